From an optimization exercise on the open Yosys and OpenROAD flow, aimed at small area, a short achievable clock period and few clock cycles; shortcuts taken in it are not production practice. Where RTL was checked, it was by simulation tests only, not by an equivalence proof against the original. Order is by start time. A run may have started before the one above it ended, and the first run may already hold edits. Not every run is shown, and edits may drop behaviour that the tests do not exercise. Only the layout flow was run in runs 2 to 6, 8, 10 and 11; the RTL was not checked for function there. No activity file was given, so power comes from the tool's default toggle rates.

File: flow/config.mk
export PLATFORM = sky130hd
export DESIGN_NAME = mips_core
export DESIGN_NICKNAME = mips_core
export VERILOG_FILES = /design/flow/design.v
export SDC_FILE = /design/flow/constraint.sdc
export NUM_CORES = 4
export LEC_CHECK = 0
export CAP_MARGIN = 20
export CORE_MARGIN = 2
export CORE_UTILIZATION = 40
export SLEW_MARGIN = 20
File: flow/constraint.sdc
create_clock -name core_clock -period 10.0 [get_ports {clk}]
set_input_delay 2.0000 -clock core_clock [delete_from_list [all_inputs] [get_ports {clk}]]
set_output_delay 2.0000 -clock core_clock [all_outputs]
set_load 0.01 [all_outputs]
File: flow/design.v
module mips_core (
    input         clk,
    input         rst,         
    output [31:0] imem_addr,
    input  [31:0] imem_data,
    output [31:0] dmem_addr,
    output [31:0] dmem_wdata,
    output        dmem_we,
    input  [31:0] dmem_rdata
);
reg  [29:0] pc;                  
reg         r1;                  
reg         v2;                  
reg  [31:0] a2, b2;              
reg  [15:0] imm2;
reg         fa2, fb2;            
reg         imm_sel2, sub2, and2, or2, slt2;
reg         wr2, ld2, st2, beq2, bne2, pred2;
reg  [4:0]  rd2;
reg  [29:0] alt2;                
reg  [31:0] res3, sd3;
reg  [4:0]  rd3;
reg         wr3, ld3, st3;
reg  [31:0] rf [1:31];
wire [31:0] wbv = ld3 ? dmem_rdata : res3;
always @(posedge clk)
    if (wr3) rf[rd3] <= wbv;
assign dmem_addr  = res3;
assign dmem_wdata = sd3;
assign dmem_we    = st3;
wire [31:0] A = fa2 ? wbv : a2;
wire [31:0] B = fb2 ? wbv : b2;
wire [31:0] Bop = imm_sel2 ? {{16{imm2[15]}}, imm2} : B;
wire [32:0] sum = {1'b0, A} + {1'b0, sub2 ? ~Bop : Bop} + {32'd0, sub2};
wire [31:0] res = slt2 ? {31'd0, ~sum[32]} :
                  and2 ? (A & Bop) :
                  or2  ? (A | Bop) : sum[31:0];
wire        eq = (A == B);
wire        taken = beq2 ? eq : ~eq;
wire        misp = v2 & (beq2 | bne2) & (taken ^ pred2);
always @(posedge clk) begin
    res3 <= res;
    sd3  <= B;
    rd3  <= rd2;
    ld3  <= ld2;
    wr3  <= ~rst & v2 & wr2;
    st3  <= ~rst & v2 & st2;
end
wire [31:0] ins = imem_data;
wire [5:0]  op  = ins[31:26];
wire [4:0]  rs  = ins[25:21];
wire [4:0]  rt  = ins[20:16];
wire [5:0]  fn  = ins[5:0];
wire        is_r    = (op == 6'b000000);
wire        is_addi = (op == 6'b001000);
wire        is_andi = (op == 6'b001100);
wire        is_lw   = (op == 6'b100011);
wire        is_sw   = (op == 6'b101011);
wire        is_beq  = (op == 6'b000100);
wire        is_bne  = (op == 6'b000101);
wire        is_j    = (op == 6'b000010);
wire        f_add = (fn == 6'b100000);
wire        f_sub = (fn == 6'b100010);
wire        f_or  = (fn == 6'b100101);
wire        f_slt = (fn == 6'b101010);
wire [4:0]  dst = is_r ? ins[15:11] : rt;
wire        wr  = (is_r | is_addi | is_andi | is_lw) & (dst != 5'd0);
wire        same = (rs == rt);
wire        pred = (is_beq & same) | (ins[15] & (is_beq | (is_bne & ~same)));
wire [29:0] pc1  = pc + 30'd1;
wire [29:0] btgt = pc1 + {{14{ins[15]}}, ins[15:0]};
wire [29:0] jtgt = {pc1[29:26], ins[25:0]};
wire [31:0] ra = (wr3 && rd3 == rs) ? wbv : (rs == 5'd0) ? 32'd0 : rf[rs];
wire [31:0] rb = (wr3 && rd3 == rt) ? wbv : (rt == 5'd0) ? 32'd0 : rf[rt];
always @(posedge clk) begin
    r1 <= rst;
    if (rst)
        pc <= 30'h3FFFFFFF;
    else if (r1)
        pc <= 30'd0;
    else if (misp)
        pc <= alt2;
    else if (is_j)
        pc <= jtgt;
    else if (pred)
        pc <= btgt;
    else
        pc <= pc1;
    v2       <= ~rst & ~r1 & ~misp;
    a2       <= ra;
    b2       <= rb;
    imm2     <= ins[15:0];
    fa2      <= v2 & wr2 & (rd2 == rs);
    fb2      <= v2 & wr2 & (rd2 == rt);
    imm_sel2 <= ~is_r;
    sub2     <= is_r & (f_sub | f_slt);
    slt2     <= is_r & f_slt;
    or2      <= is_r & f_or;
    and2     <= is_andi | (is_r & ~f_add & ~f_sub & ~f_or & ~f_slt);
    wr2      <= wr;
    rd2      <= dst;
    ld2      <= is_lw;
    st2      <= is_sw;
    beq2     <= is_beq;
    bne2     <= is_bne;
    pred2    <= pred;
    alt2     <= pred ? pc1 : btgt;
end
assign imem_addr = {pc, 2'b00};
endmodule
File: flow/run.sh
#!/bin/bash
# synth_recipe.tcl (not shown) runs the flow's synth.tcl, then flattens the netlist and writes it again
# the make line also repeats each setting of config.mk as NAME=value (left out here)
make -C /OpenROAD-flow-scripts/flow DESIGN_CONFIG=/design/flow/config.mk WORK_HOME=/design/flow/orfs CLKGATE_MAP_FILE= SYNTH_SCRIPT=/design/flow/synth_recipe.tcl finish
==> results of run 1 <==
==> final cells by class <==
| type | count | area share |
|---|---|---|
| Clock buffer | 191 | 0.05646 |
| Timing Repair Buffer | 257 | 0.03493 |
| Multi-Input combinational cell | 2362 | 0.3539 |
| Tap cell | 1930 | 0.03536 |
| Sequential cell | 1224 | 0.5044 |
| Inverter | 111 | 0.006102 |
| Clock inverter | 57 | 0.008832 |
| Antenna cell | 1 | 0.00003665 |
==> synthesized netlist by cell type, types with 11 or more instances <==
master	n
o221ai_1	51
nand2_1	114
nor4_1	15
buf_2	28
o211ai_1	11
mux2_2	73
mux2i_1	271
nand2b_1	19
o21ai_1	16
nand3_1	59
a211oi_1	22
buf_1	58
and3_1	19
edfxtp_1	992
a31oi_1	18
mux4_2	436
xnor2_1	113
o22ai_1	15
o21ai_0	143
ha_1	70
o32ai_1	64
dfxtp_1	232
nor3_1	29
a21o_1	44
nor2_1	168
a221oi_1	66
inv_1	103
xor2_1	55
nand4_1	19
clkbuf_1	194
o21a_1	31
nor2b_1	37
a21oi_1	244
==> placed cells by master (no fill, tap or decap), types with 11 or more instances in the layout <==
cell	synthesis	routed
o21a_1	31	31
a21oi_1	244	244
inv_1	103	103
nand2b_1	19	19
mux2_2	73	73
nand4_1	19	19
buf_4	4	99
clkbuf_1	194	35
and3_1	19	19
xor2_1	55	55
o21ai_0	143	143
nand2_1	114	112
xnor2_1	113	113
a211oi_1	22	22
nor2_1	168	136
a221oi_1	66	66
o21ai_1	16	16
clkinv_2	0	15
nor2b_1	37	35
a21o_1	44	44
mux4_2	436	436
clkdlybuf4s50_1	0	150
o221ai_1	51	51
o22ai_1	15	14
edfxtp_1	992	992
nor2_4	0	31
ha_1	70	70
nor4_1	15	15
nor3_1	29	27
dfxtp_1	232	227
nand3_1	59	57
clkinv_1	1	19
a31oi_1	18	18
clkbuf_16	0	140
o32ai_1	64	63
mux2i_1	271	270
clkbuf_8	0	16
o211ai_1	11	11
==> path summary, 6_finish.rpt <==
kind,cells past startpoint,start,end
worst min register to register,0,ld2,ld3
worst max register to register,14,ld3,res3[30]
worst min-delay path,0,ld2,ld3
worst max-delay path,13,dmem_rdata[23],pc[29]
==> routing by layer <==
| metal | up-vias | track usage | share of wire |
|---|---|---|---|
| li1 | 16290 | - | - |
| met3 | 422 | 0.05491 | 0.099 |
| met1 | 20420 | 0.3620 | 0.41 |
| met5 | - | 0 | 0.00020 |
| met4 | 6 | 0.09681 | 0.039 |
| met2 | 2188 | 0.3935 | 0.45 |
==> flip-flops by register name, summed over array words and instances (netlist names), 5 cells and up <==
signal / flops
rf: 992
a2: 32
b2: 32
res3: 32
sd3: 32
alt2: 30
pc: 30
imm2: 16
rd2: 5
rd3: 5
==> metrics by stage <==
| stage | hold slack [ns] | power [mW] | worst slack (ns) |
|---|---|---|---|
| floorplan | 0.3096 | 7.529 | 4.837 |
| global placement | 0.3119 | 8.423 | 2.975 |
| detailed placement | 0.3120 | 8.440 | 2.877 |
| CTS | 0.3291 | 13.39 | 3.603 |
| global route | 0.3317 | 13.79 | 3.393 |
| finish | 0.3231 | 13.38 | 3.558 |
==> cell families after synthesis <==
| group | count (synthesis) |
|---|---|
| flip-flops | 1224 |
| multiplexers | 795 |
| AO/OA/AOI/OAI | 791 |
| AND/OR/NAND/NOR | 534 |
| buffers and inverters | 400 |
| XOR/XNOR | 168 |
| adder cells (fa/ha/maj) | 72 |
| other | 1 |
==> power by group through the flow <==
stage	logic (mW)	clock network, mW	registers, mW
floorplan	1.26	0	6.27
global placement	2.10	0	6.32
detailed placement	2.12	0	6.32
CTS	2.13	5.05	6.22
global route	2.31	5.25	6.23
finish	2.17	4.99	6.22
==> metrics.cfg, run 1 <==
[pwr]
p_comb_frac=0.162
leakagePower_nw=23.02
p_clk_frac=0.373
p_switching_mw=3.661
seq_power_share=0.465
p_int_mw=9.715
ir_drop_mv=0.1722
power.density_nw_per_um2=195.9
p_sw_frac=0.2737

[setup_path]
end_kind=register
crit_arrival_ns=7.10
critical_path.startpoint_type=input port
critPathBufInv=4
cp_top_family=simple AND/OR/NAND/NOR gates
max_stage_delay_ns=0.91
slowest_stage=nor4_1
setup.worst_path.class=in -> reg
r2r_setup_slack_ns=4.03
worstPathRequired_ns=10.66
cp_max_fo=34
cp_cell_sequence=clkdlybuf4s50_1 -> mux2i_2 -> buf_4 -> inv_1 -> mux2i_2 -> xnor2_1 -> nor4_1 -> and4_1 -> a31oi_1 -> nor4_4 -> buf_4 -> nand2b_1 -> o221ai_1

[logic_synthesis]
syn_inst=3985
synth-seq-cells=1224
synth-edff-count=992
ys_types=82
synth_compound_area_frac=0.08701
synth_simple_gate_area_frac=0.04350
async_reset_ff_frac=0
ys_top_cells_by_area=edfxtp_1 50%, mux4_2 16%, dfxtp_1 7.8%
synth_xor_area_frac=0.02459
yosys.area.top_type_share=0.4977
netlist_area_um2=59850
yosys.area.top_type=edfxtp_1
syn_area_per_cell_um2=15.02
ys_seq_area_frac=0.5753
yosys_warnings=1
synthMuxAreaShare=0.2276
synth-adder-area-share=0.01530
synth_top_family_by_area=multiplexers
synth_ff_type=edfxtp_1

[placed_design]
dp_hpwl_mm=120.3
dp.cells=5884
postPlaceCellArea_um2=63820
gp_congestion=0.9743
io_buffers=160

[layout]
syn_to_final_growth_pct=14.09
drive_gt1_frac=0.2142
postLayoutCoreUtil=0.4608
layout.nets=4229
multiInputGateArea_um2=24170
fillers=12810
regArea_um2=34440
final_cells=6133
stdcell_area_um2=68280

[sta]
slew_violations=0
period_share=0.6442
rsz0062_at_grt=false
worst_pin_slew_ns=1.203
max_slew_margin=0.1754
fmax_mhz=155.2
setup_viol=0
finalHoldViolCount=0
skew_ns=0.02680
final.setup.tns_ns=0
fin_crit_ns=6.442

[clocking]
hold_buffers=0
post_cts_buffers=0
numCtsBuffers=135
cts_buffer_depth=3
cts_tree=yes
postCtsResizedCells=0
clock-root-buffer=clkbuf_16
cts_max_level=4
cts.clk_slew.worst_paths_ns=0.06
insertion_delay_ns=0.78
clkSinkCount=1224

[global_route]
grt.overflow.total=0
grt_pass1_wl_mm=281.3
grt_usage=0.2577
antenna_found_initial=5
grt_pass1_vias=38670
grt_max_degree=106

[die]
num_rows=141
io_pins=163
die_h_um=390.8
die_w_um=390.8
die_area_um2=152700
core_area_um2=148200
start_util=0.4039

[detailed_routing]
ant_nets=0
finalWirelength_mm=199.1
avgViaCountPerCell=6.412
drt_iter0_drc=5311
first_pass_iters=6
drcViolationCount=0
wire_per_inst_um=32.47
via_count=39330

[run_status]
status=timing/DRC/antenna clean

[min_path]
hp-class=reg -> reg

[run]
cap_violations=0

Testbench counts, summed over its fixed seeds: cycles 36,541.
==> run 2, diff against run 1 <==
--- a/flow/design.v
+++ b/flow/design.v
@@ -56,8 +56,9 @@
 wire        is_andi = (op == 6'b001100);
 wire        is_lw   = (op == 6'b100011);
 wire        is_sw   = (op == 6'b101011);
-wire        is_beq  = (op == 6'b000100);
-wire        is_bne  = (op == 6'b000101);
+wire        off0    = (ins[15:0] == 16'd0);    
+wire        is_beq  = (op == 6'b000100) & ~off0;
+wire        is_bne  = (op == 6'b000101) & ~off0;
 wire        is_j    = (op == 6'b000010);
 wire        f_add = (fn == 6'b100000);
 wire        f_sub = (fn == 6'b100010);
@@ -66,7 +67,7 @@
 wire [4:0]  dst = is_r ? ins[15:11] : rt;
 wire        wr  = (is_r | is_addi | is_andi | is_lw) & (dst != 5'd0);
 wire        same = (rs == rt);
-wire        pred = (is_beq & same) | (ins[15] & (is_beq | (is_bne & ~same)));
+wire        pred = (is_beq & (same | ins[15])) | (is_bne & ~same);
 wire [29:0] pc1  = pc + 30'd1;
 wire [29:0] btgt = pc1 + {{14{ins[15]}}, ins[15:0]};
 wire [29:0] jtgt = {pc1[29:26], ins[25:0]};
--- a/flow/config.mk
+++ b/flow/config.mk
@@ -5,7 +5,9 @@
 export SDC_FILE = /design/flow/constraint.sdc
 export NUM_CORES = 4
 export LEC_CHECK = 0
+export ABC_CLOCK_PERIOD_IN_PS = 3000
 export CAP_MARGIN = 20
 export CORE_MARGIN = 2
 export CORE_UTILIZATION = 40
+export SETUP_SLACK_MARGIN = 5
 export SLEW_MARGIN = 20
==> metrics.cfg, run 2 <==
[run_status]
status=timing/DRC/antenna clean  ; unchanged

[die]
die_area_um2=152800  ; was 152700 um^2
die_w_um=390.9  ; was 390.8 um
core_area_um2=148200  ; unchanged
num_rows=141  ; unchanged
die_h_um=390.9  ; was 390.8 um
io_pins=163  ; unchanged
start_util=0.4040  ; was 0.4039

[detailed_routing]
wire_per_inst_um=31.22  ; was 32.47 um
finalWirelength_mm=194.5  ; was 199.1 mm
drt_iter0_drc=5025  ; was 5311
first_pass_iters=7  ; was 6
avgViaCountPerCell=6.322  ; was 6.412
drcViolationCount=0  ; unchanged
ant_nets=0  ; unchanged
via_count=39390  ; was 39330

[logic_synthesis]
yosys.area.top_type=edfxtp_1  ; unchanged
ys_top_cells_by_area=edfxtp_1 50%, mux4_2 17%, dfxtp_1 7.8%  ; was edfxtp_1 50%, mux4_2 16%, dfxtp_1 7.8%
yosys.area.top_type_share=0.4976  ; was 0.4977
syn_area_per_cell_um2=14.97  ; was 15.02 um^2
synth-seq-cells=1224  ; unchanged
yosys_warnings=1  ; unchanged
netlist_area_um2=59870  ; was 59850 um^2
ys_top_cells_by_count=992 x edfxtp_1, 442 x mux4_2, 243 x mux2i_1  ; was 992 x edfxtp_1, 436 x mux4_2, 271 x mux2i_1
async_reset_ff_frac=0  ; unchanged
ys_types=76  ; was 82
ys_seq_area_frac=0.5751  ; was 0.5753
synth-edff-count=992  ; unchanged
synth_ff_type=edfxtp_1  ; unchanged
syn_inst=3999  ; was 3985
yosysMostFrequentCell=edfxtp_1  ; unchanged

[sta]
fmax_mhz=199.5  ; was 155.2 MHz
slew_violations=0  ; unchanged
max_slew_margin=0.2010  ; was 0.1754
worst_pin_slew_ns=1.195  ; was 1.203 ns
period_share=0.5012  ; was 0.6442
skew_ns=0.02935  ; was 0.02680 ns
rsz0062_at_grt=true  ; was false
final.setup.tns_ns=0  ; unchanged
finalHoldViolCount=0  ; unchanged
fin_crit_ns=5.012  ; was 6.442 ns
setup_viol=0  ; unchanged

[layout]
stdcell_area_um2=69830  ; was 68280 um^2
final_common_cell=edfxtp_1  ; unchanged
syn_to_final_growth_pct=16.64  ; was 14.09%
fillers=12700  ; was 12810
layout.nets=4331  ; was 4229
final_cells=6230  ; was 6133
regMostFlops=rf  ; unchanged
largest_register_ffs=992  ; unchanged
drive_gt1_frac=0.2592  ; was 0.2142
layout_common_cells=992 x edfxtp_1, 442 x mux4_2, 228 x dfxtp_1  ; was 992 x edfxtp_1, 436 x mux4_2, 270 x mux2i_1

[setup_path]
crit_arrival_ns=5.66  ; was 7.10 ns
worst-r2r-cell-count=16  ; was 14
critical_path.startpoint_type=input port  ; unchanged
setup.worst_path.class=in -> reg  ; unchanged
cp_max_fo=43  ; was 34
worstPathRequired_ns=10.65  ; was 10.66 ns
end_kind=register  ; unchanged

[clocking]
cts_tree=yes  ; unchanged
cts_max_level=4  ; unchanged
clkSinkCount=1224  ; unchanged
cts_buffer_depth=3  ; unchanged
cts.clk_slew.worst_paths_ns=0.06  ; about the same
insertion_delay_ns=0.77  ; was 0.78 ns
hold_buffers=0  ; unchanged
clock-root-buffer=clkbuf_16  ; unchanged
numCtsBuffers=130  ; was 135

[placed_design]
dp.cells=5892  ; was 5884
gp_congestion=0.9143  ; was 0.9743
dp_hpwl_mm=116.4  ; was 120.3 mm
postPlaceCellArea_um2=63860  ; was 63820 um^2
io_buffers=160  ; unchanged

[global_route]
grt_pass1_vias=38380  ; was 38670
grtUsageMet3=0.04602  ; was 0.05491
grt.overflow.total=0  ; unchanged
grt_usage=0.2502  ; was 0.2577
met2_usage=0.3932  ; was 0.3935
grt.met1_usage=0.3485  ; was 0.3620
grt_pass1_wl_mm=275.1  ; was 281.3 mm
antenna_found_initial=7  ; was 5
grt_max_degree=92  ; was 106
top_usage_layer=met2  ; unchanged

[min_path]
hp-class=reg -> reg  ; unchanged
whs_path_depth=0  ; unchanged

[pwr]
power.density_nw_per_um2=194.7  ; was 195.9 nW/um^2
ir_drop_mv=0.1978  ; was 0.1722 mV
leakagePower_nw=23.39  ; was 23.02 nW

[run]
cap_violations=0  ; unchanged

run 2: logic make-up after synthesis:
logic type | count (synthesis) | share of synthesized area
buffers and inverters | 399 | 0.02642
and+or+nand+nor | 586 | 0.04704
xor gates and xnor gates | 174 | 0.02546
muxes | 772 | 0.2253
AOI/OAI and AO/OA | 771 | 0.08533
adders and majority gates | 72 | 0.01530
other | 1 | 0.00006264
DFF | 1224 | 0.5751
run 2: metal layers:
metal / part of all wire / up-vias
li1: - / 16470
met1: 0.41 / 20440
met2: 0.46 / 2086
met3: 0.096 / 376
met4: 0.034 / 8
met5: 0.00047 / -
run 2: final cells by class:
class / count / area (um^2) / share of cell area
flip-flops and latches: 1224 / 34440 / 0.4932
well taps: 1930 / 2415 / 0.03458
clock buffers: 171 / 3615 / 0.05177
diodes: 2 / 5.005 / 0.00007167
clock inverters: 66 / 636.9 / 0.009120
inverters: 112 / 518.0 / 0.007418
repair inverters: 13 / 71.32 / 0.001021
repair buffers: 335 / 3077 / 0.04406
multi-input cells: 2377 / 25050 / 0.3587
run 2: what timing repair did:
item | in CTS | in global routing
cloned | 11 | 2
pin swaps | 10 | 39
gates resized for setup | 92 | 102
setup buffers | 38 | 48
endpoints found under the setup margin | 55 | 51
run 2: where the power goes:
| part | internal, mW | total [mW] | switching [mW] |
|---|---|---|---|
| registers | 6.08 | 6.21 | 0.130 |
| logic | 0.951 | 2.54 | 1.59 |
| clock network | 2.80 | 4.84 | 2.04 |
run 2: metrics by stage:
step | utilization | worst slack [ns] | total power [mW] | hold WS, ns
after global routing | 0.4712 | 4.874 | 14.01 | 0.3285
after detailed placement | 0.4309 | 3.395 | 8.467 | 0.3120
after CTS | 0.4654 | 4.903 | 13.46 | 0.3238
final | 0.4712 | 4.988 | 13.59 | 0.3235
after global placement | 0.4309 | 3.410 | 8.448 | 0.3114
after floorplan | - | 4.634 | 7.577 | 0.3096
run 2: path summary, 6_finish.rpt:
| kind | to | start | slack (ns) |
|---|---|---|---|
| max | pc[29] | dmem_rdata[30] | 4.99 |
| min | ld3 | ld2 | 0.32 |
| min reg2reg | ld3 | ld2 | 0.32 |
| max reg2reg | res3[30] | ld3 | 5.23 |
run 2: critical path, cell delays in order:
cell and delay [ns]:
clkdlybuf4s50_1 0.44, mux2i_4 0.33, inv_4 0.23, mux2i_1 0.40, xnor2_1 0.17, nand4_1 0.14, or4_1 0.59, nor4_2 0.39
nor4_4 0.10, buf_6 0.22, nand2b_2 0.19, a211oi_1 0.06, a221o_1 0.33
==> run 3, diff against run 2 <==
--- a/flow/design.v
+++ b/flow/design.v
@@ -28,8 +28,8 @@
 assign dmem_addr  = res3;
 assign dmem_wdata = sd3;
 assign dmem_we    = st3;
-wire [31:0] A = fa2 ? wbv : a2;
-wire [31:0] B = fb2 ? wbv : b2;
+wire [31:0] A = fa2 ? res3 : a2;
+wire [31:0] B = fb2 ? res3 : b2;
 wire [31:0] Bop = imm_sel2 ? {{16{imm2[15]}}, imm2} : B;
 wire [32:0] sum = {1'b0, A} + {1'b0, sub2 ? ~Bop : Bop} + {32'd0, sub2};
 wire [31:0] res = slt2 ? {31'd0, ~sum[32]} :
@@ -67,6 +67,11 @@
 wire [4:0]  dst = is_r ? ins[15:11] : rt;
 wire        wr  = (is_r | is_addi | is_andi | is_lw) & (dst != 5'd0);
 wire        same = (rs == rt);
+wire        use_rs = is_r | is_addi | is_andi | is_lw | is_sw | is_beq | is_bne;
+wire        use_rt = is_r | is_sw | is_beq | is_bne;
+wire        hit_rs = v2 & wr2 & (rd2 == rs) & use_rs;
+wire        hit_rt = v2 & wr2 & (rd2 == rt) & use_rt;
+wire        lu = ld2 & (hit_rs | hit_rt);
 wire        pred = (is_beq & (same | ins[15])) | (is_bne & ~same);
 wire [29:0] pc1  = pc + 30'd1;
 wire [29:0] btgt = pc1 + {{14{ins[15]}}, ins[15:0]};
@@ -81,18 +86,20 @@
         pc <= 30'd0;
     else if (misp)
         pc <= alt2;
+    else if (lu)
+        pc <= pc;
     else if (is_j)
         pc <= jtgt;
     else if (pred)
         pc <= btgt;
     else
         pc <= pc1;
-    v2       <= ~rst & ~r1 & ~misp;
+    v2       <= ~rst & ~r1 & ~misp & ~lu;
     a2       <= ra;
     b2       <= rb;
     imm2     <= ins[15:0];
-    fa2      <= v2 & wr2 & (rd2 == rs);
-    fb2      <= v2 & wr2 & (rd2 == rt);
+    fa2      <= hit_rs;
+    fb2      <= hit_rt;
     imm_sel2 <= ~is_r;
     sub2     <= is_r & (f_sub | f_slt);
     slt2     <= is_r & f_slt;
==> flow/flow/run.sh (new file) <==
#!/bin/bash
set -eo pipefail
extra=$(grep -v '^#' flow/extra_vars | tr '\n' ' ')
bash standard.sh $extra finish > flow_standard.log 2>&1
==> flow/flow/extra_vars (new file) <==
SETUP_SLACK_MARGIN=6.8
TNS_END_PERCENT=20
==> flow/standard.sh (new file) <==
#!/bin/bash
# synth_recipe.tcl (not shown) runs the flow's synth.tcl, then flattens the netlist and writes it again
# the make line also repeats each setting of config.mk as NAME=value (left out here)
make -C /OpenROAD-flow-scripts/flow DESIGN_CONFIG=/design/flow/config.mk WORK_HOME=/design/flow/orfs CLKGATE_MAP_FILE= SYNTH_SCRIPT=/design/flow/synth_recipe.tcl "${@:-finish}"
--- a/flow/config.mk
+++ b/flow/config.mk
@@ -9,5 +9,4 @@
 export CAP_MARGIN = 20
 export CORE_MARGIN = 2
 export CORE_UTILIZATION = 40
-export SETUP_SLACK_MARGIN = 5
 export SLEW_MARGIN = 20
removed: flow/run.sh
==> metrics.cfg, run 3 <==
[sta]
fin_crit_ns=4.047  ; was 5.012 ns
fmax_mhz=247.1  ; was 199.5 MHz
final.setup.tns_ns=0  ; unchanged
slew_violations=0  ; unchanged
worst_pin_slew_ns=1.115  ; was 1.195 ns
period_share=0.4047  ; was 0.5012
holdWs_ns=0.4067  ; was 0.3235 ns
max_slew_margin=0.2555  ; was 0.2010
finalHoldViolCount=0  ; unchanged
skew_ns=0.02964  ; was 0.02935 ns
worst_slack_ns=5.953  ; was 4.988 ns
rsz0062_at_grt=true  ; unchanged
setup_viol=0  ; unchanged

[setup_path]
critical_path.startpoint_type=input port  ; unchanged
end_kind=register  ; unchanged
crit_arrival_ns=4.72  ; was 5.66 ns
cp_max_fo=3  ; was 43
setup.worst_path.class=in -> reg  ; unchanged
worstPathRequired_ns=10.67  ; was 10.65 ns

[placed_design]
dp_hpwl_mm=117.7  ; was 116.4 mm
io_buffers=160  ; unchanged
postPlaceCellArea_um2=64560  ; was 63860 um^2
dpl_worst_slack_ns=4.119  ; was 3.395 ns
gp_congestion=0.9080  ; was 0.9143

[logic_synthesis]
synth_ff_type=edfxtp_1  ; unchanged
yosys_warnings=1  ; unchanged
ys_seq_area_frac=0.5721  ; was 0.5751
syn_inst=4056  ; was 3999
yosys.area.top_type=edfxtp_1  ; unchanged
async_reset_ff_frac=0  ; unchanged
ys_top_cells_by_area=edfxtp_1 49%, mux4_2 15%, dfxtp_1 7.7%  ; was edfxtp_1 50%, mux4_2 17%, dfxtp_1 7.8%
netlist_area_um2=60180  ; was 59870 um^2
yosysMostFrequentCell=edfxtp_1  ; unchanged
ys_top_cells_by_count=992 x edfxtp_1, 414 x mux4_2, 304 x mux2i_1  ; was 992 x edfxtp_1, 442 x mux4_2, 243 x mux2i_1
ys_types=77  ; was 76
syn_area_per_cell_um2=14.84  ; was 14.97 um^2
yosys.area.top_type_share=0.4950  ; was 0.4976
synth-seq-cells=1224  ; unchanged
synth-edff-count=992  ; unchanged

[detailed_routing]
finalWirelength_mm=223.4  ; was 194.5 mm
via_count=42880  ; was 39390
ant_nets=0  ; unchanged
drt_iter0_drc=5833  ; was 5025
drcViolationCount=0  ; unchanged
first_pass_iters=6  ; was 7
wire_per_inst_um=33.79  ; was 31.22 um
avgViaCountPerCell=6.487  ; was 6.322

[layout]
syn_to_final_growth_pct=26.47  ; was 16.64%
multiInputGateArea_um2=26820  ; was 25050 um^2
layout.nets=4624  ; was 4331
largest_register_ffs=992  ; unchanged
stdcell_area_um2=76120  ; was 69830 um^2
drive_gt1_frac=0.3615  ; was 0.2592
final_common_cell=edfxtp_1  ; unchanged
fillers=12180  ; was 12700
layout_common_cells=992 x edfxtp_1, 414 x mux4_2, 276 x mux2i_1  ; was 992 x edfxtp_1, 442 x mux4_2, 228 x dfxtp_1
regArea_um2=34680  ; was 34440 um^2
regMostFlops=rf  ; unchanged
postLayoutCoreUtil=0.5088  ; was 0.4712

[clocking]
clock-root-buffer=clkbuf_16  ; unchanged
insertion_delay_ns=0.79  ; was 0.77 ns
numCtsBuffers=133  ; was 130
cts_buffer_depth=3  ; unchanged
cts_max_level=4  ; unchanged
clkSinkCount=1224  ; unchanged
cts.clk_slew.worst_paths_ns=0.06  ; about the same
cts_tree=yes  ; unchanged

[die]
io_pins=163  ; unchanged
die_w_um=391.9  ; was 390.9 um
start_util=0.4023  ; was 0.4040
die_area_um2=153600  ; was 152800 um^2
num_rows=142  ; was 141
die_h_um=391.9  ; was 390.9 um
core_area_um2=149600  ; was 148200 um^2

[min_path]
hp-class=reg -> reg  ; unchanged

[pwr]
ir_drop_mv=0.1922  ; was 0.1978 mV
power.density_nw_per_um2=185.1  ; was 194.7 nW/um^2
leakagePower_nw=26.25  ; was 23.39 nW

[run]
cap_violations=0  ; unchanged

[global_route]
grt_max_degree=54  ; was 92
grt_usage=0.2855  ; was 0.2502
grt_pass1_wl_mm=310.2  ; was 275.1 mm
antenna_found_initial=7  ; unchanged
grt_pass1_vias=41690  ; was 38380
grt.overflow.total=0  ; unchanged

[run_status]
status=timing/DRC/antenna clean  ; unchanged

[run 3: worst max-delay path: stages]
cell and delay [ns]:
buf_12 0.10, ha_4 0.22, a211oi_4 0.23, o211ai_1 0.28
a31o_2 0.28, a2111o_1 0.41, a31o_2 0.27, a21oi_2 0.15
xor2_1 0.12, or3_1 0.38, a32oi_1 0.19, o21ai_1 0.07
[run 3: report_power, final]
group	leakage, nW	internal [mW]	switching (mW)
Combinational	13.3	1.09	1.70
Sequential	10.9	6.13	0.224
Clock	2.10	2.81	2.13
Total	26.3	10.0	4.06
[run 3: cells by family after synthesis]
| family | after synthesis | share of synthesized area |
|---|---|---|
| other | 1 | 0.00006231 |
| XOR/XNOR | 201 | 0.02925 |
| AO/OA/AOI/OAI | 822 | 0.09000 |
| adder cells (fa/ha/maj) | 72 | 0.01522 |
| flip-flops | 1224 | 0.5721 |
| multiplexers | 825 | 0.2257 |
| AND/OR/NAND/NOR | 509 | 0.04089 |
| buffers and inverters | 402 | 0.02676 |
[run 3: area by class of cell]
class | instances | share of cell area
antenna | 3 | 0.00009863
tap | 2016 | 0.03314
multi-input combinational | 2435 | 0.3523
clock inverter | 64 | 0.008827
timing repair inverter | 3 | 0.0002959
clock buffer | 177 | 0.04807
sequential | 1224 | 0.4556
inverter | 110 | 0.005819
timing repair buffer | 579 | 0.09583
[run 3: worst paths after layout]
kind,startpoint,slack (ns),to,cells past startpoint
worst min register to register,rd2[1],0.41,rd3[1],0
worst max-delay path,imem_data[1],5.95,pc[29],12
worst max register to register,pc[5],6.00,pc[29],15
worst min-delay path,rd2[1],0.41,rd3[1],0
[run 3: per-layer routing]
metal | wire (um) | track usage | up-vias
met3 | 25180 | 0.07658 | 624
met4 | 13020 | 0.1457 | 6
met1 | 80560 | 0.3556 | 22100
met2 | 104600 | 0.4576 | 2814
li1 | - | - | 17340
met5 | 46 | 0 | -
[run 3: metrics by stage]
step,power [mW],std cells
finish,14.09,6611
global route,14.48,6611
CTS,13.90,6542
detailed placement,8.582,6038
global placement,8.564,6037
floorplan,7.641,4057
[run 3: repair_timing]
action,in CTS,in global routing
gates resized for setup,736,369
endpoints found under the setup margin,692,857
pin swaps,151,90
buffers inserted,202,60
cloned,61,6
hold buffers,0,0
==> run 4, diff against run 3 <==
--- a/flow/design.v
+++ b/flow/design.v
@@ -1,3 +1,73 @@
+module g_nand2 (input a, input b, output y); assign y = ~(a & b); endmodule
+module g_nor2  (input a, input b, output y); assign y = ~(a | b); endmodule
+module g_and2  (input a, input b, output y); assign y = a & b; endmodule
+module g_or2   (input a, input b, output y); assign y = a | b; endmodule
+module g_xor2  (input a, input b, output y); assign y = a ^ b; endmodule
+module g_inv   (input a, output y); assign y = ~a; endmodule
+module g_a21oi (input a1, input a2, input b1, output y); assign y = ~((a1 & a2) | b1); endmodule
+module g_o21ai (input a1, input a2, input b1, output y); assign y = ~((a1 | a2) & b1); endmodule
+module ks_add32 (
+    input  [31:0] x,
+    input  [31:0] y,
+    input         ci,
+    output [31:0] s,
+    output        co
+);
+wire [31:0] gn0, tn0, p;
+wire        g0b, t0b;
+genvar i, l;
+generate
+    for (i = 0; i < 32; i = i + 1) begin : pg
+        g_xor2 u_p (.a(x[i]), .b(y[i]), .y(p[i]));
+        g_nor2 u_t (.a(x[i]), .b(y[i]), .y(tn0[i]));
+        if (i > 0) begin : gb
+            g_nand2 u_g (.a(x[i]), .b(y[i]), .y(gn0[i]));
+        end
+    end
+endgenerate
+g_and2  u_g0 (.a(x[0]), .b(y[0]), .y(g0b));
+g_or2   u_t0 (.a(x[0]), .b(y[0]), .y(t0b));
+g_a21oi u_c0 (.a1(t0b), .a2(ci), .b1(g0b), .y(gn0[0]));
+wire [31:0] gv [0:5];
+wire [31:0] tv [0:5];
+assign gv[0] = gn0;
+assign tv[0] = tn0;
+generate
+    for (l = 1; l <= 5; l = l + 1) begin : lv
+        localparam integer D = 1 << (l - 1);
+        for (i = 0; i < 32; i = i + 1) begin : nd
+            if (i < D) begin : pass
+                g_inv u_i (.a(gv[l-1][i]), .y(gv[l][i]));
+                assign tv[l][i] = 1'b0;
+            end else if (l % 2 == 1) begin : oai
+                g_o21ai u_g (.a1(tv[l-1][i]), .a2(gv[l-1][i-D]), .b1(gv[l-1][i]), .y(gv[l][i]));
+                if (i >= 2 * D) begin : t
+                    g_nor2 u_t (.a(tv[l-1][i]), .b(tv[l-1][i-D]), .y(tv[l][i]));
+                end else begin : tz
+                    assign tv[l][i] = 1'b0;
+                end
+            end else begin : aoi
+                g_a21oi u_g (.a1(tv[l-1][i]), .a2(gv[l-1][i-D]), .b1(gv[l-1][i]), .y(gv[l][i]));
+                if (i >= 2 * D) begin : t
+                    g_nand2 u_t (.a(tv[l-1][i]), .b(tv[l-1][i-D]), .y(tv[l][i]));
+                end else begin : tz
+                    assign tv[l][i] = 1'b0;
+                end
+            end
+        end
+    end
+endgenerate
+generate
+    for (i = 0; i < 32; i = i + 1) begin : sm
+        if (i == 0) begin : s0
+            g_xor2 u_s (.a(p[0]), .b(ci), .y(s[0]));
+        end else begin : sn
+            g_xor2 u_s (.a(p[i]), .b(gv[5][i-1]), .y(s[i]));
+        end
+    end
+endgenerate
+assign co = gv[5][31];
+endmodule
 module mips_core (
     input         clk,
     input         rst,         
@@ -28,13 +98,15 @@
 assign dmem_addr  = res3;
 assign dmem_wdata = sd3;
 assign dmem_we    = st3;
-wire [31:0] A = fa2 ? res3 : a2;
-wire [31:0] B = fb2 ? res3 : b2;
+wire [31:0] A = fa2 ? wbv : a2;
+wire [31:0] B = fb2 ? wbv : b2;
 wire [31:0] Bop = imm_sel2 ? {{16{imm2[15]}}, imm2} : B;
-wire [32:0] sum = {1'b0, A} + {1'b0, sub2 ? ~Bop : Bop} + {32'd0, sub2};
-wire [31:0] res = slt2 ? {31'd0, ~sum[32]} :
+wire [31:0] sum;
+wire        cout;
+ks_add32 u_add (.x(A), .y(Bop ^ {32{sub2}}), .ci(sub2), .s(sum), .co(cout));
+wire [31:0] res = slt2 ? {31'd0, ~cout} :
                   and2 ? (A & Bop) :
-                  or2  ? (A | Bop) : sum[31:0];
+                  or2  ? (A | Bop) : sum;
 wire        eq = (A == B);
 wire        taken = beq2 ? eq : ~eq;
 wire        misp = v2 & (beq2 | bne2) & (taken ^ pred2);
@@ -67,11 +139,6 @@
 wire [4:0]  dst = is_r ? ins[15:11] : rt;
 wire        wr  = (is_r | is_addi | is_andi | is_lw) & (dst != 5'd0);
 wire        same = (rs == rt);
-wire        use_rs = is_r | is_addi | is_andi | is_lw | is_sw | is_beq | is_bne;
-wire        use_rt = is_r | is_sw | is_beq | is_bne;
-wire        hit_rs = v2 & wr2 & (rd2 == rs) & use_rs;
-wire        hit_rt = v2 & wr2 & (rd2 == rt) & use_rt;
-wire        lu = ld2 & (hit_rs | hit_rt);
 wire        pred = (is_beq & (same | ins[15])) | (is_bne & ~same);
 wire [29:0] pc1  = pc + 30'd1;
 wire [29:0] btgt = pc1 + {{14{ins[15]}}, ins[15:0]};
@@ -86,20 +153,18 @@
         pc <= 30'd0;
     else if (misp)
         pc <= alt2;
-    else if (lu)
-        pc <= pc;
     else if (is_j)
         pc <= jtgt;
     else if (pred)
         pc <= btgt;
     else
         pc <= pc1;
-    v2       <= ~rst & ~r1 & ~misp & ~lu;
+    v2       <= ~rst & ~r1 & ~misp;
     a2       <= ra;
     b2       <= rb;
     imm2     <= ins[15:0];
-    fa2      <= hit_rs;
-    fb2      <= hit_rt;
+    fa2      <= v2 & wr2 & (rd2 == rs);
+    fb2      <= v2 & wr2 & (rd2 == rt);
     imm_sel2 <= ~is_r;
     sub2     <= is_r & (f_sub | f_slt);
     slt2     <= is_r & f_slt;
--- a/flow/config.mk
+++ b/flow/config.mk
@@ -10,3 +10,5 @@
 export CORE_MARGIN = 2
 export CORE_UTILIZATION = 40
 export SLEW_MARGIN = 20
+export SYNTH_HIERARCHICAL = 1
+export SYNTH_MINIMUM_KEEP_SIZE = 0
==> metrics.cfg, run 4 <==
[layout]
postLayoutCoreUtil=0.5197  ; was 0.5088
layout_common_cells=992 x edfxtp_1, 416 x mux4_2, 302 x buf_4  ; was 992 x edfxtp_1, 414 x mux4_2, 276 x mux2i_1
regMostFlops=rf  ; unchanged
layout.nets=4779  ; was 4624
regArea_um2=34460  ; was 34680 um^2
stdcell_area_um2=77940  ; was 76120 um^2
syn_to_final_growth_pct=29.06  ; was 26.47%
drive_gt1_frac=0.3955  ; was 0.3615
final_common_cell=edfxtp_1  ; unchanged
largest_register_ffs=992  ; unchanged
multiInputGateArea_um2=28510  ; was 26820 um^2
fillers=12160  ; was 12180

[sta]
worst_pin_slew_ns=1.115  ; about the same
max_slew_margin=0.2565  ; was 0.2555
finalHoldViolCount=0  ; unchanged
holdWs_ns=0.3203  ; was 0.4067 ns
period_share=0.4218  ; was 0.4047
fin_crit_ns=4.218  ; was 4.047 ns
rsz0062_at_grt=true  ; unchanged
final.setup.tns_ns=0  ; unchanged
slew_violations=0  ; unchanged
setup_viol=0  ; unchanged
skew_ns=0.03363  ; was 0.02964 ns
fmax_mhz=237.1  ; was 247.1 MHz

[global_route]
met2_usage=0.4660  ; was 0.4576
grt_usage=0.3020  ; was 0.2855
top_usage_layer=met2  ; unchanged
grt_pass1_wl_mm=326.8  ; was 310.2 mm
grt_max_degree=58  ; was 54
grt.overflow.total=0  ; unchanged
grt_pass1_vias=43800  ; was 41690
grtUsageMet3=0.07362  ; was 0.07658
grt.met1_usage=0.3927  ; was 0.3556
antenna_found_initial=3  ; was 7

[detailed_routing]
ant_nets=0  ; unchanged
finalWirelength_mm=235.9  ; was 223.4 mm
via_count=44230  ; was 42880
first_pass_iters=6  ; unchanged
drcViolationCount=0  ; unchanged
avgViaCountPerCell=6.502  ; was 6.487
drt_iter0_drc=6229  ; was 5833
wire_per_inst_um=34.69  ; was 33.79 um

[clocking]
clkSinkCount=1224  ; unchanged
cts_tree=yes  ; unchanged
cts.clk_slew.worst_paths_ns=0.06  ; about the same
numCtsBuffers=134  ; was 133
cts_buffer_depth=3  ; unchanged
hold_buffers=0  ; unchanged
cts_max_level=4  ; unchanged
clock-root-buffer=clkbuf_16  ; unchanged
insertion_delay_ns=0.79  ; about the same

[logic_synthesis]
yosys_warnings=8  ; was 1
netlist_area_um2=60390  ; was 60180 um^2
yosys.area.top_type=edfxtp_1  ; unchanged
ys_types=77  ; unchanged
async_reset_ff_frac=0  ; unchanged
yosys.area.top_type_share=0.4933  ; was 0.4950
ys_top_cells_by_count=992 x edfxtp_1, 416 x mux4_2, 295 x nor2_1  ; was 992 x edfxtp_1, 414 x mux4_2, 304 x mux2i_1
syn_area_per_cell_um2=14.39  ; was 14.84 um^2
syn_inst=4198  ; was 4056
ys_top_cells_by_area=edfxtp_1 49%, mux4_2 16%, dfxtp_1 7.7%  ; was edfxtp_1 49%, mux4_2 15%, dfxtp_1 7.7%
synth-seq-cells=1224  ; unchanged
synth_ff_type=edfxtp_1  ; unchanged
yosysMostFrequentCell=edfxtp_1  ; unchanged
ys_seq_area_frac=0.5702  ; was 0.5721
synth-edff-count=992  ; unchanged

[setup_path]
slowest_stage=nor3_4  ; was a2111o_1
worstPathRequired_ns=10.72  ; was 10.67 ns
max_stage_delay_ns=0.33  ; was 0.41 ns
setup.worst_path.class=in -> reg  ; unchanged
crit_arrival_ns=4.94  ; was 4.72 ns
cp_cell_sequence=buf_8 -> mux2i_4 -> a21o_1 -> xor2_2 -> nand4_1 -> nor3_4 -> o211ai_1 -> buf_4 -> mux2i_4 -> nand2_8 -> buf_4 -> buf_6 -> a2111oi_4 -> a311o_1  ; was buf_12 -> ha_4 -> a211oi_4 -> o211ai_1 -> a31o_2 -> a2111o_1 -> a31o_2 -> a21oi_2 -> xor2_1 -> or3_1 -> a32oi_1 -> o21ai_1
critical_path.startpoint_type=input port  ; unchanged
end_kind=register  ; unchanged
cp_max_fo=6  ; was 3

[placed_design]
postPlaceCellArea_um2=64740  ; was 64560 um^2
dp_hpwl_mm=126.4  ; was 117.7 mm
gp_congestion=0.9640  ; was 0.9080
io_buffers=160  ; unchanged

[die]
core_area_um2=150000  ; was 149600 um^2
die_h_um=392.6  ; was 391.9 um
die_area_um2=154100  ; was 153600 um^2
die_w_um=392.6  ; was 391.9 um
start_util=0.4027  ; was 0.4023
num_rows=142  ; unchanged
io_pins=163  ; unchanged

[min_path]
hp-class=reg -> reg  ; unchanged

[run_status]
status=timing/DRC/antenna clean  ; unchanged

[pwr]
power.density_nw_per_um2=189.0  ; was 185.1 nW/um^2
ir_drop_mv=0.1749  ; was 0.1922 mV
leakagePower_nw=26.85  ; was 26.25 nW

[run]
cap_violations=0  ; unchanged

## run 4: logic make-up (layout without fill, tap and decap cells)
family | Yosys count | count (layout) | share of synthesized area
other | 1 | 4 | 0.00006210
AO/OA/AOI/OAI | 834 | 834 | 0.09353
adder cells (fa/ha/maj) | 40 | 40 | 0.008412
flip-flops | 1224 | 1224 | 0.5702
AND/OR/NAND/NOR | 672 | 674 | 0.04966
XOR/XNOR | 213 | 213 | 0.03089
multiplexers | 783 | 783 | 0.2188
buffers and inverters | 431 | 1014 | 0.02843
## run 4: path summary, 6_finish.rpt
path | startpoint | endpoint | slack (ns) | cells past startpoint
setup / recovery | dmem_rdata[4] | pc[12] | 5.78 | 14
hold / removal | ld2 | ld3 | 0.32 | 0
setup reg to reg | ld3 | pc[12] | 5.91 | 15
hold reg to reg | ld2 | ld3 | 0.32 | 0
## run 4: layout make-up
type	count	share of cell area
inverter	140	0.008701
antenna	2	0.00006422
clock inverter	62	0.007337
tap	2016	0.03237
sequential	1224	0.4422
timing repair buffer	613	0.09352
timing repair inverter	14	0.001236
clock buffer	185	0.04882
multi-input combinational	2546	0.3658
## run 4: modules after synthesis, one instance, submodules excluded, excerpt
module	cells inside	cell area (um^2)
g_o21ai	1	5.005
mips_core	3811	58240
g_xor2	1	8.758
g_nand2	1	3.754
g_a21oi	1	8.758
g_inv	1	3.754
g_and2	1	6.256
g_nor2	1	3.754
g_or2	1	6.256
## run 4: layer usage
layer,vias up,wire [um]
li1,17700,-
met1,22690,87050
met2,3056,106300
met3,773,27030
met4,2,15440
met5,-,67
## run 4: through the flow
step / total power, mW / cells / worst slack [ns]
floorplan: 7.776 / 4199 / 5.588
global placement: 8.705 / 6174 / 3.262
detailed placement: 8.719 / 6174 / 3.157
CTS: 14.53 / 6740 / 5.857
global route: 15.11 / 6801 / 5.806
finish: 14.73 / 6802 / 5.782
## run 4: timing repair
action                     4_1_cts  5_1_grt
gates resized for setup        984      178
hold endpoints to repair         0        0
gates cloned                    68        1
buffers inserted               251       59
pin swaps                      227      105
setup endpoints to repair      511      272
## run 4: worst max-delay path: cells and delay by family
family,cells,cell delay (ns)
and+or+nand+nor,3,0.70
AOI/OAI and AO/OA,4,0.84
muxes,2,0.53
xor gates and xnor gates,1,0.25
buffers and inverters,4,0.59
## run 4: report_power, final
part | internal (mW) | leakage [nW] | switching, mW
clock | 2.88 | 2.14 | 2.11
combinational | 1.37 | 13.9 | 2.06
sequential | 6.13 | 10.9 | 0.191
total | 10.4 | 26.9 | 4.35
==> run 5, diff against run 4 <==
--- a/flow/design.v
+++ b/flow/design.v
@@ -1,3 +1,34 @@
+module rf_read (
+    input  [31:1]      sel,
+    input              byp,
+    input  [31:0]      bv,
+    input  [32*32-1:0] q,       
+    output [31:0]      y
+);
+genvar j, k;
+generate
+    for (j = 0; j < 32; j = j + 1) begin : b
+        wire [15:0] t;
+        wire [3:0]  n4;
+        wire [1:0]  n2;
+        for (k = 0; k < 16; k = k + 1) begin : p
+            if (k < 15) begin : r
+                g_a22oi u (.a1(sel[2*k+1]), .a2(q[32*(2*k+1) + j]),
+                           .b1(sel[2*k+2]), .b2(q[32*(2*k+2) + j]), .y(t[k]));
+            end else begin : l
+                g_a22oi u (.a1(sel[31]), .a2(q[32*31 + j]),
+                           .b1(byp), .b2(bv[j]), .y(t[k]));
+            end
+        end
+        for (k = 0; k < 4; k = k + 1) begin : n
+            g_nand4 u (.a(t[4*k]), .b(t[4*k+1]), .c(t[4*k+2]), .d(t[4*k+3]), .y(n4[k]));
+        end
+        g_nor2  u0 (.a(n4[0]), .b(n4[1]), .y(n2[0]));
+        g_nor2  u1 (.a(n4[2]), .b(n4[3]), .y(n2[1]));
+        g_nand2 u2 (.a(n2[0]), .b(n2[1]), .y(y[j]));
+    end
+endgenerate
+endmodule
 module g_nand2 (input a, input b, output y); assign y = ~(a & b); endmodule
 module g_nor2  (input a, input b, output y); assign y = ~(a | b); endmodule
 module g_and2  (input a, input b, output y); assign y = a & b; endmodule
@@ -6,18 +37,18 @@
 module g_inv   (input a, output y); assign y = ~a; endmodule
 module g_a21oi (input a1, input a2, input b1, output y); assign y = ~((a1 & a2) | b1); endmodule
 module g_o21ai (input a1, input a2, input b1, output y); assign y = ~((a1 | a2) & b1); endmodule
-module ks_add32 (
-    input  [31:0] x,
-    input  [31:0] y,
-    input         ci,
-    output [31:0] s,
-    output        co
-);
-wire [31:0] gn0, tn0, p;
+module ks_add #(parameter W = 32) (
+    input  [W-1:0] x,
+    input  [W-1:0] y,
+    input          ci,
+    output [W-1:0] s,
+    output         co
+);
+wire [W-1:0] gn0, tn0, p;
 wire        g0b, t0b;
 genvar i, l;
 generate
-    for (i = 0; i < 32; i = i + 1) begin : pg
+    for (i = 0; i < W; i = i + 1) begin : pg
         g_xor2 u_p (.a(x[i]), .b(y[i]), .y(p[i]));
         g_nor2 u_t (.a(x[i]), .b(y[i]), .y(tn0[i]));
         if (i > 0) begin : gb
@@ -28,14 +59,14 @@
 g_and2  u_g0 (.a(x[0]), .b(y[0]), .y(g0b));
 g_or2   u_t0 (.a(x[0]), .b(y[0]), .y(t0b));
 g_a21oi u_c0 (.a1(t0b), .a2(ci), .b1(g0b), .y(gn0[0]));
-wire [31:0] gv [0:5];
-wire [31:0] tv [0:5];
+wire [W-1:0] gv [0:5];
+wire [W-1:0] tv [0:5];
 assign gv[0] = gn0;
 assign tv[0] = tn0;
 generate
     for (l = 1; l <= 5; l = l + 1) begin : lv
         localparam integer D = 1 << (l - 1);
-        for (i = 0; i < 32; i = i + 1) begin : nd
+        for (i = 0; i < W; i = i + 1) begin : nd
             if (i < D) begin : pass
                 g_inv u_i (.a(gv[l-1][i]), .y(gv[l][i]));
                 assign tv[l][i] = 1'b0;
@@ -58,7 +89,7 @@
     end
 endgenerate
 generate
-    for (i = 0; i < 32; i = i + 1) begin : sm
+    for (i = 0; i < W; i = i + 1) begin : sm
         if (i == 0) begin : s0
             g_xor2 u_s (.a(p[0]), .b(ci), .y(s[0]));
         end else begin : sn
@@ -66,7 +97,33 @@
         end
     end
 endgenerate
-assign co = gv[5][31];
+assign co = gv[5][W-1];
+endmodule
+module g_a22oi (input a1, input a2, input b1, input b2, output y); assign y = ~((a1 & a2) | (b1 & b2)); endmodule
+module g_nand4 (input a, input b, input c, input d, output y); assign y = ~(a & b & c & d); endmodule
+module g_nor4  (input a, input b, input c, input d, output y); assign y = ~(a | b | c | d); endmodule
+module g_xnor2 (input a, input b, output y); assign y = ~(a ^ b); endmodule
+module ne32 (
+    input  [31:0] a,
+    input  [31:0] b,
+    output        ne
+);
+wire [31:0] e;
+wire [7:0]  n4;
+wire [1:0]  z;
+genvar i;
+generate
+    for (i = 0; i < 32; i = i + 1) begin : x
+        g_xnor2 u (.a(a[i]), .b(b[i]), .y(e[i]));
+    end
+    for (i = 0; i < 8; i = i + 1) begin : n
+        g_nand4 u (.a(e[4*i]), .b(e[4*i+1]), .c(e[4*i+2]), .d(e[4*i+3]), .y(n4[i]));
+    end
+    for (i = 0; i < 2; i = i + 1) begin : r
+        g_nor4 u (.a(n4[4*i]), .b(n4[4*i+1]), .c(n4[4*i+2]), .d(n4[4*i+3]), .y(z[i]));
+    end
+endgenerate
+g_nand2 u_ne (.a(z[0]), .b(z[1]), .y(ne));
 endmodule
 module mips_core (
     input         clk,
@@ -83,9 +140,11 @@
 reg         v2;                  
 reg  [31:0] a2, b2;              
 reg  [15:0] imm2;
-reg         fa2, fb2;            
+reg         fla2, faa2;          
+reg         flb2, fab2;          
 reg         imm_sel2, sub2, and2, or2, slt2;
-reg         wr2, ld2, st2, beq2, bne2, pred2;
+reg         wr2, ld2, st2;
+reg         meq2, mne2;          
 reg  [4:0]  rd2;
 reg  [29:0] alt2;                
 reg  [31:0] res3, sd3;
@@ -93,23 +152,30 @@
 reg         wr3, ld3, st3;
 reg  [31:0] rf [1:31];
 wire [31:0] wbv = ld3 ? dmem_rdata : res3;
-always @(posedge clk)
-    if (wr3) rf[rd3] <= wbv;
+wire [31:1] wm;                  
+genvar k;
+generate
+    for (k = 1; k < 32; k = k + 1) begin : w
+        assign wm[k] = wr3 & (rd3 == k);
+        always @(posedge clk)
+            if (wm[k]) rf[k] <= wbv;
+    end
+endgenerate
 assign dmem_addr  = res3;
 assign dmem_wdata = sd3;
 assign dmem_we    = st3;
-wire [31:0] A = fa2 ? wbv : a2;
-wire [31:0] B = fb2 ? wbv : b2;
+wire [31:0] A = fla2 ? dmem_rdata : faa2 ? res3 : a2;
+wire [31:0] B = flb2 ? dmem_rdata : fab2 ? res3 : b2;
 wire [31:0] Bop = imm_sel2 ? {{16{imm2[15]}}, imm2} : B;
 wire [31:0] sum;
 wire        cout;
-ks_add32 u_add (.x(A), .y(Bop ^ {32{sub2}}), .ci(sub2), .s(sum), .co(cout));
+ks_add #(32) u_add (.x(A), .y(Bop ^ {32{sub2}}), .ci(sub2), .s(sum), .co(cout));
 wire [31:0] res = slt2 ? {31'd0, ~cout} :
                   and2 ? (A & Bop) :
                   or2  ? (A | Bop) : sum;
-wire        eq = (A == B);
-wire        taken = beq2 ? eq : ~eq;
-wire        misp = v2 & (beq2 | bne2) & (taken ^ pred2);
+wire        ne;
+ne32 u_ne (.a(A), .b(B), .ne(ne));
+wire        misp = ne ? mne2 : meq2;
 always @(posedge clk) begin
     res3 <= res;
     sd3  <= B;
@@ -123,12 +189,12 @@
 wire [4:0]  rs  = ins[25:21];
 wire [4:0]  rt  = ins[20:16];
 wire [5:0]  fn  = ins[5:0];
+wire        off0    = (ins[15:0] == 16'd0);    
 wire        is_r    = (op == 6'b000000);
 wire        is_addi = (op == 6'b001000);
 wire        is_andi = (op == 6'b001100);
 wire        is_lw   = (op == 6'b100011);
 wire        is_sw   = (op == 6'b101011);
-wire        off0    = (ins[15:0] == 16'd0);    
 wire        is_beq  = (op == 6'b000100) & ~off0;
 wire        is_bne  = (op == 6'b000101) & ~off0;
 wire        is_j    = (op == 6'b000010);
@@ -141,10 +207,32 @@
 wire        same = (rs == rt);
 wire        pred = (is_beq & (same | ins[15])) | (is_bne & ~same);
 wire [29:0] pc1  = pc + 30'd1;
-wire [29:0] btgt = pc1 + {{14{ins[15]}}, ins[15:0]};
+wire [29:0] btgt;
+wire        btgt_co;
+ks_add #(30) u_btgt (.x(pc), .y({{14{ins[15]}}, ins[15:0]}), .ci(1'b1), .s(btgt), .co(btgt_co));
 wire [29:0] jtgt = {pc1[29:26], ins[25:0]};
-wire [31:0] ra = (wr3 && rd3 == rs) ? wbv : (rs == 5'd0) ? 32'd0 : rf[rs];
-wire [31:0] rb = (wr3 && rd3 == rt) ? wbv : (rt == 5'd0) ? 32'd0 : rf[rt];
+wire [31:1] sa, sb;
+generate
+    for (k = 1; k < 32; k = k + 1) begin : s
+        assign sa[k] = (rs == k) & ~wm[k];
+        assign sb[k] = (rt == k) & ~wm[k];
+    end
+endgenerate
+wire        bya = wr3 & (rd3 == rs);
+wire        byb = wr3 & (rd3 == rt);
+wire [32*32-1:0] rfq;
+generate
+    assign rfq[31:0] = 32'd0;
+    for (k = 1; k < 32; k = k + 1) begin : q
+        assign rfq[32*k +: 32] = rf[k];
+    end
+endgenerate
+wire [31:0] ra, rb;
+rf_read u_ra (.sel(sa), .byp(bya), .bv(wbv), .q(rfq), .y(ra));
+rf_read u_rb (.sel(sb), .byp(byb), .bv(wbv), .q(rfq), .y(rb));
+wire        hit_rs = v2 & wr2 & (rd2 == rs);
+wire        hit_rt = v2 & wr2 & (rd2 == rt);
+wire        v_next = ~rst & ~r1 & ~misp;
 always @(posedge clk) begin
     r1 <= rst;
     if (rst)
@@ -159,12 +247,14 @@
         pc <= btgt;
     else
         pc <= pc1;
-    v2       <= ~rst & ~r1 & ~misp;
+    v2       <= v_next;
     a2       <= ra;
     b2       <= rb;
     imm2     <= ins[15:0];
-    fa2      <= v2 & wr2 & (rd2 == rs);
-    fb2      <= v2 & wr2 & (rd2 == rt);
+    fla2     <= hit_rs & ld2;
+    faa2     <= hit_rs & ~ld2;
+    flb2     <= hit_rt & ld2;
+    fab2     <= hit_rt & ~ld2;
     imm_sel2 <= ~is_r;
     sub2     <= is_r & (f_sub | f_slt);
     slt2     <= is_r & f_slt;
@@ -174,9 +264,8 @@
     rd2      <= dst;
     ld2      <= is_lw;
     st2      <= is_sw;
-    beq2     <= is_beq;
-    bne2     <= is_bne;
-    pred2    <= pred;
+    meq2     <= v_next & ((is_beq & ~pred) | (is_bne & pred));
+    mne2     <= v_next & ((is_beq & pred) | (is_bne & ~pred));
     alt2     <= pred ? pc1 : btgt;
 end
 assign imem_addr = {pc, 2'b00};
==> flow/flow/extra_vars (replaced) <==
SETUP_SLACK_MARGIN=6.5
TNS_END_PERCENT=10
==> metrics.cfg, run 5 <==
[placed_design]
io_buffers=160  ; unchanged
dp_hpwl_mm=130.3  ; was 126.4 mm
dp.cells=6793  ; was 6174
dpl_worst_slack_ns=3.800  ; was 3.157 ns
postPlaceCellArea_um2=65860  ; was 64740 um^2
gp_congestion=0.9428  ; was 0.9640

[logic_synthesis]
syn_inst=4578  ; was 4198
syn_area_per_cell_um2=13.23  ; was 14.39 um^2
netlist_area_um2=60580  ; was 60390 um^2
yosys_warnings=10  ; was 8

[global_route]
antenna_found_initial=17  ; was 3
grt_pass1_vias=44590  ; was 43800
grt_usage=0.2773  ; was 0.3020
grt.overflow.total=0  ; unchanged
grt_pass1_wl_mm=310.7  ; was 326.8 mm
grt_max_degree=107  ; was 58

[clocking]
hold_buffers=0  ; unchanged
cts_tree=yes  ; unchanged
numCtsBuffers=136  ; was 134
insertion_delay_ns=0.79  ; about the same
cts_buffer_depth=3  ; unchanged
clkSinkCount=1225  ; was 1224
cts.clk_slew.worst_paths_ns=0.07  ; was 0.06 ns
cts_max_level=4  ; unchanged
clock-root-buffer=clkbuf_16  ; unchanged

[layout]
regMostFlops=rf  ; unchanged
syn_to_final_growth_pct=21.32  ; was 29.06%
fillers=12990  ; was 12160
layout_common_cells=1024 x a22oi_2, 992 x edfxtp_1, 333 x nor2_1  ; was 992 x edfxtp_1, 416 x mux4_2, 302 x buf_4
layout.nets=5105  ; was 4779
largest_register_ffs=992  ; unchanged
final_cells=7169  ; was 6802
final_common_cell=a22oi_2  ; was edfxtp_1
stdcell_area_um2=73500  ; was 77940 um^2
drive_gt1_frac=0.4142  ; was 0.3955

[setup_path]
r2r-start=fla2  ; was ld3
crit_arrival_ns=4.67  ; was 4.94 ns
timing.rr.end=pc[28]  ; was pc[12]
end_kind=register  ; unchanged
worst-r2r-cell-count=14  ; was 15
max_stage_delay_ns=0.58  ; was 0.33 ns
cp_max_fo=6  ; unchanged
r2r_setup_slack_ns=6.17  ; was 5.91 ns
worstPathRequired_ns=10.69  ; was 10.72 ns
cp_top_family=simple AND/OR/NAND/NOR gates  ; was compound AO/OA/AOI/OAI gates
cp_cell_sequence=buf_2 -> a21oi_2 -> inv_2 -> xnor2_2 -> nand4_1 -> nor4_4 -> nand2_2 -> mux2i_4 -> nor2b_4 -> buf_6 -> buf_12 -> nand2b_4 -> o211ai_1  ; was buf_8 -> mux2i_4 -> a21o_1 -> xor2_2 -> nand4_1 -> nor3_4 -> o211ai_1 -> buf_4 -> mux2i_4 -> nand2_8 -> buf_4 -> buf_6 -> a2111oi_4 -> a311o_1
setup.worst_path.class=in -> reg  ; unchanged
critical_path.startpoint_type=input port  ; unchanged
critPathBufInv=4  ; unchanged
slowest_stage=nor4_4  ; was nor3_4

[sta]
slew_violations=0  ; unchanged
skew_ns=0.03227  ; was 0.03363 ns
period_share=0.3978  ; was 0.4218
rsz0062_at_grt=true  ; unchanged
fin_crit_ns=3.978  ; was 4.218 ns
max_slew_margin=0.2737  ; was 0.2565
setup_viol=0  ; unchanged
worst_pin_slew_ns=1.089  ; was 1.115 ns
final.setup.tns_ns=0  ; unchanged
finalHoldViolCount=0  ; unchanged
fmax_mhz=251.4  ; was 237.1 MHz
worst_slack_ns=6.022  ; was 5.782 ns

[pwr]
ir_drop_mv=0.1348  ; was 0.1749 mV
total_power_mw=14.19  ; was 14.73 mW
power.density_nw_per_um2=193.1  ; was 189.0 nW/um^2
leakagePower_nw=22.71  ; was 26.85 nW

[detailed_routing]
drt_iter0_drc=4908  ; was 6229
via_count=45070  ; was 44230
finalWirelength_mm=219.4  ; was 235.9 mm
avgViaCountPerCell=6.287  ; was 6.502
first_pass_iters=6  ; unchanged
drcViolationCount=0  ; unchanged
wire_per_inst_um=30.60  ; was 34.69 um
ant_nets=0  ; unchanged

[die]
io_pins=163  ; unchanged
start_util=0.4035  ; was 0.4027
die_area_um2=154600  ; was 154100 um^2
die_h_um=393.2  ; was 392.6 um
num_rows=142  ; unchanged
die_w_um=393.2  ; was 392.6 um
core_area_um2=150100  ; was 150000 um^2

[min_path]
min_from=rd2[1]  ; was ld2
hp-class=reg -> reg  ; unchanged
worstHoldEndpoint=rd3[1]  ; was ld3
whs_path_depth=0  ; unchanged

[run]
cap_violations=0  ; unchanged

[run_status]
status=timing/DRC/antenna clean  ; unchanged

run 5: stage by stage:
step,hold slack (ns),util
after detailed placement,0.3915,0.4387
after global placement,0.3900,0.4387
after global routing,0.4031,0.4896
after CTS,0.4020,0.4834
final,0.4010,0.4896
after floorplan,0.3675,-
run 5: worst max path at each step:
stage              startpoint  endpoint  slack, ns  depth (start not counted)
2_1_floorplan   imem_data[25]    a2[10]       3.96                          7
3_3_place_gp   dmem_rdata[31]    pc[23]       3.81                         12
3_5_place_dp   dmem_rdata[31]    pc[24]       3.80                         12
4_1_cts        dmem_rdata[31]    pc[17]       6.18                         12
5_1_grt        dmem_rdata[19]  res3[24]       6.06                         14
6_report       dmem_rdata[19]    pc[28]       6.02                         13
run 5: layer usage:
metal	wire length (um)	share of wire	GRT usage
met5	13	0.000059	0
met1	89600	0.41	0.3679
met3	17990	0.082	0.04394
met4	8855	0.040	0.1153
met2	102900	0.47	0.4513
run 5: worst register-to-register path: stages, from the launching register on:
cell and delay, ns:
dfxtp_4 0.53, buf_8 0.46, nor2_1 0.23, a21oi_4 0.16, inv_2 0.08, xnor2_2 0.12, nand4_1 0.24, nor4_4 0.58
nand2_2 0.24, mux2i_4 0.31, nor2b_4 0.27, buf_6 0.18, buf_12 0.13, nand2b_4 0.06, o211ai_1 0.17
run 5: what timing repair did:
action	in CTS	in global routing
endpoints found under the setup margin	256	255
pin swaps	136	54
buffers inserted	95	22
resized for setup	583	229
cloned	4	2
run 5: final cells by class:
type	instances	area, um^2	share of cell area
flip-flops and latches	1225	34560	0.4702
multi-input cells	3157	27610	0.3756
repair buffers	418	3905	0.05313
clock buffers	174	3588	0.04882
well taps	2016	2522	0.03432
clock inverters	73	923.4	0.01256
inverters	100	375.4	0.005107
diodes	6	15.01	0.0002043
run 5: report_power, final:
| group | internal [mW] | leakage, nW | total [mW] | switching [mW] |
|---|---|---|---|---|
| combinational | 0.791 | 9.65 | 2.61 | 1.82 |
| sequential | 6.26 | 10.9 | 6.43 | 0.175 |
| clock | 3.00 | 2.19 | 5.14 | 2.14 |
==> run 6, diff against run 5 <==
--- a/flow/design.v
+++ b/flow/design.v
@@ -1,3 +1,10 @@
+module ao32 (
+    input  [31:0] s,
+    input  [31:0] d,
+    output        y
+);
+assign y = |(s & d);
+endmodule
 module rf_read (
     input  [31:1]      sel,
     input              byp,
@@ -8,24 +15,12 @@
 genvar j, k;
 generate
     for (j = 0; j < 32; j = j + 1) begin : b
-        wire [15:0] t;
-        wire [3:0]  n4;
-        wire [1:0]  n2;
-        for (k = 0; k < 16; k = k + 1) begin : p
-            if (k < 15) begin : r
-                g_a22oi u (.a1(sel[2*k+1]), .a2(q[32*(2*k+1) + j]),
-                           .b1(sel[2*k+2]), .b2(q[32*(2*k+2) + j]), .y(t[k]));
-            end else begin : l
-                g_a22oi u (.a1(sel[31]), .a2(q[32*31 + j]),
-                           .b1(byp), .b2(bv[j]), .y(t[k]));
-            end
-        end
-        for (k = 0; k < 4; k = k + 1) begin : n
-            g_nand4 u (.a(t[4*k]), .b(t[4*k+1]), .c(t[4*k+2]), .d(t[4*k+3]), .y(n4[k]));
-        end
-        g_nor2  u0 (.a(n4[0]), .b(n4[1]), .y(n2[0]));
-        g_nor2  u1 (.a(n4[2]), .b(n4[3]), .y(n2[1]));
-        g_nand2 u2 (.a(n2[0]), .b(n2[1]), .y(y[j]));
+        wire [31:0] d;
+        assign d[0] = bv[j];
+        for (k = 1; k < 32; k = k + 1) begin : c
+            assign d[k] = q[32*k + j];
+        end
+        ao32 u (.s({sel, byp}), .d(d), .y(y[j]));
     end
 endgenerate
 endmodule
@@ -99,9 +94,7 @@
 endgenerate
 assign co = gv[5][W-1];
 endmodule
-module g_a22oi (input a1, input a2, input b1, input b2, output y); assign y = ~((a1 & a2) | (b1 & b2)); endmodule
 module g_nand4 (input a, input b, input c, input d, output y); assign y = ~(a & b & c & d); endmodule
-module g_nor4  (input a, input b, input c, input d, output y); assign y = ~(a | b | c | d); endmodule
 module g_xnor2 (input a, input b, output y); assign y = ~(a ^ b); endmodule
 module ne32 (
     input  [31:0] a,
@@ -109,21 +102,21 @@
     output        ne
 );
 wire [31:0] e;
-wire [7:0]  n4;
-wire [1:0]  z;
+wire [7:0]  d4;
+wire [3:0]  z8;
 genvar i;
 generate
     for (i = 0; i < 32; i = i + 1) begin : x
         g_xnor2 u (.a(a[i]), .b(b[i]), .y(e[i]));
     end
     for (i = 0; i < 8; i = i + 1) begin : n
-        g_nand4 u (.a(e[4*i]), .b(e[4*i+1]), .c(e[4*i+2]), .d(e[4*i+3]), .y(n4[i]));
-    end
-    for (i = 0; i < 2; i = i + 1) begin : r
-        g_nor4 u (.a(n4[4*i]), .b(n4[4*i+1]), .c(n4[4*i+2]), .d(n4[4*i+3]), .y(z[i]));
-    end
-endgenerate
-g_nand2 u_ne (.a(z[0]), .b(z[1]), .y(ne));
+        g_nand4 u (.a(e[4*i]), .b(e[4*i+1]), .c(e[4*i+2]), .d(e[4*i+3]), .y(d4[i]));
+    end
+    for (i = 0; i < 4; i = i + 1) begin : r
+        g_nor2 u (.a(d4[2*i]), .b(d4[2*i+1]), .y(z8[i]));
+    end
+endgenerate
+g_nand4 u_ne (.a(z8[0]), .b(z8[1]), .c(z8[2]), .d(z8[3]), .y(ne));
 endmodule
 module mips_core (
     input         clk,
@@ -144,7 +137,8 @@
 reg         flb2, fab2;          
 reg         imm_sel2, sub2, and2, or2, slt2;
 reg         wr2, ld2, st2;
-reg         meq2, mne2;          
+reg         bx2;                 
+reg         k2;                  
 reg  [4:0]  rd2;
 reg  [29:0] alt2;                
 reg  [31:0] res3, sd3;
@@ -175,7 +169,7 @@
                   or2  ? (A | Bop) : sum;
 wire        ne;
 ne32 u_ne (.a(A), .b(B), .ne(ne));
-wire        misp = ne ? mne2 : meq2;
+wire        misp = bx2 & (ne ^ k2);
 always @(posedge clk) begin
     res3 <= res;
     sd3  <= B;
@@ -205,7 +199,9 @@
 wire [4:0]  dst = is_r ? ins[15:11] : rt;
 wire        wr  = (is_r | is_addi | is_andi | is_lw) & (dst != 5'd0);
 wire        same = (rs == rt);
-wire        pred = (is_beq & (same | ins[15])) | (is_bne & ~same);
+wire        beq_o   = (op == 6'b000100);
+wire        bne_o   = (op == 6'b000101);
+wire        pred = (beq_o & (same | ins[15])) | (bne_o & ~same);
 wire [29:0] pc1  = pc + 30'd1;
 wire [29:0] btgt;
 wire        btgt_co;
@@ -264,8 +260,8 @@
     rd2      <= dst;
     ld2      <= is_lw;
     st2      <= is_sw;
-    meq2     <= v_next & ((is_beq & ~pred) | (is_bne & pred));
-    mne2     <= v_next & ((is_beq & pred) | (is_bne & ~pred));
+    bx2      <= v_next & (is_beq | is_bne);
+    k2       <= beq_o ^ pred;
     alt2     <= pred ? pc1 : btgt;
 end
 assign imem_addr = {pc, 2'b00};
==> flow/flow/run.sh (replaced) <==
#!/bin/bash
set -eo pipefail
mapfile -t extra < <(grep -v '^#' flow/extra_vars | grep -v '^\s*$')
bash standard.sh "${extra[@]}" finish > flow_standard.log 2>&1
==> flow/flow/extra_vars (replaced) <==
SETUP_SLACK_MARGIN=6.6
TNS_END_PERCENT=10
BUFFER_PORTS_ARGS=-buffer_cell sky130_fd_sc_hd__buf_4
--- a/flow/config.mk
+++ b/flow/config.mk
@@ -8,7 +8,9 @@
 export ABC_CLOCK_PERIOD_IN_PS = 3000
 export CAP_MARGIN = 20
 export CORE_MARGIN = 2
-export CORE_UTILIZATION = 40
+export CORE_UTILIZATION = 55
+export CTS_CLUSTER_DIAMETER = 60
+export CTS_CLUSTER_SIZE = 30
 export SLEW_MARGIN = 20
 export SYNTH_HIERARCHICAL = 1
 export SYNTH_MINIMUM_KEEP_SIZE = 0
==> metrics.cfg, run 6 <==
[run_status]
status=timing/DRC/antenna clean  ; unchanged

[detailed_routing]
wire_per_inst_um=32.44  ; was 30.60 um
drt_iter0_drc=7280  ; was 4908
finalWirelength_mm=202.5  ; was 219.4 mm
ant_nets=0  ; unchanged
avgViaCountPerCell=7.128  ; was 6.287
drcViolationCount=0  ; unchanged
first_pass_iters=6  ; unchanged
via_count=44490  ; was 45070

[sta]
final.setup.tns_ns=0  ; unchanged
setup_viol=0  ; unchanged
fmax_mhz=246.1  ; was 251.4 MHz
period_share=0.4063  ; was 0.3978
fin_crit_ns=4.063  ; was 3.978 ns
skew_ns=0.03136  ; was 0.03227 ns
max_slew_margin=0.2523  ; was 0.2737
slew_violations=0  ; unchanged
rsz0062_at_grt=true  ; unchanged
worst_slack_ns=5.937  ; was 6.022 ns
worst_pin_slew_ns=1.117  ; was 1.089 ns
finalHoldViolCount=0  ; unchanged

[setup_path]
cp.depth=13  ; unchanged
r2r_setup_slack_ns=6.02  ; was 6.17 ns
crit_top_cell=nand4_1
crit_arrival_ns=4.62  ; was 4.67 ns
setup.worst_path.class=in -> reg  ; unchanged
cp-startpoint=dmem_rdata[21]  ; was dmem_rdata[19]
cp_cell_sequence=buf_8 -> nand2_4 -> o21ai_4 -> xnor2_1 -> nand4_1 -> nor2_2 -> nand4_1 -> xor2_2 -> and3b_2 -> buf_12 -> a211o_1 -> o32ai_2 -> a21oi_1  ; was buf_2 -> a21oi_2 -> inv_2 -> xnor2_2 -> nand4_1 -> nor4_4 -> nand2_2 -> mux2i_4 -> nor2b_4 -> buf_6 -> buf_12 -> nand2b_4 -> o211ai_1
max_stage_delay_ns=0.34  ; was 0.58 ns
slowest_stage=nand4_1  ; was nor4_4
critical_path.startpoint_type=input port  ; unchanged
r2r-start=fab2  ; was fla2
worstPathRequired_ns=10.56  ; was 10.69 ns
cp_top_family=simple AND/OR/NAND/NOR gates  ; unchanged
worst-r2r-cell-count=14  ; unchanged
critPathBufInv=2  ; was 4
cp_max_fo=8  ; was 6
end_kind=register  ; unchanged

[pwr]
power.density_nw_per_um2=204.5  ; was 193.1 nW/um^2
ir_drop_mv=0.1679  ; was 0.1348 mV
leakagePower_nw=20.99  ; was 22.71 nW

[global_route]
antenna_found_initial=40  ; was 17
grt_pass1_vias=41200  ; was 44590
grt_max_degree=65  ; was 107
grt_pass1_wl_mm=286.9  ; was 310.7 mm
grt_usage=0.3796  ; was 0.2773
grt.overflow.total=0  ; unchanged

[layout]
regMostFlops=rf  ; unchanged
syn_to_final_growth_pct=15.86  ; was 21.32%
layout.nets=4849  ; was 5105
largest_register_ffs=992  ; unchanged
final_common_cell=edfxtp_1  ; was a22oi_2
drive_gt1_frac=0.2079  ; was 0.4142
layout_common_cells=992 x edfxtp_1, 960 x a22oi_1, 294 x buf_4  ; was 1024 x a22oi_2, 992 x edfxtp_1, 333 x nor2_1
final_cells=6242  ; was 7169

[die]
num_rows=116  ; was 142
io_pins=163  ; unchanged
die_h_um=322.8  ; was 393.2 um
die_area_um2=104200  ; was 154600 um^2
core_area_um2=100400  ; was 150100 um^2
die_w_um=322.8  ; was 393.2 um
start_util=0.5567  ; was 0.4035

[placed_design]
dp.cells=5995  ; was 6793
io_buffers=160  ; unchanged
dpl_worst_slack_ns=4.481  ; was 3.800 ns
gp_congestion=0.9875  ; was 0.9428
dp_hpwl_mm=129.1  ; was 130.3 mm

[clocking]
clock-root-buffer=clkbuf_16  ; unchanged
insertion_delay_ns=0.73  ; was 0.79 ns
cts.clk_slew.worst_paths_ns=0.08  ; was 0.07 ns
clkSinkCount=1225  ; unchanged
cts_max_level=3  ; was 4
cts_tree=yes  ; unchanged
cts_buffer_depth=3  ; unchanged
numCtsBuffers=104  ; was 136

[min_path]
min_from=rd2[2]  ; was rd2[1]
whs_path_depth=0  ; unchanged
hp-class=reg -> reg  ; unchanged

[logic_synthesis]
yosys_warnings=10  ; unchanged
netlist_area_um2=55910  ; was 60580 um^2
syn_area_per_cell_um2=12.50  ; was 13.23 um^2
syn_inst=4474  ; was 4578

[run]
cap_violations=0  ; unchanged

[run 6: per-stage QoR]
stage	util	area, um^2	hold slack, ns	power, mW
final	0.6450	64780	0.4134	13.25
after global routing	0.6448	64770	0.4132	13.60
after CTS	0.6382	64100	0.4095	13.11
after detailed placement	0.5946	59720	0.3953	8.730
after global placement	0.5946	59720	0.3995	8.705
after floorplan	-	55980	0.3675	7.715
[run 6: path summary, 6_finish.rpt]
check	end
max	pc[2]
min	rd3[2]
min reg2reg	rd3[2]
max reg2reg	pc[2]
[run 6: timing repair]
action / 4_1_cts / 5_1_grt
hold buffers: 0 / 0
gates cloned: 2 / 0
pin swaps: 35 / 45
resized for setup: 104 / 136
setup endpoints to repair: 171 / 189
setup buffers: 24 / 12
[run 6: layout make-up]
cell class	count	area (um^2)
fill	7759	35660
sequential	1225	34460
multi-input combinational	3038	22020
clock buffer	109	2664
timing repair buffer	308	2422
tap	1357	1698
clock inverter	88	1091
inverter	105	394.1
antenna	12	30.03
[run 6: routing by layer]
layer,global-route usage,part of all wire
met5,0,0.00070
met4,0.1294,0.034
met3,0.09060,0.13
met2,0.5643,0.44
met1,0.5483,0.39
[run 6: report_power, final]
part / internal [mW] / leakage [nW] / switching (mW)
clock: 2.18 / 1.82 / 2.24
combinational: 0.662 / 8.30 / 1.69
sequential: 6.26 / 10.9 / 0.210
total: 9.10 / 21.0 / 4.14
==> run 7, diff against run 6 <==
--- a/flow/design.v
+++ b/flow/design.v
@@ -94,29 +94,16 @@
 endgenerate
 assign co = gv[5][W-1];
 endmodule
+module g_a22oi (input a1, input a2, input b1, input b2, output y); assign y = ~((a1 & a2) | (b1 & b2)); endmodule
 module g_nand4 (input a, input b, input c, input d, output y); assign y = ~(a & b & c & d); endmodule
+module g_nor4  (input a, input b, input c, input d, output y); assign y = ~(a | b | c | d); endmodule
 module g_xnor2 (input a, input b, output y); assign y = ~(a ^ b); endmodule
 module ne32 (
     input  [31:0] a,
     input  [31:0] b,
     output        ne
 );
-wire [31:0] e;
-wire [7:0]  d4;
-wire [3:0]  z8;
-genvar i;
-generate
-    for (i = 0; i < 32; i = i + 1) begin : x
-        g_xnor2 u (.a(a[i]), .b(b[i]), .y(e[i]));
-    end
-    for (i = 0; i < 8; i = i + 1) begin : n
-        g_nand4 u (.a(e[4*i]), .b(e[4*i+1]), .c(e[4*i+2]), .d(e[4*i+3]), .y(d4[i]));
-    end
-    for (i = 0; i < 4; i = i + 1) begin : r
-        g_nor2 u (.a(d4[2*i]), .b(d4[2*i+1]), .y(z8[i]));
-    end
-endgenerate
-g_nand4 u_ne (.a(z8[0]), .b(z8[1]), .c(z8[2]), .d(z8[3]), .y(ne));
+assign ne = (a != b);
 endmodule
 module mips_core (
     input         clk,
@@ -137,8 +124,7 @@
 reg         flb2, fab2;          
 reg         imm_sel2, sub2, and2, or2, slt2;
 reg         wr2, ld2, st2;
-reg         bx2;                 
-reg         k2;                  
+reg         meq2, mne2;          
 reg  [4:0]  rd2;
 reg  [29:0] alt2;                
 reg  [31:0] res3, sd3;
@@ -169,7 +155,7 @@
                   or2  ? (A | Bop) : sum;
 wire        ne;
 ne32 u_ne (.a(A), .b(B), .ne(ne));
-wire        misp = bx2 & (ne ^ k2);
+wire        misp = ne ? mne2 : meq2;
 always @(posedge clk) begin
     res3 <= res;
     sd3  <= B;
@@ -199,9 +185,7 @@
 wire [4:0]  dst = is_r ? ins[15:11] : rt;
 wire        wr  = (is_r | is_addi | is_andi | is_lw) & (dst != 5'd0);
 wire        same = (rs == rt);
-wire        beq_o   = (op == 6'b000100);
-wire        bne_o   = (op == 6'b000101);
-wire        pred = (beq_o & (same | ins[15])) | (bne_o & ~same);
+wire        pred = (is_beq & (same | ins[15])) | (is_bne & ~same);
 wire [29:0] pc1  = pc + 30'd1;
 wire [29:0] btgt;
 wire        btgt_co;
@@ -260,8 +244,8 @@
     rd2      <= dst;
     ld2      <= is_lw;
     st2      <= is_sw;
-    bx2      <= v_next & (is_beq | is_bne);
-    k2       <= beq_o ^ pred;
+    meq2     <= v_next & ((is_beq & ~pred) | (is_bne & pred));
+    mne2     <= v_next & ((is_beq & pred) | (is_bne & ~pred));
     alt2     <= pred ? pc1 : btgt;
 end
 assign imem_addr = {pc, 2'b00};
==> flow/flow/run.sh (replaced) <==
#!/bin/bash
set -eo pipefail
extra=$(grep -v '^#' flow/extra_vars | tr '\n' ' ')
bash standard.sh $extra finish > flow_standard.log 2>&1
==> flow/flow/extra_vars (replaced) <==
SETUP_SLACK_MARGIN=6.5
TNS_END_PERCENT=10
==> metrics.cfg, run 7 <==
[die]
die_area_um2=103500  ; was 104200 um^2
start_util=0.5545  ; was 0.5567
core_area_um2=100100  ; was 100400 um^2
die_w_um=321.7  ; was 322.8 um
die_h_um=321.7  ; was 322.8 um
num_rows=116  ; unchanged
io_pins=163  ; unchanged

[clocking]
numCtsBuffers=102  ; was 104
cts.clk_slew.worst_paths_ns=0.08  ; about the same
cts_buffer_depth=3  ; unchanged
clock-root-buffer=clkbuf_16  ; unchanged
cts_max_level=3  ; unchanged
insertion_delay_ns=0.74  ; was 0.73 ns
cts_tree=yes  ; unchanged
clkSinkCount=1225  ; unchanged
hold_buffers=0  ; unchanged

[detailed_routing]
finalWirelength_mm=215.7  ; was 202.5 mm
drt_iter0_drc=7540  ; was 7280
via_count=45410  ; was 44490
first_pass_iters=8  ; was 6
wire_per_inst_um=34.22  ; was 32.44 um
ant_nets=0  ; unchanged
avgViaCountPerCell=7.203  ; was 7.128
drcViolationCount=0  ; unchanged

[sta]
fmax_mhz=259.0  ; was 246.1 MHz
skew_ns=0.05896  ; was 0.03136 ns
setup_viol=0  ; unchanged
fin_crit_ns=3.861  ; was 4.063 ns
slew_violations=0  ; unchanged
worst_pin_slew_ns=1.442  ; was 1.117 ns
finalHoldViolCount=0  ; unchanged
max_slew_margin=0.03753  ; was 0.2523
holdWs_ns=0.4037  ; was 0.4134 ns
final.setup.tns_ns=0  ; unchanged
rsz0062_at_grt=true  ; unchanged
worst_slack_ns=6.139  ; was 5.937 ns
period_share=0.3861  ; was 0.4063

[placed_design]
dp_hpwl_mm=132.0  ; was 129.1 mm
io_buffers=160  ; unchanged
dpl_worst_slack_ns=4.198  ; was 4.481 ns
gp_congestion=0.9799  ; was 0.9875

[setup_path]
crit_arrival_ns=4.41  ; was 4.62 ns
setup.worst_path.class=in -> reg  ; unchanged
max_stage_delay_ns=0.70  ; was 0.34 ns
slowest_stage=or4_4  ; was nand4_1
cp_max_fo=32  ; was 8
end_kind=register  ; unchanged
cp_cell_sequence=buf_2 -> nor2_1 -> nand2_2 -> nor3_2 -> buf_4 -> a22oi_1 -> nand4_1 -> or4_4  ; was buf_8 -> nand2_4 -> o21ai_4 -> xnor2_1 -> nand4_1 -> nor2_2 -> nand4_1 -> xor2_2 -> and3b_2 -> buf_12 -> a211o_1 -> o32ai_2 -> a21oi_1
critical_path.startpoint_type=input port  ; unchanged
worstPathRequired_ns=10.55  ; was 10.56 ns
timing.rr.end=b2[25]  ; was pc[2]
r2r-start=wr3  ; was fab2
cp_top_family=simple AND/OR/NAND/NOR gates  ; unchanged
critPathBufInv=2  ; unchanged
worst-r2r-cell-count=9  ; was 14
r2r_setup_slack_ns=6.16  ; was 6.02 ns

[logic_synthesis]
netlist_area_um2=55530  ; was 55910 um^2
syn_inst=4450  ; was 4474
yosys_warnings=10  ; unchanged
syn_area_per_cell_um2=12.48  ; was 12.50 um^2

[global_route]
grt_usage=0.4048  ; was 0.3796
grt_max_degree=65  ; unchanged
grt.met1_usage=0.5468  ; was 0.5483
grt_pass1_vias=42500  ; was 41200
met2_usage=0.6106  ; was 0.5643
grt_pass1_wl_mm=300.6  ; was 286.9 mm
top_usage_layer=met2  ; unchanged
antenna_found_initial=33  ; was 40
grt.overflow.total=0  ; unchanged
grtUsageMet3=0.1181  ; was 0.09060

[pwr]
p_comb_frac=0.192  ; was 0.178
p_sw_frac=0.3153  ; was 0.3129
p_switching_mw=4.238  ; was 4.145 mW
p_int_mw=9.204  ; was 9.102 mW
p_clk_frac=0.325  ; was 0.334
leakagePower_nw=21.96  ; was 20.99 nW
power.density_nw_per_um2=199.0  ; was 204.5 nW/um^2
ir_drop_mv=0.1896  ; was 0.1679 mV
seq_power_share=0.483  ; was 0.488

[run]
cap_violations=0  ; unchanged

[layout]
postLayoutCoreUtil=0.6746  ; was 0.6450
final_common_cell=edfxtp_1  ; unchanged
largest_register_ffs=992  ; unchanged
syn_to_final_growth_pct=21.66  ; was 15.86%
layout_common_cells=992 x edfxtp_1, 959 x a22oi_1, 271 x nand4_1  ; was 992 x edfxtp_1, 960 x a22oi_1, 294 x buf_4
regMostFlops=rf  ; unchanged
layout.nets=4973  ; was 4849
drive_gt1_frac=0.2565  ; was 0.2079

[min_path]
hp-class=reg -> reg  ; unchanged
min_from=rd2[3]  ; was rd2[2]
worstHoldEndpoint=rd3[3]  ; was rd3[2]
whs_path_depth=0  ; unchanged

[run_status]
status=timing/DRC/antenna clean  ; unchanged

-- run 7: cell count changes in the layout (fill, tap and decap cells not counted), moves of 25 or more --
| cell | before | now |
|---|---|---|
| buf_4 | 294 | 218 |
| xnor2_1 | 70 | 35 |
| and3_1 | 35 | 8 |
| clkdlybuf4s50_1 | 0 | 100 |
| buf_6 | 8 | 56 |
| o21ai_2 | 27 | 58 |
| nor2_1 | 251 | 208 |
| o21ai_0 | 90 | 32 |
| nand2_2 | 3 | 40 |
| nor2_4 | 35 | 68 |
| dfxtp_1 | 225 | 194 |
| o21ai_4 | 7 | 32 |
-- run 7: how the worst max path moves through the flow --
stage                   startpoint      endpoint  depth (start not counted)  slack [ns]
floorplan            imem_data[25]         a2[0]                          6        3.98
global placement    dmem_rdata[28]        pc[22]                         12        4.14
detailed placement  dmem_rdata[28]        pc[22]                         12        4.20
CTS                          pc[4]  imem_addr[6]                          1        6.23
global route        dmem_rdata[23]        pc[13]                         13        6.14
finish               imem_data[16]         b2[8]                          8        6.14
-- run 7: worst register-to-register path, delay by kind of cell, from the launching register on --
kind	cells	cell delay, ns
compound gates	1	0.31
simple gates	6	2.04
flops	1	0.53
buf+inv	2	0.74
-- run 7: through the flow --
step / total power [mW] / std cells / cell area, um^2
2_1_floorplan: 7.633 / 4452 / 55580
3_3_place_gp: 8.720 / 5923 / 59710
3_5_place_dp: 8.734 / 5923 / 59710
4_1_cts: 13.21 / 6244 / 66070
5_1_grt: 13.76 / 6295 / 67530
6_report: 13.44 / 6304 / 67550
-- run 7: what timing repair did --
action,in CTS,in global routing
setup buffers,122,49
resized for setup,573,331
pin swaps,141,138
gates cloned,6,0
setup endpoints to repair,255,255
-- run 7: power by group through the flow --
stage | clock network [mW] | registers (mW) | logic (mW)
6_report | 4.37 | 6.49 | 2.58
5_1_grt | 4.57 | 6.49 | 2.70
4_1_cts | 4.38 | 6.47 | 2.36
3_3_place_gp | 0 | 6.58 | 2.14
3_5_place_dp | 0 | 6.58 | 2.16
2_1_floorplan | 0 | 6.49 | 1.15
-- run 7: per-layer routing --
layer	share of wire	wire length, um
met5	0.00060	130
met4	0.048	10450
met3	0.14	29470
met2	0.44	95440
met1	0.37	80220
-- run 7: cell type report --
type                       count  area [um^2]
antenna                       11        27.53
clock buffer                 110         2635
clock inverter                83         1074
fill                        7179        32590
inverter                     100        380.4
multi-input combinational   3028        23140
sequential                  1225        34520
tap                         1298         1624
timing repair buffer         449         4153
Testbench counts for the RTL of run 7, summed over its fixed seeds: cycles 35,934.
==> run 8, diff against run 7 <==
--- a/flow/design.v
+++ b/flow/design.v
@@ -1,7 +1,7 @@
-module ao32 (
-    input  [31:0] s,
-    input  [31:0] d,
-    output        y
+module ao8 (
+    input  [7:0] s,
+    input  [7:0] d,
+    output       y
 );
 assign y = |(s & d);
 endmodule
@@ -12,15 +12,23 @@
     input  [32*32-1:0] q,       
     output [31:0]      y
 );
+wire [31:0] s = {sel, byp};
 genvar j, k;
 generate
     for (j = 0; j < 32; j = j + 1) begin : b
         wire [31:0] d;
+        wire [3:0]  o;
+        wire [1:0]  z;
         assign d[0] = bv[j];
         for (k = 1; k < 32; k = k + 1) begin : c
             assign d[k] = q[32*k + j];
         end
-        ao32 u (.s({sel, byp}), .d(d), .y(y[j]));
+        for (k = 0; k < 4; k = k + 1) begin : g
+            ao8 u (.s(s[8*k +: 8]), .d(d[8*k +: 8]), .y(o[k]));
+        end
+        g_nor2  u0 (.a(o[0]), .b(o[1]), .y(z[0]));
+        g_nor2  u1 (.a(o[2]), .b(o[3]), .y(z[1]));
+        g_nand2 u2 (.a(z[0]), .b(z[1]), .y(y[j]));
     end
 endgenerate
 endmodule
@@ -94,16 +102,31 @@
 endgenerate
 assign co = gv[5][W-1];
 endmodule
-module g_a22oi (input a1, input a2, input b1, input b2, output y); assign y = ~((a1 & a2) | (b1 & b2)); endmodule
 module g_nand4 (input a, input b, input c, input d, output y); assign y = ~(a & b & c & d); endmodule
-module g_nor4  (input a, input b, input c, input d, output y); assign y = ~(a | b | c | d); endmodule
 module g_xnor2 (input a, input b, output y); assign y = ~(a ^ b); endmodule
+module g_mux2  (input a, input b, input s, output y); assign y = s ? b : a; endmodule
+module g_a21o  (input a1, input a2, input b1, output y); assign y = (a1 & a2) | b1; endmodule
 module ne32 (
     input  [31:0] a,
     input  [31:0] b,
     output        ne
 );
-assign ne = (a != b);
+wire [31:0] e;
+wire [7:0]  d4;
+wire [3:0]  z8;
+genvar i;
+generate
+    for (i = 0; i < 32; i = i + 1) begin : x
+        g_xnor2 u (.a(a[i]), .b(b[i]), .y(e[i]));
+    end
+    for (i = 0; i < 8; i = i + 1) begin : n
+        g_nand4 u (.a(e[4*i]), .b(e[4*i+1]), .c(e[4*i+2]), .d(e[4*i+3]), .y(d4[i]));
+    end
+    for (i = 0; i < 4; i = i + 1) begin : r
+        g_nor2 u (.a(d4[2*i]), .b(d4[2*i+1]), .y(z8[i]));
+    end
+endgenerate
+g_nand4 u_ne (.a(z8[0]), .b(z8[1]), .c(z8[2]), .d(z8[3]), .y(ne));
 endmodule
 module mips_core (
     input         clk,
@@ -122,9 +145,11 @@
 reg  [15:0] imm2;
 reg         fla2, faa2;          
 reg         flb2, fab2;          
-reg         imm_sel2, sub2, and2, or2, slt2;
+reg         fly2, fay2;          
+reg         imm_sel2, sub2, and2, or2, slt2, sa2;
 reg         wr2, ld2, st2;
-reg         meq2, mne2;          
+reg         bx2;                 
+reg         k2;                  
 reg  [4:0]  rd2;
 reg  [29:0] alt2;                
 reg  [31:0] res3, sd3;
@@ -133,7 +158,6 @@
 reg  [31:0] rf [1:31];
 wire [31:0] wbv = ld3 ? dmem_rdata : res3;
 wire [31:1] wm;                  
-genvar k;
 generate
     for (k = 1; k < 32; k = k + 1) begin : w
         assign wm[k] = wr3 & (rd3 == k);
@@ -146,16 +170,23 @@
 assign dmem_we    = st3;
 wire [31:0] A = fla2 ? dmem_rdata : faa2 ? res3 : a2;
 wire [31:0] B = flb2 ? dmem_rdata : fab2 ? res3 : b2;
-wire [31:0] Bop = imm_sel2 ? {{16{imm2[15]}}, imm2} : B;
+wire [31:0] Y = fly2 ? dmem_rdata : fay2 ? res3 :
+                imm_sel2 ? {{16{imm2[15]}}, imm2} : b2;
 wire [31:0] sum;
 wire        cout;
-ks_add #(32) u_add (.x(A), .y(Bop ^ {32{sub2}}), .ci(sub2), .s(sum), .co(cout));
-wire [31:0] res = slt2 ? {31'd0, ~cout} :
-                  and2 ? (A & Bop) :
-                  or2  ? (A | Bop) : sum;
+ks_add #(32) u_add (.x(A), .y(Y ^ {32{sub2}}), .ci(sub2), .s(sum), .co(cout));
+wire [31:0] lg = ({32{and2}} & A & Y) | ({32{or2}} & (A | Y)) |
+                 {31'd0, slt2 & ~cout};
+wire [31:0] res;
+genvar k;
+generate
+    for (k = 0; k < 32; k = k + 1) begin : rs_
+        g_a21o u (.a1(sa2), .a2(sum[k]), .b1(lg[k]), .y(res[k]));
+    end
+endgenerate
 wire        ne;
 ne32 u_ne (.a(A), .b(B), .ne(ne));
-wire        misp = ne ? mne2 : meq2;
+wire        misp = bx2 & (ne ^ k2);
 always @(posedge clk) begin
     res3 <= res;
     sd3  <= B;
@@ -185,7 +216,9 @@
 wire [4:0]  dst = is_r ? ins[15:11] : rt;
 wire        wr  = (is_r | is_addi | is_andi | is_lw) & (dst != 5'd0);
 wire        same = (rs == rt);
-wire        pred = (is_beq & (same | ins[15])) | (is_bne & ~same);
+wire        beq_o   = (op == 6'b000100);
+wire        bne_o   = (op == 6'b000101);
+wire        pred = (beq_o & (same | ins[15])) | (bne_o & ~same);
 wire [29:0] pc1  = pc + 30'd1;
 wire [29:0] btgt;
 wire        btgt_co;
@@ -213,20 +246,18 @@
 wire        hit_rs = v2 & wr2 & (rd2 == rs);
 wire        hit_rt = v2 & wr2 & (rd2 == rt);
 wire        v_next = ~rst & ~r1 & ~misp;
+wire [29:0] pc_f  = is_j ? jtgt : pred ? btgt : pc1;
+wire [29:0] pc_eq = rst ? 30'h3FFFFFFF : r1 ? 30'd0 : (bx2 & k2)  ? alt2 : pc_f;
+wire [29:0] pc_ne = rst ? 30'h3FFFFFFF : r1 ? 30'd0 : (bx2 & ~k2) ? alt2 : pc_f;
+wire [29:0] pc_n;
+generate
+    for (k = 0; k < 30; k = k + 1) begin : pm
+        g_mux2 u (.a(pc_eq[k]), .b(pc_ne[k]), .s(ne), .y(pc_n[k]));
+    end
+endgenerate
 always @(posedge clk) begin
     r1 <= rst;
-    if (rst)
-        pc <= 30'h3FFFFFFF;
-    else if (r1)
-        pc <= 30'd0;
-    else if (misp)
-        pc <= alt2;
-    else if (is_j)
-        pc <= jtgt;
-    else if (pred)
-        pc <= btgt;
-    else
-        pc <= pc1;
+    pc <= pc_n;
     v2       <= v_next;
     a2       <= ra;
     b2       <= rb;
@@ -235,7 +266,10 @@
     faa2     <= hit_rs & ~ld2;
     flb2     <= hit_rt & ld2;
     fab2     <= hit_rt & ~ld2;
+    fly2     <= hit_rt & ld2 & is_r;
+    fay2     <= hit_rt & ~ld2 & is_r;
     imm_sel2 <= ~is_r;
+    sa2      <= (~is_r & ~is_andi) | (is_r & (f_add | f_sub));
     sub2     <= is_r & (f_sub | f_slt);
     slt2     <= is_r & f_slt;
     or2      <= is_r & f_or;
@@ -244,8 +278,8 @@
     rd2      <= dst;
     ld2      <= is_lw;
     st2      <= is_sw;
-    meq2     <= v_next & ((is_beq & ~pred) | (is_bne & pred));
-    mne2     <= v_next & ((is_beq & pred) | (is_bne & ~pred));
+    bx2      <= v_next & (is_beq | is_bne);
+    k2       <= beq_o ^ pred;
     alt2     <= pred ? pc1 : btgt;
 end
 assign imem_addr = {pc, 2'b00};
==> flow/flow/run.sh (replaced) <==
#!/bin/bash
set -eo pipefail
mapfile -t extra < <(grep -v '^#' flow/extra_vars | grep -v '^\s*$')
bash standard.sh "${extra[@]}" finish > flow_standard.log 2>&1
==> flow/flow/extra_vars (replaced) <==
SETUP_SLACK_MARGIN=6.6
TNS_END_PERCENT=10
BUFFER_PORTS_ARGS=-buffer_cell sky130_fd_sc_hd__buf_4
==> metrics.cfg, run 8 <==
[run_status]
status=timing/DRC/antenna clean  ; unchanged

[global_route]
grt_pass1_wl_mm=294.6  ; was 300.6 mm
grt_usage=0.3778  ; was 0.4048
antenna_found_initial=10  ; was 33
grt_max_degree=65  ; unchanged
grt_pass1_vias=43450  ; was 42500
grt.overflow.total=0  ; unchanged

[layout]
largest_register_ffs=992  ; unchanged
stdcell_area_um2=66670  ; was 67550 um^2
final_common_cell=a22oi_1  ; was edfxtp_1
syn_to_final_growth_pct=16.97  ; was 21.66%
final_cells=6507  ; was 6304
regMostFlops=rf  ; unchanged
postLayoutCoreUtil=0.6460  ; was 0.6746
layout_common_cells=1024 x a22oi_1, 992 x edfxtp_1, 361 x nand2_1  ; was 992 x edfxtp_1, 959 x a22oi_1, 271 x nand4_1
regArea_um2=34530  ; was 34520 um^2
fillers=7963  ; was 7179
multiInputGateArea_um2=23410  ; was 23140 um^2
drive_gt1_frac=0.2066  ; was 0.2565
layout.nets=5105  ; was 4973

[detailed_routing]
drcViolationCount=0  ; unchanged
drt_iter0_drc=6727  ; was 7540
wire_per_inst_um=32.13  ; was 34.22 um
via_count=46020  ; was 45410
first_pass_iters=8  ; unchanged
avgViaCountPerCell=7.072  ; was 7.203
ant_nets=0  ; unchanged
finalWirelength_mm=209.1  ; was 215.7 mm

[logic_synthesis]
syn_area_per_cell_um2=12.09  ; was 12.48 um^2
syn_inst=4715  ; was 4450
yosys_warnings=10  ; unchanged
netlist_area_um2=57000  ; was 55530 um^2

[min_path]
min_from=ld2  ; was rd2[3]
hp-class=reg -> reg  ; unchanged

[die]
num_rows=118  ; was 116
die_area_um2=106200  ; was 103500 um^2
die_h_um=325.9  ; was 321.7 um
die_w_um=325.9  ; was 321.7 um
io_pins=163  ; unchanged
start_util=0.5523  ; was 0.5545
core_area_um2=103200  ; was 100100 um^2

[setup_path]
cp-startpoint=imem_data[17]  ; was imem_data[16]
crit_top_cell=buf_6
setup.worst_path.class=in -> reg  ; unchanged
critPathBufInv=3  ; was 2
cp_cell_sequence=buf_6 -> nand2b_2 -> or2_4 -> nor3_4 -> buf_4 -> buf_6 -> a22oi_1 -> nand4_1 -> nor2_1 -> nand2_1  ; was buf_2 -> nor2_1 -> nand2_2 -> nor3_2 -> buf_4 -> a22oi_1 -> nand4_1 -> or4_4
cp_top_family=simple AND/OR/NAND/NOR gates  ; unchanged
crit_arrival_ns=4.24  ; was 4.41 ns
slowest_stage=nor2_1  ; was or4_4
max_stage_delay_ns=0.53  ; was 0.70 ns
critical_path.startpoint_type=input port  ; unchanged
cp_max_fo=16  ; was 32
worstPathRequired_ns=10.56  ; was 10.55 ns
r2r-start=wr3  ; unchanged
end_kind=register  ; unchanged

[clocking]
numCtsBuffers=99  ; was 102
cts.clk_slew.worst_paths_ns=0.08  ; about the same
insertion_delay_ns=0.73  ; was 0.74 ns
cts_buffer_depth=3  ; unchanged
cts_tree=yes  ; unchanged
cts_max_level=3  ; unchanged
clock-root-buffer=clkbuf_16  ; unchanged
clkSinkCount=1228  ; was 1225

[pwr]
power.density_nw_per_um2=196.1  ; was 199.0 nW/um^2
leakagePower_nw=21.80  ; was 21.96 nW
ir_drop_mv=0.1813  ; was 0.1896 mV
p_sw_frac=0.3135  ; was 0.3153
p_switching_mw=4.098  ; was 4.238 mW
p_comb_frac=0.181  ; was 0.192
p_int_mw=8.974  ; was 9.204 mW
seq_power_share=0.497  ; was 0.483
p_clk_frac=0.322  ; was 0.325

[placed_design]
dp.cells=6274  ; was 5923
dp_hpwl_mm=126.1  ; was 132.0 mm
postPlaceCellArea_um2=61050  ; was 59710 um^2
io_buffers=160  ; unchanged
gp_congestion=0.9870  ; was 0.9799

[run]
cap_violations=0  ; unchanged

[sta]
fin_crit_ns=3.675  ; was 3.861 ns
fmax_mhz=272.1  ; was 259.0 MHz
setup_viol=0  ; unchanged
rsz0062_at_grt=true  ; unchanged
slew_violations=0  ; unchanged
final.setup.tns_ns=0  ; unchanged
holdWs_ns=0.4014  ; was 0.4037 ns
period_share=0.3675  ; was 0.3861
worst_pin_slew_ns=0.9888  ; was 1.442 ns
finalHoldViolCount=0  ; unchanged
max_slew_margin=0.3408  ; was 0.03753
skew_ns=0.04693  ; was 0.05896 ns

-- run 8: power groups by stage --
stage | combinational [mW] | clock [mW] | sequential, mW
2_1_floorplan | 1.21 | 0 | 6.52
3_3_place_gp | 2.14 | 0 | 6.60
3_5_place_dp | 2.18 | 0 | 6.60
4_1_cts | 2.22 | 4.24 | 6.48
5_1_grt | 2.50 | 4.44 | 6.51
6_report | 2.36 | 4.21 | 6.50
-- run 8: cell type report --
type                       count  share of cell area
inverter                      96            0.005442
clock inverter                85             0.01537
tap                         1380             0.02590
timing repair buffer         331             0.04641
clock buffer                 103             0.03768
multi-input combinational   3282              0.3512
antenna                        2          0.00007507
sequential                  1228              0.5180
-- run 8: worst paths after layout --
check / cells past startpoint / slack (ns) / end
max: 10 / 6.33 / b2[17]
max reg2reg: 11 / 6.48 / b2[17]
min: 0 / 0.40 / ld3
min reg2reg: 0 / 0.40 / ld3
-- run 8: layer usage --
| metal | vias to the layer above | routed length [um] | GRT usage |
|---|---|---|---|
| li1 | 19560 | - | - |
| met1 | 22800 | 79360 | 0.5011 |
| met2 | 3054 | 97070 | 0.6063 |
| met3 | 602 | 23510 | 0.08184 |
| met4 | 8 | 9105 | 0.1551 |
| met5 | - | 56 | 0 |
-- run 8: through the flow --
step,setup slack [ns],power [mW]
after floorplan,4.471,7.725
after global placement,4.923,8.743
after detailed placement,4.858,8.773
after CTS,6.364,12.94
after global routing,6.335,13.44
final,6.325,13.07
-- run 8: timing repair --
action | CTS | global route
buffers inserted | 20 | 12
gates cloned | 6 | 5
pin swaps | 46 | 30
hold buffers | 0 | 0
gates resized for setup | 142 | 310
setup endpoints to repair | 181 | 157
==> run 9, diff against run 8 <==
--- a/flow/design.v
+++ b/flow/design.v
@@ -104,7 +104,6 @@
 endmodule
 module g_nand4 (input a, input b, input c, input d, output y); assign y = ~(a & b & c & d); endmodule
 module g_xnor2 (input a, input b, output y); assign y = ~(a ^ b); endmodule
-module g_mux2  (input a, input b, input s, output y); assign y = s ? b : a; endmodule
 module g_a21o  (input a1, input a2, input b1, output y); assign y = (a1 & a2) | b1; endmodule
 module ne32 (
     input  [31:0] a,
@@ -246,18 +245,20 @@
 wire        hit_rs = v2 & wr2 & (rd2 == rs);
 wire        hit_rt = v2 & wr2 & (rd2 == rt);
 wire        v_next = ~rst & ~r1 & ~misp;
-wire [29:0] pc_f  = is_j ? jtgt : pred ? btgt : pc1;
-wire [29:0] pc_eq = rst ? 30'h3FFFFFFF : r1 ? 30'd0 : (bx2 & k2)  ? alt2 : pc_f;
-wire [29:0] pc_ne = rst ? 30'h3FFFFFFF : r1 ? 30'd0 : (bx2 & ~k2) ? alt2 : pc_f;
-wire [29:0] pc_n;
-generate
-    for (k = 0; k < 30; k = k + 1) begin : pm
-        g_mux2 u (.a(pc_eq[k]), .b(pc_ne[k]), .s(ne), .y(pc_n[k]));
-    end
-endgenerate
 always @(posedge clk) begin
     r1 <= rst;
-    pc <= pc_n;
+    if (rst)
+        pc <= 30'h3FFFFFFF;
+    else if (r1)
+        pc <= 30'd0;
+    else if (misp)
+        pc <= alt2;
+    else if (is_j)
+        pc <= jtgt;
+    else if (pred)
+        pc <= btgt;
+    else
+        pc <= pc1;
     v2       <= v_next;
     a2       <= ra;
     b2       <= rb;
==> metrics.cfg, run 9 <==
[run_status]
status=timing/DRC/antenna clean  ; unchanged

[sta]
final.setup.tns_ns=0  ; unchanged
finalHoldViolCount=0  ; unchanged
max_slew_margin=0.2973  ; was 0.3408
worst_slack_ns=6.311  ; was 6.325 ns
rsz0062_at_grt=true  ; unchanged
skew_ns=0.05891  ; was 0.04693 ns
worst_pin_slew_ns=1.054  ; was 0.9888 ns
slew_violations=0  ; unchanged
period_share=0.3689  ; was 0.3675
fmax_mhz=271.0  ; was 272.1 MHz
setup_viol=0  ; unchanged
holdWs_ns=0.3994  ; was 0.4014 ns
fin_crit_ns=3.689  ; was 3.675 ns

[die]
die_h_um=323.6  ; was 325.9 um
die_w_um=323.6  ; was 325.9 um
core_area_um2=101600  ; was 103200 um^2
die_area_um2=104700  ; was 106200 um^2
io_pins=163  ; unchanged
num_rows=117  ; was 118
start_util=0.5530  ; was 0.5523

[clocking]
cts_tree=yes  ; unchanged
cts.clk_slew.worst_paths_ns=0.08  ; about the same
numCtsBuffers=102  ; was 99
cts_max_level=3  ; unchanged
clkSinkCount=1228  ; unchanged
cts_buffer_depth=3  ; unchanged
clock-root-buffer=clkbuf_16  ; unchanged
hold_buffers=0  ; unchanged
insertion_delay_ns=0.74  ; was 0.73 ns

[layout]
final_common_cell=a22oi_1  ; unchanged
layout.nets=5175  ; was 5105
fillers=7790  ; was 7963
drive_gt1_frac=0.2126  ; was 0.2066
layout_common_cells=1024 x a22oi_1, 992 x edfxtp_1, 347 x nor2_1  ; was 1024 x a22oi_1, 992 x edfxtp_1, 361 x nand2_1
largest_register_ffs=992  ; unchanged
regMostFlops=rf  ; unchanged
syn_to_final_growth_pct=19.51  ; was 16.97%

[min_path]
hp-class=reg -> reg  ; unchanged
min_from=ld2  ; unchanged
worstHoldEndpoint=ld3  ; unchanged
whs_path_depth=0  ; unchanged

[setup_path]
end_kind=register  ; unchanged
worstPathRequired_ns=10.62  ; was 10.56 ns
worst-r2r-cell-count=13  ; was 11
r2r_setup_slack_ns=6.44  ; was 6.48 ns
critical_path.startpoint_type=input port  ; unchanged
slowest_stage=nand4_1  ; was nor2_1
crit_arrival_ns=4.31  ; was 4.24 ns
max_stage_delay_ns=0.34  ; was 0.53 ns
r2r-start=fla2  ; was wr3
timing.rr.end=pc[1]  ; was b2[17]
cp_max_fo=10  ; was 16
cp_cell_sequence=buf_8 -> nand2_4 -> o21ai_4 -> xnor2_1 -> nand4_1 -> nor2_2 -> nand4_1 -> xor2_2 -> a21oi_2 -> buf_8 -> buf_12 -> o21ai_0 -> o31ai_1  ; was buf_6 -> nand2b_2 -> or2_4 -> nor3_4 -> buf_4 -> buf_6 -> a22oi_1 -> nand4_1 -> nor2_1 -> nand2_1
setup.worst_path.class=in -> reg  ; unchanged

[detailed_routing]
ant_nets=0  ; unchanged
drcViolationCount=0  ; unchanged
wire_per_inst_um=32.91  ; was 32.13 um
via_count=46850  ; was 46020
finalWirelength_mm=216.2  ; was 209.1 mm
first_pass_iters=7  ; was 8
avgViaCountPerCell=7.131  ; was 7.072
drt_iter0_drc=7418  ; was 6727

[logic_synthesis]
netlist_area_um2=56190  ; was 57000 um^2
yosys_warnings=10  ; unchanged
syn_inst=4699  ; was 4715
syn_area_per_cell_um2=11.96  ; was 12.09 um^2

[global_route]
antenna_found_initial=5  ; was 10
grt_pass1_vias=43750  ; was 43450
grt_max_degree=67  ; was 65
grt.overflow.total=0  ; unchanged
grt_usage=0.4016  ; was 0.3778
grt_pass1_wl_mm=301.5  ; was 294.6 mm

[placed_design]
io_buffers=160  ; unchanged
dp_hpwl_mm=130.2  ; was 126.1 mm
dpl_worst_slack_ns=4.860  ; was 4.858 ns
gp_congestion=0.9669  ; was 0.9870

[pwr]
ir_drop_mv=0.1784  ; was 0.1813 mV
power.density_nw_per_um2=198.9  ; was 196.1 nW/um^2
total_power_mw=13.35  ; was 13.07 mW
leakagePower_nw=22.06  ; was 21.80 nW

[run]
cap_violations=0  ; unchanged

[run 9: timing repair]
item | 4_1_cts | 5_1_grt
hold endpoints to repair | 0 | 0
pin swaps | 75 | 69
gates resized for setup | 334 | 194
setup endpoints to repair | 157 | 175
buffers inserted | 40 | 66
cloned | 3 | 2
[run 9: how the worst max path moves through the flow]
| stage | slack [ns] | end | startpoint | cells after the start |
|---|---|---|---|---|
| 3_5_place_dp | 4.86 | pc[28] | dmem_rdata[23] | 14 |
| 3_3_place_gp | 4.90 | pc[28] | dmem_rdata[31] | 14 |
| 5_1_grt | 6.28 | pc[16] | dmem_rdata[7] | 13 |
| 6_report | 6.31 | pc[1] | dmem_rdata[31] | 13 |
| 4_1_cts | 6.43 | a2[8] | rd3[1] | 9 |
| 2_1_floorplan | 4.46 | b2[0] | imem_data[16] | 8 |
[run 9: power breakdown]
group	leakage [nW]	switching [mW]	internal [mW]
clock network	1.81	2.19	2.22
registers	10.9	0.276	6.26
logic	9.34	1.69	0.714
[run 9: final cells by class]
class                      instances  area (um^2)  area share
inverter                          84        315.3    0.004695
multi-input combinational       3281        23100      0.3440
tap                             1368         1712     0.02549
sequential                      1228        34530      0.5143
antenna                            3        7.507   0.0001118
clock inverter                    85         1069     0.01591
clock buffer                     109         2683     0.03995
timing repair buffer             411         3731     0.05556
[run 9: worst max-delay path, delay by kind of cell]
family	cells	cell delay [ns]
AND/OR/NAND/NOR	4	0.79
AO/OA/AOI/OAI	4	0.64
XOR/XNOR	2	0.49
buffers and inverters	3	0.38
[run 9: per-layer routing]
| layer | vias to the layer above | track usage | share of wire |
|---|---|---|---|
| met5 | - | 0 | 0.00011 |
| met4 | 4 | 0.1776 | 0.047 |
| met3 | 620 | 0.1069 | 0.13 |
| met2 | 3403 | 0.6147 | 0.45 |
| met1 | 23230 | 0.5402 | 0.37 |
| li1 | 19590 | - | - |
[run 9: stage by stage]
stage	std cells	instance area, um^2	util
3_3_place_gp	6261	60330	0.5938
2_1_floorplan	4701	56240	-
6_report	6569	67150	0.6610
5_1_grt	6568	67150	0.6609
3_5_place_dp	6261	60330	0.5938
4_1_cts	6498	65700	0.6467
Testbench counts for the RTL of run 9, summed over its fixed seeds: cycles 35,934.
==> run 10, diff against run 9 <==
--- a/flow/design.v
+++ b/flow/design.v
@@ -40,13 +40,14 @@
 module g_inv   (input a, output y); assign y = ~a; endmodule
 module g_a21oi (input a1, input a2, input b1, output y); assign y = ~((a1 & a2) | b1); endmodule
 module g_o21ai (input a1, input a2, input b1, output y); assign y = ~((a1 | a2) & b1); endmodule
-module ks_add #(parameter W = 32) (
+module ks_add #(parameter W = 32, parameter NOCI = 0) (
     input  [W-1:0] x,
     input  [W-1:0] y,
     input          ci,
     output [W-1:0] s,
     output         co
 );
+localparam integer LV = $clog2(W);
 wire [W-1:0] gn0, tn0, p;
 wire        g0b, t0b;
 genvar i, l;
@@ -54,20 +55,22 @@
     for (i = 0; i < W; i = i + 1) begin : pg
         g_xor2 u_p (.a(x[i]), .b(y[i]), .y(p[i]));
         g_nor2 u_t (.a(x[i]), .b(y[i]), .y(tn0[i]));
-        if (i > 0) begin : gb
+        if (i > 0 || NOCI) begin : gb
             g_nand2 u_g (.a(x[i]), .b(y[i]), .y(gn0[i]));
         end
     end
-endgenerate
-g_and2  u_g0 (.a(x[0]), .b(y[0]), .y(g0b));
-g_or2   u_t0 (.a(x[0]), .b(y[0]), .y(t0b));
-g_a21oi u_c0 (.a1(t0b), .a2(ci), .b1(g0b), .y(gn0[0]));
-wire [W-1:0] gv [0:5];
-wire [W-1:0] tv [0:5];
+    if (!NOCI) begin : c0
+        g_and2  u_g0 (.a(x[0]), .b(y[0]), .y(g0b));
+        g_or2   u_t0 (.a(x[0]), .b(y[0]), .y(t0b));
+        g_a21oi u_c0 (.a1(t0b), .a2(ci), .b1(g0b), .y(gn0[0]));
+    end
+endgenerate
+wire [W-1:0] gv [0:LV];
+wire [W-1:0] tv [0:LV];
 assign gv[0] = gn0;
 assign tv[0] = tn0;
 generate
-    for (l = 1; l <= 5; l = l + 1) begin : lv
+    for (l = 1; l <= LV; l = l + 1) begin : lv
         localparam integer D = 1 << (l - 1);
         for (i = 0; i < W; i = i + 1) begin : nd
             if (i < D) begin : pass
@@ -94,16 +97,27 @@
 generate
     for (i = 0; i < W; i = i + 1) begin : sm
         if (i == 0) begin : s0
-            g_xor2 u_s (.a(p[0]), .b(ci), .y(s[0]));
+            if (NOCI) begin : z
+                assign s[0] = p[0];
+            end else begin : c
+                g_xor2 u_s (.a(p[0]), .b(ci), .y(s[0]));
+            end
+        end else if (LV % 2 == 1) begin : sp
+            g_xor2 u_s (.a(p[i]), .b(gv[LV][i-1]), .y(s[i]));
         end else begin : sn
-            g_xor2 u_s (.a(p[i]), .b(gv[5][i-1]), .y(s[i]));
-        end
-    end
-endgenerate
-assign co = gv[5][W-1];
+            g_xnor2 u_s (.a(p[i]), .b(gv[LV][i-1]), .y(s[i]));
+        end
+    end
+    if (LV % 2 == 1) begin : cp
+        assign co = gv[LV][W-1];
+    end else begin : cn
+        g_inv u_co (.a(gv[LV][W-1]), .y(co));
+    end
+endgenerate
 endmodule
 module g_nand4 (input a, input b, input c, input d, output y); assign y = ~(a & b & c & d); endmodule
 module g_xnor2 (input a, input b, output y); assign y = ~(a ^ b); endmodule
+module g_mux2  (input a, input b, input s, output y); assign y = s ? b : a; endmodule
 module g_a21o  (input a1, input a2, input b1, output y); assign y = (a1 & a2) | b1; endmodule
 module ne32 (
     input  [31:0] a,
@@ -220,8 +234,17 @@
 wire        pred = (beq_o & (same | ins[15])) | (bne_o & ~same);
 wire [29:0] pc1  = pc + 30'd1;
 wire [29:0] btgt;
-wire        btgt_co;
-ks_add #(30) u_btgt (.x(pc), .y({{14{ins[15]}}, ins[15:0]}), .ci(1'b1), .s(btgt), .co(btgt_co));
+wire        c16;
+ks_add #(16, 1) u_btgt (.x(pc1[15:0]), .y(ins[15:0]), .ci(1'b0), .s(btgt[15:0]), .co(c16));
+wire [13:0] hinc = pc1[29:16] + 14'd1;
+wire [13:0] hdec = pc1[29:16] - 14'd1;
+wire [13:0] hc1  = ins[15] ? pc1[29:16] : hinc;     
+wire [13:0] hc0  = ins[15] ? hdec : pc1[29:16];     
+generate
+    for (k = 0; k < 14; k = k + 1) begin : bh
+        g_mux2 u (.a(hc0[k]), .b(hc1[k]), .s(c16), .y(btgt[16 + k]));
+    end
+endgenerate
 wire [29:0] jtgt = {pc1[29:26], ins[25:0]};
 wire [31:1] sa, sb;
 generate
@@ -245,20 +268,18 @@
 wire        hit_rs = v2 & wr2 & (rd2 == rs);
 wire        hit_rt = v2 & wr2 & (rd2 == rt);
 wire        v_next = ~rst & ~r1 & ~misp;
+wire [29:0] pc_f  = is_j ? jtgt : pred ? btgt : pc1;
+wire [29:0] pc_eq = rst ? 30'h3FFFFFFF : r1 ? 30'd0 : (bx2 & k2)  ? alt2 : pc_f;
+wire [29:0] pc_ne = rst ? 30'h3FFFFFFF : r1 ? 30'd0 : (bx2 & ~k2) ? alt2 : pc_f;
+wire [29:0] pc_n;
+generate
+    for (k = 0; k < 30; k = k + 1) begin : pm
+        g_mux2 u (.a(pc_eq[k]), .b(pc_ne[k]), .s(ne), .y(pc_n[k]));
+    end
+endgenerate
 always @(posedge clk) begin
     r1 <= rst;
-    if (rst)
-        pc <= 30'h3FFFFFFF;
-    else if (r1)
-        pc <= 30'd0;
-    else if (misp)
-        pc <= alt2;
-    else if (is_j)
-        pc <= jtgt;
-    else if (pred)
-        pc <= btgt;
-    else
-        pc <= pc1;
+    pc <= pc_n;
     v2       <= v_next;
     a2       <= ra;
     b2       <= rb;
==> metrics.cfg, run 10 <==
[detailed_routing]
wire_per_inst_um=33.11  ; was 32.91 um
first_pass_iters=7  ; unchanged
finalWirelength_mm=213.1  ; was 216.2 mm
drt_iter0_drc=6811  ; was 7418
via_count=46000  ; was 46850
avgViaCountPerCell=7.147  ; was 7.131
ant_nets=0  ; unchanged
drcViolationCount=0  ; unchanged

[setup_path]
slowest_stage=nor4_1  ; was nand4_1
cp_cell_sequence=buf_4 -> xor2_1 -> nor4_1 -> and3_1 -> buf_4 -> a22oi_1 -> nand4_1 -> nor2_1 -> nand2_1  ; was buf_8 -> nand2_4 -> o21ai_4 -> xnor2_1 -> nand4_1 -> nor2_2 -> nand4_1 -> xor2_2 -> a21oi_2 -> buf_8 -> buf_12 -> o21ai_0 -> o31ai_1
r2r-start=rd3[3]  ; was fla2
worst-r2r-cell-count=9  ; was 13
critical_path.startpoint_type=input port  ; unchanged
timing.rr.end=b2[30]  ; was pc[1]
setup.worst_path.class=in -> reg  ; unchanged
crit_arrival_ns=4.52  ; was 4.31 ns
cp_max_fo=32  ; was 10
worstPathRequired_ns=10.61  ; was 10.62 ns
max_stage_delay_ns=0.60  ; was 0.34 ns
crit_top_cell=buf_4
end_kind=register  ; unchanged
r2r_setup_slack_ns=6.10  ; was 6.44 ns

[pwr]
ir_drop_mv=0.2001  ; was 0.1784 mV
p_switching_mw=4.143  ; was 4.158 mW
power.density_nw_per_um2=201.5  ; was 198.9 nW/um^2
p_int_mw=9.161  ; was 9.196 mW
p_clk_frac=0.331  ; was 0.330
p_comb_frac=0.179  ; was 0.180
leakagePower_nw=21.48  ; was 22.06 nW
seq_power_share=0.490  ; about the same
p_sw_frac=0.3114  ; about the same

[global_route]
grt.overflow.total=0  ; unchanged
grt_pass1_vias=43510  ; was 43750
grt_usage=0.3906  ; was 0.4016
antenna_found_initial=4  ; was 5
grt_pass1_wl_mm=301.0  ; was 301.5 mm
grt_max_degree=82  ; was 67

[run_status]
status=timing/DRC/antenna clean  ; unchanged

[logic_synthesis]
yosys.area.top_type_share=0.5256
syn_area_per_cell_um2=12.17  ; was 11.96 um^2
yosysMostFrequentCell=a22oi_1
yosys_warnings=10  ; unchanged
synth_ff_type=edfxtp_1
ys_top_cells_by_count=1024 x a22oi_1, 992 x edfxtp_1, 370 x nand2_1
yosys.area.top_type=edfxtp_1
synth-seq-cells=1228
async_reset_ff_frac=0
syn_inst=4658  ; was 4699
ys_seq_area_frac=0.6089
ys_types=59
synth-edff-count=992
ys_top_cells_by_area=edfxtp_1 53%, a22oi_1 14%, dfxtp_1 8.3%
netlist_area_um2=56680  ; was 56190 um^2

[clocking]
numCtsBuffers=103  ; was 102
cts_tree=yes  ; unchanged
cts_buffer_depth=3  ; unchanged
hold_buffers=0  ; unchanged
cts_max_level=3  ; unchanged
insertion_delay_ns=0.74  ; about the same
cts.clk_slew.worst_paths_ns=0.08  ; about the same
clkSinkCount=1228  ; unchanged
clock-root-buffer=clkbuf_16  ; unchanged

[layout]
regMostFlops=rf  ; unchanged
syn_to_final_growth_pct=16.47  ; was 19.51%
drive_gt1_frac=0.1938  ; was 0.2126
fillers=7786  ; was 7790
antenna-diode-count=0  ; was 3
largest_register_ffs=992  ; unchanged
layout.nets=5046  ; was 5175
layout_common_cells=1024 x a22oi_1, 992 x edfxtp_1, 359 x nand2_1  ; was 1024 x a22oi_1, 992 x edfxtp_1, 347 x nor2_1
final_common_cell=a22oi_1  ; unchanged

[placed_design]
dp_hpwl_mm=126.5  ; was 130.2 mm
io_buffers=160  ; unchanged
gp_congestion=0.9219  ; was 0.9669
dpl_worst_slack_ns=5.011  ; was 4.860 ns

[sta]
finalHoldViolCount=0  ; unchanged
max_slew_margin=0.2385  ; was 0.2973
fin_crit_ns=3.913  ; was 3.689 ns
worst_pin_slew_ns=1.142  ; was 1.054 ns
fmax_mhz=255.5  ; was 271.0 MHz
worst_slack_ns=6.087  ; was 6.311 ns
setup_viol=0  ; unchanged
rsz0062_at_grt=true  ; unchanged
skew_ns=0.06583  ; was 0.05891 ns
slew_violations=0  ; unchanged
final.setup.tns_ns=0  ; unchanged
period_share=0.3913  ; was 0.3689

[min_path]
whs_path_depth=0  ; unchanged
min_from=rd2[2]  ; was ld2
worstHoldEndpoint=rd3[2]  ; was ld3
hp-class=reg -> reg  ; unchanged

[die]
io_pins=163  ; unchanged
die_area_um2=105600  ; was 104700 um^2
num_rows=117  ; unchanged
die_h_um=325.0  ; was 323.6 um
core_area_um2=102000  ; was 101600 um^2
die_w_um=325.0  ; was 323.6 um
start_util=0.5555  ; was 0.5530

[run]
cap_violations=0  ; unchanged

-- run 10: routing by layer --
| metal | wire (um) | vias up | GRT usage |
|---|---|---|---|
| met5 | 30 | - | 0 |
| met4 | 10320 | 4 | 0.1618 |
| met3 | 28180 | 710 | 0.1102 |
| met2 | 95440 | 3284 | 0.6073 |
| met1 | 79100 | 22630 | 0.5167 |
| li1 | - | 19370 | - |
-- run 10: worst max path at each step --
stage	startpoint	endpoint	slack [ns]	depth (start not counted)
after floorplan	imem_data[16]	b2[0]	4.45	8
after global placement	imem_data[19]	pc[22]	4.97	10
after detailed placement	imem_data[4]	pc[25]	5.01	11
after CTS	imem_data[5]	pc[25]	6.26	12
after global routing	imem_data[17]	b2[13]	6.15	9
final	imem_data[17]	b2[13]	6.09	9
-- run 10: repair_timing --
item | CTS | global route
cloned | 1 | 1
pin swaps | 62 | 24
resized for setup | 143 | 182
endpoints found under the setup margin | 138 | 134
buffers inserted | 21 | 19
hold endpoints to repair | 0 | 0
-- run 10: worst max-delay path: cells and delay by family --
family                    cells  cell delay [ns]
AOI/OAI and AO/OA             1             0.19
buffers and inverters         2             0.72
xor gates and xnor gates      1             0.18
and+or+nand+nor               5             1.35
-- run 10: kinds of logic (layout without fill, tap and decap cells) --
logic type	after synthesis	in the layout	synth area share
DFF	1228	1228	0.6089
adders and majority gates	3	3	0.0006623
buffers and inverters	196	605	0.01327
other	1	2	0.00006616
AOI/OAI and AO/OA	1551	1551	0.1965
xor gates and xnor gates	234	234	0.03629
muxes	175	175	0.03561
and+or+nand+nor	1270	1270	0.1087
-- run 10: final cells by class --
cell class / count / area, um^2 / area share
flip-flops and latches: 1228 / 34560 / 0.5236
clock inverters: 85 / 1072 / 0.01624
repair buffers: 336 / 2859 / 0.04331
well taps: 1368 / 1712 / 0.02593
multi-input cells: 3235 / 22880 / 0.3466
inverters: 73 / 277.8 / 0.004208
clock buffers: 111 / 2649 / 0.04013
-- run 10: power by group through the flow --
stage                     sequential (mW)  clock (mW)  combinational, mW
after floorplan                      6.51           0               1.21
final                                6.52        4.41               2.38
after CTS                            6.50        4.43               2.26
after global routing                 6.53        4.63               2.50
after global placement               6.62           0               2.18
after detailed placement             6.61           0               2.20
-- run 10: per-stage QoR --
stage	total power, mW	hold slack (ns)	instance area, um^2	instances	util
CTS	13.19	0.4358	65270	6416	0.6396
finish	13.30	0.4247	66010	6436	0.6469
global route	13.66	0.4376	66010	6436	0.6469
detailed placement	8.812	0.4090	60750	6198	0.5954
global placement	8.792	0.4054	60740	6198	0.5953
floorplan	7.720	0.3746	56730	4659	-
-- run 10: modules after synthesis (local to each module, per instance), a selection --
module	cells	copies in the design
ao8	5	256
g_xor2	1	80
g_a21oi	1	77
g_and2	1	1
g_or2	1	1
g_o21ai	1	102
g_nor2	1	254
g_inv	1	47
==> run 11, diff against run 10 <==
--- a/flow/design.v
+++ b/flow/design.v
@@ -32,6 +32,50 @@
     end
 endgenerate
 endmodule
+module g_nand3 (input a, input b, input c, output y); assign y = ~(a & b & c); endmodule
+module g_nor3  (input a, input b, input c, output y); assign y = ~(a | b | c); endmodule
+module rdec (
+    input  [4:0]  r,
+    input  [31:1] m,
+    output [31:1] sel
+);
+wire [4:0] rn;
+wire [3:0] pan;
+wire [7:0] pbn;
+genvar k;
+generate
+    for (k = 0; k < 5; k = k + 1) begin : iv
+        g_inv u (.a(r[k]), .y(rn[k]));
+    end
+    for (k = 0; k < 4; k = k + 1) begin : pa
+        g_nand2 u (.a(k[1] ? r[1] : rn[1]), .b(k[0] ? r[0] : rn[0]), .y(pan[k]));
+    end
+    for (k = 0; k < 8; k = k + 1) begin : pb
+        g_nand3 u (.a(k[2] ? r[4] : rn[4]), .b(k[1] ? r[3] : rn[3]), .c(k[0] ? r[2] : rn[2]), .y(pbn[k]));
+    end
+    for (k = 1; k < 32; k = k + 1) begin : s
+        g_nor3 u (.a(pan[k % 4]), .b(pbn[k / 4]), .c(m[k]), .y(sel[k]));
+    end
+endgenerate
+endmodule
+module eq5w (
+    input  [4:0] a,
+    input  [4:0] b,
+    input        w,
+    output       y
+);
+wire [4:0] e;
+wire [1:0] n;
+genvar k;
+generate
+    for (k = 0; k < 5; k = k + 1) begin : x
+        g_xnor2 u (.a(a[k]), .b(b[k]), .y(e[k]));
+    end
+endgenerate
+g_nand3 u0 (.a(e[0]), .b(e[1]), .c(e[2]), .y(n[0]));
+g_nand3 u1 (.a(e[3]), .b(e[4]), .c(w), .y(n[1]));
+g_nor2  u2 (.a(n[0]), .b(n[1]), .y(y));
+endmodule
 module g_nand2 (input a, input b, output y); assign y = ~(a & b); endmodule
 module g_nor2  (input a, input b, output y); assign y = ~(a | b); endmodule
 module g_and2  (input a, input b, output y); assign y = a & b; endmodule
@@ -247,14 +291,11 @@
 endgenerate
 wire [29:0] jtgt = {pc1[29:26], ins[25:0]};
 wire [31:1] sa, sb;
-generate
-    for (k = 1; k < 32; k = k + 1) begin : s
-        assign sa[k] = (rs == k) & ~wm[k];
-        assign sb[k] = (rt == k) & ~wm[k];
-    end
-endgenerate
-wire        bya = wr3 & (rd3 == rs);
-wire        byb = wr3 & (rd3 == rt);
+rdec u_da (.r(rs), .m(wm), .sel(sa));
+rdec u_db (.r(rt), .m(wm), .sel(sb));
+wire        bya, byb;
+eq5w u_ea (.a(rs), .b(rd3), .w(wr3), .y(bya));
+eq5w u_eb (.a(rt), .b(rd3), .w(wr3), .y(byb));
 wire [32*32-1:0] rfq;
 generate
     assign rfq[31:0] = 32'd0;
==> metrics.cfg, run 11 <==
[pwr]
ir_drop_mv=0.2014  ; was 0.2001 mV
leakagePower_nw=22.01  ; was 21.48 nW
power.density_nw_per_um2=200.4  ; was 201.5 nW/um^2
total_power_mw=13.49  ; was 13.30 mW

[die]
start_util=0.5531  ; was 0.5555
die_area_um2=106500  ; was 105600 um^2
die_w_um=326.4  ; was 325.0 um
die_h_um=326.4  ; was 325.0 um
io_pins=163  ; unchanged
num_rows=118  ; was 117
core_area_um2=103300  ; was 102000 um^2

[sta]
fmax_mhz=262.4  ; was 255.5 MHz
slew_violations=0  ; unchanged
setup_viol=0  ; unchanged
period_share=0.3811  ; was 0.3913
max_slew_margin=0.05273  ; was 0.2385
holdWs_ns=0.3994  ; was 0.4247 ns
final.setup.tns_ns=0  ; unchanged
finalHoldViolCount=0  ; unchanged
fin_crit_ns=3.811  ; was 3.913 ns
skew_ns=0.07674  ; was 0.06583 ns
worst_slack_ns=6.189  ; was 6.087 ns
rsz0062_at_grt=true  ; unchanged
worst_pin_slew_ns=1.421  ; was 1.142 ns

[logic_synthesis]
ys_seq_area_frac=0.6038  ; was 0.6089
yosys.area.top_type_share=0.5211  ; was 0.5256
netlist_area_um2=57160  ; was 56680 um^2
ys_top_cells_by_area=edfxtp_1 52%, a22oi_1 13%, dfxtp_1 8.3%  ; was edfxtp_1 53%, a22oi_1 14%, dfxtp_1 8.3%
ys_types=71  ; was 59
ys_top_cells_by_count=1024 x a22oi_1, 992 x edfxtp_1, 406 x nand2_1  ; was 1024 x a22oi_1, 992 x edfxtp_1, 370 x nand2_1
synth-seq-cells=1228  ; unchanged
async_reset_ff_frac=0  ; unchanged
synth-edff-count=992  ; unchanged
syn_area_per_cell_um2=12.16  ; was 12.17 um^2
synth_ff_type=edfxtp_1  ; unchanged
yosys_warnings=10  ; unchanged
syn_inst=4702  ; was 4658
yosysMostFrequentCell=a22oi_1  ; unchanged
yosys.area.top_type=edfxtp_1  ; unchanged

[detailed_routing]
finalWirelength_mm=211.0  ; was 213.1 mm
first_pass_iters=6  ; was 7
drt_iter0_drc=6977  ; was 6811
avgViaCountPerCell=7.081  ; was 7.147
drcViolationCount=0  ; unchanged
via_count=46330  ; was 46000
ant_nets=0  ; unchanged
wire_per_inst_um=32.26  ; was 33.11 um

[setup_path]
end_kind=register  ; unchanged
cp_cell_sequence=buf_4 -> inv_1 -> nand3_1 -> nor3_4 -> buf_4 -> a22oi_1 -> nand4_1 -> nor2_1 -> nand2_1  ; was buf_4 -> xor2_1 -> nor4_1 -> and3_1 -> buf_4 -> a22oi_1 -> nand4_1 -> nor2_1 -> nand2_1
worstPathRequired_ns=10.52  ; was 10.61 ns
critical_path.startpoint_type=input port  ; unchanged
setup.worst_path.class=in -> reg  ; unchanged
max_stage_delay_ns=0.46  ; was 0.60 ns
r2r_setup_slack_ns=6.32  ; was 6.10 ns
slowest_stage=nand3_1  ; was nor4_1
crit_top_cell=buf_4  ; unchanged
cp_max_fo=32  ; unchanged
crit_arrival_ns=4.33  ; was 4.52 ns

[global_route]
grt_usage=0.3851  ; was 0.3906
grt_pass1_wl_mm=299.3  ; was 301.0 mm
grt.overflow.total=0  ; unchanged
grt_pass1_vias=43810  ; was 43510
grt_max_degree=68  ; was 82
antenna_found_initial=12  ; was 4

[clocking]
cts_tree=yes  ; unchanged
clkSinkCount=1228  ; unchanged
cts.clk_slew.worst_paths_ns=0.09  ; was 0.08 ns
clock-root-buffer=clkbuf_16  ; unchanged
numCtsBuffers=103  ; unchanged
cts_max_level=3  ; unchanged
cts_buffer_depth=3  ; unchanged
insertion_delay_ns=0.76  ; was 0.74 ns

[layout]
largest_register_ffs=992  ; unchanged
layout.nets=5138  ; was 5046
stdcell_area_um2=67330  ; was 66010 um^2
syn_to_final_growth_pct=17.78  ; was 16.47%
final_cells=6542  ; was 6436
fillers=7854  ; was 7786
drive_gt1_frac=0.2138  ; was 0.1938
layout_common_cells=1024 x a22oi_1, 992 x edfxtp_1, 372 x nand2_1  ; was 1024 x a22oi_1, 992 x edfxtp_1, 359 x nand2_1
regMostFlops=rf  ; unchanged
regArea_um2=34590  ; was 34560 um^2
final_common_cell=a22oi_1  ; unchanged
multiInputGateArea_um2=23760  ; was 22880 um^2
postLayoutCoreUtil=0.6514  ; was 0.6469

[placed_design]
postPlaceCellArea_um2=61540  ; was 60750 um^2
dp.cells=6268  ; was 6198
dpl_worst_slack_ns=5.102  ; was 5.011 ns
io_buffers=160  ; unchanged
dp_hpwl_mm=126.5  ; about the same
gp_congestion=0.9323  ; was 0.9219

[run]
cap_violations=0  ; unchanged

[min_path]
hp-class=reg -> reg  ; unchanged

[run_status]
status=timing/DRC/antenna clean  ; unchanged

run 11: critical path, delay by kind of cell:
family                 cells  cell delay [ns]
and+or+nand+nor            5             1.38
buffers and inverters      3             0.63
AOI/OAI and AO/OA          1             0.27
run 11: logic make-up after synthesis:
family | count (synthesis) | share of synthesized area
compound gates | 1542 | 0.1935
xor+xnor | 239 | 0.03734
fa+ha+maj | 3 | 0.0006567
buf+inv | 198 | 0.01335
flops | 1228 | 0.6038
mux | 175 | 0.03531
other cells | 1 | 0.00006560
simple gates | 1316 | 0.1160
run 11: worst paths after layout:
kind,startpoint,to,cells after the start
setup reg to reg,wr3,a2[25],10
setup / recovery,imem_data[20],b2[0],9
hold reg to reg,rd2[3],rd3[3],0
hold / removal,rd2[3],rd3[3],0
run 11: Yosys stat by module (local to each module, per instance), excerpt:
module / flip-flops and latches / area, um^2
ao8: 0 / 36.28
g_a21oi: 0 / 8.758
g_and2: 0 / 6.256
g_inv: 0 / 3.754
g_mux2: 0 / 15.01
g_nand2: 0 / 3.754
g_nand3: 0 / 5.005
g_nand4: 0 / 6.256
g_nor2: 0 / 3.754
g_nor3: 0 / 10.01
g_o21ai: 0 / 5.005
g_or2: 0 / 6.256
g_xnor2: 0 / 8.758
g_xor2: 0 / 8.758
mips_core: 1228 / 41960
run 11: final cells by class:
type,count,share of cell area
sequential,1228,0.5137
multi-input combinational,3278,0.3530
timing repair buffer,363,0.04451
clock buffer,110,0.03945
tap,1380,0.02565
clock inverter,84,0.01818
inverter,95,0.005352
antenna,4,0.0001487
run 11: timing repair:
item | in CTS | in global routing
endpoints found under the setup margin | 167 | 137
pin swaps | 47 | 56
cloned | 5 | 0
gates resized for setup | 163 | 141
hold buffers | 0 | 0
setup buffers | 48 | 23
run 11: power breakdown:
group | switching, mW | internal [mW] | leakage (nW)
clock network | 2.27 | 2.22 | 1.85
logic | 1.72 | 0.742 | 9.25
registers | 0.266 | 6.28 | 10.9
total | 4.25 | 9.24 | 22.0
run 11: metal layers:
layer | global-route usage | share of wire
met1 | 0.5110 | 0.37
met2 | 0.6066 | 0.46
met3 | 0.09455 | 0.12
met4 | 0.1647 | 0.045
met5 | 0 | 0.00021
==> run 12, diff against run 11 <==
--- a/flow/design.v
+++ b/flow/design.v
@@ -91,7 +91,7 @@
     output [W-1:0] s,
     output         co
 );
-localparam integer LV = $clog2(W);
+localparam integer LV = (W > 16) ? 5 : (W > 8) ? 4 : (W > 4) ? 3 : (W > 2) ? 2 : 1;
 wire [W-1:0] gn0, tn0, p;
 wire        g0b, t0b;
 genvar i, l;
@@ -309,13 +309,23 @@
 wire        hit_rs = v2 & wr2 & (rd2 == rs);
 wire        hit_rt = v2 & wr2 & (rd2 == rt);
 wire        v_next = ~rst & ~r1 & ~misp;
-wire [29:0] pc_f  = is_j ? jtgt : pred ? btgt : pc1;
-wire [29:0] pc_eq = rst ? 30'h3FFFFFFF : r1 ? 30'd0 : (bx2 & k2)  ? alt2 : pc_f;
-wire [29:0] pc_ne = rst ? 30'h3FFFFFFF : r1 ? 30'd0 : (bx2 & ~k2) ? alt2 : pc_f;
-wire [29:0] pc_n;
+wire [29:0] pc_nj = is_j ? jtgt : pc1;
+wire [13:0] ph1   = pred ? hc1 : pc_nj[29:16];
+wire [13:0] ph0   = pred ? hc0 : pc_nj[29:16];
+wire        feq   = rst | r1 | (bx2 & k2);
+wire        fne   = rst | r1 | (bx2 & ~k2);
+wire [29:0] altx  = rst ? 30'h3FFFFFFF : r1 ? 30'd0 : alt2;
+wire [29:0] pc_f, pc_eq, pc_ne, pc_n;
 generate
     for (k = 0; k < 30; k = k + 1) begin : pm
-        g_mux2 u (.a(pc_eq[k]), .b(pc_ne[k]), .s(ne), .y(pc_n[k]));
+        if (k < 16) begin : lo
+            g_mux2 uf (.a(pc_nj[k]), .b(btgt[k]), .s(pred), .y(pc_f[k]));
+        end else begin : hi
+            g_mux2 uf (.a(ph0[k-16]), .b(ph1[k-16]), .s(c16), .y(pc_f[k]));
+        end
+        g_mux2 ue (.a(pc_f[k]), .b(altx[k]), .s(feq), .y(pc_eq[k]));
+        g_mux2 un (.a(pc_f[k]), .b(altx[k]), .s(fne), .y(pc_ne[k]));
+        g_mux2 u  (.a(pc_eq[k]), .b(pc_ne[k]), .s(ne), .y(pc_n[k]));
     end
 endgenerate
 always @(posedge clk) begin
--- a/flow/config.mk
+++ b/flow/config.mk
@@ -9,8 +9,8 @@
 export CAP_MARGIN = 20
 export CORE_MARGIN = 2
 export CORE_UTILIZATION = 55
-export CTS_CLUSTER_DIAMETER = 60
-export CTS_CLUSTER_SIZE = 30
+export CTS_CLUSTER_DIAMETER = 80
+export CTS_CLUSTER_SIZE = 25
 export SLEW_MARGIN = 20
 export SYNTH_HIERARCHICAL = 1
 export SYNTH_MINIMUM_KEEP_SIZE = 0
==> metrics.cfg, run 12 <==
[logic_synthesis]
syn_inst=4712  ; was 4702
synth_top_family_by_area=compound AO/OA/AOI/OAI gates  ; unchanged
yosys_warnings=10  ; unchanged
synth_compound_area_frac=0.1882  ; was 0.1935
synth_xor_area_frac=0.03633  ; was 0.03734
netlist_area_um2=58100  ; was 57160 um^2
yosys.area.top_type_share=0.5127  ; was 0.5211
syn_area_per_cell_um2=12.33  ; was 12.16 um^2
yosys.area.top_type=edfxtp_1  ; unchanged
async_reset_ff_frac=0  ; unchanged
synth_simple_gate_area_frac=0.1077  ; was 0.1160
ys_seq_area_frac=0.5940  ; was 0.6038
synth-edff-count=992  ; unchanged
ys_top_cells_by_count=1025 x a22oi_1, 992 x edfxtp_1, 367 x nand2_1  ; was 1024 x a22oi_1, 992 x edfxtp_1, 406 x nand2_1
ys_types=78  ; was 71
synth-adder-area-share=0.0006461  ; was 0.0006566
yosysMostFrequentCell=a22oi_1  ; unchanged
synth-seq-cells=1228  ; unchanged
synthMuxAreaShare=0.05974  ; was 0.03531
ys_top_cells_by_area=edfxtp_1 51%, a22oi_1 13%, dfxtp_1 8.1%  ; was edfxtp_1 52%, a22oi_1 13%, dfxtp_1 8.3%
synth_ff_type=edfxtp_1  ; unchanged

[sta]
period_share=0.3790  ; was 0.3811
slew_violations=0  ; unchanged
max_slew_margin=0.1785  ; was 0.05273
fin_crit_ns=3.790  ; was 3.811 ns
worst_pin_slew_ns=1.232  ; was 1.421 ns
rsz0062_at_grt=true  ; unchanged
final.setup.tns_ns=0  ; unchanged
skew_ns=0.04541  ; was 0.07674 ns
finalHoldViolCount=0  ; unchanged
fmax_mhz=263.9  ; was 262.4 MHz
setup_viol=0  ; unchanged

[run]
cap_violations=0  ; unchanged

[min_path]
whs_path_depth=0  ; unchanged
worstHoldEndpoint=rd3[1]  ; was rd3[3]
hp-class=reg -> reg  ; unchanged
min_from=rd2[1]  ; was rd2[3]

[placed_design]
gp_congestion=0.9228  ; was 0.9323
dp_hpwl_mm=128.1  ; was 126.5 mm
io_buffers=160  ; unchanged

[layout]
postLayoutCoreUtil=0.6303  ; was 0.6514
regMostFlops=rf  ; unchanged
final_common_cell=a22oi_1  ; unchanged
drive_gt1_frac=0.1982  ; was 0.2138
syn_to_final_growth_pct=13.88  ; was 17.78%
fillers=8131  ; was 7854
layout.nets=5093  ; was 5138
layout_common_cells=1025 x a22oi_1, 992 x edfxtp_1, 340 x nand2_1  ; was 1024 x a22oi_1, 992 x edfxtp_1, 372 x nand2_1
largest_register_ffs=992  ; unchanged

[clocking]
cts.clk_slew.worst_paths_ns=0.09  ; about the same
insertion_delay_ns=0.70  ; was 0.76 ns
numCtsBuffers=67  ; was 103
cts_buffer_depth=3  ; unchanged
clkSinkCount=1228  ; unchanged
hold_buffers=0  ; unchanged
cts_max_level=3  ; unchanged
clock-root-buffer=clkbuf_16  ; unchanged
cts_tree=yes  ; unchanged

[die]
die_h_um=329.0  ; was 326.4 um
die_w_um=329.0  ; was 326.4 um
start_util=0.5535  ; was 0.5531
die_area_um2=108200  ; was 106500 um^2
core_area_um2=105000  ; was 103300 um^2
num_rows=119  ; was 118
io_pins=163  ; unchanged

[setup_path]
worstPathRequired_ns=10.56  ; was 10.52 ns
worst-r2r-cell-count=10  ; unchanged
cp_max_fo=17  ; was 32
r2r_setup_slack_ns=6.36  ; was 6.32 ns
critical_path.startpoint_type=input port  ; unchanged
crit_arrival_ns=4.35  ; was 4.33 ns
timing.rr.end=pc[29]  ; was a2[25]
end_kind=register  ; unchanged
r2r-start=pc[17]  ; was wr3
setup.worst_path.class=in -> reg  ; unchanged

[pwr]
ir_drop_mv=0.1758  ; was 0.2014 mV
total_power_mw=12.74  ; was 13.49 mW
power.density_nw_per_um2=192.5  ; was 200.4 nW/um^2
leakagePower_nw=21.80  ; was 22.01 nW

[detailed_routing]
avgViaCountPerCell=7.146  ; was 7.081
finalWirelength_mm=214.5  ; was 211.0 mm
drt_iter0_drc=6948  ; was 6977
ant_nets=0  ; unchanged
wire_per_inst_um=33.23  ; was 32.26 um
drcViolationCount=0  ; unchanged
first_pass_iters=7  ; was 6
via_count=46120  ; was 46330

[global_route]
grt_pass1_wl_mm=301.4  ; was 299.3 mm
grt_pass1_vias=43350  ; was 43810
grt_max_degree=65  ; was 68
grt_usage=0.3867  ; was 0.3851
grt.overflow.total=0  ; unchanged
antenna_found_initial=10  ; was 12

[run_status]
status=timing/DRC/antenna clean  ; unchanged

run 12: changes by cell type after synthesis, moves of 12 or more:
cell      delta
nor4_1      +13
a21o_1      +31
mux2_4      +91
nor2_1      +12
nor3_1      -46
a311oi_1    -46
a21oi_1     +16
o211ai_1    -17
clkbuf_1    -16
nand2_1     -39
run 12: where the power goes:
part / switching [mW] / leakage [nW] / internal, mW / total [mW]
combinational: 1.97 / 9.90 / 1.04 / 3.01
sequential: 0.314 / 10.9 / 6.31 / 6.63
clock: 1.77 / 0.998 / 1.33 / 3.10
total: 4.06 / 21.8 / 8.68 / 12.7
run 12: per-layer routing:
metal	GRT usage	routed length, um
met2	0.6034	97290
met3	0.09099	26570
met5	0	41
met1	0.5199	80910
met4	0.1669	9658
run 12: through the flow:
stage,std cells,hold WS (ns),worst slack [ns],area (um^2)
finish,6454,0.4091,6.210,66160
global route,6453,0.4182,6.159,66160
CTS,6449,0.4074,6.295,65350
detailed placement,6307,0.3882,4.679,62540
global placement,6306,0.3902,4.691,62530
floorplan,4713,0.3746,5.144,58340
run 12: critical path: stages:
cell        delay [ns]
buf_12            0.13
xor2_2            0.18
nor3_2            0.23
a211o_1           0.21
nand3_4           0.11
clkinvlp_4        0.13
buf_6             0.21
mux2_2            0.35
mux2_4            0.26
mux2_4            0.27
mux2_4            0.26
run 12: final cells by class:
class / instances / area [um^2] / share of cell area
Antenna cell: 3 / 7.507 / 0.0001135
Clock buffer: 83 / 1757 / 0.02655
Clock inverter: 22 / 296.5 / 0.004482
Inverter: 99 / 380.4 / 0.005749
Multi-Input combinational cell: 3296 / 24430 / 0.3692
Sequential cell: 1228 / 34540 / 0.5220
Tap cell: 1391 / 1740 / 0.02630
Timing Repair Buffer: 332 / 3017 / 0.04559
run 12: how the worst max path moves through the flow:
stage / startpoint / end / slack [ns] / depth (start not counted)
4_1_cts: imem_data[29] / pc[29] / 6.30 / 13
5_1_grt: imem_data[18] / pc[16] / 6.16 / 13
2_1_floorplan: dmem_rdata[13] / bx2 / 5.14 / 10
3_3_place_gp: imem_data[25] / pc[29] / 4.69 / 13
3_5_place_dp: imem_data[25] / pc[29] / 4.68 / 13
6_report: imem_data[25] / pc[21] / 6.21 / 11
run 12: cells by family (layout without fill, tap and decap cells):
group | after synthesis | in the layout
compound gates | 1540 | 1540
xor+xnor | 241 | 241
fa+ha+maj | 3 | 3
buf+inv | 189 | 536
flops | 1228 | 1228
mux | 274 | 274
other cells | 1 | 5
simple gates | 1236 | 1236
run 12: repair_timing:
action	CTS	global route
endpoints found under the hold margin	0	0
pin swaps	19	27
gates resized for setup	83	214
setup buffers	34	2
setup endpoints to repair	147	154
cloned	3	0
run 12: per-module statistics from Yosys (local to each module, per instance), a selection:
| module | flip-flops and latches | cells inside | times used | cell area, um^2 |
|---|---|---|---|---|
| g_xor2 | 0 | 1 | 80 | 8.758 |
| g_or2 | 0 | 1 | 1 | 6.256 |
| ao8 | 0 | 5 | 256 | 36.28 |
| g_a21o | 0 | 1 | 32 | 7.507 |
| g_a21oi | 0 | 1 | 77 | 8.758 |
| g_xnor2 | 0 | 1 | 57 | 8.758 |
| g_nand3 | 0 | 1 | 20 | 5.005 |
| g_nor3 | 0 | 1 | 62 | 10.01 |
| g_nand2 | 0 | 1 | 175 | 3.754 |
| g_mux2 | 0 | 1 | 134 | 15.01 |
| g_o21ai | 0 | 1 | 102 | 5.005 |
| g_inv | 0 | 1 | 57 | 3.754 |
| mips_core | 1228 | 2368 | 1 | 41540 |
| g_nor2 | 0 | 1 | 256 | 3.754 |
Testbench counts for the RTL of run 12, summed over its fixed seeds: cycles 35,934.
==> run 13, diff against run 12 <==
==> flow/design.v: back to that of run 9 <==
==> metrics.cfg, run 13 <==
[run_status]
status=timing/DRC/antenna clean  ; unchanged

[setup_path]
r2r_setup_slack_ns=6.36  ; about the same
cp_cell_sequence=buf_8 -> nand2_4 -> o21ai_4 -> xnor2_1 -> nand4_1 -> nor2_2 -> nand4_1 -> xor2_2 -> nand2_2 -> nor2_4 -> buf_12 -> a21o_1 -> a31oi_1 -> o31ai_2  ; was buf_12 -> xor2_2 -> nor3_2 -> a211o_1 -> nand3_4 -> clkinvlp_4 -> buf_6 -> mux2_2 -> mux2_4 -> mux2_4 -> mux2_4
end_kind=register  ; unchanged
endpoint=pc[29]  ; was pc[21]
worst-r2r-cell-count=14  ; was 10
setup.worst_path.class=in -> reg  ; unchanged
crit_arrival_ns=4.33  ; was 4.35 ns
cp-startpoint=dmem_rdata[22]  ; was imem_data[25]
critical_path.startpoint_type=input port  ; unchanged
worstPathRequired_ns=10.57  ; was 10.56 ns
crit_top_cell=nand4_1  ; was mux2_4
r2r-start=fla2  ; was pc[17]
cp_max_fo=8  ; was 17
max_stage_delay_ns=0.34  ; was 0.35 ns
slowest_stage=nand4_1  ; was mux2_2
timing.rr.end=pc[29]  ; unchanged

[global_route]
grt.overflow.total=0  ; unchanged
grt_max_degree=67  ; was 65
grt_pass1_wl_mm=300.5  ; was 301.4 mm
grt_usage=0.4001  ; was 0.3867
grt_pass1_vias=43530  ; was 43350
antenna_found_initial=10  ; unchanged

[detailed_routing]
drcViolationCount=0  ; unchanged
drt_iter0_drc=7314  ; was 6948
first_pass_iters=7  ; unchanged
via_count=46430  ; was 46120
ant_nets=0  ; unchanged
finalWirelength_mm=215.8  ; was 214.5 mm
wire_per_inst_um=33.38  ; was 33.23 um
avgViaCountPerCell=7.181  ; was 7.146

[clocking]
cts_tree=yes  ; unchanged
clkSinkCount=1228  ; unchanged
hold_buffers=0  ; unchanged
numCtsBuffers=60  ; was 67
cts_buffer_depth=3  ; unchanged
cts.clk_slew.worst_paths_ns=0.10  ; was 0.09 ns
insertion_delay_ns=0.75  ; was 0.70 ns
clock-root-buffer=clkbuf_16  ; unchanged
cts_max_level=2  ; was 3

[layout]
layout_common_cells=1024 x a22oi_1, 992 x edfxtp_1, 348 x nor2_1  ; was 1025 x a22oi_1, 992 x edfxtp_1, 340 x nand2_1
largest_register_ffs=992  ; unchanged
final_cells=6466  ; was 6454
postLayoutCoreUtil=0.6382  ; was 0.6303
syn_to_final_growth_pct=15.40  ; was 13.88%
fillers=8075  ; was 8131
drive_gt1_frac=0.1863  ; was 0.1982
stdcell_area_um2=64840  ; was 66160 um^2
regMostFlops=rf  ; unchanged
final_common_cell=a22oi_1  ; unchanged
layout.nets=5106  ; was 5093

[die]
core_area_um2=101600  ; was 105000 um^2
die_h_um=323.6  ; was 329.0 um
start_util=0.5530  ; was 0.5535
die_area_um2=104700  ; was 108200 um^2
num_rows=117  ; was 119
io_pins=163  ; unchanged
die_w_um=323.6  ; was 329.0 um

[sta]
max_slew_margin=0.2205  ; was 0.1785
finalHoldViolCount=0  ; unchanged
fmax_mhz=266.2  ; was 263.9 MHz
worst_pin_slew_ns=1.169  ; was 1.232 ns
final.setup.tns_ns=0  ; unchanged
skew_ns=0.05018  ; was 0.04541 ns
rsz0062_at_grt=true  ; unchanged
setup_viol=0  ; unchanged
period_share=0.3757  ; was 0.3790
slew_violations=0  ; unchanged
worst_slack_ns=6.243  ; was 6.210 ns
fin_crit_ns=3.757  ; was 3.790 ns

[placed_design]
postPlaceCellArea_um2=60330  ; was 62540 um^2
io_buffers=160  ; unchanged
dp_hpwl_mm=130.2  ; was 128.1 mm
dpl_worst_slack_ns=4.860  ; was 4.679 ns
gp_congestion=0.9669  ; was 0.9228
dp.cells=6261  ; was 6307

[run]
cap_violations=0  ; unchanged

[logic_synthesis]
syn_inst=4699  ; was 4712
netlist_area_um2=56190  ; was 58100 um^2
syn_area_per_cell_um2=11.96  ; was 12.33 um^2
yosys_warnings=10  ; unchanged

[pwr]
leakagePower_nw=20.94  ; was 21.80 nW
power.density_nw_per_um2=182.1  ; was 192.5 nW/um^2
ir_drop_mv=0.1828  ; was 0.1758 mV

[min_path]
hp-class=reg -> reg  ; unchanged

run 13: per-stage QoR:
| step | power, mW | hold slack (ns) |
|---|---|---|
| after floorplan | 7.663 | 0.3675 |
| after global placement | 8.761 | 0.3874 |
| after detailed placement | 8.777 | 0.3885 |
| after CTS | 11.69 | 0.4011 |
| after global routing | 12.12 | 0.4146 |
| final | 11.81 | 0.4039 |
run 13: area by class of cell:
cell class / count / area [um^2] / share of cell area
Clock buffer: 91 / 1628 / 0.02511
Clock inverter: 20 / 230.2 / 0.003551
Inverter: 84 / 315.3 / 0.004863
Sequential cell: 1228 / 34530 / 0.5325
Multi-Input combinational cell: 3281 / 22940 / 0.3538
Timing Repair Buffer: 384 / 3465 / 0.05343
Tap cell: 1368 / 1712 / 0.02640
Antenna cell: 10 / 25.02 / 0.0003859
run 13: power by group:
part	switching [mW]	internal, mW	leakage (nW)
combinational	1.67	0.700	9.14
clock	1.72	1.19	0.899
sequential	0.274	6.26	10.9
run 13: worst max-delay path: cells and delay by family:
| kind | cells | cell delay, ns |
|---|---|---|
| XOR/XNOR | 2 | 0.53 |
| buffers and inverters | 2 | 0.26 |
| AO/OA/AOI/OAI | 4 | 0.51 |
| AND/OR/NAND/NOR | 6 | 1.02 |
run 13: what timing repair did:
item / in CTS / in global routing
setup buffers: 51 / 28
cloned: 2 / 3
pin swaps: 73 / 56
resized for setup: 349 / 153
endpoints found under the setup margin: 161 / 179
run 13: worst min path at each step:
stage	startpoint	to	cells past startpoint
finish	ld2	ld3	0
floorplan	ld2	ld3	0
detailed placement	ld2	ld3	0
global placement	ld2	ld3	0
CTS	ld2	ld3	0
global route	ld2	ld3	0
run 13: layer usage:
| layer | GRT usage | wire, um |
|---|---|---|
| met1 | 0.5349 | 80120 |
| met5 | 0 | 52 |
| met4 | 0.1695 | 10600 |
| met2 | 0.6162 | 96360 |
| met3 | 0.1108 | 28670 |
Testbench counts for the RTL of run 13, summed over its fixed seeds: cycles 35,934.
==> run 14, diff against run 13 <==
--- a/flow/design.v
+++ b/flow/design.v
@@ -32,6 +32,50 @@
     end
 endgenerate
 endmodule
+module g_nand3 (input a, input b, input c, output y); assign y = ~(a & b & c); endmodule
+module g_nor3  (input a, input b, input c, output y); assign y = ~(a | b | c); endmodule
+module rdec (
+    input  [4:0]  r,
+    input  [31:1] m,
+    output [31:1] sel
+);
+wire [4:0] rn;
+wire [3:0] pan;
+wire [7:0] pbn;
+genvar k;
+generate
+    for (k = 0; k < 5; k = k + 1) begin : iv
+        g_inv u (.a(r[k]), .y(rn[k]));
+    end
+    for (k = 0; k < 4; k = k + 1) begin : pa
+        g_nand2 u (.a(k[1] ? r[1] : rn[1]), .b(k[0] ? r[0] : rn[0]), .y(pan[k]));
+    end
+    for (k = 0; k < 8; k = k + 1) begin : pb
+        g_nand3 u (.a(k[2] ? r[4] : rn[4]), .b(k[1] ? r[3] : rn[3]), .c(k[0] ? r[2] : rn[2]), .y(pbn[k]));
+    end
+    for (k = 1; k < 32; k = k + 1) begin : s
+        g_nor3 u (.a(pan[k % 4]), .b(pbn[k / 4]), .c(m[k]), .y(sel[k]));
+    end
+endgenerate
+endmodule
+module eq5w (
+    input  [4:0] a,
+    input  [4:0] b,
+    input        w,
+    output       y
+);
+wire [4:0] e;
+wire [1:0] n;
+genvar k;
+generate
+    for (k = 0; k < 5; k = k + 1) begin : x
+        g_xnor2 u (.a(a[k]), .b(b[k]), .y(e[k]));
+    end
+endgenerate
+g_nand3 u0 (.a(e[0]), .b(e[1]), .c(e[2]), .y(n[0]));
+g_nand3 u1 (.a(e[3]), .b(e[4]), .c(w), .y(n[1]));
+g_nor2  u2 (.a(n[0]), .b(n[1]), .y(y));
+endmodule
 module g_nand2 (input a, input b, output y); assign y = ~(a & b); endmodule
 module g_nor2  (input a, input b, output y); assign y = ~(a | b); endmodule
 module g_and2  (input a, input b, output y); assign y = a & b; endmodule
@@ -224,14 +268,11 @@
 ks_add #(30) u_btgt (.x(pc), .y({{14{ins[15]}}, ins[15:0]}), .ci(1'b1), .s(btgt), .co(btgt_co));
 wire [29:0] jtgt = {pc1[29:26], ins[25:0]};
 wire [31:1] sa, sb;
-generate
-    for (k = 1; k < 32; k = k + 1) begin : s
-        assign sa[k] = (rs == k) & ~wm[k];
-        assign sb[k] = (rt == k) & ~wm[k];
-    end
-endgenerate
-wire        bya = wr3 & (rd3 == rs);
-wire        byb = wr3 & (rd3 == rt);
+rdec u_da (.r(rs), .m(wm), .sel(sa));
+rdec u_db (.r(rt), .m(wm), .sel(sb));
+wire        bya, byb;
+eq5w u_ea (.a(rs), .b(rd3), .w(wr3), .y(bya));
+eq5w u_eb (.a(rt), .b(rd3), .w(wr3), .y(byb));
 wire [32*32-1:0] rfq;
 generate
     assign rfq[31:0] = 32'd0;
==> metrics.cfg, run 14 <==
[die]
num_rows=117  ; unchanged
core_area_um2=101900  ; was 101600 um^2
io_pins=163  ; unchanged
die_area_um2=105300  ; was 104700 um^2
die_h_um=324.5  ; was 323.6 um
die_w_um=324.5  ; was 323.6 um
start_util=0.5544  ; was 0.5530

[sta]
fin_crit_ns=3.605  ; was 3.757 ns
skew_ns=0.03327  ; was 0.05018 ns
rsz0062_at_grt=true  ; unchanged
final.setup.tns_ns=0  ; unchanged
worst_pin_slew_ns=1.106  ; was 1.169 ns
setup_viol=0  ; unchanged
slew_violations=0  ; unchanged
worst_slack_ns=6.395  ; was 6.243 ns
finalHoldViolCount=0  ; unchanged
period_share=0.3605  ; was 0.3757
fmax_mhz=277.4  ; was 266.2 MHz
max_slew_margin=0.2626  ; was 0.2205

[logic_synthesis]
yosys_warnings=10  ; unchanged
syn_inst=4650  ; was 4699
netlist_area_um2=56480  ; was 56190 um^2
syn_area_per_cell_um2=12.15  ; was 11.96 um^2

[layout]
drive_gt1_frac=0.2004  ; was 0.1863
syn_to_final_growth_pct=15.46  ; was 15.40%
layout.nets=5037  ; was 5106
final_common_cell=a22oi_1  ; unchanged
final_cells=6395  ; was 6466
largest_register_ffs=992  ; unchanged
layout_common_cells=1022 x a22oi_1, 992 x edfxtp_1, 309 x nand2_1  ; was 1024 x a22oi_1, 992 x edfxtp_1, 348 x nor2_1
regMostFlops=rf  ; unchanged

[setup_path]
critical_path.startpoint_type=input port  ; unchanged
cp_max_fo=32  ; was 8
end_kind=register  ; unchanged
crit_arrival_ns=4.15  ; was 4.33 ns
setup.worst_path.class=in -> reg  ; unchanged
worstPathRequired_ns=10.55  ; was 10.57 ns

[clocking]
cts_buffer_depth=3  ; unchanged
clkSinkCount=1228  ; unchanged
hold_buffers=0  ; unchanged
cts_tree=yes  ; unchanged
cts.clk_slew.worst_paths_ns=0.10  ; about the same
cts_max_level=2  ; unchanged
insertion_delay_ns=0.74  ; was 0.75 ns
clock-root-buffer=clkbuf_16  ; unchanged
numCtsBuffers=60  ; unchanged

[placed_design]
dp.cells=6218  ; was 6261
dp_hpwl_mm=125.5  ; was 130.2 mm
gp_congestion=0.9377  ; was 0.9669
dpl_worst_slack_ns=5.193  ; was 4.860 ns
io_buffers=160  ; unchanged

[pwr]
seq_power_share=0.554  ; was 0.553
p_comb_frac=0.201  ; about the same
p_clk_frac=0.245  ; was 0.246
p_sw_frac=0.3073  ; was 0.3101
leakagePower_nw=20.97  ; was 20.94 nW
p_switching_mw=3.606  ; was 3.662 mW
power.density_nw_per_um2=179.9  ; was 182.1 nW/um^2
p_int_mw=8.129  ; was 8.146 mW
ir_drop_mv=0.1917  ; was 0.1828 mV

[detailed_routing]
ant_nets=0  ; unchanged
wire_per_inst_um=32.61  ; was 33.38 um
drt_iter0_drc=6667  ; was 7314
via_count=45410  ; was 46430
first_pass_iters=6  ; was 7
finalWirelength_mm=208.5  ; was 215.8 mm
drcViolationCount=0  ; unchanged
avgViaCountPerCell=7.101  ; was 7.181

[min_path]
hp-class=reg -> reg  ; unchanged

[global_route]
grt_usage=0.3809  ; was 0.4001
grt.overflow.total=0  ; unchanged
grt_pass1_vias=42680  ; was 43530
grt_pass1_wl_mm=293.1  ; was 300.5 mm
antenna_found_initial=11  ; was 10
grt_max_degree=88  ; was 67

[run]
cap_violations=0  ; unchanged

[run_status]
status=timing/DRC/antenna clean  ; unchanged

==> run 14: power by group through the flow <==
| stage | clock network, mW | logic [mW] | registers (mW) |
|---|---|---|---|
| after floorplan | 0 | 1.18 | 6.52 |
| after global placement | 0 | 2.15 | 6.61 |
| after detailed placement | 0 | 2.18 | 6.60 |
| after CTS | 2.88 | 2.21 | 6.49 |
| after global routing | 3.06 | 2.47 | 6.51 |
| final | 2.87 | 2.36 | 6.50 |
==> run 14: layout make-up <==
class / instances / area [um^2]
tap: 1368 / 1712
antenna: 7 / 17.52
timing repair buffer: 340 / 2900
clock buffer: 97 / 1640
fill: 7884 / 36670
inverter: 96 / 397.9
multi-input combinational: 3244 / 23800
clock inverter: 15 / 209.0
sequential: 1228 / 34540
==> run 14: stage by stage <==
stage	hold WS [ns]	total power [mW]	area, um^2	utilization
floorplan	0.3675	7.706	57590	-
global placement	0.4125	8.759	61730	0.6059
detailed placement	0.4156	8.780	61730	0.6059
CTS	0.4273	11.59	64130	0.6294
global route	0.4314	12.04	65210	0.6400
finish	0.4356	11.73	65220	0.6401
==> run 14: worst max-delay path, stage by stage <==
cell and delay [ns]:
buf_4 0.23, clkinvlp_4 0.26, nand2_8 0.23, nor3_4 0.07, buf_6 0.23, a22oi_1 0.27, nand4_1 0.19, nor2_1 0.33
nand2_1 0.27
==> run 14: metal layers <==
layer / routed length (um) / up-vias / share of wire / GRT usage
li1: - / 19210 / - / -
met1: 76830 / 22510 / 0.37 / 0.5014
met2: 96840 / 3169 / 0.46 / 0.6073
met3: 26430 / 516 / 0.13 / 0.09538
met4: 8358 / 8 / 0.040 / 0.1533
met5: 49 / - / 0.00024 / 0
==> run 14: repair_timing <==
item,CTS,global route
pin swaps,34,71
cloned,0,2
buffers inserted,29,27
gates resized for setup,91,207
setup endpoints to repair,173,185
==> run 14: final timing paths <==
kind                                to     startpoint  cells past startpoint  slack [ns]
worst min-delay path            rd3[1]         rd2[1]                      0        0.44
worst max-delay path             b2[2]  imem_data[16]                      9        6.39
worst min register to register  rd3[1]         rd2[1]                      0        0.44
worst max register to register  pc[25]           faa2                     13        6.54
Testbench counts for the RTL of run 14, summed over its fixed seeds: cycles 35,934.
==> run 15, diff against run 14 <==
--- a/flow/design.v
+++ b/flow/design.v
@@ -148,6 +148,7 @@
 endmodule
 module g_nand4 (input a, input b, input c, input d, output y); assign y = ~(a & b & c & d); endmodule
 module g_xnor2 (input a, input b, output y); assign y = ~(a ^ b); endmodule
+module g_mux2  (input a, input b, input s, output y); assign y = s ? b : a; endmodule
 module g_a21o  (input a1, input a2, input b1, output y); assign y = (a1 & a2) | b1; endmodule
 module ne32 (
     input  [31:0] a,
@@ -286,20 +287,18 @@
 wire        hit_rs = v2 & wr2 & (rd2 == rs);
 wire        hit_rt = v2 & wr2 & (rd2 == rt);
 wire        v_next = ~rst & ~r1 & ~misp;
+wire [29:0] pc_f  = is_j ? jtgt : pred ? btgt : pc1;
+wire [29:0] pc_eq = rst ? 30'h3FFFFFFF : r1 ? 30'd0 : (bx2 & k2)  ? alt2 : pc_f;
+wire [29:0] pc_ne = rst ? 30'h3FFFFFFF : r1 ? 30'd0 : (bx2 & ~k2) ? alt2 : pc_f;
+wire [29:0] pc_n;
+generate
+    for (k = 0; k < 30; k = k + 1) begin : pm
+        g_mux2 u (.a(pc_eq[k]), .b(pc_ne[k]), .s(ne), .y(pc_n[k]));
+    end
+endgenerate
 always @(posedge clk) begin
     r1 <= rst;
-    if (rst)
-        pc <= 30'h3FFFFFFF;
-    else if (r1)
-        pc <= 30'd0;
-    else if (misp)
-        pc <= alt2;
-    else if (is_j)
-        pc <= jtgt;
-    else if (pred)
-        pc <= btgt;
-    else
-        pc <= pc1;
+    pc <= pc_n;
     v2       <= v_next;
     a2       <= ra;
     b2       <= rb;
==> metrics.cfg, run 15 <==
[clocking]
insertion_delay_ns=0.76  ; was 0.74 ns
cts_tree=yes  ; unchanged
cts.clk_slew.worst_paths_ns=0.10  ; about the same
cts_max_level=2  ; unchanged
clkSinkCount=1228  ; unchanged
numCtsBuffers=59  ; was 60
cts_buffer_depth=3  ; unchanged
clock-root-buffer=clkbuf_16  ; unchanged
hold_buffers=0  ; unchanged

[detailed_routing]
first_pass_iters=6  ; unchanged
via_count=46390  ; was 45410
avgViaCountPerCell=7.113  ; was 7.101
wire_per_inst_um=31.96  ; was 32.61 um
finalWirelength_mm=208.4  ; was 208.5 mm
drt_iter0_drc=7016  ; was 6667
ant_nets=0  ; unchanged
drcViolationCount=0  ; unchanged

[layout]
syn_to_final_growth_pct=15.25  ; was 15.46%
layout.nets=5166  ; was 5037
final_common_cell=a22oi_1  ; unchanged
final_cells=6522  ; was 6395
regMostFlops=rf  ; unchanged
largest_register_ffs=992  ; unchanged
layout_common_cells=1024 x a22oi_1, 992 x edfxtp_1, 370 x nand2_1  ; was 1022 x a22oi_1, 992 x edfxtp_1, 309 x nand2_1
drive_gt1_frac=0.2046  ; was 0.2004

[setup_path]
max_stage_delay_ns=0.73  ; was 0.33 ns
end_kind=output port  ; was register
cp_cell_sequence=buf_4  ; was buf_4 -> clkinvlp_4 -> nand2_8 -> nor3_4 -> buf_6 -> a22oi_1 -> nand4_1 -> nor2_1 -> nand2_1
cp_max_fo=8  ; was 32
crit_arrival_ns=1.70  ; was 4.15 ns
setup.worst_path.class=reg -> out  ; was in -> reg
critPathBufInv=1  ; was 3
cp_top_family=flip-flops  ; was simple AND/OR/NAND/NOR gates
slowest_stage=dfxtp_1  ; was nor2_1
worstPathRequired_ns=8.00  ; was 10.55 ns
critical_path.startpoint_type=register  ; was input port

[sta]
max_slew_margin=0.03566  ; was 0.2626
setup_viol=0  ; unchanged
final.setup.tns_ns=0  ; unchanged
skew_ns=0.05287  ; was 0.03327 ns
worst_pin_slew_ns=1.447  ; was 1.106 ns
fin_crit_ns=3.700  ; was 3.605 ns
slew_violations=0  ; unchanged
period_share=0.3700  ; was 0.3605
finalHoldViolCount=0  ; unchanged
fmax_mhz=270.3  ; was 277.4 MHz
rsz0062_at_grt=true  ; unchanged

[die]
die_h_um=327.6  ; was 324.5 um
io_pins=163  ; unchanged
start_util=0.5557  ; was 0.5544
num_rows=118  ; was 117
die_area_um2=107300  ; was 105300 um^2
die_w_um=327.6  ; was 324.5 um
core_area_um2=103600  ; was 101900 um^2

[global_route]
grt_pass1_wl_mm=293.7  ; was 293.1 mm
antenna_found_initial=9  ; was 11
grt.overflow.total=0  ; unchanged
grt_pass1_vias=43530  ; was 42680
grt_max_degree=65  ; was 88
grt_usage=0.3753  ; was 0.3809

[min_path]
hp-class=reg -> reg  ; unchanged

[placed_design]
dp.cells=6338  ; was 6218
dp_hpwl_mm=128.5  ; was 125.5 mm
io_buffers=160  ; unchanged
gp_congestion=0.9512  ; was 0.9377

[logic_synthesis]
yosys_warnings=10  ; unchanged
netlist_area_um2=57590  ; was 56480 um^2
syn_area_per_cell_um2=12.11  ; was 12.15 um^2
syn_inst=4756  ; was 4650

[run_status]
status=timing/DRC/antenna clean  ; unchanged

[pwr]
leakagePower_nw=21.42  ; was 20.97 nW
total_power_mw=11.78  ; was 11.73 mW
ir_drop_mv=0.1885  ; was 0.1917 mV
power.density_nw_per_um2=177.5  ; was 179.9 nW/um^2

[run]
cap_violations=0  ; unchanged

run 15: repair_timing:
item                                   in CTS  in global routing
pin swaps                                  44                 72
endpoints found under the hold margin       0                  0
setup endpoints to repair                 183                196
gates cloned                                8                  0
setup buffers                              40                 32
gates resized for setup                   142                274
run 15: routing by layer:
| layer | vias to the layer above | wire length [um] | global-route usage |
|---|---|---|---|
| met1 | 22920 | 79340 | 0.5138 |
| met2 | 3223 | 94900 | 0.5862 |
| met3 | 543 | 25780 | 0.08146 |
| met5 | - | 53 | 0 |
| li1 | 19700 | - | - |
| met4 | 8 | 8379 | 0.1502 |
run 15: path summary, 6_finish.rpt:
| check | from | endpoint | slack [ns] | depth (start not counted) |
|---|---|---|---|---|
| max | pc[7] | imem_addr[9] | 6.30 | 1 |
| min | rd2[3] | rd3[3] | 0.40 | 0 |
| max reg2reg | rd3[1] | b2[12] | 6.50 | 9 |
| min reg2reg | rd2[3] | rd3[3] | 0.40 | 0 |
run 15: area by class of cell:
| type | count | area [um^2] |
|---|---|---|
| repair buffers | 374 | 3254 |
| fillers | 8087 | 37270 |
| inverters | 87 | 330.3 |
| diodes | 6 | 15.01 |
| clock inverters | 13 | 215.2 |
| well taps | 1380 | 1727 |
| clock buffers | 85 | 1617 |
| multi-input cells | 3349 | 24680 |
| flip-flops and latches | 1228 | 34540 |
run 15: where the power goes:
part | internal (mW) | switching [mW]
sequential | 6.26 | 0.229
clock | 1.18 | 1.70
combinational | 0.709 | 1.71
total | 8.15 | 3.64
run 15: stage by stage:
step | worst slack, ns | cell area [um^2] | util | hold slack, ns
after floorplan | 5.067 | 57930 | - | 0.3675
after global placement | 4.701 | 62140 | 0.5996 | 0.3868
after detailed placement | 4.621 | 62140 | 0.5996 | 0.3842
after CTS | 6.394 | 64890 | 0.6261 | 0.4077
after global routing | 6.304 | 66360 | 0.6403 | 0.4083
final | 6.300 | 66370 | 0.6404 | 0.4046
Testbench counts for the RTL of run 15, summed over its fixed seeds: cycles 35,934.
==> run 16, diff against run 15 <==
--- a/flow/design.v
+++ b/flow/design.v
@@ -148,7 +148,6 @@
 endmodule
 module g_nand4 (input a, input b, input c, input d, output y); assign y = ~(a & b & c & d); endmodule
 module g_xnor2 (input a, input b, output y); assign y = ~(a ^ b); endmodule
-module g_mux2  (input a, input b, input s, output y); assign y = s ? b : a; endmodule
 module g_a21o  (input a1, input a2, input b1, output y); assign y = (a1 & a2) | b1; endmodule
 module ne32 (
     input  [31:0] a,
@@ -287,18 +286,20 @@
 wire        hit_rs = v2 & wr2 & (rd2 == rs);
 wire        hit_rt = v2 & wr2 & (rd2 == rt);
 wire        v_next = ~rst & ~r1 & ~misp;
-wire [29:0] pc_f  = is_j ? jtgt : pred ? btgt : pc1;
-wire [29:0] pc_eq = rst ? 30'h3FFFFFFF : r1 ? 30'd0 : (bx2 & k2)  ? alt2 : pc_f;
-wire [29:0] pc_ne = rst ? 30'h3FFFFFFF : r1 ? 30'd0 : (bx2 & ~k2) ? alt2 : pc_f;
-wire [29:0] pc_n;
-generate
-    for (k = 0; k < 30; k = k + 1) begin : pm
-        g_mux2 u (.a(pc_eq[k]), .b(pc_ne[k]), .s(ne), .y(pc_n[k]));
-    end
-endgenerate
 always @(posedge clk) begin
     r1 <= rst;
-    pc <= pc_n;
+    if (rst)
+        pc <= 30'h3FFFFFFF;
+    else if (r1)
+        pc <= 30'd0;
+    else if (misp)
+        pc <= alt2;
+    else if (is_j)
+        pc <= jtgt;
+    else if (pred)
+        pc <= btgt;
+    else
+        pc <= pc1;
     v2       <= v_next;
     a2       <= ra;
     b2       <= rb;
==> flow/flow/extra_vars (replaced) <==
SETUP_SLACK_MARGIN=6.9
TNS_END_PERCENT=10
BUFFER_PORTS_ARGS=-buffer_cell sky130_fd_sc_hd__buf_4
==> metrics.cfg, run 16 <==
[pwr]
p_switching_mw=3.638  ; was 3.637 mW
seq_power_share=0.551  ; about the same
p_sw_frac=0.3084  ; was 0.3087
p_clk_frac=0.245  ; was 0.244
power.density_nw_per_um2=176.3  ; was 177.5 nW/um^2
ir_drop_mv=0.1895  ; was 0.1885 mV
leakagePower_nw=21.58  ; was 21.42 nW
p_int_mw=8.160  ; was 8.146 mW
p_comb_frac=0.204  ; was 0.205

[layout]
final_common_cell=edfxtp_1  ; was a22oi_1
largest_register_ffs=992  ; unchanged
syn_to_final_growth_pct=18.48  ; was 15.25%
fillers=7666  ; was 8087
regMostFlops=rf  ; unchanged
layout.nets=5110  ; was 5166
drive_gt1_frac=0.2225  ; was 0.2046
final_cells=6467  ; was 6522
layout_common_cells=992 x edfxtp_1, 984 x a22oi_1, 301 x nand2_1  ; was 1024 x a22oi_1, 992 x edfxtp_1, 370 x nand2_1

[setup_path]
critical_path.startpoint_type=input port  ; was register
setup.worst_path.class=in -> reg  ; was reg -> out
critPathBufInv=1  ; unchanged
cp_max_fo=7  ; was 8
cp_cell_sequence=buf_8 -> nand2_2 -> o21ai_4 -> xnor2_2 -> nand4_1 -> nor2_4 -> nand4_1 -> xor2_2 -> nand2_2 -> nand2b_4 -> nor2_4 -> o21ai_1 -> o31ai_1  ; was buf_4
slowest_stage=nand4_1  ; was dfxtp_1
crit_arrival_ns=4.24  ; was 1.70 ns
max_stage_delay_ns=0.29  ; was 0.73 ns
timing.rr.end=pc[22]  ; was b2[12]
worst-r2r-cell-count=13  ; was 9
cp-startpoint=dmem_rdata[25]  ; was pc[7]
r2r_setup_slack_ns=6.50  ; about the same
end_kind=register  ; was output port
worstPathRequired_ns=10.64  ; was 8.00 ns
cp_top_family=simple AND/OR/NAND/NOR gates  ; was flip-flops
r2r-start=flb2  ; was rd3[1]

[global_route]
grt.overflow.total=0  ; unchanged
grt_pass1_vias=42800  ; was 43530
grt_pass1_wl_mm=293.9  ; was 293.7 mm
grt_max_degree=88  ; was 65
grt_usage=0.3819  ; was 0.3753
antenna_found_initial=10  ; was 9

[sta]
slew_violations=0  ; unchanged
setup_viol=0  ; unchanged
worst_pin_slew_ns=1.131  ; was 1.447 ns
fin_crit_ns=3.604  ; was 3.700 ns
fmax_mhz=277.5  ; was 270.3 MHz
skew_ns=0.03692  ; was 0.05287 ns
rsz0062_at_grt=true  ; unchanged
final.setup.tns_ns=0  ; unchanged
finalHoldViolCount=0  ; unchanged
max_slew_margin=0.2460  ; was 0.03566
period_share=0.3604  ; was 0.3700

[die]
die_w_um=324.5  ; was 327.6 um
io_pins=163  ; unchanged
core_area_um2=101900  ; was 103600 um^2
die_area_um2=105300  ; was 107300 um^2
num_rows=117  ; was 118
start_util=0.5544  ; was 0.5557
die_h_um=324.5  ; was 327.6 um

[min_path]
min_from=rd2[1]  ; was rd2[3]
worstHoldEndpoint=rd3[1]  ; was rd3[3]
hp-class=reg -> reg  ; unchanged
whs_path_depth=0  ; unchanged

[run_status]
status=timing/DRC/antenna clean  ; unchanged

[detailed_routing]
avgViaCountPerCell=7.101  ; was 7.113
first_pass_iters=6  ; unchanged
drcViolationCount=0  ; unchanged
drt_iter0_drc=6792  ; was 7016
ant_nets=0  ; unchanged
wire_per_inst_um=32.93  ; was 31.96 um
finalWirelength_mm=213.0  ; was 208.4 mm
via_count=45920  ; was 46390

[logic_synthesis]
syn_area_per_cell_um2=12.15  ; was 12.11 um^2
syn_inst=4650  ; was 4756
yosys_warnings=10  ; unchanged
netlist_area_um2=56480  ; was 57590 um^2

[clocking]
clkSinkCount=1228  ; unchanged
clock-root-buffer=clkbuf_16  ; unchanged
cts_tree=yes  ; unchanged
hold_buffers=0  ; unchanged
numCtsBuffers=60  ; was 59
cts.clk_slew.worst_paths_ns=0.10  ; about the same
insertion_delay_ns=0.75  ; was 0.76 ns
cts_max_level=2  ; unchanged
cts_buffer_depth=3  ; unchanged

[placed_design]
gp_congestion=0.9377  ; was 0.9512
io_buffers=160  ; unchanged
dp.cells=6218  ; was 6338
dp_hpwl_mm=125.5  ; was 128.5 mm

[run]
cap_violations=0  ; unchanged

run 16: cell types whose count changed in the layout (fill, tap and decap cells not counted), sizes merged, moves of 18 or more:
cell	previous run	this run
a21oi	116	137
nor3b	1	20
mux2i	128	101
nand2b	50	20
nand2	400	375
buf	369	403
a211o	24	0
clkbuf	89	108
o21ai	283	305
o31a	0	18
o31ai	2	39
run 16: timing repair:
action / 4_1_cts / 5_1_grt
buffers inserted: 35 / 83
cloned: 2 / 11
endpoints found under the setup margin: 251 / 254
pin swaps: 45 / 123
gates resized for setup: 120 / 438
run 16: worst register-to-register path, stage by stage, from the launching register on:
cell,delay (ns)
dfxtp_2,0.32
buf_4,0.82
nand2_2,0.23
o21ai_4,0.13
xnor2_2,0.15
nand4_1,0.15
nor2_4,0.19
nand4_1,0.29
xor2_2,0.28
nand2_2,0.13
nand2b_4,0.10
nor2_4,0.21
o21ai_1,0.14
o31ai_1,0.25
run 16: layout make-up:
cell class / instances / area, um^2 / area share
tap: 1368 / 1712 / 0.02558
timing repair buffer: 414 / 4299 / 0.06424
sequential: 1228 / 34550 / 0.5163
clock inverter: 15 / 209.0 / 0.003122
inverter: 96 / 397.9 / 0.005946
multi-input combinational: 3243 / 24100 / 0.3601
clock buffer: 97 / 1640 / 0.02451
antenna: 6 / 15.01 / 0.0002244
run 16: per-stage QoR:
stage            util  hold slack [ns]  worst slack, ns  total power, mW  instance area [um^2]
2_1_floorplan       -           0.3675            6.261            7.706                 57590
3_3_place_gp   0.6059           0.4125            5.163            8.759                 61730
3_5_place_dp   0.6059           0.4156            5.193            8.780                 61730
4_1_cts        0.6310           0.4273            6.488            11.60                 64290
5_1_grt        0.6567           0.4323            6.378            12.09                 66910
6_report       0.6568           0.4346            6.396            11.80                 66920
run 16: power groups by stage:
stage,combinational (mW),clock [mW],sequential [mW]
3_5_place_dp,2.18,0,6.60
3_3_place_gp,2.15,0,6.61
6_report,2.41,2.88,6.50
2_1_floorplan,1.18,0,6.52
4_1_cts,2.22,2.88,6.49
5_1_grt,2.52,3.06,6.51
run 16: routing by layer:
layer | track usage | vias up | part of all wire
li1 | - | 19350 | -
met5 | 0 | - | 0.00023
met3 | 0.1001 | 518 | 0.12
met1 | 0.5003 | 22960 | 0.37
met4 | 0.1544 | 10 | 0.041
met2 | 0.6075 | 3088 | 0.47
run 16: how the worst max path moves through the flow:
stage,endpoint,slack (ns),cells past startpoint
finish,pc[22],6.40,13
global route,pc[22],6.38,13
CTS,a2[4],6.49,9
global placement,pc[16],5.16,14
floorplan,a2[0],6.26,7
detailed placement,pc[16],5.19,14
Testbench counts for the RTL of run 16, summed over its fixed seeds: cycles 35,934.
==> run 17, diff against run 16 <==
==> flow/flow/extra_vars (replaced) <==
SETUP_SLACK_MARGIN=6.3
TNS_END_PERCENT=10
BUFFER_PORTS_ARGS=-buffer_cell sky130_fd_sc_hd__buf_4
==> metrics.cfg, run 17 <==
[run_status]
status=timing/DRC/antenna clean  ; unchanged

[clocking]
numCtsBuffers=66  ; was 60
clkSinkCount=1228  ; unchanged
cts.clk_slew.worst_paths_ns=0.10  ; about the same
cts_buffer_depth=3  ; unchanged
cts_max_level=3  ; was 2
cts_tree=yes  ; unchanged
hold_buffers=0  ; unchanged
insertion_delay_ns=0.69  ; was 0.75 ns
clock-root-buffer=clkbuf_16  ; unchanged

[die]
start_util=0.5544  ; unchanged
die_w_um=324.5  ; unchanged
num_rows=117  ; unchanged
io_pins=163  ; unchanged
die_h_um=324.5  ; unchanged
core_area_um2=101900  ; unchanged
die_area_um2=105300  ; unchanged

[logic_synthesis]
syn_inst=4650  ; unchanged
yosys_warnings=10  ; unchanged
syn_area_per_cell_um2=12.15  ; unchanged
netlist_area_um2=56480  ; unchanged

[pwr]
ir_drop_mv=0.1411  ; was 0.1895 mV
total_power_mw=11.91  ; was 11.80 mW
power.density_nw_per_um2=185.9  ; was 176.3 nW/um^2
leakagePower_nw=20.66  ; was 21.58 nW

[setup_path]
end_kind=register  ; unchanged
worstPathRequired_ns=10.49  ; was 10.64 ns
crit_arrival_ns=4.40  ; was 4.24 ns
r2r-start=rd3[1]  ; was flb2
setup.worst_path.class=in -> reg  ; unchanged
cp_max_fo=27  ; was 7
critical_path.startpoint_type=input port  ; unchanged
cp-startpoint=imem_data[25]  ; was dmem_rdata[25]

[layout]
layout_common_cells=1024 x a22oi_1, 992 x edfxtp_1, 343 x nand2_1  ; was 992 x edfxtp_1, 984 x a22oi_1, 301 x nand2_1
regArea_um2=34530  ; was 34550 um^2
regMostFlops=rf  ; unchanged
fillers=7995  ; was 7666
multiInputGateArea_um2=22720  ; was 24100 um^2
layout.nets=5032  ; was 5110
syn_to_final_growth_pct=13.46  ; was 18.48%
largest_register_ffs=992  ; unchanged
final_common_cell=a22oi_1  ; was edfxtp_1
postLayoutCoreUtil=0.6290  ; was 0.6568
drive_gt1_frac=0.1692  ; was 0.2225

[sta]
worst_slack_ns=6.093  ; was 6.396 ns
skew_ns=0.04726  ; was 0.03692 ns
setup_viol=0  ; unchanged
worst_pin_slew_ns=1.134  ; was 1.131 ns
fin_crit_ns=3.907  ; was 3.604 ns
finalHoldViolCount=0  ; unchanged
rsz0062_at_grt=true  ; unchanged
max_slew_margin=0.2442  ; was 0.2460
final.setup.tns_ns=0  ; unchanged
fmax_mhz=255.9  ; was 277.5 MHz
period_share=0.3907  ; was 0.3604
slew_violations=0  ; unchanged

[global_route]
grt_pass1_wl_mm=294.6  ; was 293.9 mm
antenna_found_initial=9  ; was 10
grt.overflow.total=0  ; unchanged
grt_usage=0.3816  ; was 0.3819
grt_pass1_vias=42990  ; was 42800
grt_max_degree=88  ; unchanged

[detailed_routing]
ant_nets=0  ; unchanged
via_count=45880  ; was 45920
first_pass_iters=8  ; was 6
wire_per_inst_um=32.58  ; was 32.93 um
drcViolationCount=0  ; unchanged
drt_iter0_drc=7552  ; was 6792
finalWirelength_mm=208.2  ; was 213.0 mm
avgViaCountPerCell=7.178  ; was 7.101

[placed_design]
dp_hpwl_mm=126.0  ; was 125.5 mm
dpl_worst_slack_ns=5.069  ; was 5.193 ns
io_buffers=160  ; unchanged
gp_congestion=0.9580  ; was 0.9377

[run]
cap_violations=0  ; unchanged

[min_path]
min_from=rd2[2]  ; was rd2[1]
hp-class=reg -> reg  ; unchanged

==> run 17: cell types whose count changed in the layout (fill, tap and decap cells not counted), sizes merged <==
cell / change
buf: -75
nor3: +1
bufbuf: +1
clkinvlp: -7
clkinv: +1
inv: +13
bufinv: +1
diode: +1
clkbuf: -11
==> run 17: cell type report <==
cell class                 instances  share of cell area
multi-input combinational       3244              0.3545
inverter                          96            0.005857
tap                             1368             0.02671
timing repair buffer             329             0.04110
sequential                      1228              0.5387
antenna                            7           0.0002733
clock inverter                    23            0.004881
clock buffer                      97             0.02792
==> run 17: power breakdown <==
| part | internal (mW) | switching, mW | total (mW) |
|---|---|---|---|
| registers | 6.26 | 0.244 | 6.51 |
| clock network | 1.35 | 1.78 | 3.13 |
| logic | 0.648 | 1.63 | 2.28 |
==> run 17: worst max-delay path, cell delays in order <==
cell,delay (ns)
buf_4,0.25
clkinvlp_4,0.21
nand3_2,0.29
nor3_4,0.14
buf_4,0.34
a22oi_1,0.25
nand4_1,0.11
nor2_1,0.45
nand2_1,0.33
==> run 17: layer usage <==
layer / share of wire / track usage / up-vias
met5: 0.00014 / 0 / -
met4: 0.041 / 0.1481 / 4
met3: 0.13 / 0.09581 / 567
met2: 0.45 / 0.5931 / 3406
met1: 0.37 / 0.5179 / 22690
li1: - / - / 19210
==> run 17: what timing repair did <==
item                       in CTS  in global routing
setup buffers                  15                 33
gates resized for setup        39                131
setup endpoints to repair     122                100
cloned                          1                  1
pin swaps                      17                 43
==> run 17: worst paths after layout <==
path	end	slack, ns	cells after the start
hold reg to reg	rd3[2]	0.41	0
setup / recovery	a2[1]	6.09	9
hold / removal	rd3[2]	0.41	0
setup reg to reg	a2[1]	6.24	9
==> run 17: through the flow <==
stage	std cells	cell area (um^2)	hold WS (ns)
after detailed placement	6215	60860	0.3898
after global placement	6215	60860	0.3929
after CTS	6351	63270	0.4075
final	6392	64090	0.4102
after floorplan	4652	56740	0.3675
after global routing	6388	64080	0.4146
==> run 18, diff against run 17 <==
==> flow/flow/extra_vars (replaced) <==
SETUP_SLACK_MARGIN=6.6
TNS_END_PERCENT=10
BUFFER_PORTS_ARGS=-buffer_cell sky130_fd_sc_hd__buf_4
--- a/flow/config.mk
+++ b/flow/config.mk
@@ -11,6 +11,7 @@
 export CORE_UTILIZATION = 55
 export CTS_CLUSTER_DIAMETER = 80
 export CTS_CLUSTER_SIZE = 25
+export PLACE_DENSITY = 0.7
 export SLEW_MARGIN = 20
 export SYNTH_HIERARCHICAL = 1
 export SYNTH_MINIMUM_KEEP_SIZE = 0
==> metrics.cfg, run 18 <==
[layout]
regArea_um2=34530  ; about the same
layout_common_cells=1024 x a22oi_1, 992 x edfxtp_1, 321 x nor2_1  ; was 1024 x a22oi_1, 992 x edfxtp_1, 343 x nand2_1
regMostFlops=rf  ; unchanged
fillers=7863  ; was 7995
multiInputGateArea_um2=23440  ; was 22720 um^2
drive_gt1_frac=0.1855  ; was 0.1692
largest_register_ffs=992  ; unchanged
layout.nets=5014  ; was 5032
syn_to_final_growth_pct=14.45  ; was 13.46%
final_common_cell=a22oi_1  ; unchanged

[detailed_routing]
via_count=45890  ; was 45880
drcViolationCount=0  ; unchanged
avgViaCountPerCell=7.227  ; was 7.178
first_pass_iters=7  ; was 8
drt_iter0_drc=7520  ; was 7552
wire_per_inst_um=31.70  ; was 32.58 um
ant_nets=0  ; unchanged
finalWirelength_mm=201.3  ; was 208.2 mm

[setup_path]
cp.depth=14  ; was 9
cp_top_family=simple AND/OR/NAND/NOR gates  ; unchanged
crit_arrival_ns=4.34  ; was 4.40 ns
max_stage_delay_ns=0.28  ; was 0.45 ns
crit_top_cell=buf_4  ; unchanged
worst-r2r-cell-count=14  ; was 9
critical_path.startpoint_type=input port  ; unchanged
setup.worst_path.class=in -> reg  ; unchanged
worstPathRequired_ns=10.65  ; was 10.49 ns
slowest_stage=nand4_1  ; was nor2_1
end_kind=register  ; unchanged
critPathBufInv=4  ; was 3
cp_cell_sequence=buf_4 -> nand2_1 -> o21ai_2 -> xnor2_2 -> nand4_1 -> nor2_2 -> nand4_1 -> xor2_1 -> buf_4 -> a21oi_4 -> buf_6 -> buf_4 -> o21ai_0 -> o31ai_1  ; was buf_4 -> clkinvlp_4 -> nand3_2 -> nor3_4 -> buf_4 -> a22oi_1 -> nand4_1 -> nor2_1 -> nand2_1
cp_max_fo=7  ; was 27

[global_route]
antenna_found_initial=12  ; was 9
grt_max_degree=88  ; unchanged
grt_usage=0.3685  ; was 0.3816
grt_pass1_wl_mm=286.8  ; was 294.6 mm
grt_pass1_vias=42820  ; was 42990
grt.overflow.total=0  ; unchanged

[logic_synthesis]
netlist_area_um2=56480  ; unchanged
syn_area_per_cell_um2=12.15  ; unchanged
syn_inst=4650  ; unchanged
yosys_warnings=10  ; unchanged

[sta]
worst_pin_slew_ns=1.152  ; was 1.134 ns
final.setup.tns_ns=0  ; unchanged
max_slew_margin=0.2318  ; was 0.2442
rsz0062_at_grt=true  ; unchanged
skew_ns=0.05591  ; was 0.04726 ns
finalHoldViolCount=0  ; unchanged
fin_crit_ns=3.694  ; was 3.907 ns
worst_slack_ns=6.306  ; was 6.093 ns
slew_violations=0  ; unchanged
period_share=0.3694  ; was 0.3907
setup_viol=0  ; unchanged
fmax_mhz=270.7  ; was 255.9 MHz

[clocking]
cts_tree=yes  ; unchanged
insertion_delay_ns=0.75  ; was 0.69 ns
clkSinkCount=1228  ; unchanged
numCtsBuffers=61  ; was 66
cts.clk_slew.worst_paths_ns=0.10  ; about the same
clock-root-buffer=clkbuf_16  ; unchanged
cts_buffer_depth=3  ; unchanged
hold_buffers=0  ; unchanged
cts_max_level=2  ; was 3

[die]
io_pins=163  ; unchanged
die_area_um2=105300  ; unchanged
die_h_um=324.5  ; unchanged
core_area_um2=101900  ; unchanged
num_rows=117  ; unchanged
start_util=0.5544  ; unchanged
die_w_um=324.5  ; unchanged

[placed_design]
gp_congestion=0.9584  ; was 0.9580
dp_hpwl_mm=120.6  ; was 126.0 mm
dpl_worst_slack_ns=5.179  ; was 5.069 ns
io_buffers=160  ; unchanged

[min_path]
whs_path_depth=0  ; unchanged
hp-class=reg -> reg  ; unchanged

[pwr]
power.density_nw_per_um2=181.5  ; was 185.9 nW/um^2
total_power_mw=11.74  ; was 11.91 mW
ir_drop_mv=0.1617  ; was 0.1411 mV
leakagePower_nw=20.74  ; was 20.66 nW

[run_status]
status=timing/DRC/antenna clean  ; unchanged

[run]
cap_violations=0  ; unchanged

## run 18: changes by cell type in the layout (fill, tap and decap cells not counted), moves of 17 or more
cell | previous run | this run
buf_4 | 307 | 255
buf_6 | 13 | 52
nand2_1 | 343 | 318
nor2_1 | 338 | 321
o21ai_0 | 102 | 85
xnor2_1 | 86 | 56
xnor2_2 | 11 | 41
## run 18: path summary, 6_finish.rpt
kind              slack, ns           from    end
setup reg to reg       6.37           faa2  pc[7]
hold reg to reg        0.41            ld2    ld3
setup / recovery       6.31  dmem_rdata[6]  pc[7]
hold / removal         0.41            ld2    ld3
## run 18: per-stage QoR
stage	cell area, um^2	utilization	hold WS [ns]	cells
after floorplan	57590	-	0.3675	4652
after global placement	61740	0.6060	0.3859	6221
after detailed placement	61740	0.6060	0.3936	6221
after CTS	64090	0.6290	0.4143	6334
after global routing	64640	0.6344	0.4254	6347
final	64640	0.6345	0.4091	6349
## run 18: routing by layer
metal,vias up,global-route usage,wire [um]
met4,10,0.1602,8747
met3,585,0.09422,28880
met1,22440,0.4964,73120
met2,3714,0.5676,90470
met5,-,0,70
li1,19140,-,-
## run 18: worst register-to-register path, stage by stage, from the launching register on
cell and delay (ns):
dfxtp_2 0.33, buf_4 0.56, mux2i_1 0.47, o21ai_4 0.11, xnor2_2 0.19, nand4_1 0.21, nor2_4 0.23, nand4_1 0.28
xor2_1 0.27, buf_4 0.16, a21oi_4 0.15, buf_6 0.17, buf_4 0.12, o21ai_0 0.07, o31ai_1 0.23
## run 18: what timing repair did
action / CTS / global route
setup buffers: 19 / 11
resized for setup: 85 / 117
setup endpoints to repair: 167 / 182
pin swaps: 36 / 50
cloned: 1 / 0
## run 18: area by class of cell
cell class / count / area share
flip-flops and latches: 1228 / 0.5342
diodes: 4 / 0.0001548
well taps: 1368 / 0.02648
multi-input cells: 3243 / 0.3626
repair buffers: 317 / 0.04128
clock buffers: 76 / 0.02448
inverters: 96 / 0.006155
clock inverters: 17 / 0.004645
## run 18: power breakdown
| part | internal, mW | leakage (nW) | switching (mW) |
|---|---|---|---|
| clock network | 1.22 | 0.907 | 1.71 |
| registers | 6.26 | 10.9 | 0.226 |
| logic | 0.673 | 8.93 | 1.66 |
| total | 8.15 | 20.7 | 3.59 |

separate check: timing with driven ports:
In the flow no input, the clock included, has a driving cell. The finished layouts below were timed again as built, in two steps. Step 1: set_driving_cell puts a clkbuf_16 on clk and a buf_2 on each other input, an assumption about the parent block. Step 2 adds t to the input delays and takes it off the output delays; t is the mean of the earliest and latest rising clock arrival at the registers after step 1. Input paths then give back, and output paths get back, about the clock's delay inside the block. Three values: ideal ports, drivers, drivers and shift; two values: the first two.
| run | t, ns | setup slack, ns | worst hold slack (ns) |
|---|---|---|---|
| run 1 | 0.840 | 3.558 / 3.611 / 2.771 | 0.323 / 0.323 / 0.323 |
| run 2 | 0.841 | 4.988 / 5.045 / 4.204 | 0.324 / 0.324 / 0.324 |
| run 3 | 0.863 | 5.953 / 5.989 / 5.126 | 0.407 / 0.407 / 0.407 |
| run 4 | 0.859 | 5.782 / 5.834 / 4.975 | 0.320 / 0.320 / 0.320 |
| run 5 | 0.857 | 6.022 / 6.023 / 5.166 | 0.401 / 0.401 / 0.401 |
| run 6 | 0.792 | 5.937 / 5.968 / 5.176 | 0.413 / 0.413 / 0.413 |
| run 7 | 0.791 | 6.139 / 6.080 / 5.289 | 0.404 / 0.404 / 0.404 |
| run 8 | 0.789 | 6.325 / 6.287 / 5.498 | 0.401 / 0.401 / 0.401 |
| run 9 | 0.788 | 6.311 / 6.309 / 5.520 | 0.399 / 0.399 / 0.399 |
| run 10 | 0.786 | 6.087 / 6.103 / 5.356 | 0.425 / 0.425 / 0.425 |
| run 11 | 0.799 | 6.189 / 6.238 / 5.439 | 0.399 / 0.399 / 0.399 |
| run 12 | 0.751 | 6.210 / 6.189 / 5.438 | 0.409 / 0.409 / 0.409 |
| run 13 | 0.798 | 6.243 / 6.264 / 5.466 | 0.404 / 0.404 / 0.404 |
| run 14 | 0.802 | 6.395 / 6.381 / 5.640 | 0.436 / 0.436 / 0.436 |
| run 15 | 0.801 | 6.300 / 6.230 / 5.546 | 0.405 / 0.405 / 0.405 |
| run 16 | 0.803 | 6.396 / 6.407 / 5.603 | 0.435 / 0.435 / 0.435 |
| run 17 | 0.746 | 6.093 / 6.070 / 5.324 | 0.410 / 0.410 / 0.410 |
| run 18 | 0.794 | 6.306 / 6.295 / 5.501 | 0.409 / 0.409 / 0.409 |
After both steps every run listed still meets setup and hold. The setup slack of run 5, which loses most, moves by +0.001 ns with the drivers and by -0.856 ns with both steps.
